This design comes from an exercise in tuning for small area and a short achievable clock period on the open sky130 flow, not from production work.
RTL that was checked went through simulation tests only; none was proved equivalent to the original.
Order is by start time. A run may have started before the one above it ended, and the first run may already hold edits.
Not every run is shown, and edits may drop behaviour that the tests do not exercise.
Only the layout flow was run in runs 4 to 7; the RTL was not checked for function there.

===== design/flow/config.mk =====
export PLATFORM = sky130hd
export DESIGN_NAME = ml_accelerator
export DESIGN_NICKNAME = ml_accelerator
export VERILOG_FILES = /design/flow/design.v
export SDC_FILE = /design/flow/constraint.sdc
export NUM_CORES = 4
export LEC_CHECK = 0
export CAP_MARGIN = 20
export CORE_MARGIN = 2
export CORE_UTILIZATION = 40
export PLACE_DENSITY = 0.6
export SLEW_MARGIN = 20

===== design/flow/constraint.sdc =====
create_clock -name core_clock -period 17.0 [get_ports {clk}]
set_input_delay 3.4000 -clock core_clock [delete_from_list [all_inputs] [get_ports {clk}]]
set_output_delay 3.4000 -clock core_clock [all_outputs]
set_load 0.01 [all_outputs]

===== design/flow/design.v =====
`timescale 1ns/10ps
module accumulator
    #(
        parameter WIDTH = 16     
    )
    (
        input signed    [WIDTH-1:0]  operand_a,
        input signed    [WIDTH-1:0]  operand_b,
        output signed   [WIDTH-1:0]  result
    );
    assign result = operand_a + operand_b;
endmodule
`timescale 1ns/10ps
module multiplier
    #(
        parameter WIDTH = 16     
    )
    (
        input signed    [WIDTH-1:0]   operand_a, 
        input signed    [WIDTH-1:0]   operand_b,
        output signed   [WIDTH-1:0]  result
    );
    assign result = operand_a * operand_b;
endmodule
`timescale 1ns/10ps
module fifo
    #(
        parameter ADDR_WIDTH  = 3,               
        parameter DATA_WIDTH  = 16,              
        parameter DEPTH       = 2**ADDR_WIDTH    
    )
    (
        input                           clk,
        input                           rstb,
        input                           load_enable, 
        input  signed [DATA_WIDTH-1:0]  value_in,    
        input         [ADDR_WIDTH-1:0]  reg_select,  
        output signed [DATA_WIDTH-1:0]  value_out    
    );
    reg [DATA_WIDTH-1:0] memory [0:DEPTH-1];
    integer i;
    assign value_out = memory[reg_select];
    always @(posedge clk or negedge rstb) begin
        if (!rstb) begin
            for (i = 0; i < DEPTH; i = i + 1) begin
                memory[i] <= 'b0;
            end
        end else begin
            if (load_enable) begin
                for (i = DEPTH-1; i > 0; i = i - 1) begin
                    memory[i] <= memory[i-1];
                end
                memory[0] <= value_in;
            end
        end
    end
endmodule
`timescale 1ns/10ps
module pe
    #(
        parameter BITWIDTH      = 16,
        parameter RF_ADDR_WIDTH = 3,
        parameter RF_DATA_DEPTH = 2**RF_ADDR_WIDTH,
        parameter   LOAD    = 0,
                    MAC     = 1,
                    ACC     = 2,
                    NEXT_ROW= 3
    )
    (
        input   clk,             
        input   rstb,            
        input   ifmap_enable,    
        input   filter_enable,   
        output reg ready,           
        input   signed [BITWIDTH-1:0] ifmap,
        input   signed [BITWIDTH-1:0] filter,
        input   signed [BITWIDTH-1:0] input_psum,
        output  signed [BITWIDTH-1:0] output_psum
    );
    wire signed [BITWIDTH-1:0]          ifmap_from_fifo;
    wire signed [BITWIDTH-1:0]          filter_from_fifo;
    wire signed [BITWIDTH-1:0]          psum_from_fifo;
    reg                                 psum_enable;
    wire signed [BITWIDTH-1:0]          adder_input1;
    wire signed [BITWIDTH-1:0]          adder_input2;
    wire signed [BITWIDTH-1:0]          multiplier_output;
    wire signed [BITWIDTH-1:0]          acc_output;
    reg         [RF_ADDR_WIDTH-1:0]     ifmap_select;
    reg         [RF_ADDR_WIDTH-1:0]     filter_select;
    reg         [RF_ADDR_WIDTH-1:0]     psum_select;
    reg                                 acc_input_psum;
    reg                                 acc_reset;
    reg         [RF_ADDR_WIDTH-1:0]     filter_size;
    reg         [RF_ADDR_WIDTH-1:0]     final_psum_select;
    reg         [RF_ADDR_WIDTH-1:0]     count;
    reg         [2:0]                   pe_state;
    multiplier
        #(
            .WIDTH(BITWIDTH)
        )
        mac_multiplier(
            .operand_a  (filter_from_fifo),
            .operand_b  (ifmap_from_fifo),
            .result     (multiplier_output)
        );     
    accumulator 
        #(
            .WIDTH(BITWIDTH)
        )
        mac_accumulator(
            .operand_a  (adder_input1),
            .operand_b  (adder_input2),
            .result     (acc_output)
        );
    fifo
        #(
            .ADDR_WIDTH (RF_ADDR_WIDTH),
            .DATA_WIDTH (BITWIDTH),
            .DEPTH      (RF_DATA_DEPTH)
        )
        ifmap_fifo
        (
            .clk        (clk),
            .rstb       (rstb),
            .load_enable(ifmap_enable),
            .value_in   (ifmap),
            .reg_select (ifmap_select),
            .value_out  (ifmap_from_fifo)
        );
    fifo
        #(
            .ADDR_WIDTH (RF_ADDR_WIDTH),
            .DATA_WIDTH (BITWIDTH),
            .DEPTH      (RF_DATA_DEPTH)
        )
        filter_fifo
        (
            .clk        (clk),
            .rstb       (rstb),
            .load_enable(filter_enable),
            .value_in   (filter),
            .reg_select (filter_select),
            .value_out  (filter_from_fifo)
        );
        fifo
        #(
            .ADDR_WIDTH (RF_ADDR_WIDTH),
            .DATA_WIDTH (BITWIDTH),
            .DEPTH      (RF_DATA_DEPTH)
        )
        psum_fifo
        (
            .clk        (clk),
            .rstb       (rstb),
            .load_enable(psum_enable),
            .value_in   (acc_output),   
            .reg_select (psum_select),
            .value_out  (psum_from_fifo)
        );
    assign adder_input1 = (acc_input_psum) ? input_psum : multiplier_output; 
    assign adder_input2 = (acc_reset) ? 'sd0 : psum_from_fifo;
    assign output_psum = acc_output;
    always @(posedge clk or negedge rstb) begin
        if (!rstb) begin
            ifmap_select        <= 'b0;
            filter_select       <= 'b0;
            psum_select         <= 'b0;
            psum_enable         <= 'b0;
            acc_input_psum      <= 'b0;
            acc_reset           <= 'b1;
            ready               <= 'b0;
            filter_size         <= 'd3;  
            count               <= 'b0;
            pe_state            <= LOAD;
        end else begin
            case (pe_state)
                LOAD: begin
                    if (count < filter_size) begin
                        count <= (ifmap_enable) ? count + 'b1 : count;
                        acc_input_psum  <= 'b0;
                        acc_reset       <= 'b1;
                        filter_select   <= 'b0;
                        ifmap_select    <= 'b0;
                        psum_select     <= 'b0;
                        psum_enable     <= 'b1;
                        ready           <= 'b1;
                        pe_state        <= LOAD;
                    end else begin
                        count           <= 'b0;      
                        pe_state        <= MAC;      
                    end
                end
                MAC: begin
                    if (count < filter_size) begin
                        count           <= count + 'b1;
                        acc_input_psum  <= 'b0;
                        acc_reset       <= 'b0;
                        filter_select   <= filter_select + 'b1;
                        ifmap_select    <= ifmap_select + 'b1;
                        psum_select     <= 'b0;
                        psum_enable     <= 'b1;
                        ready           <= 'b0;
                        pe_state        <= MAC;
                    end else begin
                        acc_input_psum  <= 'b1;
                        count           <= 'b0;      
                        pe_state        <= ACC;      
                    end
                end
                ACC: begin
                    if (count < filter_size) begin
                        count           <= count + 'b1;
                        acc_input_psum  <= 'b1;
                        acc_reset       <= 'b0;
                        filter_select   <= 'b0;
                        ifmap_select    <= 'b0;
                        psum_select     <= count + 'b1;
                        psum_enable     <= 'b1;
                        ready           <= 'b0;
                        pe_state        <= ACC;
                    end else begin
                        acc_input_psum  <= 'b0;
                        acc_reset       <= 'b1;
                        psum_select     <= 'b0;
                        pe_state        <= NEXT_ROW;
                    end
                end
                NEXT_ROW: begin
                    if (count < filter_size) begin
                        count <= (filter_enable) ? count + 'b1 : count;
                        acc_input_psum  <= 'b0;
                        acc_reset       <= 'b0;
                        filter_select   <= 'b0;
                        ifmap_select    <= 'b0;
                        psum_select     <= 'b0;
                        psum_enable     <= 'b1;
                        ready           <= 'b1;
                        pe_state        <= NEXT_ROW;
                    end else begin
                        acc_input_psum  <= 'b0;
                        acc_reset       <= 'b1;
                        count           <= 'b1;      
                        pe_state        <= MAC;
                    end
                end
                default: begin
                end
            endcase
        end
    end
endmodule
`timescale 1ns/10ps
module multicast_controller
#(
    parameter ADDRESS_WIDTH = 4,
    parameter BITWIDTH      = 16
)
(
    input                           clk,
    input                           rstb,
    input                           program_en,             
    input       [ADDRESS_WIDTH-1:0] scan_tag_in,
    output reg  [ADDRESS_WIDTH-1:0] scan_tag_out,
    input                           controller_enable,   
    output wire                     controller_ready,    
    input       [ADDRESS_WIDTH-1:0] tag,                 
    input       [BITWIDTH-1:0]      input_value,
    output wire                     target_enable,       
    input                           target_ready,        
    output wire [BITWIDTH-1:0]      output_value         
);
    reg [ADDRESS_WIDTH-1:0] tag_id_reg;
    assign target_enable = controller_enable & target_ready & (tag_id_reg == tag);
    assign output_value = (target_enable) ? input_value : 'b0;
    assign controller_ready = target_ready;
    always @(posedge clk or negedge rstb) begin
        if (!rstb) begin
            tag_id_reg      <= 'd0;
            scan_tag_out    <= 'd0;
        end else begin
            if (program_en) begin
                tag_id_reg      <= scan_tag_in;
                scan_tag_out    <= tag_id_reg;
            end
        end
    end
endmodule
`timescale 1ns/10ps
module gin_bus
    #(
        parameter BITWIDTH          = 16,
        parameter TAG_LENGTH        = 4,
        parameter NUM_CONTROLLERS   = 4
    )
    (
        input                           clk,
        input                           rstb,
        input                           program_en,
        input  [TAG_LENGTH-1:0]         scan_tag_in,
        output [TAG_LENGTH-1:0]         scan_tag_next_bus,
        input                           bus_enable,
        output                          bus_ready,
        input  [TAG_LENGTH-1:0]         tag,
        input  [BITWIDTH-1:0]           data_source,
        input  [NUM_CONTROLLERS-1:0]    target_ready,    
        output [NUM_CONTROLLERS-1:0]    target_enable,   
        output [(BITWIDTH*NUM_CONTROLLERS)-1:0] output_value
    );
        wire   [TAG_LENGTH-1:0]         scan_tag_out    [0:NUM_CONTROLLERS];
        wire   [BITWIDTH-1:0]           mc_output       [0:NUM_CONTROLLERS-1];
        wire   [BITWIDTH-1:0]           input_value;
        wire   [NUM_CONTROLLERS-1:0]    controller_ready;
        assign scan_tag_out[0]   = scan_tag_in;
        assign scan_tag_next_bus = scan_tag_out[NUM_CONTROLLERS];
        assign bus_ready = &controller_ready;
        generate
            genvar i;
            for (i = 0; i < NUM_CONTROLLERS; i = i+1) begin : mc_vector
                assign output_value[BITWIDTH*(i+1)-1:(BITWIDTH*i)] = mc_output[i];
                multicast_controller
                #(
                    .ADDRESS_WIDTH  (TAG_LENGTH),
                    .BITWIDTH       (BITWIDTH)
                )
                mc (
                    .clk                (clk),
                    .rstb               (rstb),
                    .program_en            (program_en),
                    .scan_tag_in        (scan_tag_out[i]),
                    .scan_tag_out       (scan_tag_out[i+1]),
                    .controller_enable  (bus_enable),
                    .controller_ready   (controller_ready[i]),
                    .tag                (tag),
                    .input_value        (data_source),
                    .target_enable      (target_enable[i]),
                    .target_ready       (target_ready[i]),
                    .output_value       (mc_output[i])
                );
            end
        endgenerate
endmodule
`timescale 1ns/10ps
module gin
#(
    parameter BITWIDTH          = 16,
    parameter TAG_LENGTH        = 4,
    parameter NUM_CONTROLLERS   = 4,
    parameter Y_BUS_SIZE      = NUM_CONTROLLERS,
    parameter X_BUS_SIZE      = NUM_CONTROLLERS,
    parameter Y_PACKET_LENGTH   = 2*TAG_LENGTH + BITWIDTH,
    parameter X_PACKET_LENGTH   = TAG_LENGTH + BITWIDTH
)
(
    input                           clk,
    input                           rstb,
    input                           program_en,
    input  [TAG_LENGTH-1:0]         scan_tag_in,
    output [TAG_LENGTH-1:0]         scan_tag_out,
    input                           gin_enable,
    output                          gin_ready,
    input  [Y_PACKET_LENGTH-1:0]    data_packet,  
    output [X_BUS_SIZE*Y_BUS_SIZE-1:0] pe_enable,
    input  [X_BUS_SIZE*Y_BUS_SIZE-1:0] pe_ready,
    output [(BITWIDTH*X_BUS_SIZE*Y_BUS_SIZE)-1:0] pe_value
);
    wire [TAG_LENGTH-1:0]                   row_id;
    wire [X_PACKET_LENGTH-1:0]              y_value_to_pass;
    wire [(X_PACKET_LENGTH*Y_BUS_SIZE)-1:0] y_bus_output;
    wire [TAG_LENGTH-1:0]               col_id          [0:Y_BUS_SIZE-1];
    wire [X_PACKET_LENGTH-1:0]          x_data_packet   [0:Y_BUS_SIZE-1];
    wire [(BITWIDTH*X_BUS_SIZE)-1:0]    x_bus_output    [0:Y_BUS_SIZE-1];
    wire [BITWIDTH-1:0]                 x_value_to_pass [0:Y_BUS_SIZE-1];
    wire [Y_BUS_SIZE-1:0]               x_bus_enable;
    wire [Y_BUS_SIZE-1:0]               x_bus_ready; 
    wire [X_BUS_SIZE-1:0]               x_bus_pe_enable [0:Y_BUS_SIZE-1];
    wire [X_BUS_SIZE-1:0]               x_bus_pe_ready  [0:Y_BUS_SIZE-1];
    wire [TAG_LENGTH-1:0]               bus_scan_tag_out[0:Y_BUS_SIZE];
    assign scan_tag_out = bus_scan_tag_out[Y_BUS_SIZE];
    assign row_id = data_packet[Y_PACKET_LENGTH-1:X_PACKET_LENGTH];
    assign y_value_to_pass = data_packet[X_PACKET_LENGTH-1:0];
    assign gin_ready = &x_bus_ready;
    gin_bus
    #(
        .BITWIDTH       (X_PACKET_LENGTH),
        .TAG_LENGTH     (TAG_LENGTH),
        .NUM_CONTROLLERS(Y_BUS_SIZE)
    )
    y_bus
    (
        .clk                (clk),
        .rstb               (rstb),
        .program_en            (program_en),
        .scan_tag_in        (scan_tag_in),
        .scan_tag_next_bus  (bus_scan_tag_out[0]), 
        .bus_enable         (gin_enable),
        .bus_ready          (),
        .tag                (row_id),
        .data_source        (y_value_to_pass),
        .target_enable      (x_bus_enable),
        .target_ready       (x_bus_ready),
        .output_value       (y_bus_output)
    );
    generate
        genvar i;
        for (i = 0; i < Y_BUS_SIZE; i = i+1) begin: x_bus_vector
            assign x_data_packet[i]
                = y_bus_output[X_PACKET_LENGTH*(i+1)-1:(X_PACKET_LENGTH*i)];
            assign col_id[i] = x_data_packet[i][X_PACKET_LENGTH-1:BITWIDTH];
            assign x_value_to_pass[i] = x_data_packet[i][BITWIDTH-1:0];
            assign pe_enable[i*X_BUS_SIZE +: X_BUS_SIZE] = x_bus_pe_enable[i];
            assign pe_value[i*X_BUS_SIZE*BITWIDTH +: X_BUS_SIZE*BITWIDTH] = x_bus_output[i];
            assign x_bus_pe_ready[i] = pe_ready[i*X_BUS_SIZE +: X_BUS_SIZE];
            gin_bus
            #(
                .BITWIDTH       (BITWIDTH),
                .TAG_LENGTH     (TAG_LENGTH),
                .NUM_CONTROLLERS(X_BUS_SIZE)
            )
            x_bus
            (
                .clk                (clk),
                .rstb               (rstb),
                .program_en            (program_en),
                .scan_tag_in        (bus_scan_tag_out[i]),
                .scan_tag_next_bus  (bus_scan_tag_out[i+1]),
                .bus_enable         (x_bus_enable[i]),
                .bus_ready          (x_bus_ready[i]),
                .tag                (col_id[i]),
                .data_source        (x_value_to_pass[i]),
                .target_enable      (x_bus_pe_enable[i]),
                .target_ready       (x_bus_pe_ready[i]),
                .output_value       (x_bus_output[i])
            );
        end
    endgenerate
endmodule
`timescale 1ns/10ps
module ml_accelerator
    #(
        parameter BITWIDTH              = 16,
        parameter PE_Y_SIZE             = 3,
        parameter PE_X_SIZE             = 3,
        parameter TAG_LENGTH            = 4,
        parameter PACKET_LENGTH         = 2*TAG_LENGTH+BITWIDTH,
        parameter NUM_PE                = PE_Y_SIZE*PE_X_SIZE
    )
    (
        input   clk,
        input   rstb,
        input  [PACKET_LENGTH-1:0]          data_packet_ifmap,
        input  [PACKET_LENGTH-1:0]          data_packet_filter,
        output [BITWIDTH*PE_X_SIZE-1:0]     ofmap,
        input  [TAG_LENGTH-1:0]             scan_chain_input_ifmap,
        input  [TAG_LENGTH-1:0]             scan_chain_input_filter,
        output                              ready,
        input                               program_en,
        input                               gin_enable_filter,
        input                               gin_enable_ifmap,
        input                               pe_reset
    );
    genvar i;
    genvar j;
    wire [TAG_LENGTH-1:0]       scan_chain_output_ifmap;
    wire                        gin_ready_ifmap;
    wire [NUM_PE-1:0]           pe_enable_ifmap;
    wire [NUM_PE-1:0]           pe_ready_ifmap;
    wire [BITWIDTH*NUM_PE-1:0]  pe_value_ifmap;
    wire [TAG_LENGTH-1:0]       scan_chain_output_filter;
    wire                        gin_ready_filter;
    wire [NUM_PE-1:0]           pe_enable_filter;
    wire [NUM_PE-1:0]           pe_ready_filter;
    wire [BITWIDTH*NUM_PE-1:0]  pe_value_filter;
    wire [NUM_PE-1:0]           pe_enable;
    wire [NUM_PE-1:0]           pe_ready;
    wire [BITWIDTH*NUM_PE-1:0]  pe_psum;
    wire [BITWIDTH*(NUM_PE+PE_X_SIZE)-1:0] pe_bottom_psum;    
    wire                        pe_reset_signal;
    assign ready = gin_ready_filter & gin_ready_ifmap;
    assign pe_reset_signal = rstb & pe_reset;  
    gin
    #(
        .BITWIDTH           (BITWIDTH),
        .TAG_LENGTH         (TAG_LENGTH),
        .Y_BUS_SIZE         (PE_Y_SIZE),
        .X_BUS_SIZE         (PE_X_SIZE)
    )
    gin_ifmap
    (
        .clk                (clk),
        .rstb               (rstb),
        .program_en            (program_en),
        .scan_tag_in        (scan_chain_input_ifmap),
        .scan_tag_out       (scan_chain_output_ifmap),
        .gin_enable         (gin_enable_ifmap),
        .gin_ready          (gin_ready_ifmap),
        .data_packet        (data_packet_ifmap),
        .pe_enable          (pe_enable_ifmap),
        .pe_ready           (pe_ready),
        .pe_value           (pe_value_ifmap)
    );
    gin
    #(
        .BITWIDTH           (BITWIDTH),
        .TAG_LENGTH         (TAG_LENGTH),
        .Y_BUS_SIZE         (PE_Y_SIZE),
        .X_BUS_SIZE         (PE_X_SIZE)
    )
    gin_filter
    (
        .clk                (clk),
        .rstb               (rstb),
        .program_en            (program_en),
        .scan_tag_in        (scan_chain_input_filter),
        .scan_tag_out       (scan_chain_output_filter),
        .gin_enable         (gin_enable_filter),
        .gin_ready          (gin_ready_filter),
        .data_packet        (data_packet_filter),
        .pe_enable          (pe_enable_filter),
        .pe_ready           (pe_ready),
        .pe_value           (pe_value_filter)
    );
    generate
        for (i = 0; i < PE_Y_SIZE; i = i + 1) begin : pe_row
            for (j = 0; j < PE_X_SIZE; j = j + 1) begin : pe_col
                pe
                #(
                    .BITWIDTH       (BITWIDTH)
                )
                pe_unit
                (
                    .clk            (clk),
                    .rstb           (pe_reset_signal),
                    .ifmap_enable   (pe_enable_ifmap[i*PE_X_SIZE+j]),
                    .filter_enable  (pe_enable_filter[i*PE_X_SIZE+j]),
                    .ifmap          (pe_value_ifmap[(i*PE_X_SIZE + j)*BITWIDTH +: BITWIDTH]),
                    .filter         (pe_value_filter[(i*PE_X_SIZE + j)*BITWIDTH +: BITWIDTH]),
                    .input_psum     (pe_bottom_psum[((i+1)*PE_X_SIZE + j)*BITWIDTH +: BITWIDTH]),
                    .ready          (pe_ready[i*PE_X_SIZE+j]),
                    .output_psum    (pe_bottom_psum[(i*PE_X_SIZE + j)*BITWIDTH +: BITWIDTH])
                );
            end
        end
    endgenerate
    assign pe_bottom_psum[BITWIDTH*(NUM_PE+PE_X_SIZE)-1 : BITWIDTH*NUM_PE] = 'b0;
    generate
        for (i = 0; i < PE_X_SIZE; i = i + 1) begin
            assign ofmap[i*BITWIDTH +: BITWIDTH] = pe_bottom_psum[i*BITWIDTH +: BITWIDTH];
        end
    endgenerate
endmodule

===== design/flow/run.sh =====
#!/bin/bash
# synth_recipe.tcl (not shown) runs the flow's synth.tcl, then flattens the netlist and writes it again
# the make line also repeats each setting of config.mk as NAME=value (left out here)
make -C /OpenROAD-flow-scripts/flow DESIGN_CONFIG=/design/flow/config.mk WORK_HOME=/design/flow/orfs CLKGATE_MAP_FILE= SYNTH_SCRIPT=/design/flow/synth_recipe.tcl finish

==> reports/metrics.cfg, run 1 <==
[setup_path]
critPathMaxStageDelay_ns=0.67
crit_path_max_fanout=26
r2r_start=pe_row[2].pe_col[2].pe_unit.ifmap_select[0]
rrSetupSlack_ns=5.69
slowest_stage=clkdlybuf4s50_1
worstPathArrival_ns=12.67
cp_data_required_time_ns=13.60
critPathLaunchType=flip-flop
critPathCaptureType=output pin
crit_type=reg -> out
worst-r2r-cell-count=43

[clock_tree]
postCtsSetupBuffers=0
cts-resized-gates=0
ctsRootBufferMaster=clkbuf_16
postCtsHoldBufs=0
cts.sinks=3802
cts_tree=yes
cts_htree_levels=5
clkLatencyLatePin_ns=1.02
cts_max_path_buffers=4
cts_made_buffers=418
clkSlewWorstSetupHoldPaths_ns=0.06

[global_route]
first_global_vias=139000
grt_max_degree=178
grt-ovfl-total=0
grt_pass1_wl_um=833000
antenna_found_initial=46
grtUsageTotal_pct=19.6

[timing]
max_freq_mhz=62.2
min_period_over_period_pct=94.5
setup-violations-final=0
fin_crit_ns=16.07
hold_viol_final=0
slew_violations=0
finalSetupTns_ns=0
finalWorstSetupSlack_ns=0.927
slew_headroom_pct=21.7
rsz0062_at_grt=no
fin_skew_ns=0.0617
tightest_slew_ns=1.16

[floorplan]
core_area_um2=527000
die_y_um=731
initial_core_util_pct=40.1
die_width_um=731
rows=267
die-area_um2=534000
io_pins=111

[hold_path]
hp-class=reg -> reg
holdPathStages=2
hp-start=pe_row[0].pe_col[2].pe_unit.psum_select[1]
holdPathEnd=pe_row[0].pe_col[2].pe_unit.psum_select[1]

[job]
maxCapViolations=0

[routing]
drc_errors=0
postRouteAntennaNets=0
wl_per_cell_um=21.0
first_pass_iters=9
drt_iter0_markers=10900
wl_um=528000
routed_via_density=5.45
vias=137000

[synthesis]
synth_edf_count=0
yosysTopAreaCell=dfrtp_1
synthTopCellsByArea=dfrtp_1 (45%), mux2_2 (20%), fa_1 (6.8%), ha_1 (5.0%), inv_1 (2.4%)
synthMostInstantiatedCell=dfrtp_1
yosys_warnings=8
syn_area_um2=211000
syn_inst=17900
synth_common_cells=dfrtp_1 (3,793), mux2_2 (3,771), inv_1 (1,358)
synth_top_cell_area_share_pct=44.9
ys_ff_latch=3802
ys.flop_type=dfrtp_1
synthArstFlopShare_pct=100
avgSynthCellArea_um2=11.8
ys_types=84
synth_fp_nets=19500
ys_seq_area_share_pct=45.0

[outcome]
status=finished clean

[cells_and_area]
reg_top3=pe_row.pe_col.pe_unit.filter_fifo.memory: 1152 flops, pe_row.pe_col.pe_unit.ifmap_fifo.memory: 1152 flops, pe_row.pe_col.pe_unit.psum_fifo.memory: 1152 flops
syn_to_final_growth_pct=10.8
nets=19400
drive_above_1_share_pct=28.1

[placed_design]
port_buffers=110
dpl_worst_slack_ns=1.87
gp_congestion=0.866
place_hpwl_um=354000

[logic make-up after synthesis]
kind of cell               synth area share, %
AOI/OAI and AO/OA                         8.05
muxes                                     22.1
buffers and inverters                     4.41
xor gates and xnor gates                  2.44
DFF                                       45.0
and+or+nand+nor                           6.11
adders and majority gates                 11.9
[worst max-delay path by stage]
stage | start | to | cells past startpoint | slack (ns)
2_1_floorplan | rstb | asynchronous set/reset pin | 1 | -21.36
3_3_place_gp | pe_row[2].pe_col[0].pe_unit.filter_select[2] | ofmap[15] | 48 | 2.00
3_5_place_dp | pe_row[2].pe_col[0].pe_unit.filter_select[2] | ofmap[15] | 49 | 1.87
4_1_cts | pe_row[2].pe_col[0].pe_unit.filter_select[2] | ofmap[15] | 49 | 0.73
5_1_grt | pe_row[2].pe_col[0].pe_unit.filter_select[2] | ofmap[15] | 48 | 0.19
6_report | pe_row[2].pe_col[0].pe_unit.filter_select[2] | ofmap[15] | 49 | 0.93
[placed cells by master (no fill, tap or decap), drive strengths merged, types with 59 or more instances in the layout]
| cell | count |
|---|---|
| clkinv | 86 |
| or2 | 74 |
| dfrtp | 3793 |
| o22ai | 83 |
| xor2 | 151 |
| mux2 | 3772 |
| clkdlybuf4s50 | 75 |
| o21ai | 502 |
| nor2 | 1265 |
| diode | 59 |
| nand2 | 890 |
| ha | 853 |
| a22o | 90 |
| xnor2 | 391 |
| a21oi | 566 |
| mux2i | 225 |
| inv | 1377 |
| nor2b | 118 |
| a222oi | 262 |
| a22oi | 102 |
| a221oi | 236 |
| a211oi | 103 |
| nand4 | 71 |
| fa | 720 |
| nand2b | 115 |
| clkbuf | 617 |
| o21bai | 70 |
| nand3 | 88 |
| a21o | 63 |
| nor3 | 202 |
| mux4 | 90 |
| buf | 402 |
[per-stage QoR]
step / hold WS (ns) / util [%] / std cells / instance area (um^2)
after floorplan: 0.449 / - / 17900 / 211000
after global placement: 0.468 / 41.7 / 24300 / 220000
after detailed placement: 0.472 / 41.7 / 24300 / 220000
after CTS: 0.479 / 44.4 / 25000 / 234000
after global routing: 0.499 / 44.4 / 25100 / 234000
final: 0.479 / 44.4 / 25100 / 234000
[metal layers]
metal	part of all wire, %	up-vias	GRT usage [%]	wire length [um]
met5	0.028	-	0	150
met4	2.7	22	4.94	14300
met3	5.8	740	2.86	30800
met2	45	3092	31.0	240000
met1	46	70500	28.3	243000
li1	-	62400	-	-
[critical path: cells and delay by family, from the launching register on]
family / cells / cell delay [ns]
XOR/XNOR: 4 / 1.22
adder cells (fa/ha/maj): 11 / 3.81
AO/OA/AOI/OAI: 13 / 2.26
flip-flops: 1 / 0.64
AND/OR/NAND/NOR: 10 / 1.99
buffers and inverters: 11 / 1.74
[cell type report]
type                       instances  area [um^2]
fill                           48500       293000
antenna                           59          148
timing repair buffer             478         3960
sequential                      3802        95200
inverter                        1370         5140
clock buffer                     616        12200
multi-input combinational      11600       107000
tap                             6994         8750
clock inverter                   138         1830
Power of run 1 is not shown: the default activity estimate is doubtful for this run.
==> run 2, diff against run 1 <==
==> design/flow/design.v (replaced) <==
`timescale 1ns/10ps
module gin_tags
    (
        input             clk,
        input             rstb,
        input             program_en,
        input      [3:0]  scan_in,
        output     [47:0] tags     
    );
    reg [3:0] chain [0:22];
    integer k;
    always @(posedge clk or negedge rstb) begin
        if (!rstb) begin
            for (k = 0; k < 23; k = k + 1) chain[k] <= 4'd0;
        end else if (program_en) begin
            chain[0] <= scan_in;
            for (k = 1; k < 23; k = k + 1) chain[k] <= chain[k-1];
        end
    end
    genvar g;
    generate
        for (g = 0; g < 12; g = g + 1) begin : t
            assign tags[4*g +: 4] = chain[2*g];
        end
    endgenerate
endmodule
module pe_unit
    (
        input             clk,
        input             rstb,
        input             ifmap_enable,
        input             filter_enable,
        input      [15:0] ifmap,
        input      [15:0] filter,
        input      [15:0] input_psum,
        output reg        ready,
        output     [15:0] output_psum
    );
    reg [15:0] fm [0:3];
    reg [15:0] im [0:3];
    reg [15:0] acc;
    reg        ld;       
    reg [3:0]  st;       
    integer k;
    always @(posedge clk or negedge rstb) begin
        if (!rstb) begin
            for (k = 0; k < 4; k = k + 1) begin
                fm[k] <= 16'd0;
                im[k] <= 16'd0;
            end
        end else begin
            if (filter_enable) begin
                fm[0] <= filter;
                for (k = 1; k < 4; k = k + 1) fm[k] <= fm[k-1];
            end
            if (ifmap_enable) begin
                im[0] <= ifmap;
                for (k = 1; k < 4; k = k + 1) im[k] <= im[k-1];
            end
        end
    end
    wire is_acc = !ld && st[3:2] == 2'b01;
    always @(posedge clk or negedge rstb) begin
        if (!rstb) begin
            ld    <= 1'b1;
            st    <= 4'd0;
            ready <= 1'b0;
        end else begin
            ready <= ld;
            if (ld) begin
                if (st == 4'd3) begin
                    ld <= 1'b0;
                    st <= 4'd0;
                end else if (ifmap_enable) begin
                    st <= st + 4'd1;
                end
            end else begin
                st <= (st == 4'd11) ? 4'd4 : st + 4'd1;
            end
        end
    end
    reg [1:0] sel;
    reg       add_acc;
    always @(*) begin
        sel     = 2'd0;
        add_acc = 1'b0;
        if (!ld) begin
            case (st)
                4'd1:  begin sel = 2'd1; add_acc = 1'b1; end
                4'd2:  begin sel = 2'd2; add_acc = 1'b1; end
                4'd3:  begin sel = 2'd3; add_acc = 1'b1; end
                4'd4, 4'd5, 4'd6, 4'd7: add_acc = 1'b1;
                4'd10: begin sel = 2'd1; add_acc = 1'b1; end
                4'd11: begin sel = 2'd2; add_acc = 1'b1; end
                default: ;
            endcase
        end
    end
    wire [15:0] prod = fm[sel] * im[sel];
    wire [15:0] a    = is_acc ? input_psum : prod;
    wire [15:0] b    = add_acc ? acc : 16'd0;
    assign output_psum = a + b;
    always @(posedge clk) begin
        if (!is_acc) acc <= output_psum;
    end
endmodule
module ml_accelerator
    #(
        parameter BITWIDTH              = 16,
        parameter PE_Y_SIZE             = 3,
        parameter PE_X_SIZE             = 3,
        parameter TAG_LENGTH            = 4,
        parameter PACKET_LENGTH         = 2*TAG_LENGTH+BITWIDTH,
        parameter NUM_PE                = PE_Y_SIZE*PE_X_SIZE
    )
    (
        input   clk,
        input   rstb,
        input  [PACKET_LENGTH-1:0]          data_packet_ifmap,
        input  [PACKET_LENGTH-1:0]          data_packet_filter,
        output [BITWIDTH*PE_X_SIZE-1:0]     ofmap,
        input  [TAG_LENGTH-1:0]             scan_chain_input_ifmap,
        input  [TAG_LENGTH-1:0]             scan_chain_input_filter,
        output                              ready,
        input                               program_en,
        input                               gin_enable_filter,
        input                               gin_enable_ifmap,
        input                               pe_reset
    );
    wire pe_rstb = rstb & pe_reset;
    wire [47:0] tags_i, tags_f;
    gin_tags gt_i (.clk(clk), .rstb(rstb), .program_en(program_en),
                   .scan_in(scan_chain_input_ifmap), .tags(tags_i));
    gin_tags gt_f (.clk(clk), .rstb(rstb), .program_en(program_en),
                   .scan_in(scan_chain_input_filter), .tags(tags_f));
    wire [8:0]  pe_ready;
    wire [15:0] psum [0:11];
    assign psum[9]  = 16'd0;
    assign psum[10] = 16'd0;
    assign psum[11] = 16'd0;
    wire [3:0] rt_i = data_packet_ifmap[23:20],  ct_i = data_packet_ifmap[19:16];
    wire [3:0] rt_f = data_packet_filter[23:20], ct_f = data_packet_filter[19:16];
    genvar i, j;
    generate
        for (i = 0; i < 3; i = i + 1) begin : row
            wire row_ready = &pe_ready[3*i +: 3];
            wire row_i = gin_enable_ifmap  & row_ready & (tags_i[4*i +: 4] == rt_i);
            wire row_f = gin_enable_filter & row_ready & (tags_f[4*i +: 4] == rt_f);
            for (j = 0; j < 3; j = j + 1) begin : col
                wire en_i = row_i & (tags_i[4*(3+3*i+j) +: 4] == ct_i);
                wire en_f = row_f & (tags_f[4*(3+3*i+j) +: 4] == ct_f);
                pe_unit u (
                    .clk          (clk),
                    .rstb         (pe_rstb),
                    .ifmap_enable (en_i),
                    .filter_enable(en_f),
                    .ifmap        (data_packet_ifmap[15:0]),
                    .filter       (data_packet_filter[15:0]),
                    .input_psum   (psum[3*(i+1)+j]),
                    .ready        (pe_ready[3*i+j]),
                    .output_psum  (psum[3*i+j])
                );
            end
        end
    endgenerate
    assign ready = &pe_ready;
    assign ofmap = {psum[2], psum[1], psum[0]};
endmodule
==> run 2 against run 1 <==
Against the previous run: non-clock buffer count shrank 174; clock skew grew 0.0086 ns; die area shrank 48%; synthesized cell count shrank 42%; clock-buffer cell count shrank 374; synthesized area shrank 48%; critical path type unchanged; cell area shrank 48%; via count shrank 45%; worst setup slack gained 0.42 ns.
==> reports/metrics.cfg, run 2 <==
[clock_tree]
postCtsSetupBuffers=0  ; unchanged
postCtsHoldBufs=0  ; unchanged
cts.sinks=1534  ; was 3,802
cts_tree=yes  ; unchanged
cts-resized-gates=0  ; unchanged
cts_max_path_buffers=3  ; was 4
cts_made_buffers=171  ; was 418
ctsRootBufferMaster=clkbuf_16  ; unchanged
cts_htree_levels=4  ; was 5
clkSlewWorstSetupHoldPaths_ns=0.06  ; about the same
clkLatencyLatePin_ns=0.87  ; was 1.02 ns

[synthesis]
ys_ff_latch=1534  ; was 3,802
synthTopCellsByArea=dfrtp_1 (31%), mux2_2 (15%), fa_1 (13%), ha_1 (7.0%), inv_1 (4.5%)  ; was dfrtp_1 (45%), mux2_2 (20%), fa_1 (6.8%), ha_1 (5.0%), inv_1 (2.4%)
ys_types=85  ; was 84
synthMostInstantiatedCell=mux2_2  ; was dfrtp_1
syn_area_um2=110000  ; was 211,000 um^2
synth_common_cells=mux2_2 (1,441), dfrtp_1 (1,381), inv_1 (1,324)  ; was dfrtp_1 (3,793), mux2_2 (3,771), inv_1 (1,358)
synth_top_cell_area_share_pct=31.5  ; was 44.9%
synthArstFlopShare_pct=90.6  ; was 100%
ys.flop_type=dfrtp_1  ; unchanged
yosysTopAreaCell=dfrtp_1  ; unchanged
syn_inst=10400  ; was 17,900
synth_edf_count=144  ; was 0
synth_fp_nets=11800  ; was 19,500
ys_seq_area_share_pct=35.6  ; was 45.0%
yosys_warnings=6  ; was 8
avgSynthCellArea_um2=10.5  ; was 11.8 um^2

[timing]
setup-violations-final=0  ; unchanged
finalSetupTns_ns=0  ; unchanged
tightest_slew_ns=1.18  ; was 1.16 ns
slew_headroom_pct=19.1  ; was 21.7%
min_period_over_period_pct=92.1  ; was 94.5%
slew_violations=0  ; unchanged
max_freq_mhz=63.9  ; was 62.2 MHz
fin_skew_ns=0.0703  ; was 0.0617 ns
rsz0062_at_grt=no  ; unchanged
hold_viol_final=0  ; unchanged
fin_crit_ns=15.65  ; was 16.07 ns

[floorplan]
die-area_um2=279000  ; was 534,000 um^2
rows=192  ; was 267
die_width_um=528  ; was 731 um
initial_core_util_pct=40.2  ; was 40.1%
core_area_um2=273000  ; was 527,000 um^2
die_y_um=528  ; was 731 um
io_pins=111  ; unchanged

[setup_path]
crit_type=reg -> out  ; unchanged
critical_path.most_common_cell=ha_1
crit_path_max_fanout=34  ; was 26
critPathCaptureType=output pin  ; unchanged
critPathMaxStageDelay_ns=0.94  ; was 0.67 ns
slowest_stage=dfstp_2  ; was clkdlybuf4s50_1
worstPathArrival_ns=12.25  ; was 12.67 ns
critPathLaunchType=flip-flop  ; unchanged
cp_data_required_time_ns=13.60  ; about the same

[global_route]
first_global_vias=78800  ; was 139,000
grt-ovfl-total=0  ; unchanged
grtUsageTotal_pct=20.6  ; was 19.6%
antenna_found_initial=30  ; was 46
grt_pass1_wl_um=453000  ; was 833,000 um
grt_max_degree=174  ; was 178

[routing]
vias=74600  ; was 137,000
postRouteAntennaNets=0  ; unchanged
drc_errors=0  ; unchanged
wl_um=285000  ; was 528,000 um
routed_via_density=5.25  ; was 5.45
drt_iter0_markers=4882  ; was 10,900
wl_per_cell_um=20.0  ; was 21.0 um
first_pass_iters=7  ; was 9

[cells_and_area]
reg_top3=row.col.u.fm: 576 flops, row.col.u.im: 576 flops, row.col.u.acc: 144 flops  ; was pe_row.pe_col.pe_unit.filter_fifo.memory: 1152 flops, pe_row.pe_col.pe_unit.ifmap_fifo.memory: 1152 flops, pe_row.pe_col.pe_unit.psum_fifo.memory: 1152 flops
nets=11900  ; was 19,400
layout_common_cells=mux2_2 (1,441), dfrtp_1 (1,381), inv_1 (1,324), nand2_1 (857), nor2_1 (760)  ; was dfrtp_1 (3,774), mux2_2 (3,771), inv_1 (1,358), nor2_1 (1,264), nand2_1 (887)
drive_above_1_share_pct=20.9  ; was 28.1%
final_common_cell=mux2_2  ; was dfrtp_1
syn_to_final_growth_pct=10.7  ; was 10.8%

[placed_design]
place_hpwl_um=201000  ; was 354,000 um
gp_congestion=0.882  ; was 0.866
port_buffers=110  ; unchanged

[hold_path]
hp-class=reg -> reg  ; unchanged

[outcome]
status=finished clean  ; unchanged

[job]
maxCapViolations=0  ; unchanged

-- run 2: cell count changes in the layout (fill, tap and decap cells not counted), sizes merged, moves of 144 or more --
cell	change
or2	+151
clkbuf	-374
dfrtp	-2412
edfxtp	+144
a222oi	-262
buf	-207
a221oi	-226
mux2	-2331
nor2	-480
a21oi	-258
nor3	-148
o21ai	-269
ha	-241
-- run 2: worst max-delay path, delay by kind of cell (launching register included) --
kind                       cells  cell delay (ns)
AOI/OAI and AO/OA             15             3.82
xor gates and xnor gates       4             0.80
adders and majority gates     10             3.76
buffers and inverters          7             1.20
DFF                            1             0.94
and+or+nand+nor                7             0.89
-- run 2: final cells by class --
type	count	area, um^2
multi-input cells	7149	64300
diodes	13	32.5
inverters	1326	4980
clock buffers	242	4960
clock inverters	73	945
fillers	25500	152000
well taps	3589	4490
repair buffers	304	2640
flip-flops and latches	1534	39100
-- run 2: through the flow --
stage          cell area [um^2]  cells  worst slack (ns)  hold slack [ns]  util, %
2_1_floorplan            110000  10400              2.02            0.388        -
3_3_place_gp             115000  13900              2.38            0.481     42.2
3_5_place_dp             115000  13900              2.38            0.486     42.2
4_1_cts                  121000  14200              1.38            0.476     44.4
5_1_grt                  121000  14200             0.482            0.511     44.4
6_report                 121000  14200              1.35            0.491     44.4
-- run 2: worst paths after layout --
check	startpoint	to	slack, ns	cells after the start
worst max-delay path	row[2].col[1].u.ld	ofmap[31]	1.35	43
worst min-delay path	row[1].col[0].u.fm[1][5]	row[1].col[0].u.fm[2][5]	0.49	1
worst max register to register	row[2].col[1].u.ld	row[0].col[1].u.acc[15]	5.95	42
worst min register to register	row[1].col[0].u.fm[1][5]	row[1].col[0].u.fm[2][5]	0.49	1
max in group asynchronous	rstb	row[0].col[2].u.fm[1][8]	10.49	5
min in group asynchronous	rstb	gt_i.chain[0][1]	2.55	1
-- run 2: layer usage --
metal  GRT usage, %  vias up  share of wire (%)
li1               -    34400                  -
met1           27.1    38100                 44
met2           34.8     1700                 48
met3           2.98      435                4.9
met4           6.44       10                3.1
met5              0        -              0.024
-- run 2: logic make-up after synthesis --
kind of cell,after synthesis,synth area share (%)
adder cells (fa/ha/maj),1341,20.3
buffers and inverters,1738,6.03
AO/OA/AOI/OAI,1028,5.93
flip-flops,1534,35.6
XOR/XNOR,551,4.60
multiplexers,1659,16.8
AND/OR/NAND/NOR,2570,10.8
Power of run 2 is not shown: the default activity estimate is doubtful for this run.
==> run 3, diff against run 2 <==
==> design/flow/design.v (replaced) <==
`timescale 1ns/10ps
module gin_tags
    (
        input             clk,
        input             rstb,
        input             program_en,
        input      [3:0]  scan_in,
        output     [47:0] tags     
    );
    reg [3:0] chain [0:22];
    integer k;
    always @(posedge clk or negedge rstb) begin
        if (!rstb) begin
            for (k = 0; k < 23; k = k + 1) chain[k] <= 4'd0;
        end else if (program_en) begin
            chain[0] <= scan_in;
            for (k = 1; k < 23; k = k + 1) chain[k] <= chain[k-1];
        end
    end
    genvar g;
    generate
        for (g = 0; g < 12; g = g + 1) begin : t
            assign tags[4*g +: 4] = chain[2*g];
        end
    endgenerate
endmodule
module pe_unit
    #(
        parameter TOP = 0    
    )
    (
        input             clk,
        input             rstb,
        input             ifmap_enable,    
        input             filter_enable,   
        input             ifmap_op,        
        input             filter_op,       
        input      [15:0] ifmap,
        input      [15:0] filter,
        output reg        ready,
        output reg        in_acc,    
        output            in_acc_n,  
        output reg [15:0] cs_s,      
        output reg [15:0] cs_c,
        output     [15:0] acc_next,  
        input             up_acc_n,  
        input      [15:0] up_acc     
    );
    reg [15:0] fm [0:3];
    reg [15:0] im [0:3];
    reg [3:0]  fv, iv;
    reg [15:0] acc;
    reg        ld;       
    reg [3:0]  st;       
    integer k;
    always @(posedge clk) begin
        if (filter_enable) begin
            fm[0] <= filter;
            for (k = 1; k < 4; k = k + 1) fm[k] <= fm[k-1];
        end
        if (ifmap_enable) begin
            im[0] <= ifmap;
            for (k = 1; k < 4; k = k + 1) im[k] <= im[k-1];
        end
    end
    always @(posedge clk or negedge rstb) begin
        if (!rstb) begin
            fv <= 4'd0;
            iv <= 4'd0;
        end else begin
            if (filter_enable) fv <= {fv[2:0], 1'b1};
            if (ifmap_enable)  iv <= {iv[2:0], 1'b1};
        end
    end
    wire [15:0] f0 = fm[0] & {16{fv[0]}};
    wire [15:0] i0 = im[0] & {16{iv[0]}};
    wire [3:0] st_n = ld ? ((st == 4'd3) ? 4'd0 : (ifmap_enable ? st + 4'd1 : st))
                         : ((st == 4'd11) ? 4'd4 : st + 4'd1);
    wire       ld_n = ld & (st != 4'd3);
    assign in_acc_n = !ld && (st == 4'd3 || st == 4'd4 || st == 4'd5 ||
                              st == 4'd6 || st == 4'd11);
    always @(posedge clk or negedge rstb) begin
        if (!rstb) begin
            ld     <= 1'b1;
            st     <= 4'd0;
            ready  <= 1'b0;
            in_acc <= 1'b0;
        end else begin
            ready  <= ld;
            ld     <= ld_n;
            st     <= st_n;
            in_acc <= in_acc_n;
        end
    end
    reg [1:0] nsel;     
    reg       nzero;    
    reg       nadd;     
    always @(*) begin
        nsel  = 2'd0;
        nzero = 1'b0;
        nadd  = 1'b0;
        if (!ld) begin
            case (st)
                4'd0:  begin nsel = 2'd1; nadd = 1'b1; end
                4'd1:  begin nsel = 2'd2; nadd = 1'b1; end
                4'd2:  begin nsel = 2'd3; nadd = 1'b1; end
                4'd3, 4'd4, 4'd5, 4'd6, 4'd11: begin nzero = 1'b1; nadd = 1'b1; end
                4'd9:  begin nsel = 2'd1; nadd = 1'b1; end
                4'd10: begin nsel = 2'd2; nadd = 1'b1; end
                default: ;
            endcase
        end
    end
    wire        gfv = !nzero & fv[nsel];
    wire        giv = !nzero & iv[nsel];
    wire [15:0] gf = fm[nsel] & {16{gfv}};
    wire [15:0] gi = im[nsel] & {16{giv}};
    wire [15:0] opf = filter_op ? (ld ? filter : f0) : gf;
    wire [7:0] xo, xt, xn, go, gt, gn;
    booth_enc ex (.b(ld ? ifmap : i0), .d_one(xo), .d_two(xt), .d_neg(xn));
    booth_enc eg (.b(gi), .d_one(go), .d_two(gt), .d_neg(gn));
    wire [7:0] d_one = ifmap_op ? xo : go;
    wire [7:0] d_two = ifmap_op ? xt : gt;
    wire [7:0] d_neg = ifmap_op ? xn : gn;
    wire [15:0] v = cs_s + cs_c;
    wire [15:0] acc_n = in_acc ? acc : v;
    always @(posedge clk) acc <= acc_n;
    assign acc_next = acc_n;
    wire [15:0] ns, nc;
    generate
        if (TOP) begin : t
            mul_cs_z2 m (.a(opf), .d_one(d_one), .d_two(d_two), .d_neg(d_neg),
                         .z(nadd ? acc_n : 16'd0),
                         .z2(up_acc & {16{nzero & up_acc_n}}), .s(ns), .c(nc));
        end else begin : t
            mul_cs m (.a(opf), .d_one(d_one), .d_two(d_two), .d_neg(d_neg),
                      .z(nadd ? acc_n : 16'd0), .s(ns), .c(nc));
        end
    endgenerate
    always @(posedge clk or negedge rstb) begin
        if (!rstb) begin
            cs_s <= 16'd0;
            cs_c <= 16'd0;
        end else begin
            cs_s <= ns;
            cs_c <= nc;
        end
    end
endmodule
module tag_en
    (
        input       gin_enable,
        input       row_ready,
        input [3:0] row_tag,
        input [3:0] col_tag,
        input [3:0] y_tag,
        input [3:0] x_tag,
        output      en
    );
    assign en = gin_enable & row_ready & (row_tag == y_tag) & (col_tag == x_tag);
endmodule
module ml_accelerator
    #(
        parameter BITWIDTH              = 16,
        parameter PE_Y_SIZE             = 3,
        parameter PE_X_SIZE             = 3,
        parameter TAG_LENGTH            = 4,
        parameter PACKET_LENGTH         = 2*TAG_LENGTH+BITWIDTH,
        parameter NUM_PE                = PE_Y_SIZE*PE_X_SIZE
    )
    (
        input   clk,
        input   rstb,
        input  [PACKET_LENGTH-1:0]          data_packet_ifmap,
        input  [PACKET_LENGTH-1:0]          data_packet_filter,
        output [BITWIDTH*PE_X_SIZE-1:0]     ofmap,
        input  [TAG_LENGTH-1:0]             scan_chain_input_ifmap,
        input  [TAG_LENGTH-1:0]             scan_chain_input_filter,
        output                              ready,
        input                               program_en,
        input                               gin_enable_filter,
        input                               gin_enable_ifmap,
        input                               pe_reset
    );
    wire pe_rstb = rstb & pe_reset;
    wire [47:0] tags_i, tags_f;
    gin_tags gt_i (.clk(clk), .rstb(rstb), .program_en(program_en),
                   .scan_in(scan_chain_input_ifmap), .tags(tags_i));
    gin_tags gt_f (.clk(clk), .rstb(rstb), .program_en(program_en),
                   .scan_in(scan_chain_input_filter), .tags(tags_f));
    wire [8:0]  pe_ready;
    wire [8:0]  pe_acc;
    wire [8:0]  pe_acc_n;
    wire [15:0] pe_s [0:8];
    wire [15:0] pe_c [0:8];
    wire [15:0] pe_an [0:8];
    wire [3:0] rt_i = data_packet_ifmap[23:20],  ct_i = data_packet_ifmap[19:16];
    wire [3:0] rt_f = data_packet_filter[23:20], ct_f = data_packet_filter[19:16];
    genvar i, j;
    generate
        for (i = 0; i < 3; i = i + 1) begin : row
            wire row_ready = &pe_ready[3*i +: 3];
            for (j = 0; j < 3; j = j + 1) begin : col
                wire en_i, en_f, op_i, op_f;
                tag_en tei (.gin_enable(gin_enable_ifmap), .row_ready(row_ready),
                            .row_tag(rt_i), .col_tag(ct_i), .y_tag(tags_i[4*i +: 4]),
                            .x_tag(tags_i[4*(3+3*i+j) +: 4]), .en(en_i));
                tag_en toi (.gin_enable(gin_enable_ifmap), .row_ready(row_ready),
                            .row_tag(rt_i), .col_tag(ct_i), .y_tag(tags_i[4*i +: 4]),
                            .x_tag(tags_i[4*(3+3*i+j) +: 4]), .en(op_i));
                tag_en tef (.gin_enable(gin_enable_filter), .row_ready(row_ready),
                            .row_tag(rt_f), .col_tag(ct_f), .y_tag(tags_f[4*i +: 4]),
                            .x_tag(tags_f[4*(3+3*i+j) +: 4]), .en(en_f));
                tag_en tof (.gin_enable(gin_enable_filter), .row_ready(row_ready),
                            .row_tag(rt_f), .col_tag(ct_f), .y_tag(tags_f[4*i +: 4]),
                            .x_tag(tags_f[4*(3+3*i+j) +: 4]), .en(op_f));
                pe_unit #(.TOP(i == 0)) u (
                    .clk          (clk),
                    .rstb         (pe_rstb),
                    .ifmap_enable (en_i),
                    .filter_enable(en_f),
                    .ifmap_op     (op_i),
                    .filter_op    (op_f),
                    .ifmap        (data_packet_ifmap[15:0]),
                    .filter       (data_packet_filter[15:0]),
                    .ready        (pe_ready[3*i+j]),
                    .in_acc       (pe_acc[3*i+j]),
                    .in_acc_n     (pe_acc_n[3*i+j]),
                    .cs_s         (pe_s[3*i+j]),
                    .cs_c         (pe_c[3*i+j]),
                    .acc_next     (pe_an[3*i+j]),
                    .up_acc_n     (i == 0 ? pe_acc_n[3+j] : 1'b0),
                    .up_acc       (i == 0 ? pe_an[3+j] : 16'd0)
                );
            end
        end
        for (j = 0; j < 3; j = j + 1) begin : outcol
            reg sm, sb;
            always @(posedge clk or negedge pe_rstb) begin
                if (!pe_rstb) begin
                    sm <= 1'b0;
                    sb <= 1'b0;
                end else begin
                    sm <= pe_acc_n[j] & !pe_acc_n[3+j];
                    sb <= pe_acc_n[j] & pe_acc_n[3+j];
                end
            end
            sum4 s4 (
                .r0(pe_s[j]), .r1(pe_c[j]),
                .r2((pe_s[3+j] & {16{sm}}) | (pe_s[6+j] & {16{sb}})),
                .r3((pe_c[3+j] & {16{sm}}) | (pe_c[6+j] & {16{sb}})),
                .y(ofmap[16*j +: 16])
            );
        end
    endgenerate
    assign ready = &pe_ready;
endmodule
module xor3 (input a, input b, input c, output y);
    assign y = a ^ b ^ c;
endmodule
module xor2 (input a, input b, output y);
    assign y = a ^ b;
endmodule
module booth_enc
    (
        input  [15:0] b,
        output [7:0]  d_one,
        output [7:0]  d_two,
        output [7:0]  d_neg
    );
    assign d_one[0] = b[0] ^ 1'b0;
    assign d_two[0] = (b[1] & ~b[0] & ~1'b0) | (~b[1] & b[0] & 1'b0);
    assign d_neg[0] = b[1];
    assign d_one[1] = b[2] ^ b[1];
    assign d_two[1] = (b[3] & ~b[2] & ~b[1]) | (~b[3] & b[2] & b[1]);
    assign d_neg[1] = b[3];
    assign d_one[2] = b[4] ^ b[3];
    assign d_two[2] = (b[5] & ~b[4] & ~b[3]) | (~b[5] & b[4] & b[3]);
    assign d_neg[2] = b[5];
    assign d_one[3] = b[6] ^ b[5];
    assign d_two[3] = (b[7] & ~b[6] & ~b[5]) | (~b[7] & b[6] & b[5]);
    assign d_neg[3] = b[7];
    assign d_one[4] = b[8] ^ b[7];
    assign d_two[4] = (b[9] & ~b[8] & ~b[7]) | (~b[9] & b[8] & b[7]);
    assign d_neg[4] = b[9];
    assign d_one[5] = b[10] ^ b[9];
    assign d_two[5] = (b[11] & ~b[10] & ~b[9]) | (~b[11] & b[10] & b[9]);
    assign d_neg[5] = b[11];
    assign d_one[6] = b[12] ^ b[11];
    assign d_two[6] = (b[13] & ~b[12] & ~b[11]) | (~b[13] & b[12] & b[11]);
    assign d_neg[6] = b[13];
    assign d_one[7] = b[14] ^ b[13];
    assign d_two[7] = (b[15] & ~b[14] & ~b[13]) | (~b[15] & b[14] & b[13]);
    assign d_neg[7] = b[15];
endmodule
module mul_cs
    (
        input  [15:0] a,
        input  [7:0]  d_one,
        input  [7:0]  d_two,
        input  [7:0]  d_neg,
        input  [15:0] z,
        output [15:0] s,
        output [15:0] c
    );
    wire one0 = d_one[0];
    wire two0 = d_two[0];
    wire neg0 = d_neg[0];
    wire pp0_0 = ((one0 & a[0]) | (two0 & 1'b0)) ^ neg0;
    wire pp0_1 = ((one0 & a[1]) | (two0 & a[0])) ^ neg0;
    wire pp0_2 = ((one0 & a[2]) | (two0 & a[1])) ^ neg0;
    wire pp0_3 = ((one0 & a[3]) | (two0 & a[2])) ^ neg0;
    wire pp0_4 = ((one0 & a[4]) | (two0 & a[3])) ^ neg0;
    wire pp0_5 = ((one0 & a[5]) | (two0 & a[4])) ^ neg0;
    wire pp0_6 = ((one0 & a[6]) | (two0 & a[5])) ^ neg0;
    wire pp0_7 = ((one0 & a[7]) | (two0 & a[6])) ^ neg0;
    wire pp0_8 = ((one0 & a[8]) | (two0 & a[7])) ^ neg0;
    wire pp0_9 = ((one0 & a[9]) | (two0 & a[8])) ^ neg0;
    wire pp0_10 = ((one0 & a[10]) | (two0 & a[9])) ^ neg0;
    wire pp0_11 = ((one0 & a[11]) | (two0 & a[10])) ^ neg0;
    wire pp0_12 = ((one0 & a[12]) | (two0 & a[11])) ^ neg0;
    wire pp0_13 = ((one0 & a[13]) | (two0 & a[12])) ^ neg0;
    wire pp0_14 = ((one0 & a[14]) | (two0 & a[13])) ^ neg0;
    wire pp0_15 = ((one0 & a[15]) | (two0 & a[14])) ^ neg0;
    wire one1 = d_one[1];
    wire two1 = d_two[1];
    wire neg1 = d_neg[1];
    wire pp1_0 = ((one1 & a[0]) | (two1 & 1'b0)) ^ neg1;
    wire pp1_1 = ((one1 & a[1]) | (two1 & a[0])) ^ neg1;
    wire pp1_2 = ((one1 & a[2]) | (two1 & a[1])) ^ neg1;
    wire pp1_3 = ((one1 & a[3]) | (two1 & a[2])) ^ neg1;
    wire pp1_4 = ((one1 & a[4]) | (two1 & a[3])) ^ neg1;
    wire pp1_5 = ((one1 & a[5]) | (two1 & a[4])) ^ neg1;
    wire pp1_6 = ((one1 & a[6]) | (two1 & a[5])) ^ neg1;
    wire pp1_7 = ((one1 & a[7]) | (two1 & a[6])) ^ neg1;
    wire pp1_8 = ((one1 & a[8]) | (two1 & a[7])) ^ neg1;
    wire pp1_9 = ((one1 & a[9]) | (two1 & a[8])) ^ neg1;
    wire pp1_10 = ((one1 & a[10]) | (two1 & a[9])) ^ neg1;
    wire pp1_11 = ((one1 & a[11]) | (two1 & a[10])) ^ neg1;
    wire pp1_12 = ((one1 & a[12]) | (two1 & a[11])) ^ neg1;
    wire pp1_13 = ((one1 & a[13]) | (two1 & a[12])) ^ neg1;
    wire one2 = d_one[2];
    wire two2 = d_two[2];
    wire neg2 = d_neg[2];
    wire pp2_0 = ((one2 & a[0]) | (two2 & 1'b0)) ^ neg2;
    wire pp2_1 = ((one2 & a[1]) | (two2 & a[0])) ^ neg2;
    wire pp2_2 = ((one2 & a[2]) | (two2 & a[1])) ^ neg2;
    wire pp2_3 = ((one2 & a[3]) | (two2 & a[2])) ^ neg2;
    wire pp2_4 = ((one2 & a[4]) | (two2 & a[3])) ^ neg2;
    wire pp2_5 = ((one2 & a[5]) | (two2 & a[4])) ^ neg2;
    wire pp2_6 = ((one2 & a[6]) | (two2 & a[5])) ^ neg2;
    wire pp2_7 = ((one2 & a[7]) | (two2 & a[6])) ^ neg2;
    wire pp2_8 = ((one2 & a[8]) | (two2 & a[7])) ^ neg2;
    wire pp2_9 = ((one2 & a[9]) | (two2 & a[8])) ^ neg2;
    wire pp2_10 = ((one2 & a[10]) | (two2 & a[9])) ^ neg2;
    wire pp2_11 = ((one2 & a[11]) | (two2 & a[10])) ^ neg2;
    wire one3 = d_one[3];
    wire two3 = d_two[3];
    wire neg3 = d_neg[3];
    wire pp3_0 = ((one3 & a[0]) | (two3 & 1'b0)) ^ neg3;
    wire pp3_1 = ((one3 & a[1]) | (two3 & a[0])) ^ neg3;
    wire pp3_2 = ((one3 & a[2]) | (two3 & a[1])) ^ neg3;
    wire pp3_3 = ((one3 & a[3]) | (two3 & a[2])) ^ neg3;
    wire pp3_4 = ((one3 & a[4]) | (two3 & a[3])) ^ neg3;
    wire pp3_5 = ((one3 & a[5]) | (two3 & a[4])) ^ neg3;
    wire pp3_6 = ((one3 & a[6]) | (two3 & a[5])) ^ neg3;
    wire pp3_7 = ((one3 & a[7]) | (two3 & a[6])) ^ neg3;
    wire pp3_8 = ((one3 & a[8]) | (two3 & a[7])) ^ neg3;
    wire pp3_9 = ((one3 & a[9]) | (two3 & a[8])) ^ neg3;
    wire one4 = d_one[4];
    wire two4 = d_two[4];
    wire neg4 = d_neg[4];
    wire pp4_0 = ((one4 & a[0]) | (two4 & 1'b0)) ^ neg4;
    wire pp4_1 = ((one4 & a[1]) | (two4 & a[0])) ^ neg4;
    wire pp4_2 = ((one4 & a[2]) | (two4 & a[1])) ^ neg4;
    wire pp4_3 = ((one4 & a[3]) | (two4 & a[2])) ^ neg4;
    wire pp4_4 = ((one4 & a[4]) | (two4 & a[3])) ^ neg4;
    wire pp4_5 = ((one4 & a[5]) | (two4 & a[4])) ^ neg4;
    wire pp4_6 = ((one4 & a[6]) | (two4 & a[5])) ^ neg4;
    wire pp4_7 = ((one4 & a[7]) | (two4 & a[6])) ^ neg4;
    wire one5 = d_one[5];
    wire two5 = d_two[5];
    wire neg5 = d_neg[5];
    wire pp5_0 = ((one5 & a[0]) | (two5 & 1'b0)) ^ neg5;
    wire pp5_1 = ((one5 & a[1]) | (two5 & a[0])) ^ neg5;
    wire pp5_2 = ((one5 & a[2]) | (two5 & a[1])) ^ neg5;
    wire pp5_3 = ((one5 & a[3]) | (two5 & a[2])) ^ neg5;
    wire pp5_4 = ((one5 & a[4]) | (two5 & a[3])) ^ neg5;
    wire pp5_5 = ((one5 & a[5]) | (two5 & a[4])) ^ neg5;
    wire one6 = d_one[6];
    wire two6 = d_two[6];
    wire neg6 = d_neg[6];
    wire pp6_0 = ((one6 & a[0]) | (two6 & 1'b0)) ^ neg6;
    wire pp6_1 = ((one6 & a[1]) | (two6 & a[0])) ^ neg6;
    wire pp6_2 = ((one6 & a[2]) | (two6 & a[1])) ^ neg6;
    wire pp6_3 = ((one6 & a[3]) | (two6 & a[2])) ^ neg6;
    wire one7 = d_one[7];
    wire two7 = d_two[7];
    wire neg7 = d_neg[7];
    wire x7_0 = one7 & a[0];
    wire x7_1 = (one7 & a[1]) | (two7 & a[0]);
    wire pp7_0 = x7_0;
    wire pp7_1 = x7_1 ^ (neg7 & x7_0);
    wire t_1 = pp0_8 ^ pp1_6;
    wire t_2 = pp0_8 & pp1_6;
    wire t_3 = pp0_9 ^ pp1_7;
    wire t_4 = pp0_9 & pp1_7;
    wire t_5 = pp0_10 ^ pp1_8 ^ pp2_6;
    wire t_6 = (pp0_10 & pp1_8) | (pp0_10 & pp2_6) | (pp1_8 & pp2_6);
    wire t_7 = pp3_4 ^ pp4_2;
    wire t_8 = pp3_4 & pp4_2;
    wire t_9 = pp0_11 ^ pp1_9 ^ pp2_7;
    wire t_10 = (pp0_11 & pp1_9) | (pp0_11 & pp2_7) | (pp1_9 & pp2_7);
    wire t_11 = pp3_5 ^ pp4_3;
    wire t_12 = pp3_5 & pp4_3;
    wire t_13 = pp0_12 ^ pp1_10 ^ pp2_8;
    wire t_14 = (pp0_12 & pp1_10) | (pp0_12 & pp2_8) | (pp1_10 & pp2_8);
    wire t_15 = pp3_6 ^ pp4_4 ^ pp5_2;
    wire t_16 = (pp3_6 & pp4_4) | (pp3_6 & pp5_2) | (pp4_4 & pp5_2);
    wire t_17 = pp6_0 ^ neg6;
    wire t_18 = pp6_0 & neg6;
    wire t_19 = pp0_13 ^ pp1_11 ^ pp2_9;
    wire t_20 = (pp0_13 & pp1_11) | (pp0_13 & pp2_9) | (pp1_11 & pp2_9);
    wire t_21 = pp3_7 ^ pp4_5 ^ pp5_3;
    wire t_22 = (pp3_7 & pp4_5) | (pp3_7 & pp5_3) | (pp4_5 & pp5_3);
    wire t_23 = pp6_1 ^ z[13];
    wire t_24 = pp6_1 & z[13];
    wire t_25 = pp0_14 ^ pp1_12 ^ pp2_10;
    wire t_26 = (pp0_14 & pp1_12) | (pp0_14 & pp2_10) | (pp1_12 & pp2_10);
    wire t_27 = pp3_8 ^ pp4_6 ^ pp5_4;
    wire t_28 = (pp3_8 & pp4_6) | (pp3_8 & pp5_4) | (pp4_6 & pp5_4);
    wire t_29 = pp6_2 ^ pp7_0 ^ z[14];
    wire t_30 = (pp6_2 & pp7_0) | (pp6_2 & z[14]) | (pp7_0 & z[14]);
    wire t_31;
    xor3 t_31_x (.a(pp0_15), .b(pp1_13), .c(pp2_11), .y(t_31));
    wire t_33;
    xor3 t_33_x (.a(pp3_9), .b(pp4_7), .c(pp5_5), .y(t_33));
    wire t_35;
    xor3 t_35_x (.a(pp6_3), .b(pp7_1), .c(z[15]), .y(t_35));
    wire t_37 = pp0_4 ^ pp1_2;
    wire t_38 = pp0_4 & pp1_2;
    wire t_39 = pp0_5 ^ pp1_3;
    wire t_40 = pp0_5 & pp1_3;
    wire t_41 = pp0_6 ^ pp1_4 ^ pp2_2;
    wire t_42 = (pp0_6 & pp1_4) | (pp0_6 & pp2_2) | (pp1_4 & pp2_2);
    wire t_43 = pp3_0 ^ neg3;
    wire t_44 = pp3_0 & neg3;
    wire t_45 = pp0_7 ^ pp1_5 ^ pp2_3;
    wire t_46 = (pp0_7 & pp1_5) | (pp0_7 & pp2_3) | (pp1_5 & pp2_3);
    wire t_47 = pp3_1 ^ z[7];
    wire t_48 = pp3_1 & z[7];
    wire t_49 = pp2_4 ^ pp3_2 ^ pp4_0;
    wire t_50 = (pp2_4 & pp3_2) | (pp2_4 & pp4_0) | (pp3_2 & pp4_0);
    wire t_51 = neg4 ^ z[8] ^ t_1;
    wire t_52 = (neg4 & z[8]) | (neg4 & t_1) | (z[8] & t_1);
    wire t_53 = pp2_5 ^ pp3_3 ^ pp4_1;
    wire t_54 = (pp2_5 & pp3_3) | (pp2_5 & pp4_1) | (pp3_3 & pp4_1);
    wire t_55 = z[9] ^ t_2 ^ t_3;
    wire t_56 = (z[9] & t_2) | (z[9] & t_3) | (t_2 & t_3);
    wire t_57 = pp5_0 ^ neg5 ^ z[10];
    wire t_58 = (pp5_0 & neg5) | (pp5_0 & z[10]) | (neg5 & z[10]);
    wire t_59 = t_4 ^ t_5 ^ t_7;
    wire t_60 = (t_4 & t_5) | (t_4 & t_7) | (t_5 & t_7);
    wire t_61 = pp5_1 ^ z[11] ^ t_6;
    wire t_62 = (pp5_1 & z[11]) | (pp5_1 & t_6) | (z[11] & t_6);
    wire t_63 = t_8 ^ t_9 ^ t_11;
    wire t_64 = (t_8 & t_9) | (t_8 & t_11) | (t_9 & t_11);
    wire t_65 = z[12] ^ t_10 ^ t_12;
    wire t_66 = (z[12] & t_10) | (z[12] & t_12) | (t_10 & t_12);
    wire t_67 = t_13 ^ t_15 ^ t_17;
    wire t_68 = (t_13 & t_15) | (t_13 & t_17) | (t_15 & t_17);
    wire t_69 = t_14 ^ t_16 ^ t_18;
    wire t_70 = (t_14 & t_16) | (t_14 & t_18) | (t_16 & t_18);
    wire t_71 = t_19 ^ t_21 ^ t_23;
    wire t_72 = (t_19 & t_21) | (t_19 & t_23) | (t_21 & t_23);
    wire t_73 = t_20 ^ t_22 ^ t_24;
    wire t_74 = (t_20 & t_22) | (t_20 & t_24) | (t_22 & t_24);
    wire t_75 = t_25 ^ t_27 ^ t_29;
    wire t_76 = (t_25 & t_27) | (t_25 & t_29) | (t_27 & t_29);
    wire t_77;
    xor3 t_77_x (.a(t_26), .b(t_28), .c(t_30), .y(t_77));
    wire t_79;
    xor3 t_79_x (.a(t_31), .b(t_33), .c(t_35), .y(t_79));
    wire t_81 = pp0_2 ^ pp1_0;
    wire t_82 = pp0_2 & pp1_0;
    wire t_83 = pp0_3 ^ pp1_1;
    wire t_84 = pp0_3 & pp1_1;
    wire t_85 = pp2_0 ^ neg2 ^ z[4];
    wire t_86 = (pp2_0 & neg2) | (pp2_0 & z[4]) | (neg2 & z[4]);
    wire t_87 = pp2_1 ^ z[5] ^ t_38;
    wire t_88 = (pp2_1 & z[5]) | (pp2_1 & t_38) | (z[5] & t_38);
    wire t_89 = z[6] ^ t_40 ^ t_41;
    wire t_90 = (z[6] & t_40) | (z[6] & t_41) | (t_40 & t_41);
    wire t_91 = t_42 ^ t_44 ^ t_45;
    wire t_92 = (t_42 & t_44) | (t_42 & t_45) | (t_44 & t_45);
    wire t_93 = t_46 ^ t_48 ^ t_49;
    wire t_94 = (t_46 & t_48) | (t_46 & t_49) | (t_48 & t_49);
    wire t_95 = t_50 ^ t_52 ^ t_53;
    wire t_96 = (t_50 & t_52) | (t_50 & t_53) | (t_52 & t_53);
    wire t_97 = t_54 ^ t_56 ^ t_57;
    wire t_98 = (t_54 & t_56) | (t_54 & t_57) | (t_56 & t_57);
    wire t_99 = t_58 ^ t_60 ^ t_61;
    wire t_100 = (t_58 & t_60) | (t_58 & t_61) | (t_60 & t_61);
    wire t_101 = t_62 ^ t_64 ^ t_65;
    wire t_102 = (t_62 & t_64) | (t_62 & t_65) | (t_64 & t_65);
    wire t_103 = t_66 ^ t_68 ^ t_69;
    wire t_104 = (t_66 & t_68) | (t_66 & t_69) | (t_68 & t_69);
    wire t_105 = t_70 ^ t_72 ^ t_73;
    wire t_106 = (t_70 & t_72) | (t_70 & t_73) | (t_72 & t_73);
    wire t_107;
    xor3 t_107_x (.a(t_74), .b(t_76), .c(t_77), .y(t_107));
    wire t_109 = pp0_0 ^ neg0;
    wire t_110 = pp0_0 & neg0;
    wire t_111 = pp0_1 ^ z[1];
    wire t_112 = pp0_1 & z[1];
    wire t_113 = neg1 ^ z[2] ^ t_81;
    wire t_114 = (neg1 & z[2]) | (neg1 & t_81) | (z[2] & t_81);
    wire t_115 = z[3] ^ t_82 ^ t_83;
    wire t_116 = (z[3] & t_82) | (z[3] & t_83) | (t_82 & t_83);
    wire t_117 = t_37 ^ t_84 ^ t_85;
    wire t_118 = (t_37 & t_84) | (t_37 & t_85) | (t_84 & t_85);
    wire t_119 = t_39 ^ t_86 ^ t_87;
    wire t_120 = (t_39 & t_86) | (t_39 & t_87) | (t_86 & t_87);
    wire t_121 = t_43 ^ t_88 ^ t_89;
    wire t_122 = (t_43 & t_88) | (t_43 & t_89) | (t_88 & t_89);
    wire t_123 = t_47 ^ t_90 ^ t_91;
    wire t_124 = (t_47 & t_90) | (t_47 & t_91) | (t_90 & t_91);
    wire t_125 = t_51 ^ t_92 ^ t_93;
    wire t_126 = (t_51 & t_92) | (t_51 & t_93) | (t_92 & t_93);
    wire t_127 = t_55 ^ t_94 ^ t_95;
    wire t_128 = (t_55 & t_94) | (t_55 & t_95) | (t_94 & t_95);
    wire t_129 = t_59 ^ t_96 ^ t_97;
    wire t_130 = (t_59 & t_96) | (t_59 & t_97) | (t_96 & t_97);
    wire t_131 = t_63 ^ t_98 ^ t_99;
    wire t_132 = (t_63 & t_98) | (t_63 & t_99) | (t_98 & t_99);
    wire t_133 = t_67 ^ t_100 ^ t_101;
    wire t_134 = (t_67 & t_100) | (t_67 & t_101) | (t_100 & t_101);
    wire t_135 = t_71 ^ t_102 ^ t_103;
    wire t_136 = (t_71 & t_102) | (t_71 & t_103) | (t_102 & t_103);
    wire t_137 = t_75 ^ t_104 ^ t_105;
    wire t_138 = (t_75 & t_104) | (t_75 & t_105) | (t_104 & t_105);
    wire t_139;
    xor3 t_139_x (.a(t_79), .b(t_106), .c(t_107), .y(t_139));
    assign s = {t_138, t_136, t_134, t_132, t_130, t_128, t_126, t_124, t_122, t_120, t_118, t_116, t_114, t_112, t_110, z[0]};
    assign c = {t_139, t_137, t_135, t_133, t_131, t_129, t_127, t_125, t_123, t_121, t_119, t_117, t_115, t_113, t_111, t_109};
endmodule
module mul_cs_z2
    (
        input  [15:0] a,
        input  [15:0] z2,     
        input  [7:0]  d_one,
        input  [7:0]  d_two,
        input  [7:0]  d_neg,
        input  [15:0] z,
        output [15:0] s,
        output [15:0] c
    );
    wire one0 = d_one[0];
    wire two0 = d_two[0];
    wire neg0 = d_neg[0];
    wire pp0_0 = (((one0 & a[0]) | (two0 & 1'b0)) ^ neg0) | z2[0];
    wire pp0_1 = (((one0 & a[1]) | (two0 & a[0])) ^ neg0) | z2[1];
    wire pp0_2 = (((one0 & a[2]) | (two0 & a[1])) ^ neg0) | z2[2];
    wire pp0_3 = (((one0 & a[3]) | (two0 & a[2])) ^ neg0) | z2[3];
    wire pp0_4 = (((one0 & a[4]) | (two0 & a[3])) ^ neg0) | z2[4];
    wire pp0_5 = (((one0 & a[5]) | (two0 & a[4])) ^ neg0) | z2[5];
    wire pp0_6 = (((one0 & a[6]) | (two0 & a[5])) ^ neg0) | z2[6];
    wire pp0_7 = (((one0 & a[7]) | (two0 & a[6])) ^ neg0) | z2[7];
    wire pp0_8 = (((one0 & a[8]) | (two0 & a[7])) ^ neg0) | z2[8];
    wire pp0_9 = (((one0 & a[9]) | (two0 & a[8])) ^ neg0) | z2[9];
    wire pp0_10 = (((one0 & a[10]) | (two0 & a[9])) ^ neg0) | z2[10];
    wire pp0_11 = (((one0 & a[11]) | (two0 & a[10])) ^ neg0) | z2[11];
    wire pp0_12 = (((one0 & a[12]) | (two0 & a[11])) ^ neg0) | z2[12];
    wire pp0_13 = (((one0 & a[13]) | (two0 & a[12])) ^ neg0) | z2[13];
    wire pp0_14 = (((one0 & a[14]) | (two0 & a[13])) ^ neg0) | z2[14];
    wire pp0_15 = (((one0 & a[15]) | (two0 & a[14])) ^ neg0) | z2[15];
    wire one1 = d_one[1];
    wire two1 = d_two[1];
    wire neg1 = d_neg[1];
    wire pp1_0 = ((one1 & a[0]) | (two1 & 1'b0)) ^ neg1;
    wire pp1_1 = ((one1 & a[1]) | (two1 & a[0])) ^ neg1;
    wire pp1_2 = ((one1 & a[2]) | (two1 & a[1])) ^ neg1;
    wire pp1_3 = ((one1 & a[3]) | (two1 & a[2])) ^ neg1;
    wire pp1_4 = ((one1 & a[4]) | (two1 & a[3])) ^ neg1;
    wire pp1_5 = ((one1 & a[5]) | (two1 & a[4])) ^ neg1;
    wire pp1_6 = ((one1 & a[6]) | (two1 & a[5])) ^ neg1;
    wire pp1_7 = ((one1 & a[7]) | (two1 & a[6])) ^ neg1;
    wire pp1_8 = ((one1 & a[8]) | (two1 & a[7])) ^ neg1;
    wire pp1_9 = ((one1 & a[9]) | (two1 & a[8])) ^ neg1;
    wire pp1_10 = ((one1 & a[10]) | (two1 & a[9])) ^ neg1;
    wire pp1_11 = ((one1 & a[11]) | (two1 & a[10])) ^ neg1;
    wire pp1_12 = ((one1 & a[12]) | (two1 & a[11])) ^ neg1;
    wire pp1_13 = ((one1 & a[13]) | (two1 & a[12])) ^ neg1;
    wire one2 = d_one[2];
    wire two2 = d_two[2];
    wire neg2 = d_neg[2];
    wire pp2_0 = ((one2 & a[0]) | (two2 & 1'b0)) ^ neg2;
    wire pp2_1 = ((one2 & a[1]) | (two2 & a[0])) ^ neg2;
    wire pp2_2 = ((one2 & a[2]) | (two2 & a[1])) ^ neg2;
    wire pp2_3 = ((one2 & a[3]) | (two2 & a[2])) ^ neg2;
    wire pp2_4 = ((one2 & a[4]) | (two2 & a[3])) ^ neg2;
    wire pp2_5 = ((one2 & a[5]) | (two2 & a[4])) ^ neg2;
    wire pp2_6 = ((one2 & a[6]) | (two2 & a[5])) ^ neg2;
    wire pp2_7 = ((one2 & a[7]) | (two2 & a[6])) ^ neg2;
    wire pp2_8 = ((one2 & a[8]) | (two2 & a[7])) ^ neg2;
    wire pp2_9 = ((one2 & a[9]) | (two2 & a[8])) ^ neg2;
    wire pp2_10 = ((one2 & a[10]) | (two2 & a[9])) ^ neg2;
    wire pp2_11 = ((one2 & a[11]) | (two2 & a[10])) ^ neg2;
    wire one3 = d_one[3];
    wire two3 = d_two[3];
    wire neg3 = d_neg[3];
    wire pp3_0 = ((one3 & a[0]) | (two3 & 1'b0)) ^ neg3;
    wire pp3_1 = ((one3 & a[1]) | (two3 & a[0])) ^ neg3;
    wire pp3_2 = ((one3 & a[2]) | (two3 & a[1])) ^ neg3;
    wire pp3_3 = ((one3 & a[3]) | (two3 & a[2])) ^ neg3;
    wire pp3_4 = ((one3 & a[4]) | (two3 & a[3])) ^ neg3;
    wire pp3_5 = ((one3 & a[5]) | (two3 & a[4])) ^ neg3;
    wire pp3_6 = ((one3 & a[6]) | (two3 & a[5])) ^ neg3;
    wire pp3_7 = ((one3 & a[7]) | (two3 & a[6])) ^ neg3;
    wire pp3_8 = ((one3 & a[8]) | (two3 & a[7])) ^ neg3;
    wire pp3_9 = ((one3 & a[9]) | (two3 & a[8])) ^ neg3;
    wire one4 = d_one[4];
    wire two4 = d_two[4];
    wire neg4 = d_neg[4];
    wire pp4_0 = ((one4 & a[0]) | (two4 & 1'b0)) ^ neg4;
    wire pp4_1 = ((one4 & a[1]) | (two4 & a[0])) ^ neg4;
    wire pp4_2 = ((one4 & a[2]) | (two4 & a[1])) ^ neg4;
    wire pp4_3 = ((one4 & a[3]) | (two4 & a[2])) ^ neg4;
    wire pp4_4 = ((one4 & a[4]) | (two4 & a[3])) ^ neg4;
    wire pp4_5 = ((one4 & a[5]) | (two4 & a[4])) ^ neg4;
    wire pp4_6 = ((one4 & a[6]) | (two4 & a[5])) ^ neg4;
    wire pp4_7 = ((one4 & a[7]) | (two4 & a[6])) ^ neg4;
    wire one5 = d_one[5];
    wire two5 = d_two[5];
    wire neg5 = d_neg[5];
    wire pp5_0 = ((one5 & a[0]) | (two5 & 1'b0)) ^ neg5;
    wire pp5_1 = ((one5 & a[1]) | (two5 & a[0])) ^ neg5;
    wire pp5_2 = ((one5 & a[2]) | (two5 & a[1])) ^ neg5;
    wire pp5_3 = ((one5 & a[3]) | (two5 & a[2])) ^ neg5;
    wire pp5_4 = ((one5 & a[4]) | (two5 & a[3])) ^ neg5;
    wire pp5_5 = ((one5 & a[5]) | (two5 & a[4])) ^ neg5;
    wire one6 = d_one[6];
    wire two6 = d_two[6];
    wire neg6 = d_neg[6];
    wire pp6_0 = ((one6 & a[0]) | (two6 & 1'b0)) ^ neg6;
    wire pp6_1 = ((one6 & a[1]) | (two6 & a[0])) ^ neg6;
    wire pp6_2 = ((one6 & a[2]) | (two6 & a[1])) ^ neg6;
    wire pp6_3 = ((one6 & a[3]) | (two6 & a[2])) ^ neg6;
    wire one7 = d_one[7];
    wire two7 = d_two[7];
    wire neg7 = d_neg[7];
    wire x7_0 = one7 & a[0];
    wire x7_1 = (one7 & a[1]) | (two7 & a[0]);
    wire pp7_0 = x7_0;
    wire pp7_1 = x7_1 ^ (neg7 & x7_0);
    wire t_1 = pp0_8 ^ pp1_6;
    wire t_2 = pp0_8 & pp1_6;
    wire t_3 = pp0_9 ^ pp1_7;
    wire t_4 = pp0_9 & pp1_7;
    wire t_5 = pp0_10 ^ pp1_8 ^ pp2_6;
    wire t_6 = (pp0_10 & pp1_8) | (pp0_10 & pp2_6) | (pp1_8 & pp2_6);
    wire t_7 = pp3_4 ^ pp4_2;
    wire t_8 = pp3_4 & pp4_2;
    wire t_9 = pp0_11 ^ pp1_9 ^ pp2_7;
    wire t_10 = (pp0_11 & pp1_9) | (pp0_11 & pp2_7) | (pp1_9 & pp2_7);
    wire t_11 = pp3_5 ^ pp4_3;
    wire t_12 = pp3_5 & pp4_3;
    wire t_13 = pp0_12 ^ pp1_10 ^ pp2_8;
    wire t_14 = (pp0_12 & pp1_10) | (pp0_12 & pp2_8) | (pp1_10 & pp2_8);
    wire t_15 = pp3_6 ^ pp4_4 ^ pp5_2;
    wire t_16 = (pp3_6 & pp4_4) | (pp3_6 & pp5_2) | (pp4_4 & pp5_2);
    wire t_17 = pp6_0 ^ neg6;
    wire t_18 = pp6_0 & neg6;
    wire t_19 = pp0_13 ^ pp1_11 ^ pp2_9;
    wire t_20 = (pp0_13 & pp1_11) | (pp0_13 & pp2_9) | (pp1_11 & pp2_9);
    wire t_21 = pp3_7 ^ pp4_5 ^ pp5_3;
    wire t_22 = (pp3_7 & pp4_5) | (pp3_7 & pp5_3) | (pp4_5 & pp5_3);
    wire t_23 = pp6_1 ^ z[13];
    wire t_24 = pp6_1 & z[13];
    wire t_25 = pp0_14 ^ pp1_12 ^ pp2_10;
    wire t_26 = (pp0_14 & pp1_12) | (pp0_14 & pp2_10) | (pp1_12 & pp2_10);
    wire t_27 = pp3_8 ^ pp4_6 ^ pp5_4;
    wire t_28 = (pp3_8 & pp4_6) | (pp3_8 & pp5_4) | (pp4_6 & pp5_4);
    wire t_29 = pp6_2 ^ pp7_0 ^ z[14];
    wire t_30 = (pp6_2 & pp7_0) | (pp6_2 & z[14]) | (pp7_0 & z[14]);
    wire t_31;
    xor3 t_31_x (.a(pp0_15), .b(pp1_13), .c(pp2_11), .y(t_31));
    wire t_33;
    xor3 t_33_x (.a(pp3_9), .b(pp4_7), .c(pp5_5), .y(t_33));
    wire t_35;
    xor3 t_35_x (.a(pp6_3), .b(pp7_1), .c(z[15]), .y(t_35));
    wire t_37 = pp0_4 ^ pp1_2;
    wire t_38 = pp0_4 & pp1_2;
    wire t_39 = pp0_5 ^ pp1_3;
    wire t_40 = pp0_5 & pp1_3;
    wire t_41 = pp0_6 ^ pp1_4 ^ pp2_2;
    wire t_42 = (pp0_6 & pp1_4) | (pp0_6 & pp2_2) | (pp1_4 & pp2_2);
    wire t_43 = pp3_0 ^ neg3;
    wire t_44 = pp3_0 & neg3;
    wire t_45 = pp0_7 ^ pp1_5 ^ pp2_3;
    wire t_46 = (pp0_7 & pp1_5) | (pp0_7 & pp2_3) | (pp1_5 & pp2_3);
    wire t_47 = pp3_1 ^ z[7];
    wire t_48 = pp3_1 & z[7];
    wire t_49 = pp2_4 ^ pp3_2 ^ pp4_0;
    wire t_50 = (pp2_4 & pp3_2) | (pp2_4 & pp4_0) | (pp3_2 & pp4_0);
    wire t_51 = neg4 ^ z[8] ^ t_1;
    wire t_52 = (neg4 & z[8]) | (neg4 & t_1) | (z[8] & t_1);
    wire t_53 = pp2_5 ^ pp3_3 ^ pp4_1;
    wire t_54 = (pp2_5 & pp3_3) | (pp2_5 & pp4_1) | (pp3_3 & pp4_1);
    wire t_55 = z[9] ^ t_2 ^ t_3;
    wire t_56 = (z[9] & t_2) | (z[9] & t_3) | (t_2 & t_3);
    wire t_57 = pp5_0 ^ neg5 ^ z[10];
    wire t_58 = (pp5_0 & neg5) | (pp5_0 & z[10]) | (neg5 & z[10]);
    wire t_59 = t_4 ^ t_5 ^ t_7;
    wire t_60 = (t_4 & t_5) | (t_4 & t_7) | (t_5 & t_7);
    wire t_61 = pp5_1 ^ z[11] ^ t_6;
    wire t_62 = (pp5_1 & z[11]) | (pp5_1 & t_6) | (z[11] & t_6);
    wire t_63 = t_8 ^ t_9 ^ t_11;
    wire t_64 = (t_8 & t_9) | (t_8 & t_11) | (t_9 & t_11);
    wire t_65 = z[12] ^ t_10 ^ t_12;
    wire t_66 = (z[12] & t_10) | (z[12] & t_12) | (t_10 & t_12);
    wire t_67 = t_13 ^ t_15 ^ t_17;
    wire t_68 = (t_13 & t_15) | (t_13 & t_17) | (t_15 & t_17);
    wire t_69 = t_14 ^ t_16 ^ t_18;
    wire t_70 = (t_14 & t_16) | (t_14 & t_18) | (t_16 & t_18);
    wire t_71 = t_19 ^ t_21 ^ t_23;
    wire t_72 = (t_19 & t_21) | (t_19 & t_23) | (t_21 & t_23);
    wire t_73 = t_20 ^ t_22 ^ t_24;
    wire t_74 = (t_20 & t_22) | (t_20 & t_24) | (t_22 & t_24);
    wire t_75 = t_25 ^ t_27 ^ t_29;
    wire t_76 = (t_25 & t_27) | (t_25 & t_29) | (t_27 & t_29);
    wire t_77;
    xor3 t_77_x (.a(t_26), .b(t_28), .c(t_30), .y(t_77));
    wire t_79;
    xor3 t_79_x (.a(t_31), .b(t_33), .c(t_35), .y(t_79));
    wire t_81 = pp0_2 ^ pp1_0;
    wire t_82 = pp0_2 & pp1_0;
    wire t_83 = pp0_3 ^ pp1_1;
    wire t_84 = pp0_3 & pp1_1;
    wire t_85 = pp2_0 ^ neg2 ^ z[4];
    wire t_86 = (pp2_0 & neg2) | (pp2_0 & z[4]) | (neg2 & z[4]);
    wire t_87 = pp2_1 ^ z[5] ^ t_38;
    wire t_88 = (pp2_1 & z[5]) | (pp2_1 & t_38) | (z[5] & t_38);
    wire t_89 = z[6] ^ t_40 ^ t_41;
    wire t_90 = (z[6] & t_40) | (z[6] & t_41) | (t_40 & t_41);
    wire t_91 = t_42 ^ t_44 ^ t_45;
    wire t_92 = (t_42 & t_44) | (t_42 & t_45) | (t_44 & t_45);
    wire t_93 = t_46 ^ t_48 ^ t_49;
    wire t_94 = (t_46 & t_48) | (t_46 & t_49) | (t_48 & t_49);
    wire t_95 = t_50 ^ t_52 ^ t_53;
    wire t_96 = (t_50 & t_52) | (t_50 & t_53) | (t_52 & t_53);
    wire t_97 = t_54 ^ t_56 ^ t_57;
    wire t_98 = (t_54 & t_56) | (t_54 & t_57) | (t_56 & t_57);
    wire t_99 = t_58 ^ t_60 ^ t_61;
    wire t_100 = (t_58 & t_60) | (t_58 & t_61) | (t_60 & t_61);
    wire t_101 = t_62 ^ t_64 ^ t_65;
    wire t_102 = (t_62 & t_64) | (t_62 & t_65) | (t_64 & t_65);
    wire t_103 = t_66 ^ t_68 ^ t_69;
    wire t_104 = (t_66 & t_68) | (t_66 & t_69) | (t_68 & t_69);
    wire t_105 = t_70 ^ t_72 ^ t_73;
    wire t_106 = (t_70 & t_72) | (t_70 & t_73) | (t_72 & t_73);
    wire t_107;
    xor3 t_107_x (.a(t_74), .b(t_76), .c(t_77), .y(t_107));
    wire t_109 = pp0_0 ^ neg0;
    wire t_110 = pp0_0 & neg0;
    wire t_111 = pp0_1 ^ z[1];
    wire t_112 = pp0_1 & z[1];
    wire t_113 = neg1 ^ z[2] ^ t_81;
    wire t_114 = (neg1 & z[2]) | (neg1 & t_81) | (z[2] & t_81);
    wire t_115 = z[3] ^ t_82 ^ t_83;
    wire t_116 = (z[3] & t_82) | (z[3] & t_83) | (t_82 & t_83);
    wire t_117 = t_37 ^ t_84 ^ t_85;
    wire t_118 = (t_37 & t_84) | (t_37 & t_85) | (t_84 & t_85);
    wire t_119 = t_39 ^ t_86 ^ t_87;
    wire t_120 = (t_39 & t_86) | (t_39 & t_87) | (t_86 & t_87);
    wire t_121 = t_43 ^ t_88 ^ t_89;
    wire t_122 = (t_43 & t_88) | (t_43 & t_89) | (t_88 & t_89);
    wire t_123 = t_47 ^ t_90 ^ t_91;
    wire t_124 = (t_47 & t_90) | (t_47 & t_91) | (t_90 & t_91);
    wire t_125 = t_51 ^ t_92 ^ t_93;
    wire t_126 = (t_51 & t_92) | (t_51 & t_93) | (t_92 & t_93);
    wire t_127 = t_55 ^ t_94 ^ t_95;
    wire t_128 = (t_55 & t_94) | (t_55 & t_95) | (t_94 & t_95);
    wire t_129 = t_59 ^ t_96 ^ t_97;
    wire t_130 = (t_59 & t_96) | (t_59 & t_97) | (t_96 & t_97);
    wire t_131 = t_63 ^ t_98 ^ t_99;
    wire t_132 = (t_63 & t_98) | (t_63 & t_99) | (t_98 & t_99);
    wire t_133 = t_67 ^ t_100 ^ t_101;
    wire t_134 = (t_67 & t_100) | (t_67 & t_101) | (t_100 & t_101);
    wire t_135 = t_71 ^ t_102 ^ t_103;
    wire t_136 = (t_71 & t_102) | (t_71 & t_103) | (t_102 & t_103);
    wire t_137 = t_75 ^ t_104 ^ t_105;
    wire t_138 = (t_75 & t_104) | (t_75 & t_105) | (t_104 & t_105);
    wire t_139;
    xor3 t_139_x (.a(t_79), .b(t_106), .c(t_107), .y(t_139));
    assign s = {t_138, t_136, t_134, t_132, t_130, t_128, t_126, t_124, t_122, t_120, t_118, t_116, t_114, t_112, t_110, z[0]};
    assign c = {t_139, t_137, t_135, t_133, t_131, t_129, t_127, t_125, t_123, t_121, t_119, t_117, t_115, t_113, t_111, t_109};
endmodule
module sum4
    (
        input  [15:0] r0, r1, r2, r3,
        output [15:0] y
    );
    wire u_1 = r0[0] ^ r1[0];
    wire u_2 = r0[0] & r1[0];
    wire u_3 = r0[1] ^ r1[1] ^ r2[1];
    wire u_4 = (r0[1] & r1[1]) | (r0[1] & r2[1]) | (r1[1] & r2[1]);
    wire u_5 = r0[2] ^ r1[2] ^ r2[2];
    wire u_6 = (r0[2] & r1[2]) | (r0[2] & r2[2]) | (r1[2] & r2[2]);
    wire u_7 = r0[3] ^ r1[3] ^ r2[3];
    wire u_8 = (r0[3] & r1[3]) | (r0[3] & r2[3]) | (r1[3] & r2[3]);
    wire u_9 = r0[4] ^ r1[4] ^ r2[4];
    wire u_10 = (r0[4] & r1[4]) | (r0[4] & r2[4]) | (r1[4] & r2[4]);
    wire u_11 = r0[5] ^ r1[5] ^ r2[5];
    wire u_12 = (r0[5] & r1[5]) | (r0[5] & r2[5]) | (r1[5] & r2[5]);
    wire u_13 = r0[6] ^ r1[6] ^ r2[6];
    wire u_14 = (r0[6] & r1[6]) | (r0[6] & r2[6]) | (r1[6] & r2[6]);
    wire u_15 = r0[7] ^ r1[7] ^ r2[7];
    wire u_16 = (r0[7] & r1[7]) | (r0[7] & r2[7]) | (r1[7] & r2[7]);
    wire u_17 = r0[8] ^ r1[8] ^ r2[8];
    wire u_18 = (r0[8] & r1[8]) | (r0[8] & r2[8]) | (r1[8] & r2[8]);
    wire u_19 = r0[9] ^ r1[9] ^ r2[9];
    wire u_20 = (r0[9] & r1[9]) | (r0[9] & r2[9]) | (r1[9] & r2[9]);
    wire u_21 = r0[10] ^ r1[10] ^ r2[10];
    wire u_22 = (r0[10] & r1[10]) | (r0[10] & r2[10]) | (r1[10] & r2[10]);
    wire u_23 = r0[11] ^ r1[11] ^ r2[11];
    wire u_24 = (r0[11] & r1[11]) | (r0[11] & r2[11]) | (r1[11] & r2[11]);
    wire u_25 = r0[12] ^ r1[12] ^ r2[12];
    wire u_26 = (r0[12] & r1[12]) | (r0[12] & r2[12]) | (r1[12] & r2[12]);
    wire u_27 = r0[13] ^ r1[13] ^ r2[13];
    wire u_28 = (r0[13] & r1[13]) | (r0[13] & r2[13]) | (r1[13] & r2[13]);
    wire u_29 = r0[14] ^ r1[14] ^ r2[14];
    wire u_30 = (r0[14] & r1[14]) | (r0[14] & r2[14]) | (r1[14] & r2[14]);
    wire u_31;
    xor3 u_31_x (.a(r0[15]), .b(r1[15]), .c(r2[15]), .y(u_31));
    wire u_33 = r2[0] ^ r3[0];
    wire u_34 = r2[0] & r3[0];
    wire u_35 = r3[1] ^ u_2 ^ u_3;
    wire u_36 = (r3[1] & u_2) | (r3[1] & u_3) | (u_2 & u_3);
    wire u_37 = r3[2] ^ u_4 ^ u_5;
    wire u_38 = (r3[2] & u_4) | (r3[2] & u_5) | (u_4 & u_5);
    wire u_39 = r3[3] ^ u_6 ^ u_7;
    wire u_40 = (r3[3] & u_6) | (r3[3] & u_7) | (u_6 & u_7);
    wire u_41 = r3[4] ^ u_8 ^ u_9;
    wire u_42 = (r3[4] & u_8) | (r3[4] & u_9) | (u_8 & u_9);
    wire u_43 = r3[5] ^ u_10 ^ u_11;
    wire u_44 = (r3[5] & u_10) | (r3[5] & u_11) | (u_10 & u_11);
    wire u_45 = r3[6] ^ u_12 ^ u_13;
    wire u_46 = (r3[6] & u_12) | (r3[6] & u_13) | (u_12 & u_13);
    wire u_47 = r3[7] ^ u_14 ^ u_15;
    wire u_48 = (r3[7] & u_14) | (r3[7] & u_15) | (u_14 & u_15);
    wire u_49 = r3[8] ^ u_16 ^ u_17;
    wire u_50 = (r3[8] & u_16) | (r3[8] & u_17) | (u_16 & u_17);
    wire u_51 = r3[9] ^ u_18 ^ u_19;
    wire u_52 = (r3[9] & u_18) | (r3[9] & u_19) | (u_18 & u_19);
    wire u_53 = r3[10] ^ u_20 ^ u_21;
    wire u_54 = (r3[10] & u_20) | (r3[10] & u_21) | (u_20 & u_21);
    wire u_55 = r3[11] ^ u_22 ^ u_23;
    wire u_56 = (r3[11] & u_22) | (r3[11] & u_23) | (u_22 & u_23);
    wire u_57 = r3[12] ^ u_24 ^ u_25;
    wire u_58 = (r3[12] & u_24) | (r3[12] & u_25) | (u_24 & u_25);
    wire u_59 = r3[13] ^ u_26 ^ u_27;
    wire u_60 = (r3[13] & u_26) | (r3[13] & u_27) | (u_26 & u_27);
    wire u_61 = r3[14] ^ u_28 ^ u_29;
    wire u_62 = (r3[14] & u_28) | (r3[14] & u_29) | (u_28 & u_29);
    wire u_63;
    xor3 u_63_x (.a(r3[15]), .b(u_30), .c(u_31), .y(u_63));
    wire [15:0] p = {u_62, u_60, u_58, u_56, u_54, u_52, u_50, u_48, u_46, u_44, u_42, u_40, u_38, u_36, u_34, u_1};
    wire [15:0] q = {u_63, u_61, u_59, u_57, u_55, u_53, u_51, u_49, u_47, u_45, u_43, u_41, u_39, u_37, u_35, u_33};
    assign y = p + q;
endmodule
--- a/design/flow/config.mk
+++ b/design/flow/config.mk
@@ -8,5 +8,7 @@
 export CAP_MARGIN = 20
 export CORE_MARGIN = 2
-export CORE_UTILIZATION = 40
-export PLACE_DENSITY = 0.6
-export SLEW_MARGIN = 20
+export CORE_UTILIZATION = 55
+export PLACE_DENSITY = 0.7
+export SLEW_MARGIN = 40
+export SYNTH_HIERARCHICAL = 1
+export SYNTH_MINIMUM_KEEP_SIZE = 0
==> run 3 against run 2 <==
Against the previous run: critical path depth is 31 lower; via count is 19% higher; non-clock buffer count is 13 higher; synthesized cell count rose by 11%.
==> reports/metrics.cfg, run 3 <==
[outcome]
status=finished clean  ; unchanged

[floorplan]
io_pins=111  ; unchanged
die_y_um=487  ; was 528 um
initial_core_util_pct=55.2  ; was 40.2%
rows=177  ; was 192
die-area_um2=237000  ; was 279,000 um^2
die_width_um=487  ; was 528 um
core_area_um2=232000  ; was 273,000 um^2

[timing]
rsz0062_at_grt=no  ; unchanged
tightest_slew_ns=0.901  ; was 1.18 ns
fin_skew_ns=0.0569  ; was 0.0703 ns
fin_crit_ns=9.32  ; was 15.65 ns
finalSetupTns_ns=0  ; unchanged
setup-violations-final=0  ; unchanged
min_period_over_period_pct=54.8  ; was 92.1%
slew_headroom_pct=39.5  ; was 19.1%
hold_viol_final=0  ; unchanged
slew_violations=0  ; unchanged
max_freq_mhz=107  ; was 63.9 MHz

[cells_and_area]
final_util_pct=58.1  ; was 44.4%
layout_common_cells=edfxtp_1 (1,152), nand2_1 (947), xnor2_1 (837), inv_1 (831), dfrtp_1 (595)  ; was mux2_2 (1,441), dfrtp_1 (1,381), inv_1 (1,324), nand2_1 (857), nor2_1 (760)
drive_above_1_share_pct=13.8  ; was 20.9%
syn_to_final_growth_pct=5.34  ; was 10.7%
final_common_cell=edfxtp_1  ; was mux2_2
reg_top3=row.col.u.fm: 576 flops, row.col.u.im: 576 flops  ; was row.col.u.fm: 576 flops, row.col.u.im: 576 flops, row.col.u.acc: 144 flops
nets=11800  ; was 11,900

[setup_path]
crit_type=reg -> out  ; unchanged
cp_data_required_time_ns=13.60  ; about the same
critPathLaunchType=flip-flop  ; unchanged
worstPathArrival_ns=5.92  ; was 12.25 ns
critPathCaptureType=output pin  ; unchanged
crit_path_max_fanout=32  ; was 34
rrSetupSlack_ns=10.53  ; was 5.95 ns

[synthesis]
yosys_warnings=15  ; was 6
avgSynthCellArea_um2=11.1  ; was 10.5 um^2
synth_fp_nets=12400  ; was 11,800
syn_area_um2=128000  ; was 110,000 um^2
syn_inst=11500  ; was 10,400

[placed_design]
gp_congestion=0.953  ; was 0.882
port_buffers=110  ; unchanged
place_hpwl_um=238000  ; was 201,000 um

[clock_tree]
cts_max_path_buffers=3  ; unchanged
clkLatencyLatePin_ns=0.88  ; was 0.87 ns
postCtsSetupBuffers=0  ; unchanged
ctsRootBufferMaster=clkbuf_16  ; unchanged
clkSlewWorstSetupHoldPaths_ns=0.07  ; was 0.06 ns
cts_htree_levels=4  ; unchanged
cts_made_buffers=205  ; was 171
postCtsHoldBufs=0  ; unchanged
cts_tree=yes  ; unchanged
cts-resized-gates=0  ; unchanged
cts.sinks=1909  ; was 1,534

[global_route]
grt-ovfl-total=0  ; unchanged
grt_pass1_wl_um=535000  ; was 453,000 um
first_global_vias=87500  ; was 78,800
antenna_found_initial=25  ; was 30
grtUsageTotal_pct=29.2  ; was 20.6%
grt_max_degree=82  ; was 174

[routing]
wl_per_cell_um=24.8  ; was 20.0 um
first_pass_iters=7  ; unchanged
routed_via_density=6.26  ; was 5.25
vias=88600  ; was 74,600
postRouteAntennaNets=0  ; unchanged
drt_iter0_markers=9945  ; was 4,882
wl_um=351000  ; was 285,000 um
drc_errors=0  ; unchanged

[job]
maxCapViolations=0  ; unchanged

[hold_path]
hp-class=reg -> reg  ; unchanged

## run 3: path summary, 6_finish.rpt
path,cells after the start,startpoint,to
min in group asynchronous,1,rstb,gt_f.chain[13][3]
worst max-delay path,12,outcol[1].sm,ofmap[31]
max in group asynchronous,5,rstb,row[0].col[0].u.st[1]
worst min register to register,0,row[1].col[1].u.im[1][0],row[1].col[1].u.im[2][0]
worst max register to register,19,row[0].col[1].u.st[0],row[0].col[1].u.cs_c[14]
worst min-delay path,0,row[1].col[1].u.im[1][0],row[1].col[1].u.im[2][0]
## run 3: metal layers
layer  vias up  wire (um)  track usage (%)
met2      3854     158000             44.8
met5         -        239                0
met4         6      15600             11.9
met1     44700     148000             40.6
li1      39400          -                -
met3       664      29400             5.80
## run 3: cell type report
| type | instances | area (um^2) |
|---|---|---|
| clock buffers | 262 | 5660 |
| well taps | 3043 | 3810 |
| flip-flops and latches | 1909 | 52800 |
| inverters | 834 | 3130 |
| repair buffers | 317 | 2570 |
| diodes | 7 | 17.5 |
| clock inverters | 130 | 1470 |
| multi-input cells | 7653 | 65500 |
| fillers | 18900 | 97100 |
## run 3: critical path, stage by stage, from the launching register on
cell and delay [ns]:
dfrtp_2 0.74, a22o_1 0.24, inv_1 0.11, fa_1 0.49, fa_1 0.52, inv_1 0.07, ha_1 0.31, a211oi_1 0.54
o211ai_1 0.28, a221oi_1 0.70, xnor2_1 0.20, buf_4 0.22, clkdlybuf4s50_1 0.61
## run 3: through the flow
step / hold slack [ns] / setup WS (ns) / instances / cell area [um^2]
3_3_place_gp: 0.424 / 7.50 / 13800 / 128000
4_1_cts: 0.402 / 7.54 / 14100 / 135000
6_report: 0.399 / 7.68 / 14200 / 135000
5_1_grt: 0.418 / 7.35 / 14100 / 135000
2_1_floorplan: 0.388 / 6.34 / 11500 / 128000
3_5_place_dp: 0.431 / 8.20 / 13800 / 128000
Power of run 3 is not shown: the default activity estimate is doubtful for this run.
==> run 4, diff against run 3 <==
--- a/design/flow/design.v
+++ b/design/flow/design.v
@@ -148,4 +148,13 @@
     end
 endmodule
+module pe_en
+    (
+        input       row_hit,
+        input [3:0] col_tag,
+        input [3:0] x_tag,
+        output      en
+    );
+    assign en = row_hit & (col_tag == x_tag);
+endmodule
 module tag_en
     (
@@ -201,15 +210,15 @@
         for (i = 0; i < 3; i = i + 1) begin : row
             wire row_ready = &pe_ready[3*i +: 3];
+            wire hit_i = gin_enable_ifmap  & row_ready & (tags_i[4*i +: 4] == rt_i);
+            wire hit_f = gin_enable_filter & row_ready & (tags_f[4*i +: 4] == rt_f);
             for (j = 0; j < 3; j = j + 1) begin : col
                 wire en_i, en_f, op_i, op_f;
-                tag_en tei (.gin_enable(gin_enable_ifmap), .row_ready(row_ready),
-                            .row_tag(rt_i), .col_tag(ct_i), .y_tag(tags_i[4*i +: 4]),
-                            .x_tag(tags_i[4*(3+3*i+j) +: 4]), .en(en_i));
+                pe_en tei (.row_hit(hit_i), .col_tag(ct_i),
+                           .x_tag(tags_i[4*(3+3*i+j) +: 4]), .en(en_i));
                 tag_en toi (.gin_enable(gin_enable_ifmap), .row_ready(row_ready),
                             .row_tag(rt_i), .col_tag(ct_i), .y_tag(tags_i[4*i +: 4]),
                             .x_tag(tags_i[4*(3+3*i+j) +: 4]), .en(op_i));
-                tag_en tef (.gin_enable(gin_enable_filter), .row_ready(row_ready),
-                            .row_tag(rt_f), .col_tag(ct_f), .y_tag(tags_f[4*i +: 4]),
-                            .x_tag(tags_f[4*(3+3*i+j) +: 4]), .en(en_f));
+                pe_en tef (.row_hit(hit_f), .col_tag(ct_f),
+                           .x_tag(tags_f[4*(3+3*i+j) +: 4]), .en(en_f));
                 tag_en tof (.gin_enable(gin_enable_filter), .row_ready(row_ready),
                             .row_tag(rt_f), .col_tag(ct_f), .y_tag(tags_f[4*i +: 4]),
--- a/design/flow/config.mk
+++ b/design/flow/config.mk
@@ -6,9 +6,9 @@
 export NUM_CORES = 4
 export LEC_CHECK = 0
-export CAP_MARGIN = 20
+export CAP_MARGIN = 50
 export CORE_MARGIN = 2
 export CORE_UTILIZATION = 55
 export PLACE_DENSITY = 0.7
-export SLEW_MARGIN = 40
+export SLEW_MARGIN = 80
 export SYNTH_HIERARCHICAL = 1
 export SYNTH_MINIMUM_KEEP_SIZE = 0
==> run 4 against run 3 <==
Against the previous run: maximum frequency is 4.0% higher; critical endpoint is now ofmap[41]; critical path type unchanged; worst hold slack gained 0.025 ns; synthesized cell count about the same; non-clock buffer count up 361; highest routed layer is now met4; core utilization up 5.1 points.
==> reports/metrics.cfg, run 4 <==
[timing]
min_period_over_period_pct=52.7  ; was 54.8%
fin_skew_ns=0.0545  ; was 0.0569 ns
hold_viol_final=0  ; unchanged
slew_violations=0  ; unchanged
rsz0062_at_grt=no  ; unchanged
finalWorstSetupSlack_ns=8.03  ; was 7.68 ns
setup-violations-final=0  ; unchanged
slew_headroom_pct=77.9  ; was 39.5%
max_freq_mhz=112  ; was 107 MHz
tightest_slew_ns=0.331  ; was 0.901 ns
fin_crit_ns=8.97  ; was 9.32 ns
finalSetupTns_ns=0  ; unchanged

[cells_and_area]
nets=12200  ; was 11,800
reg_top3=row.col.u.fm: 576 flops, row.col.u.im: 576 flops  ; unchanged
drive_above_1_share_pct=21.2  ; was 13.8%
fin_cells=14500  ; was 14,200
final_common_cell=edfxtp_1  ; unchanged
layout_common_cells=edfxtp_1 (1,152), nand2_1 (937), inv_1 (875), xnor2_1 (657), dfrtp_1 (547)  ; was edfxtp_1 (1,152), nand2_1 (947), xnor2_1 (837), inv_1 (831), dfrtp_1 (595)
syn_to_final_growth_pct=14.2  ; was 5.34%
fill_cells=17300  ; was 18,900

[synthesis]
avgSynthCellArea_um2=11.1  ; about the same
syn_inst=11500  ; about the same
yosys_warnings=15  ; unchanged
synth_fp_nets=12400  ; about the same
syn_area_um2=128000  ; about the same

[routing]
drt_iter0_markers=9526  ; was 9,945
wl_per_cell_um=24.7  ; was 24.8 um
wl_um=358000  ; was 351,000 um
first_pass_iters=6  ; was 7
vias=90700  ; was 88,600
postRouteAntennaNets=0  ; unchanged
routed_via_density=6.26  ; about the same
drc_errors=0  ; unchanged

[global_route]
antenna_found_initial=12  ; was 25
first_global_vias=90700  ; was 87,500
grt_pass1_wl_um=549000  ; was 535,000 um
grtUsageTotal_pct=29.7  ; was 29.2%
grt_max_degree=49  ; was 82
grt-ovfl-total=0  ; unchanged

[floorplan]
io_pins=111  ; unchanged
die_y_um=486  ; was 487 um
core_area_um2=231000  ; was 232,000 um^2
die-area_um2=236000  ; was 237,000 um^2
rows=176  ; was 177
initial_core_util_pct=55.4  ; was 55.2%
die_width_um=486  ; was 487 um

[placed_design]
place_hpwl_um=261000  ; was 238,000 um
port_buffers=110  ; unchanged
dpl_worst_slack_ns=8.33  ; was 8.20 ns
dp_cells=14000  ; was 13,800
gp_congestion=0.926  ; was 0.953

[setup_path]
cp_top_family=buffers and inverters  ; was compound AO/OA/AOI/OAI gates
slowest_stage=clkdlybuf4s50_1  ; was dfrtp_2
worst-path-buf-inv=6  ; was 4
worstPathArrival_ns=5.57  ; was 5.92 ns
critPathCaptureType=output pin  ; unchanged
crit_chain=buf_6 > a22o_1 > inv_1 > fa_1 > fa_1 > inv_1 > ha_2 > nor2_1 > a2111oi_4 > clkdlybuf4s50_1 > clkdlybuf4s50_1 > o311ai_2 > clkdlybuf4s50_1  ; was a22o_1 > inv_1 > fa_1 > fa_1 > inv_1 > ha_1 > a211oi_1 > o211ai_1 > a221oi_1 > xnor2_1 > buf_4 > clkdlybuf4s50_1
crit_type=reg -> out  ; unchanged
cp_data_required_time_ns=13.60  ; about the same
crit_path_max_fanout=22  ; was 32
critical_path.most_common_cell=clkdlybuf4s50_1
critPathLaunchType=flip-flop  ; unchanged
critPathMaxStageDelay_ns=0.56  ; was 0.74 ns

[clock_tree]
ctsRootBufferMaster=clkbuf_16  ; unchanged
postCtsSetupBuffers=0  ; unchanged
cts.sinks=1909  ; unchanged
clkSlewWorstSetupHoldPaths_ns=0.06  ; was 0.07 ns
cts_max_path_buffers=3  ; unchanged
cts-resized-gates=0  ; unchanged
cts_htree_levels=4  ; unchanged
postCtsHoldBufs=0  ; unchanged
cts_tree=yes  ; unchanged
cts_made_buffers=208  ; was 205
clkLatencyLatePin_ns=0.88  ; about the same

[hold_path]
hp-class=reg -> reg  ; unchanged

[job]
maxCapViolations=0  ; unchanged

[outcome]
status=finished clean  ; unchanged

## run 4: worst paths after layout
path / start / endpoint / slack, ns / depth (start not counted)
min in group asynchronous: rstb / gt_f.chain[4][3] / 2.41 / 1
max in group asynchronous: pe_reset / row[2].col[1].u.ld / 12.39 / 9
worst max-delay path: outcol[2].sm / ofmap[41] / 8.03 / 13
worst min register to register: row[1].col[2].u.im[2][12] / row[1].col[2].u.im[3][12] / 0.42 / 0
worst min-delay path: row[1].col[2].u.im[2][12] / row[1].col[2].u.im[3][12] / 0.42 / 0
worst max register to register: row[0].col[0].u.st[0] / row[0].col[0].u.cs_c[14] / 10.81 / 24
## run 4: stage by stage
step / hold slack (ns) / util [%] / cell area [um^2]
after floorplan: 0.388 / - / 128000
after global placement: 0.424 / 55.2 / 127000
after detailed placement: 0.429 / 59.4 / 137000
after CTS: 0.436 / 62.5 / 144000
after global routing: 0.433 / 63.3 / 146000
final: 0.424 / 63.3 / 146000
## run 4: layout make-up
cell class                      instances  area (um^2)  share of cell area [%]
Clock inverter                        121         1540                    1.05
Tap cell                             3026         3790                    2.60
Sequential cell                      1909        53000                    36.3
Clock buffer                          274         5740                    3.94
Multi-Input combinational cell       7583        69700                    47.8
Timing Repair Buffer                  678         8750                    6.00
Inverter                              897         3400                    2.33
Antenna cell                            3         7.51                 0.00515
## run 4: per-layer routing
metal,wire (um),vias to the layer above,global-route usage [%]
met1,151000,45800,42.1
li1,-,40200,-
met2,162000,4040,45.9
met4,16200,0,12.2
met5,0,-,0
met3,28300,721,4.64
Power of run 4 is not shown: the default activity estimate is doubtful for this run.
==> run 5, diff against run 4 <==
--- a/design/flow/design.v
+++ b/design/flow/design.v
@@ -44,4 +44,6 @@
         output reg [15:0] cs_c,
         output     [15:0] acc_next,  
+        output     [15:0] cs_s_next,  
+        output     [15:0] cs_c_next,
         input             up_acc_n,  
         input      [15:0] up_acc     
@@ -127,4 +129,6 @@
     always @(posedge clk) acc <= acc_n;
     assign acc_next = acc_n;
+    assign cs_s_next = ns;
+    assign cs_c_next = nc;
     wire [15:0] ns, nc;
     generate
@@ -204,4 +208,6 @@
     wire [15:0] pe_c [0:8];
     wire [15:0] pe_an [0:8];
+    wire [15:0] pe_sn [0:8];
+    wire [15:0] pe_cn [0:8];
     wire [3:0] rt_i = data_packet_ifmap[23:20],  ct_i = data_packet_ifmap[19:16];
     wire [3:0] rt_f = data_packet_filter[23:20], ct_f = data_packet_filter[19:16];
@@ -239,4 +245,6 @@
                     .cs_c         (pe_c[3*i+j]),
                     .acc_next     (pe_an[3*i+j]),
+                    .cs_s_next    (pe_sn[3*i+j]),
+                    .cs_c_next    (pe_cn[3*i+j]),
                     .up_acc_n     (i == 0 ? pe_acc_n[3+j] : 1'b0),
                     .up_acc       (i == 0 ? pe_an[3+j] : 16'd0)
@@ -245,20 +253,18 @@
         end
         for (j = 0; j < 3; j = j + 1) begin : outcol
-            reg sm, sb;
+            wire sm = pe_acc_n[j] & !pe_acc_n[3+j];
+            wire sb = pe_acc_n[j] & pe_acc_n[3+j];
+            reg [15:0] xs, xc;
             always @(posedge clk or negedge pe_rstb) begin
                 if (!pe_rstb) begin
-                    sm <= 1'b0;
-                    sb <= 1'b0;
+                    xs <= 16'd0;
+                    xc <= 16'd0;
                 end else begin
-                    sm <= pe_acc_n[j] & !pe_acc_n[3+j];
-                    sb <= pe_acc_n[j] & pe_acc_n[3+j];
+                    xs <= (pe_sn[3+j] & {16{sm}}) | (pe_sn[6+j] & {16{sb}});
+                    xc <= (pe_cn[3+j] & {16{sm}}) | (pe_cn[6+j] & {16{sb}});
                 end
             end
-            sum4 s4 (
-                .r0(pe_s[j]), .r1(pe_c[j]),
-                .r2((pe_s[3+j] & {16{sm}}) | (pe_s[6+j] & {16{sb}})),
-                .r3((pe_c[3+j] & {16{sm}}) | (pe_c[6+j] & {16{sb}})),
-                .y(ofmap[16*j +: 16])
-            );
+            sum4 s4 (.r0(pe_s[j]), .r1(pe_c[j]), .r2(xs), .r3(xc),
+                     .y(ofmap[16*j +: 16]));
         end
     endgenerate
--- a/design/flow/config.mk
+++ b/design/flow/config.mk
@@ -8,6 +8,6 @@
 export CAP_MARGIN = 50
 export CORE_MARGIN = 2
-export CORE_UTILIZATION = 55
-export PLACE_DENSITY = 0.7
+export CORE_UTILIZATION = 70
+export PLACE_DENSITY = 0.8
 export SLEW_MARGIN = 80
 export SYNTH_HIERARCHICAL = 1
==> run 5 against run 4 <==
Against the previous run: sequential share of layout area grew 0.95 points; synthesized cell count rose by 1.6%; wire length grew 5.5%; first-iteration DRC count is 28% higher; non-clock buffer count is 8 lower; cell count down 2.5%; clock skew fell by 0.0073 ns; via count is 4.9% higher; sequential cell count rose by 90; maximum frequency rose by 4.8%; core utilization increased by 17 points; synthesized area grew 2.4%; critical path type is now in -> reg.
==> reports/metrics.cfg, run 5 <==
[outcome]
status=finished clean  ; unchanged

[floorplan]
die-area_um2=190000  ; was 236,000 um^2
die_width_um=436  ; was 486 um
io_pins=111  ; unchanged
core_area_um2=186000  ; was 231,000 um^2
die_y_um=436  ; was 486 um
initial_core_util_pct=70.5  ; was 55.4%
rows=158  ; was 176

[synthesis]
syn_inst=11700  ; was 11,500
syn_area_um2=131000  ; was 128,000 um^2
synth_fp_nets=12600  ; was 12,400
avgSynthCellArea_um2=11.2  ; was 11.1 um^2
yosys_warnings=15  ; unchanged

[routing]
drc_errors=0  ; unchanged
vias=95100  ; was 90,700
routed_via_density=6.73  ; was 6.26
wl_um=378000  ; was 358,000 um
drt_iter0_markers=12200  ; was 9,526
first_pass_iters=7  ; was 6
wl_per_cell_um=26.7  ; was 24.7 um
postRouteAntennaNets=0  ; unchanged

[clock_tree]
ctsRootBufferMaster=clkbuf_16  ; unchanged
cts_max_path_buffers=3  ; unchanged
postCtsSetupBuffers=0  ; unchanged
cts_htree_levels=4  ; unchanged
cts.sinks=1999  ; was 1,909
clkSlewWorstSetupHoldPaths_ns=0.06  ; about the same
cts_made_buffers=204  ; was 208
postCtsHoldBufs=0  ; unchanged
clkLatencyLatePin_ns=0.88  ; about the same
cts_tree=yes  ; unchanged
cts-resized-gates=0  ; unchanged

[hold_path]
holdPathEnd=row[0].col[1].u.im[3][7]  ; was row[1].col[2].u.im[3][12]
hp-start=row[0].col[1].u.im[2][7]  ; was row[1].col[2].u.im[2][12]
hp-class=reg -> reg  ; unchanged
holdPathStages=0  ; unchanged

[setup_path]
r2r_start=row[2].col[1].u.st[0]  ; was row[0].col[0].u.st[0]
worstPathArrival_ns=9.35  ; was 5.57 ns
rrSetupSlack_ns=10.38  ; was 10.81 ns
crit_type=in -> reg  ; was reg -> out
worst-r2r-cell-count=25  ; was 24
critPathLaunchType=input pin  ; was flip-flop
critPathCaptureType=flip-flop  ; was output pin
cp_data_required_time_ns=17.79  ; was 13.60 ns
r2r_end=outcol[1].xc[14]  ; was row[0].col[0].u.cs_c[14]
crit_path_max_fanout=27  ; was 22

[placed_design]
dpl_worst_slack_ns=7.66  ; was 8.33 ns
port_buffers=110  ; unchanged
place_hpwl_um=269000  ; was 261,000 um
gp_congestion=0.953  ; was 0.926

[timing]
fin_crit_ns=8.56  ; was 8.97 ns
hold_viol_final=0  ; unchanged
fin_skew_ns=0.0472  ; was 0.0545 ns
slew_violations=0  ; unchanged
rsz0062_at_grt=no  ; unchanged
finalWorstSetupSlack_ns=8.44  ; was 8.03 ns
min_period_over_period_pct=50.3  ; was 52.7%
max_freq_mhz=117  ; was 112 MHz
setup-violations-final=0  ; unchanged
tightest_slew_ns=0.370  ; was 0.331 ns
finalSetupTns_ns=0  ; unchanged
slew_headroom_pct=75.3  ; was 77.9%

[global_route]
grt_pass1_wl_um=571000  ; was 549,000 um
first_global_vias=94100  ; was 90,700
antenna_found_initial=17  ; was 12
grt_max_degree=44  ; was 49
grt-ovfl-total=0  ; unchanged
grtUsageTotal_pct=38.8  ; was 29.7%

[cells_and_area]
reg_top3=row.col.u.fm: 576 flops, row.col.u.im: 576 flops  ; unchanged
layout_common_cells=edfxtp_1 (1,152), nand2_1 (938), inv_1 (876), xnor2_1 (646), dfrtp_1 (638)  ; was edfxtp_1 (1,152), nand2_1 (937), inv_1 (875), xnor2_1 (657), dfrtp_1 (547)
final_common_cell=edfxtp_1  ; unchanged
nets=12400  ; was 12,200
syn_to_final_growth_pct=13.3  ; was 14.2%
drive_above_1_share_pct=21.1  ; was 21.2%

[job]
maxCapViolations=0  ; unchanged

-- run 5: through the flow --
stage / instances / cell area, um^2 / util (%) / hold WS [ns]
after floorplan: 11700 / 131000 / - / 0.388
after global placement: 13400 / 130000 / 69.8 / 0.422
after detailed placement: 13700 / 139000 / 74.9 / 0.431
after CTS: 14100 / 146000 / 78.7 / 0.430
after global routing: 14100 / 148000 / 79.8 / 0.440
final: 14100 / 148000 / 79.8 / 0.439
-- run 5: metal layers --
metal | vias to the layer above | share of wire (%) | track usage (%)
li1 | 40600 | - | -
met1 | 47800 | 39 | 53.6
met2 | 5734 | 45 | 59.2
met3 | 932 | 11 | 8.55
met4 | 4 | 5.2 | 17.7
met5 | - | 0.0064 | 0
-- run 5: critical path, cell delays in order --
cell and delay, ns:
clkdlybuf4s50_1 0.49, buf_6 0.26, xnor2_1 0.16, nand3_1 0.14, nor3_4 0.20, buf_2 0.25, buf_2 0.22, clkdlybuf4s15_2 0.28
clkdlybuf4s15_2 0.28, buf_2 0.18, buf_1 0.22, mux2_2 0.46, a22oi_1 0.25, xnor2_1 0.12, fa_1 0.43, fa_1 0.51
inv_1 0.05, fa_1 0.57, inv_1 0.07, fa_1 0.58, mux2i_1 0.08, nor2b_1 0.11
-- run 5: cell type report --
class | count | area, um^2
multi-input cells | 7673 | 70500
flip-flops and latches | 1999 | 55200
fillers | 10700 | 37500
repair buffers | 670 | 8710
clock buffers | 277 | 5800
inverters | 896 | 3390
well taps | 2480 | 3100
clock inverters | 111 | 1370
diodes | 20 | 50.0
-- run 5: worst max-delay path by stage --
stage	startpoint	end	cells after the start
floorplan	rstb	outcol[0].xc[0]	1
global placement	data_packet_filter[16]	outcol[1].xc[13]	18
detailed placement	data_packet_ifmap[18]	outcol[2].xc[13]	22
CTS	data_packet_ifmap[16]	outcol[2].xc[13]	22
global route	data_packet_ifmap[17]	outcol[2].xc[14]	22
finish	data_packet_ifmap[16]	outcol[2].xc[14]	22
Power of run 5 is not shown: the default activity estimate is doubtful for this run.
==> run 6, diff against run 5 <==
--- a/design/flow/design.v
+++ b/design/flow/design.v
@@ -39,13 +39,24 @@
         input      [15:0] filter,
         output reg        ready,
-        output reg        in_acc,    
-        output            in_acc_n,  
-        output reg [15:0] cs_s,      
-        output reg [15:0] cs_c,
-        output     [15:0] acc_next,  
-        output     [15:0] cs_s_next,  
-        output     [15:0] cs_c_next,
-        input             up_acc_n,  
-        input      [15:0] up_acc     
+        output            in_acc_n,    
+        output     [15:0] v,           
+        output     [15:0] o_a,
+        output     [7:0]  o_one,
+        output     [7:0]  o_two,
+        output     [7:0]  o_neg,
+        output     [15:0] o_z,
+        output     [15:0] o_acc,
+        input             m_in_acc_n,
+        input      [15:0] m_a,
+        input      [7:0]  m_one,
+        input      [7:0]  m_two,
+        input      [7:0]  m_neg,
+        input      [15:0] m_z,
+        input      [15:0] m_acc,
+        input      [15:0] b_a,
+        input      [7:0]  b_one,
+        input      [7:0]  b_two,
+        input      [7:0]  b_neg,
+        input      [15:0] b_z
     );
     reg [15:0] fm [0:3];
@@ -55,4 +66,6 @@
     reg        ld;       
     reg [3:0]  st;       
+    reg        in_acc;   
+    reg [15:0] cs_s, cs_c;
     integer k;
     always @(posedge clk) begin
@@ -125,19 +138,31 @@
     wire [7:0] d_two = ifmap_op ? xt : gt;
     wire [7:0] d_neg = ifmap_op ? xn : gn;
-    wire [15:0] v = cs_s + cs_c;
+    assign v = cs_s + cs_c;
     wire [15:0] acc_n = in_acc ? acc : v;
     always @(posedge clk) acc <= acc_n;
-    assign acc_next = acc_n;
-    assign cs_s_next = ns;
-    assign cs_c_next = nc;
+    wire [15:0] z = nadd ? acc_n : 16'd0;
+    assign o_a   = opf;
+    assign o_one = d_one;
+    assign o_two = d_two;
+    assign o_neg = d_neg;
+    assign o_z   = z;
+    assign o_acc = acc_n;
     wire [15:0] ns, nc;
     generate
         if (TOP) begin : t
-            mul_cs_z2 m (.a(opf), .d_one(d_one), .d_two(d_two), .d_neg(d_neg),
-                         .z(nadd ? acc_n : 16'd0),
-                         .z2(up_acc & {16{nzero & up_acc_n}}), .s(ns), .c(nc));
+            wire        sm = nzero & !m_in_acc_n;
+            wire        sb = nzero & m_in_acc_n;
+            wire [15:0] zm = m_z + acc_n;
+            wire [15:0] zb = b_z + acc_n + m_acc;
+            wire [15:0] a   = opf   | (m_a   & {16{sm}}) | (b_a   & {16{sb}});
+            wire [7:0]  one = d_one | (m_one & {8{sm}})  | (b_one & {8{sb}});
+            wire [7:0]  two = d_two | (m_two & {8{sm}})  | (b_two & {8{sb}});
+            wire [7:0]  neg = d_neg | (m_neg & {8{sm}})  | (b_neg & {8{sb}});
+            wire [15:0] zz  = sm ? zm : sb ? zb : z;
+            mul_cs m (.a(a), .d_one(one), .d_two(two), .d_neg(neg),
+                      .z(zz), .s(ns), .c(nc));
         end else begin : t
             mul_cs m (.a(opf), .d_one(d_one), .d_two(d_two), .d_neg(d_neg),
-                      .z(nadd ? acc_n : 16'd0), .s(ns), .c(nc));
+                      .z(z), .s(ns), .c(nc));
         end
     endgenerate
@@ -203,11 +228,12 @@
                    .scan_in(scan_chain_input_filter), .tags(tags_f));
     wire [8:0]  pe_ready;
-    wire [8:0]  pe_acc;
     wire [8:0]  pe_acc_n;
-    wire [15:0] pe_s [0:8];
-    wire [15:0] pe_c [0:8];
-    wire [15:0] pe_an [0:8];
-    wire [15:0] pe_sn [0:8];
-    wire [15:0] pe_cn [0:8];
+    wire [15:0] pe_v   [0:8];
+    wire [15:0] pe_a   [0:8];
+    wire [7:0]  pe_one [0:8];
+    wire [7:0]  pe_two [0:8];
+    wire [7:0]  pe_neg [0:8];
+    wire [15:0] pe_z   [0:8];
+    wire [15:0] pe_acc [0:8];
     wire [3:0] rt_i = data_packet_ifmap[23:20],  ct_i = data_packet_ifmap[19:16];
     wire [3:0] rt_f = data_packet_filter[23:20], ct_f = data_packet_filter[19:16];
@@ -240,34 +266,30 @@
                     .filter       (data_packet_filter[15:0]),
                     .ready        (pe_ready[3*i+j]),
-                    .in_acc       (pe_acc[3*i+j]),
                     .in_acc_n     (pe_acc_n[3*i+j]),
-                    .cs_s         (pe_s[3*i+j]),
-                    .cs_c         (pe_c[3*i+j]),
-                    .acc_next     (pe_an[3*i+j]),
-                    .cs_s_next    (pe_sn[3*i+j]),
-                    .cs_c_next    (pe_cn[3*i+j]),
-                    .up_acc_n     (i == 0 ? pe_acc_n[3+j] : 1'b0),
-                    .up_acc       (i == 0 ? pe_an[3+j] : 16'd0)
+                    .v            (pe_v[3*i+j]),
+                    .o_a          (pe_a[3*i+j]),
+                    .o_one        (pe_one[3*i+j]),
+                    .o_two        (pe_two[3*i+j]),
+                    .o_neg        (pe_neg[3*i+j]),
+                    .o_z          (pe_z[3*i+j]),
+                    .o_acc        (pe_acc[3*i+j]),
+                    .m_in_acc_n   (i == 0 ? pe_acc_n[3+j] : 1'b0),
+                    .m_a          (i == 0 ? pe_a[3+j]     : 16'd0),
+                    .m_one        (i == 0 ? pe_one[3+j]   : 8'd0),
+                    .m_two        (i == 0 ? pe_two[3+j]   : 8'd0),
+                    .m_neg        (i == 0 ? pe_neg[3+j]   : 8'd0),
+                    .m_z          (i == 0 ? pe_z[3+j]     : 16'd0),
+                    .m_acc        (i == 0 ? pe_acc[3+j]   : 16'd0),
+                    .b_a          (i == 0 ? pe_a[6+j]     : 16'd0),
+                    .b_one        (i == 0 ? pe_one[6+j]   : 8'd0),
+                    .b_two        (i == 0 ? pe_two[6+j]   : 8'd0),
+                    .b_neg        (i == 0 ? pe_neg[6+j]   : 8'd0),
+                    .b_z          (i == 0 ? pe_z[6+j]     : 16'd0)
                 );
             end
         end
-        for (j = 0; j < 3; j = j + 1) begin : outcol
-            wire sm = pe_acc_n[j] & !pe_acc_n[3+j];
-            wire sb = pe_acc_n[j] & pe_acc_n[3+j];
-            reg [15:0] xs, xc;
-            always @(posedge clk or negedge pe_rstb) begin
-                if (!pe_rstb) begin
-                    xs <= 16'd0;
-                    xc <= 16'd0;
-                end else begin
-                    xs <= (pe_sn[3+j] & {16{sm}}) | (pe_sn[6+j] & {16{sb}});
-                    xc <= (pe_cn[3+j] & {16{sm}}) | (pe_cn[6+j] & {16{sb}});
-                end
-            end
-            sum4 s4 (.r0(pe_s[j]), .r1(pe_c[j]), .r2(xs), .r3(xc),
-                     .y(ofmap[16*j +: 16]));
-        end
     endgenerate
     assign ready = &pe_ready;
+    assign ofmap = {pe_v[2], pe_v[1], pe_v[0]};
 endmodule
 module xor3 (input a, input b, input c, output y);
@@ -560,327 +582,2 @@
     assign c = {t_139, t_137, t_135, t_133, t_131, t_129, t_127, t_125, t_123, t_121, t_119, t_117, t_115, t_113, t_111, t_109};
 endmodule
-module mul_cs_z2
-    (
-        input  [15:0] a,
-        input  [15:0] z2,     
-        input  [7:0]  d_one,
-        input  [7:0]  d_two,
-        input  [7:0]  d_neg,
-        input  [15:0] z,
-        output [15:0] s,
-        output [15:0] c
-    );
-    wire one0 = d_one[0];
-    wire two0 = d_two[0];
-    wire neg0 = d_neg[0];
-    wire pp0_0 = (((one0 & a[0]) | (two0 & 1'b0)) ^ neg0) | z2[0];
-    wire pp0_1 = (((one0 & a[1]) | (two0 & a[0])) ^ neg0) | z2[1];
-    wire pp0_2 = (((one0 & a[2]) | (two0 & a[1])) ^ neg0) | z2[2];
-    wire pp0_3 = (((one0 & a[3]) | (two0 & a[2])) ^ neg0) | z2[3];
-    wire pp0_4 = (((one0 & a[4]) | (two0 & a[3])) ^ neg0) | z2[4];
-    wire pp0_5 = (((one0 & a[5]) | (two0 & a[4])) ^ neg0) | z2[5];
-    wire pp0_6 = (((one0 & a[6]) | (two0 & a[5])) ^ neg0) | z2[6];
-    wire pp0_7 = (((one0 & a[7]) | (two0 & a[6])) ^ neg0) | z2[7];
-    wire pp0_8 = (((one0 & a[8]) | (two0 & a[7])) ^ neg0) | z2[8];
-    wire pp0_9 = (((one0 & a[9]) | (two0 & a[8])) ^ neg0) | z2[9];
-    wire pp0_10 = (((one0 & a[10]) | (two0 & a[9])) ^ neg0) | z2[10];
-    wire pp0_11 = (((one0 & a[11]) | (two0 & a[10])) ^ neg0) | z2[11];
-    wire pp0_12 = (((one0 & a[12]) | (two0 & a[11])) ^ neg0) | z2[12];
-    wire pp0_13 = (((one0 & a[13]) | (two0 & a[12])) ^ neg0) | z2[13];
-    wire pp0_14 = (((one0 & a[14]) | (two0 & a[13])) ^ neg0) | z2[14];
-    wire pp0_15 = (((one0 & a[15]) | (two0 & a[14])) ^ neg0) | z2[15];
-    wire one1 = d_one[1];
-    wire two1 = d_two[1];
-    wire neg1 = d_neg[1];
-    wire pp1_0 = ((one1 & a[0]) | (two1 & 1'b0)) ^ neg1;
-    wire pp1_1 = ((one1 & a[1]) | (two1 & a[0])) ^ neg1;
-    wire pp1_2 = ((one1 & a[2]) | (two1 & a[1])) ^ neg1;
-    wire pp1_3 = ((one1 & a[3]) | (two1 & a[2])) ^ neg1;
-    wire pp1_4 = ((one1 & a[4]) | (two1 & a[3])) ^ neg1;
-    wire pp1_5 = ((one1 & a[5]) | (two1 & a[4])) ^ neg1;
-    wire pp1_6 = ((one1 & a[6]) | (two1 & a[5])) ^ neg1;
-    wire pp1_7 = ((one1 & a[7]) | (two1 & a[6])) ^ neg1;
-    wire pp1_8 = ((one1 & a[8]) | (two1 & a[7])) ^ neg1;
-    wire pp1_9 = ((one1 & a[9]) | (two1 & a[8])) ^ neg1;
-    wire pp1_10 = ((one1 & a[10]) | (two1 & a[9])) ^ neg1;
-    wire pp1_11 = ((one1 & a[11]) | (two1 & a[10])) ^ neg1;
-    wire pp1_12 = ((one1 & a[12]) | (two1 & a[11])) ^ neg1;
-    wire pp1_13 = ((one1 & a[13]) | (two1 & a[12])) ^ neg1;
-    wire one2 = d_one[2];
-    wire two2 = d_two[2];
-    wire neg2 = d_neg[2];
-    wire pp2_0 = ((one2 & a[0]) | (two2 & 1'b0)) ^ neg2;
-    wire pp2_1 = ((one2 & a[1]) | (two2 & a[0])) ^ neg2;
-    wire pp2_2 = ((one2 & a[2]) | (two2 & a[1])) ^ neg2;
-    wire pp2_3 = ((one2 & a[3]) | (two2 & a[2])) ^ neg2;
-    wire pp2_4 = ((one2 & a[4]) | (two2 & a[3])) ^ neg2;
-    wire pp2_5 = ((one2 & a[5]) | (two2 & a[4])) ^ neg2;
-    wire pp2_6 = ((one2 & a[6]) | (two2 & a[5])) ^ neg2;
-    wire pp2_7 = ((one2 & a[7]) | (two2 & a[6])) ^ neg2;
-    wire pp2_8 = ((one2 & a[8]) | (two2 & a[7])) ^ neg2;
-    wire pp2_9 = ((one2 & a[9]) | (two2 & a[8])) ^ neg2;
-    wire pp2_10 = ((one2 & a[10]) | (two2 & a[9])) ^ neg2;
-    wire pp2_11 = ((one2 & a[11]) | (two2 & a[10])) ^ neg2;
-    wire one3 = d_one[3];
-    wire two3 = d_two[3];
-    wire neg3 = d_neg[3];
-    wire pp3_0 = ((one3 & a[0]) | (two3 & 1'b0)) ^ neg3;
-    wire pp3_1 = ((one3 & a[1]) | (two3 & a[0])) ^ neg3;
-    wire pp3_2 = ((one3 & a[2]) | (two3 & a[1])) ^ neg3;
-    wire pp3_3 = ((one3 & a[3]) | (two3 & a[2])) ^ neg3;
-    wire pp3_4 = ((one3 & a[4]) | (two3 & a[3])) ^ neg3;
-    wire pp3_5 = ((one3 & a[5]) | (two3 & a[4])) ^ neg3;
-    wire pp3_6 = ((one3 & a[6]) | (two3 & a[5])) ^ neg3;
-    wire pp3_7 = ((one3 & a[7]) | (two3 & a[6])) ^ neg3;
-    wire pp3_8 = ((one3 & a[8]) | (two3 & a[7])) ^ neg3;
-    wire pp3_9 = ((one3 & a[9]) | (two3 & a[8])) ^ neg3;
-    wire one4 = d_one[4];
-    wire two4 = d_two[4];
-    wire neg4 = d_neg[4];
-    wire pp4_0 = ((one4 & a[0]) | (two4 & 1'b0)) ^ neg4;
-    wire pp4_1 = ((one4 & a[1]) | (two4 & a[0])) ^ neg4;
-    wire pp4_2 = ((one4 & a[2]) | (two4 & a[1])) ^ neg4;
-    wire pp4_3 = ((one4 & a[3]) | (two4 & a[2])) ^ neg4;
-    wire pp4_4 = ((one4 & a[4]) | (two4 & a[3])) ^ neg4;
-    wire pp4_5 = ((one4 & a[5]) | (two4 & a[4])) ^ neg4;
-    wire pp4_6 = ((one4 & a[6]) | (two4 & a[5])) ^ neg4;
-    wire pp4_7 = ((one4 & a[7]) | (two4 & a[6])) ^ neg4;
-    wire one5 = d_one[5];
-    wire two5 = d_two[5];
-    wire neg5 = d_neg[5];
-    wire pp5_0 = ((one5 & a[0]) | (two5 & 1'b0)) ^ neg5;
-    wire pp5_1 = ((one5 & a[1]) | (two5 & a[0])) ^ neg5;
-    wire pp5_2 = ((one5 & a[2]) | (two5 & a[1])) ^ neg5;
-    wire pp5_3 = ((one5 & a[3]) | (two5 & a[2])) ^ neg5;
-    wire pp5_4 = ((one5 & a[4]) | (two5 & a[3])) ^ neg5;
-    wire pp5_5 = ((one5 & a[5]) | (two5 & a[4])) ^ neg5;
-    wire one6 = d_one[6];
-    wire two6 = d_two[6];
-    wire neg6 = d_neg[6];
-    wire pp6_0 = ((one6 & a[0]) | (two6 & 1'b0)) ^ neg6;
-    wire pp6_1 = ((one6 & a[1]) | (two6 & a[0])) ^ neg6;
-    wire pp6_2 = ((one6 & a[2]) | (two6 & a[1])) ^ neg6;
-    wire pp6_3 = ((one6 & a[3]) | (two6 & a[2])) ^ neg6;
-    wire one7 = d_one[7];
-    wire two7 = d_two[7];
-    wire neg7 = d_neg[7];
-    wire x7_0 = one7 & a[0];
-    wire x7_1 = (one7 & a[1]) | (two7 & a[0]);
-    wire pp7_0 = x7_0;
-    wire pp7_1 = x7_1 ^ (neg7 & x7_0);
-    wire t_1 = pp0_8 ^ pp1_6;
-    wire t_2 = pp0_8 & pp1_6;
-    wire t_3 = pp0_9 ^ pp1_7;
-    wire t_4 = pp0_9 & pp1_7;
-    wire t_5 = pp0_10 ^ pp1_8 ^ pp2_6;
-    wire t_6 = (pp0_10 & pp1_8) | (pp0_10 & pp2_6) | (pp1_8 & pp2_6);
-    wire t_7 = pp3_4 ^ pp4_2;
-    wire t_8 = pp3_4 & pp4_2;
-    wire t_9 = pp0_11 ^ pp1_9 ^ pp2_7;
-    wire t_10 = (pp0_11 & pp1_9) | (pp0_11 & pp2_7) | (pp1_9 & pp2_7);
-    wire t_11 = pp3_5 ^ pp4_3;
-    wire t_12 = pp3_5 & pp4_3;
-    wire t_13 = pp0_12 ^ pp1_10 ^ pp2_8;
-    wire t_14 = (pp0_12 & pp1_10) | (pp0_12 & pp2_8) | (pp1_10 & pp2_8);
-    wire t_15 = pp3_6 ^ pp4_4 ^ pp5_2;
-    wire t_16 = (pp3_6 & pp4_4) | (pp3_6 & pp5_2) | (pp4_4 & pp5_2);
-    wire t_17 = pp6_0 ^ neg6;
-    wire t_18 = pp6_0 & neg6;
-    wire t_19 = pp0_13 ^ pp1_11 ^ pp2_9;
-    wire t_20 = (pp0_13 & pp1_11) | (pp0_13 & pp2_9) | (pp1_11 & pp2_9);
-    wire t_21 = pp3_7 ^ pp4_5 ^ pp5_3;
-    wire t_22 = (pp3_7 & pp4_5) | (pp3_7 & pp5_3) | (pp4_5 & pp5_3);
-    wire t_23 = pp6_1 ^ z[13];
-    wire t_24 = pp6_1 & z[13];
-    wire t_25 = pp0_14 ^ pp1_12 ^ pp2_10;
-    wire t_26 = (pp0_14 & pp1_12) | (pp0_14 & pp2_10) | (pp1_12 & pp2_10);
-    wire t_27 = pp3_8 ^ pp4_6 ^ pp5_4;
-    wire t_28 = (pp3_8 & pp4_6) | (pp3_8 & pp5_4) | (pp4_6 & pp5_4);
-    wire t_29 = pp6_2 ^ pp7_0 ^ z[14];
-    wire t_30 = (pp6_2 & pp7_0) | (pp6_2 & z[14]) | (pp7_0 & z[14]);
-    wire t_31;
-    xor3 t_31_x (.a(pp0_15), .b(pp1_13), .c(pp2_11), .y(t_31));
-    wire t_33;
-    xor3 t_33_x (.a(pp3_9), .b(pp4_7), .c(pp5_5), .y(t_33));
-    wire t_35;
-    xor3 t_35_x (.a(pp6_3), .b(pp7_1), .c(z[15]), .y(t_35));
-    wire t_37 = pp0_4 ^ pp1_2;
-    wire t_38 = pp0_4 & pp1_2;
-    wire t_39 = pp0_5 ^ pp1_3;
-    wire t_40 = pp0_5 & pp1_3;
-    wire t_41 = pp0_6 ^ pp1_4 ^ pp2_2;
-    wire t_42 = (pp0_6 & pp1_4) | (pp0_6 & pp2_2) | (pp1_4 & pp2_2);
-    wire t_43 = pp3_0 ^ neg3;
-    wire t_44 = pp3_0 & neg3;
-    wire t_45 = pp0_7 ^ pp1_5 ^ pp2_3;
-    wire t_46 = (pp0_7 & pp1_5) | (pp0_7 & pp2_3) | (pp1_5 & pp2_3);
-    wire t_47 = pp3_1 ^ z[7];
-    wire t_48 = pp3_1 & z[7];
-    wire t_49 = pp2_4 ^ pp3_2 ^ pp4_0;
-    wire t_50 = (pp2_4 & pp3_2) | (pp2_4 & pp4_0) | (pp3_2 & pp4_0);
-    wire t_51 = neg4 ^ z[8] ^ t_1;
-    wire t_52 = (neg4 & z[8]) | (neg4 & t_1) | (z[8] & t_1);
-    wire t_53 = pp2_5 ^ pp3_3 ^ pp4_1;
-    wire t_54 = (pp2_5 & pp3_3) | (pp2_5 & pp4_1) | (pp3_3 & pp4_1);
-    wire t_55 = z[9] ^ t_2 ^ t_3;
-    wire t_56 = (z[9] & t_2) | (z[9] & t_3) | (t_2 & t_3);
-    wire t_57 = pp5_0 ^ neg5 ^ z[10];
-    wire t_58 = (pp5_0 & neg5) | (pp5_0 & z[10]) | (neg5 & z[10]);
-    wire t_59 = t_4 ^ t_5 ^ t_7;
-    wire t_60 = (t_4 & t_5) | (t_4 & t_7) | (t_5 & t_7);
-    wire t_61 = pp5_1 ^ z[11] ^ t_6;
-    wire t_62 = (pp5_1 & z[11]) | (pp5_1 & t_6) | (z[11] & t_6);
-    wire t_63 = t_8 ^ t_9 ^ t_11;
-    wire t_64 = (t_8 & t_9) | (t_8 & t_11) | (t_9 & t_11);
-    wire t_65 = z[12] ^ t_10 ^ t_12;
-    wire t_66 = (z[12] & t_10) | (z[12] & t_12) | (t_10 & t_12);
-    wire t_67 = t_13 ^ t_15 ^ t_17;
-    wire t_68 = (t_13 & t_15) | (t_13 & t_17) | (t_15 & t_17);
-    wire t_69 = t_14 ^ t_16 ^ t_18;
-    wire t_70 = (t_14 & t_16) | (t_14 & t_18) | (t_16 & t_18);
-    wire t_71 = t_19 ^ t_21 ^ t_23;
-    wire t_72 = (t_19 & t_21) | (t_19 & t_23) | (t_21 & t_23);
-    wire t_73 = t_20 ^ t_22 ^ t_24;
-    wire t_74 = (t_20 & t_22) | (t_20 & t_24) | (t_22 & t_24);
-    wire t_75 = t_25 ^ t_27 ^ t_29;
-    wire t_76 = (t_25 & t_27) | (t_25 & t_29) | (t_27 & t_29);
-    wire t_77;
-    xor3 t_77_x (.a(t_26), .b(t_28), .c(t_30), .y(t_77));
-    wire t_79;
-    xor3 t_79_x (.a(t_31), .b(t_33), .c(t_35), .y(t_79));
-    wire t_81 = pp0_2 ^ pp1_0;
-    wire t_82 = pp0_2 & pp1_0;
-    wire t_83 = pp0_3 ^ pp1_1;
-    wire t_84 = pp0_3 & pp1_1;
-    wire t_85 = pp2_0 ^ neg2 ^ z[4];
-    wire t_86 = (pp2_0 & neg2) | (pp2_0 & z[4]) | (neg2 & z[4]);
-    wire t_87 = pp2_1 ^ z[5] ^ t_38;
-    wire t_88 = (pp2_1 & z[5]) | (pp2_1 & t_38) | (z[5] & t_38);
-    wire t_89 = z[6] ^ t_40 ^ t_41;
-    wire t_90 = (z[6] & t_40) | (z[6] & t_41) | (t_40 & t_41);
-    wire t_91 = t_42 ^ t_44 ^ t_45;
-    wire t_92 = (t_42 & t_44) | (t_42 & t_45) | (t_44 & t_45);
-    wire t_93 = t_46 ^ t_48 ^ t_49;
-    wire t_94 = (t_46 & t_48) | (t_46 & t_49) | (t_48 & t_49);
-    wire t_95 = t_50 ^ t_52 ^ t_53;
-    wire t_96 = (t_50 & t_52) | (t_50 & t_53) | (t_52 & t_53);
-    wire t_97 = t_54 ^ t_56 ^ t_57;
-    wire t_98 = (t_54 & t_56) | (t_54 & t_57) | (t_56 & t_57);
-    wire t_99 = t_58 ^ t_60 ^ t_61;
-    wire t_100 = (t_58 & t_60) | (t_58 & t_61) | (t_60 & t_61);
-    wire t_101 = t_62 ^ t_64 ^ t_65;
-    wire t_102 = (t_62 & t_64) | (t_62 & t_65) | (t_64 & t_65);
-    wire t_103 = t_66 ^ t_68 ^ t_69;
-    wire t_104 = (t_66 & t_68) | (t_66 & t_69) | (t_68 & t_69);
-    wire t_105 = t_70 ^ t_72 ^ t_73;
-    wire t_106 = (t_70 & t_72) | (t_70 & t_73) | (t_72 & t_73);
-    wire t_107;
-    xor3 t_107_x (.a(t_74), .b(t_76), .c(t_77), .y(t_107));
-    wire t_109 = pp0_0 ^ neg0;
-    wire t_110 = pp0_0 & neg0;
-    wire t_111 = pp0_1 ^ z[1];
-    wire t_112 = pp0_1 & z[1];
-    wire t_113 = neg1 ^ z[2] ^ t_81;
-    wire t_114 = (neg1 & z[2]) | (neg1 & t_81) | (z[2] & t_81);
-    wire t_115 = z[3] ^ t_82 ^ t_83;
-    wire t_116 = (z[3] & t_82) | (z[3] & t_83) | (t_82 & t_83);
-    wire t_117 = t_37 ^ t_84 ^ t_85;
-    wire t_118 = (t_37 & t_84) | (t_37 & t_85) | (t_84 & t_85);
-    wire t_119 = t_39 ^ t_86 ^ t_87;
-    wire t_120 = (t_39 & t_86) | (t_39 & t_87) | (t_86 & t_87);
-    wire t_121 = t_43 ^ t_88 ^ t_89;
-    wire t_122 = (t_43 & t_88) | (t_43 & t_89) | (t_88 & t_89);
-    wire t_123 = t_47 ^ t_90 ^ t_91;
-    wire t_124 = (t_47 & t_90) | (t_47 & t_91) | (t_90 & t_91);
-    wire t_125 = t_51 ^ t_92 ^ t_93;
-    wire t_126 = (t_51 & t_92) | (t_51 & t_93) | (t_92 & t_93);
-    wire t_127 = t_55 ^ t_94 ^ t_95;
-    wire t_128 = (t_55 & t_94) | (t_55 & t_95) | (t_94 & t_95);
-    wire t_129 = t_59 ^ t_96 ^ t_97;
-    wire t_130 = (t_59 & t_96) | (t_59 & t_97) | (t_96 & t_97);
-    wire t_131 = t_63 ^ t_98 ^ t_99;
-    wire t_132 = (t_63 & t_98) | (t_63 & t_99) | (t_98 & t_99);
-    wire t_133 = t_67 ^ t_100 ^ t_101;
-    wire t_134 = (t_67 & t_100) | (t_67 & t_101) | (t_100 & t_101);
-    wire t_135 = t_71 ^ t_102 ^ t_103;
-    wire t_136 = (t_71 & t_102) | (t_71 & t_103) | (t_102 & t_103);
-    wire t_137 = t_75 ^ t_104 ^ t_105;
-    wire t_138 = (t_75 & t_104) | (t_75 & t_105) | (t_104 & t_105);
-    wire t_139;
-    xor3 t_139_x (.a(t_79), .b(t_106), .c(t_107), .y(t_139));
-    assign s = {t_138, t_136, t_134, t_132, t_130, t_128, t_126, t_124, t_122, t_120, t_118, t_116, t_114, t_112, t_110, z[0]};
-    assign c = {t_139, t_137, t_135, t_133, t_131, t_129, t_127, t_125, t_123, t_121, t_119, t_117, t_115, t_113, t_111, t_109};
-endmodule
-module sum4
-    (
-        input  [15:0] r0, r1, r2, r3,
-        output [15:0] y
-    );
-    wire u_1 = r0[0] ^ r1[0];
-    wire u_2 = r0[0] & r1[0];
-    wire u_3 = r0[1] ^ r1[1] ^ r2[1];
-    wire u_4 = (r0[1] & r1[1]) | (r0[1] & r2[1]) | (r1[1] & r2[1]);
-    wire u_5 = r0[2] ^ r1[2] ^ r2[2];
-    wire u_6 = (r0[2] & r1[2]) | (r0[2] & r2[2]) | (r1[2] & r2[2]);
-    wire u_7 = r0[3] ^ r1[3] ^ r2[3];
-    wire u_8 = (r0[3] & r1[3]) | (r0[3] & r2[3]) | (r1[3] & r2[3]);
-    wire u_9 = r0[4] ^ r1[4] ^ r2[4];
-    wire u_10 = (r0[4] & r1[4]) | (r0[4] & r2[4]) | (r1[4] & r2[4]);
-    wire u_11 = r0[5] ^ r1[5] ^ r2[5];
-    wire u_12 = (r0[5] & r1[5]) | (r0[5] & r2[5]) | (r1[5] & r2[5]);
-    wire u_13 = r0[6] ^ r1[6] ^ r2[6];
-    wire u_14 = (r0[6] & r1[6]) | (r0[6] & r2[6]) | (r1[6] & r2[6]);
-    wire u_15 = r0[7] ^ r1[7] ^ r2[7];
-    wire u_16 = (r0[7] & r1[7]) | (r0[7] & r2[7]) | (r1[7] & r2[7]);
-    wire u_17 = r0[8] ^ r1[8] ^ r2[8];
-    wire u_18 = (r0[8] & r1[8]) | (r0[8] & r2[8]) | (r1[8] & r2[8]);
-    wire u_19 = r0[9] ^ r1[9] ^ r2[9];
-    wire u_20 = (r0[9] & r1[9]) | (r0[9] & r2[9]) | (r1[9] & r2[9]);
-    wire u_21 = r0[10] ^ r1[10] ^ r2[10];
-    wire u_22 = (r0[10] & r1[10]) | (r0[10] & r2[10]) | (r1[10] & r2[10]);
-    wire u_23 = r0[11] ^ r1[11] ^ r2[11];
-    wire u_24 = (r0[11] & r1[11]) | (r0[11] & r2[11]) | (r1[11] & r2[11]);
-    wire u_25 = r0[12] ^ r1[12] ^ r2[12];
-    wire u_26 = (r0[12] & r1[12]) | (r0[12] & r2[12]) | (r1[12] & r2[12]);
-    wire u_27 = r0[13] ^ r1[13] ^ r2[13];
-    wire u_28 = (r0[13] & r1[13]) | (r0[13] & r2[13]) | (r1[13] & r2[13]);
-    wire u_29 = r0[14] ^ r1[14] ^ r2[14];
-    wire u_30 = (r0[14] & r1[14]) | (r0[14] & r2[14]) | (r1[14] & r2[14]);
-    wire u_31;
-    xor3 u_31_x (.a(r0[15]), .b(r1[15]), .c(r2[15]), .y(u_31));
-    wire u_33 = r2[0] ^ r3[0];
-    wire u_34 = r2[0] & r3[0];
-    wire u_35 = r3[1] ^ u_2 ^ u_3;
-    wire u_36 = (r3[1] & u_2) | (r3[1] & u_3) | (u_2 & u_3);
-    wire u_37 = r3[2] ^ u_4 ^ u_5;
-    wire u_38 = (r3[2] & u_4) | (r3[2] & u_5) | (u_4 & u_5);
-    wire u_39 = r3[3] ^ u_6 ^ u_7;
-    wire u_40 = (r3[3] & u_6) | (r3[3] & u_7) | (u_6 & u_7);
-    wire u_41 = r3[4] ^ u_8 ^ u_9;
-    wire u_42 = (r3[4] & u_8) | (r3[4] & u_9) | (u_8 & u_9);
-    wire u_43 = r3[5] ^ u_10 ^ u_11;
-    wire u_44 = (r3[5] & u_10) | (r3[5] & u_11) | (u_10 & u_11);
-    wire u_45 = r3[6] ^ u_12 ^ u_13;
-    wire u_46 = (r3[6] & u_12) | (r3[6] & u_13) | (u_12 & u_13);
-    wire u_47 = r3[7] ^ u_14 ^ u_15;
-    wire u_48 = (r3[7] & u_14) | (r3[7] & u_15) | (u_14 & u_15);
-    wire u_49 = r3[8] ^ u_16 ^ u_17;
-    wire u_50 = (r3[8] & u_16) | (r3[8] & u_17) | (u_16 & u_17);
-    wire u_51 = r3[9] ^ u_18 ^ u_19;
-    wire u_52 = (r3[9] & u_18) | (r3[9] & u_19) | (u_18 & u_19);
-    wire u_53 = r3[10] ^ u_20 ^ u_21;
-    wire u_54 = (r3[10] & u_20) | (r3[10] & u_21) | (u_20 & u_21);
-    wire u_55 = r3[11] ^ u_22 ^ u_23;
-    wire u_56 = (r3[11] & u_22) | (r3[11] & u_23) | (u_22 & u_23);
-    wire u_57 = r3[12] ^ u_24 ^ u_25;
-    wire u_58 = (r3[12] & u_24) | (r3[12] & u_25) | (u_24 & u_25);
-    wire u_59 = r3[13] ^ u_26 ^ u_27;
-    wire u_60 = (r3[13] & u_26) | (r3[13] & u_27) | (u_26 & u_27);
-    wire u_61 = r3[14] ^ u_28 ^ u_29;
-    wire u_62 = (r3[14] & u_28) | (r3[14] & u_29) | (u_28 & u_29);
-    wire u_63;
-    xor3 u_63_x (.a(r3[15]), .b(u_30), .c(u_31), .y(u_63));
-    wire [15:0] p = {u_62, u_60, u_58, u_56, u_54, u_52, u_50, u_48, u_46, u_44, u_42, u_40, u_38, u_36, u_34, u_1};
-    wire [15:0] q = {u_63, u_61, u_59, u_57, u_55, u_53, u_51, u_49, u_47, u_45, u_43, u_41, u_39, u_37, u_35, u_33};
-    assign y = p + q;
-endmodule
--- a/design/flow/config.mk
+++ b/design/flow/config.mk
@@ -6,9 +6,9 @@
 export NUM_CORES = 4
 export LEC_CHECK = 0
-export CAP_MARGIN = 50
+export CAP_MARGIN = 20
 export CORE_MARGIN = 2
-export CORE_UTILIZATION = 70
-export PLACE_DENSITY = 0.8
-export SLEW_MARGIN = 80
+export CORE_UTILIZATION = 55
+export PLACE_DENSITY = 0.7
+export SLEW_MARGIN = 40
 export SYNTH_HIERARCHICAL = 1
 export SYNTH_MINIMUM_KEEP_SIZE = 0
==> run 6 against run 5 <==
Against the previous run: non-clock buffer count fell by 282; critical path depth shrank 5; synthesized area fell by 1.6%; core utilization fell by 21 points.
==> reports/metrics.cfg, run 6 <==
[setup_path]
endpoint=row[0].col[1].u.cs_c[13]  ; was outcol[2].xc[14]
rrSetupSlack_ns=9.68  ; was 10.38 ns
crit_chain=clkdlybuf4s50_1 > xnor2_1 > nand3_1 > nor3_4 > buf_4 > or3_1 > o21ai_1 > mux2i_1 > o21bai_1 > a22oi_1 > xnor2_1 > fa_1 > fa_1 > inv_1 > fa_1 > inv_1 > fa_1  ; was clkdlybuf4s50_1 > buf_6 > xnor2_1 > nand3_1 > nor3_4 > buf_2 > buf_2 > clkdlybuf4s15_2 > clkdlybuf4s15_2 > buf_2 > buf_1 > mux2_2 > a22oi_1 > xnor2_1 > fa_1 > fa_1 > inv_1 > fa_1 > inv_1 > fa_1 > mux2i_1 > nor2b_1
critPathCaptureType=flip-flop  ; unchanged
crit_path_max_fanout=17  ; was 27
r2r_end=row[0].col[2].u.cs_c[13]  ; was outcol[1].xc[14]
worstPathArrival_ns=9.97  ; was 9.35 ns
slowest_stage=clkdlybuf4s50_1  ; was fa_1
crit_start=data_packet_filter[23]  ; was data_packet_ifmap[16]
critPathLaunchType=input pin  ; unchanged
crit_type=in -> reg  ; unchanged
cp_data_required_time_ns=17.76  ; was 17.79 ns
r2r_start=row[2].col[2].u.st[0]  ; was row[2].col[1].u.st[0]
critical_path.most_common_cell=fa_1  ; unchanged
critPathMaxStageDelay_ns=0.80  ; was 0.58 ns
worst-r2r-cell-count=21  ; was 25

[floorplan]
initial_core_util_pct=55.3  ; was 70.5%
rows=177  ; was 158
core_area_um2=233000  ; was 186,000 um^2
die_y_um=488  ; was 436 um
io_pins=111  ; unchanged
die-area_um2=238000  ; was 190,000 um^2
die_width_um=488  ; was 436 um

[cells_and_area]
layout_common_cells=edfxtp_1 (1,152), nand2_1 (1,141), xnor2_1 (771), inv_1 (714), dfrtp_1 (592)  ; was edfxtp_1 (1,152), nand2_1 (938), inv_1 (876), xnor2_1 (646), dfrtp_1 (638)
syn_to_final_growth_pct=5.93  ; was 13.3%
drive_above_1_share_pct=13.7  ; was 21.1%
fill_cells=19100  ; was 10,700
final_util_pct=58.6  ; was 79.8%
final_common_cell=edfxtp_1  ; unchanged
nets=12200  ; was 12,400
reg_top3=row.col.u.fm: 576 flops, row.col.u.im: 576 flops  ; unchanged

[clock_tree]
postCtsHoldBufs=0  ; unchanged
cts_max_path_buffers=3  ; unchanged
cts-resized-gates=0  ; unchanged
cts_made_buffers=206  ; was 204
postCtsSetupBuffers=0  ; unchanged
clkSlewWorstSetupHoldPaths_ns=0.07  ; was 0.06 ns
cts_tree=yes  ; unchanged
cts_htree_levels=4  ; unchanged
ctsRootBufferMaster=clkbuf_16  ; unchanged
clkLatencyLatePin_ns=0.89  ; was 0.88 ns
cts.sinks=1903  ; was 1,999

[routing]
vias=91800  ; was 95,100
wl_per_cell_um=25.7  ; was 26.7 um
routed_via_density=6.33  ; was 6.73
postRouteAntennaNets=0  ; unchanged
drc_errors=0  ; unchanged
drt_iter0_markers=10800  ; was 12,200
first_pass_iters=7  ; unchanged
wl_um=373000  ; was 378,000 um

[outcome]
status=finished clean  ; unchanged

[global_route]
grt-ovfl-total=0  ; unchanged
grtUsageTotal_pct=31.0  ; was 38.8%
antenna_found_initial=16  ; was 17
grt_max_degree=84  ; was 44
grt_pass1_wl_um=566000  ; was 571,000 um
first_global_vias=90600  ; was 94,100

[timing]
fin_skew_ns=0.0798  ; was 0.0472 ns
hold_viol_final=0  ; unchanged
rsz0062_at_grt=no  ; unchanged
max_freq_mhz=109  ; was 117 MHz
finalSetupTns_ns=0  ; unchanged
min_period_over_period_pct=54.2  ; was 50.3%
tightest_slew_ns=0.952  ; was 0.370 ns
fin_crit_ns=9.21  ; was 8.56 ns
slew_headroom_pct=35.9  ; was 75.3%
slew_violations=0  ; unchanged
setup-violations-final=0  ; unchanged

[job]
maxCapViolations=0  ; unchanged

[placed_design]
gp_congestion=0.963  ; was 0.953
port_buffers=110  ; unchanged
place_hpwl_um=261000  ; was 269,000 um

[hold_path]
hp-class=reg -> reg  ; unchanged
hp-start=row[1].col[0].u.im[2][10]  ; was row[0].col[1].u.im[2][7]

[synthesis]
avgSynthCellArea_um2=10.9  ; was 11.2 um^2
syn_area_um2=129000  ; was 131,000 um^2
yosys_warnings=15  ; unchanged
synth_fp_nets=12800  ; was 12,600
syn_inst=11800  ; was 11,700

## run 6: worst min path at each step
stage          cells past startpoint                        end  slack [ns]
2_1_floorplan                      0      row[0].col[0].u.ready        0.39
3_3_place_gp                       0   row[2].col[1].u.im[2][8]        0.43
3_5_place_dp                       0   row[2].col[2].u.fm[2][8]        0.43
4_1_cts                            0   row[0].col[1].u.fm[2][5]        0.42
5_1_grt                            0  row[1].col[0].u.im[3][10]        0.44
6_report                           0  row[1].col[0].u.im[3][10]        0.43
## run 6: final cells by class
type                       count  area, um^2  share of cell area [%]
multi-input combinational   8062       66800                    49.0
tap                         3043        3810                    2.79
timing repair buffer         388        3170                    2.32
inverter                     714        2680                    1.97
clock inverter               106        1340                   0.984
clock buffer                 288        5780                    4.24
sequential                  1903       52700                    38.7
antenna                        6        15.0                  0.0110
## run 6: critical path: cells and delay by family
family	cells	cell delay [ns]
adder cells (fa/ha/maj)	4	1.98
AO/OA/AOI/OAI	3	1.63
AND/OR/NAND/NOR	3	0.91
XOR/XNOR	2	0.47
buffers and inverters	4	1.13
multiplexers	1	0.38
## run 6: per-stage QoR
step / setup slack, ns / cell area, um^2 / hold slack (ns) / std cells
floorplan: 6.45 / 129000 / 0.388 / 11800
global placement: 6.47 / 129000 / 0.428 / 14100
detailed placement: 6.94 / 129000 / 0.431 / 14100
CTS: 7.84 / 136000 / 0.420 / 14500
global route: 7.56 / 136000 / 0.440 / 14500
finish: 7.79 / 136000 / 0.426 / 14500
## run 6: layer usage
| metal | track usage (%) | part of all wire [%] | routed length [um] |
|---|---|---|---|
| met1 | 43.7 | 42 | 157000 |
| met4 | 11.8 | 4.1 | 15300 |
| met3 | 5.59 | 8.9 | 33300 |
| met5 | 0.694 | 0.057 | 214 |
| met2 | 47.6 | 45 | 168000 |
Power of run 6 is not shown: the default activity estimate is doubtful for this run.
==> run 7, diff against run 6 <==
==> design/flow/design.v (replaced) <==
`timescale 1ns/10ps
module gin_tags
    (
        input             clk,
        input             rstb,
        input             program_en,
        input      [3:0]  scan_in,
        output     [47:0] tags     
    );
    reg [3:0] chain [0:22];
    integer k;
    always @(posedge clk or negedge rstb) begin
        if (!rstb) begin
            for (k = 0; k < 23; k = k + 1) chain[k] <= 4'd0;
        end else if (program_en) begin
            chain[0] <= scan_in;
            for (k = 1; k < 23; k = k + 1) chain[k] <= chain[k-1];
        end
    end
    genvar g;
    generate
        for (g = 0; g < 12; g = g + 1) begin : t
            assign tags[4*g +: 4] = chain[2*g];
        end
    endgenerate
endmodule
module pe_unit
    #(
        parameter TOP = 0    
    )
    (
        input             clk,
        input             rstb,
        input             ifmap_enable,    
        input             filter_enable,   
        input             gin_enable_ifmap,
        input             gin_enable_filter,
        input             row_ready,
        input      [7:0]  tag_i,           
        input      [7:0]  tag_f,
        input      [7:0]  own_i,           
        input      [7:0]  own_f,
        input      [15:0] ifmap,
        input      [15:0] filter,
        output reg        ready,
        output            in_acc_n,    
        output     [15:0] v,           
        output     [15:0] o_a,
        output     [7:0]  o_one,
        output     [7:0]  o_two,
        output     [7:0]  o_neg,
        output     [15:0] o_z,
        output     [15:0] o_acc,
        input             m_in_acc_n,
        input      [15:0] m_a,
        input      [7:0]  m_one,
        input      [7:0]  m_two,
        input      [7:0]  m_neg,
        input      [15:0] m_z,
        input      [15:0] m_acc,
        input      [15:0] b_a,
        input      [7:0]  b_one,
        input      [7:0]  b_two,
        input      [7:0]  b_neg,
        input      [15:0] b_z
    );
    reg [15:0] fm [0:3];
    reg [15:0] im [0:3];
    reg [3:0]  fv, iv;
    reg [15:0] acc;
    reg        ld;       
    reg [3:0]  st;       
    reg        in_acc;   
    reg [15:0] cs_s, cs_c;
    integer k;
    always @(posedge clk) begin
        if (filter_enable) begin
            fm[0] <= filter;
            for (k = 1; k < 4; k = k + 1) fm[k] <= fm[k-1];
        end
        if (ifmap_enable) begin
            im[0] <= ifmap;
            for (k = 1; k < 4; k = k + 1) im[k] <= im[k-1];
        end
    end
    always @(posedge clk or negedge rstb) begin
        if (!rstb) begin
            fv <= 4'd0;
            iv <= 4'd0;
        end else begin
            if (filter_enable) fv <= {fv[2:0], 1'b1};
            if (ifmap_enable)  iv <= {iv[2:0], 1'b1};
        end
    end
    wire ifmap_op  = gin_enable_ifmap  & row_ready & (tag_i == own_i);
    wire filter_op = gin_enable_filter & row_ready & (tag_f == own_f);
    wire [15:0] f0 = fm[0] & {16{fv[0]}};
    wire [15:0] i0 = im[0] & {16{iv[0]}};
    wire [3:0] st_n = ld ? ((st == 4'd3) ? 4'd0 : (ifmap_enable ? st + 4'd1 : st))
                         : ((st == 4'd11) ? 4'd4 : st + 4'd1);
    wire       ld_n = ld & (st != 4'd3);
    assign in_acc_n = !ld && (st == 4'd3 || st == 4'd4 || st == 4'd5 ||
                              st == 4'd6 || st == 4'd11);
    always @(posedge clk or negedge rstb) begin
        if (!rstb) begin
            ld     <= 1'b1;
            st     <= 4'd0;
            ready  <= 1'b0;
            in_acc <= 1'b0;
        end else begin
            ready  <= ld;
            ld     <= ld_n;
            st     <= st_n;
            in_acc <= in_acc_n;
        end
    end
    reg [1:0] nsel;     
    reg       nzero;    
    reg       nadd;     
    always @(*) begin
        nsel  = 2'd0;
        nzero = 1'b0;
        nadd  = 1'b0;
        if (!ld) begin
            case (st)
                4'd0:  begin nsel = 2'd1; nadd = 1'b1; end
                4'd1:  begin nsel = 2'd2; nadd = 1'b1; end
                4'd2:  begin nsel = 2'd3; nadd = 1'b1; end
                4'd3, 4'd4, 4'd5, 4'd6, 4'd11: begin nzero = 1'b1; nadd = 1'b1; end
                4'd9:  begin nsel = 2'd1; nadd = 1'b1; end
                4'd10: begin nsel = 2'd2; nadd = 1'b1; end
                default: ;
            endcase
        end
    end
    wire        gfv = !nzero & fv[nsel];
    wire        giv = !nzero & iv[nsel];
    wire [15:0] gf = fm[nsel] & {16{gfv}};
    wire [15:0] gi = im[nsel] & {16{giv}};
    wire [15:0] opf = filter_op ? (ld ? filter : f0) : gf;
    wire [7:0] xo, xt, xn, go, gt, gn;
    booth_enc ex (.b(ld ? ifmap : i0), .d_one(xo), .d_two(xt), .d_neg(xn));
    booth_enc eg (.b(gi), .d_one(go), .d_two(gt), .d_neg(gn));
    wire [7:0] d_one = ifmap_op ? xo : go;
    wire [7:0] d_two = ifmap_op ? xt : gt;
    wire [7:0] d_neg = ifmap_op ? xn : gn;
    add16 vadd (.a(cs_s), .b(cs_c), .y(v));
    wire [15:0] acc_n = in_acc ? acc : v;
    always @(posedge clk) acc <= acc_n;
    wire [15:0] z = nadd ? acc_n : 16'd0;
    assign o_a   = opf;
    assign o_one = d_one;
    assign o_two = d_two;
    assign o_neg = d_neg;
    assign o_z   = z;
    assign o_acc = acc_n;
    wire [15:0] ns, nc;
    generate
        if (TOP) begin : t
            wire        sm = nzero & !m_in_acc_n;
            wire        sb = nzero & m_in_acc_n;
            wire [15:0] zm = m_z + acc_n;
            wire [15:0] zb = b_z + acc_n + m_acc;
            wire [15:0] a   = opf   | (m_a   & {16{sm}}) | (b_a   & {16{sb}});
            wire [7:0]  one = d_one | (m_one & {8{sm}})  | (b_one & {8{sb}});
            wire [7:0]  two = d_two | (m_two & {8{sm}})  | (b_two & {8{sb}});
            wire [7:0]  neg = d_neg | (m_neg & {8{sm}})  | (b_neg & {8{sb}});
            wire [15:0] zz  = sm ? zm : sb ? zb : z;
            assign ma = a;
            assign m_o = one;
            assign m_t = two;
            assign m_n = neg;
            assign mz = zz;
        end else begin : t
            assign ma = opf;
            assign m_o = d_one;
            assign m_t = d_two;
            assign m_n = d_neg;
            assign mz = z;
        end
    endgenerate
    wire [15:0] ma, mz;
    wire [7:0]  m_o, m_t, m_n;
    wire pp0_0 = ((m_o[0] & ma[0]) | (m_t[0] & 1'b0)) ^ m_n[0];
    wire pp0_1 = ((m_o[0] & ma[1]) | (m_t[0] & ma[0])) ^ m_n[0];
    wire pp0_2 = ((m_o[0] & ma[2]) | (m_t[0] & ma[1])) ^ m_n[0];
    wire pp0_3 = ((m_o[0] & ma[3]) | (m_t[0] & ma[2])) ^ m_n[0];
    wire pp0_4 = ((m_o[0] & ma[4]) | (m_t[0] & ma[3])) ^ m_n[0];
    wire pp0_5 = ((m_o[0] & ma[5]) | (m_t[0] & ma[4])) ^ m_n[0];
    wire pp0_6 = ((m_o[0] & ma[6]) | (m_t[0] & ma[5])) ^ m_n[0];
    wire pp0_7 = ((m_o[0] & ma[7]) | (m_t[0] & ma[6])) ^ m_n[0];
    wire pp0_8 = ((m_o[0] & ma[8]) | (m_t[0] & ma[7])) ^ m_n[0];
    wire pp0_9 = ((m_o[0] & ma[9]) | (m_t[0] & ma[8])) ^ m_n[0];
    wire pp0_10 = ((m_o[0] & ma[10]) | (m_t[0] & ma[9])) ^ m_n[0];
    wire pp0_11 = ((m_o[0] & ma[11]) | (m_t[0] & ma[10])) ^ m_n[0];
    wire pp0_12 = ((m_o[0] & ma[12]) | (m_t[0] & ma[11])) ^ m_n[0];
    wire pp0_13 = ((m_o[0] & ma[13]) | (m_t[0] & ma[12])) ^ m_n[0];
    wire pp0_14 = ((m_o[0] & ma[14]) | (m_t[0] & ma[13])) ^ m_n[0];
    wire pp0_15 = ((m_o[0] & ma[15]) | (m_t[0] & ma[14])) ^ m_n[0];
    wire pp1_0 = ((m_o[1] & ma[0]) | (m_t[1] & 1'b0)) ^ m_n[1];
    wire pp1_1 = ((m_o[1] & ma[1]) | (m_t[1] & ma[0])) ^ m_n[1];
    wire pp1_2 = ((m_o[1] & ma[2]) | (m_t[1] & ma[1])) ^ m_n[1];
    wire pp1_3 = ((m_o[1] & ma[3]) | (m_t[1] & ma[2])) ^ m_n[1];
    wire pp1_4 = ((m_o[1] & ma[4]) | (m_t[1] & ma[3])) ^ m_n[1];
    wire pp1_5 = ((m_o[1] & ma[5]) | (m_t[1] & ma[4])) ^ m_n[1];
    wire pp1_6 = ((m_o[1] & ma[6]) | (m_t[1] & ma[5])) ^ m_n[1];
    wire pp1_7 = ((m_o[1] & ma[7]) | (m_t[1] & ma[6])) ^ m_n[1];
    wire pp1_8 = ((m_o[1] & ma[8]) | (m_t[1] & ma[7])) ^ m_n[1];
    wire pp1_9 = ((m_o[1] & ma[9]) | (m_t[1] & ma[8])) ^ m_n[1];
    wire pp1_10 = ((m_o[1] & ma[10]) | (m_t[1] & ma[9])) ^ m_n[1];
    wire pp1_11 = ((m_o[1] & ma[11]) | (m_t[1] & ma[10])) ^ m_n[1];
    wire pp1_12 = ((m_o[1] & ma[12]) | (m_t[1] & ma[11])) ^ m_n[1];
    wire pp1_13 = ((m_o[1] & ma[13]) | (m_t[1] & ma[12])) ^ m_n[1];
    wire pp2_0 = ((m_o[2] & ma[0]) | (m_t[2] & 1'b0)) ^ m_n[2];
    wire pp2_1 = ((m_o[2] & ma[1]) | (m_t[2] & ma[0])) ^ m_n[2];
    wire pp2_2 = ((m_o[2] & ma[2]) | (m_t[2] & ma[1])) ^ m_n[2];
    wire pp2_3 = ((m_o[2] & ma[3]) | (m_t[2] & ma[2])) ^ m_n[2];
    wire pp2_4 = ((m_o[2] & ma[4]) | (m_t[2] & ma[3])) ^ m_n[2];
    wire pp2_5 = ((m_o[2] & ma[5]) | (m_t[2] & ma[4])) ^ m_n[2];
    wire pp2_6 = ((m_o[2] & ma[6]) | (m_t[2] & ma[5])) ^ m_n[2];
    wire pp2_7 = ((m_o[2] & ma[7]) | (m_t[2] & ma[6])) ^ m_n[2];
    wire pp2_8 = ((m_o[2] & ma[8]) | (m_t[2] & ma[7])) ^ m_n[2];
    wire pp2_9 = ((m_o[2] & ma[9]) | (m_t[2] & ma[8])) ^ m_n[2];
    wire pp2_10 = ((m_o[2] & ma[10]) | (m_t[2] & ma[9])) ^ m_n[2];
    wire pp2_11 = ((m_o[2] & ma[11]) | (m_t[2] & ma[10])) ^ m_n[2];
    wire pp3_0 = ((m_o[3] & ma[0]) | (m_t[3] & 1'b0)) ^ m_n[3];
    wire pp3_1 = ((m_o[3] & ma[1]) | (m_t[3] & ma[0])) ^ m_n[3];
    wire pp3_2 = ((m_o[3] & ma[2]) | (m_t[3] & ma[1])) ^ m_n[3];
    wire pp3_3 = ((m_o[3] & ma[3]) | (m_t[3] & ma[2])) ^ m_n[3];
    wire pp3_4 = ((m_o[3] & ma[4]) | (m_t[3] & ma[3])) ^ m_n[3];
    wire pp3_5 = ((m_o[3] & ma[5]) | (m_t[3] & ma[4])) ^ m_n[3];
    wire pp3_6 = ((m_o[3] & ma[6]) | (m_t[3] & ma[5])) ^ m_n[3];
    wire pp3_7 = ((m_o[3] & ma[7]) | (m_t[3] & ma[6])) ^ m_n[3];
    wire pp3_8 = ((m_o[3] & ma[8]) | (m_t[3] & ma[7])) ^ m_n[3];
    wire pp3_9 = ((m_o[3] & ma[9]) | (m_t[3] & ma[8])) ^ m_n[3];
    wire pp4_0 = ((m_o[4] & ma[0]) | (m_t[4] & 1'b0)) ^ m_n[4];
    wire pp4_1 = ((m_o[4] & ma[1]) | (m_t[4] & ma[0])) ^ m_n[4];
    wire pp4_2 = ((m_o[4] & ma[2]) | (m_t[4] & ma[1])) ^ m_n[4];
    wire pp4_3 = ((m_o[4] & ma[3]) | (m_t[4] & ma[2])) ^ m_n[4];
    wire pp4_4 = ((m_o[4] & ma[4]) | (m_t[4] & ma[3])) ^ m_n[4];
    wire pp4_5 = ((m_o[4] & ma[5]) | (m_t[4] & ma[4])) ^ m_n[4];
    wire pp4_6 = ((m_o[4] & ma[6]) | (m_t[4] & ma[5])) ^ m_n[4];
    wire pp4_7 = ((m_o[4] & ma[7]) | (m_t[4] & ma[6])) ^ m_n[4];
    wire pp5_0 = ((m_o[5] & ma[0]) | (m_t[5] & 1'b0)) ^ m_n[5];
    wire pp5_1 = ((m_o[5] & ma[1]) | (m_t[5] & ma[0])) ^ m_n[5];
    wire pp5_2 = ((m_o[5] & ma[2]) | (m_t[5] & ma[1])) ^ m_n[5];
    wire pp5_3 = ((m_o[5] & ma[3]) | (m_t[5] & ma[2])) ^ m_n[5];
    wire pp5_4 = ((m_o[5] & ma[4]) | (m_t[5] & ma[3])) ^ m_n[5];
    wire pp5_5 = ((m_o[5] & ma[5]) | (m_t[5] & ma[4])) ^ m_n[5];
    wire pp6_0 = ((m_o[6] & ma[0]) | (m_t[6] & 1'b0)) ^ m_n[6];
    wire pp6_1 = ((m_o[6] & ma[1]) | (m_t[6] & ma[0])) ^ m_n[6];
    wire pp6_2 = ((m_o[6] & ma[2]) | (m_t[6] & ma[1])) ^ m_n[6];
    wire pp6_3 = ((m_o[6] & ma[3]) | (m_t[6] & ma[2])) ^ m_n[6];
    wire x7_0 = m_o[7] & ma[0];
    wire x7_1 = (m_o[7] & ma[1]) | (m_t[7] & ma[0]);
    wire pp7_0 = x7_0;
    wire pp7_1 = x7_1 ^ (m_n[7] & x7_0);
    wire mt_1 = pp0_8 ^ pp1_6;
    wire mt_2 = pp0_8 & pp1_6;
    wire mt_3 = pp0_9 ^ pp1_7;
    wire mt_4 = pp0_9 & pp1_7;
    wire mt_5 = pp0_10 ^ pp1_8 ^ pp2_6;
    wire mt_6 = (pp0_10 & pp1_8) | (pp0_10 & pp2_6) | (pp1_8 & pp2_6);
    wire mt_7 = pp3_4 ^ pp4_2;
    wire mt_8 = pp3_4 & pp4_2;
    wire mt_9 = pp0_11 ^ pp1_9 ^ pp2_7;
    wire mt_10 = (pp0_11 & pp1_9) | (pp0_11 & pp2_7) | (pp1_9 & pp2_7);
    wire mt_11 = pp3_5 ^ pp4_3;
    wire mt_12 = pp3_5 & pp4_3;
    wire mt_13 = pp0_12 ^ pp1_10 ^ pp2_8;
    wire mt_14 = (pp0_12 & pp1_10) | (pp0_12 & pp2_8) | (pp1_10 & pp2_8);
    wire mt_15 = pp3_6 ^ pp4_4 ^ pp5_2;
    wire mt_16 = (pp3_6 & pp4_4) | (pp3_6 & pp5_2) | (pp4_4 & pp5_2);
    wire mt_17 = pp6_0 ^ m_n[6];
    wire mt_18 = pp6_0 & m_n[6];
    wire mt_19 = pp0_13 ^ pp1_11 ^ pp2_9;
    wire mt_20 = (pp0_13 & pp1_11) | (pp0_13 & pp2_9) | (pp1_11 & pp2_9);
    wire mt_21 = pp3_7 ^ pp4_5 ^ pp5_3;
    wire mt_22 = (pp3_7 & pp4_5) | (pp3_7 & pp5_3) | (pp4_5 & pp5_3);
    wire mt_23 = pp6_1 ^ mz[13];
    wire mt_24 = pp6_1 & mz[13];
    wire mt_25 = pp0_14 ^ pp1_12 ^ pp2_10;
    wire mt_26 = (pp0_14 & pp1_12) | (pp0_14 & pp2_10) | (pp1_12 & pp2_10);
    wire mt_27 = pp3_8 ^ pp4_6 ^ pp5_4;
    wire mt_28 = (pp3_8 & pp4_6) | (pp3_8 & pp5_4) | (pp4_6 & pp5_4);
    wire mt_29 = pp6_2 ^ pp7_0 ^ mz[14];
    wire mt_30 = (pp6_2 & pp7_0) | (pp6_2 & mz[14]) | (pp7_0 & mz[14]);
    wire mt_31;
    xor3 mt_31_x (.a(pp0_15), .b(pp1_13), .c(pp2_11), .y(mt_31));
    wire mt_33;
    xor3 mt_33_x (.a(pp3_9), .b(pp4_7), .c(pp5_5), .y(mt_33));
    wire mt_35;
    xor3 mt_35_x (.a(pp6_3), .b(pp7_1), .c(mz[15]), .y(mt_35));
    wire mt_37 = pp0_4 ^ pp1_2;
    wire mt_38 = pp0_4 & pp1_2;
    wire mt_39 = pp0_5 ^ pp1_3;
    wire mt_40 = pp0_5 & pp1_3;
    wire mt_41 = pp0_6 ^ pp1_4 ^ pp2_2;
    wire mt_42 = (pp0_6 & pp1_4) | (pp0_6 & pp2_2) | (pp1_4 & pp2_2);
    wire mt_43 = pp3_0 ^ m_n[3];
    wire mt_44 = pp3_0 & m_n[3];
    wire mt_45 = pp0_7 ^ pp1_5 ^ pp2_3;
    wire mt_46 = (pp0_7 & pp1_5) | (pp0_7 & pp2_3) | (pp1_5 & pp2_3);
    wire mt_47 = pp3_1 ^ mz[7];
    wire mt_48 = pp3_1 & mz[7];
    wire mt_49 = pp2_4 ^ pp3_2 ^ pp4_0;
    wire mt_50 = (pp2_4 & pp3_2) | (pp2_4 & pp4_0) | (pp3_2 & pp4_0);
    wire mt_51 = m_n[4] ^ mz[8] ^ mt_1;
    wire mt_52 = (m_n[4] & mz[8]) | (m_n[4] & mt_1) | (mz[8] & mt_1);
    wire mt_53 = pp2_5 ^ pp3_3 ^ pp4_1;
    wire mt_54 = (pp2_5 & pp3_3) | (pp2_5 & pp4_1) | (pp3_3 & pp4_1);
    wire mt_55 = mz[9] ^ mt_2 ^ mt_3;
    wire mt_56 = (mz[9] & mt_2) | (mz[9] & mt_3) | (mt_2 & mt_3);
    wire mt_57 = pp5_0 ^ m_n[5] ^ mz[10];
    wire mt_58 = (pp5_0 & m_n[5]) | (pp5_0 & mz[10]) | (m_n[5] & mz[10]);
    wire mt_59 = mt_4 ^ mt_5 ^ mt_7;
    wire mt_60 = (mt_4 & mt_5) | (mt_4 & mt_7) | (mt_5 & mt_7);
    wire mt_61 = pp5_1 ^ mz[11] ^ mt_6;
    wire mt_62 = (pp5_1 & mz[11]) | (pp5_1 & mt_6) | (mz[11] & mt_6);
    wire mt_63 = mt_8 ^ mt_9 ^ mt_11;
    wire mt_64 = (mt_8 & mt_9) | (mt_8 & mt_11) | (mt_9 & mt_11);
    wire mt_65 = mz[12] ^ mt_10 ^ mt_12;
    wire mt_66 = (mz[12] & mt_10) | (mz[12] & mt_12) | (mt_10 & mt_12);
    wire mt_67 = mt_13 ^ mt_15 ^ mt_17;
    wire mt_68 = (mt_13 & mt_15) | (mt_13 & mt_17) | (mt_15 & mt_17);
    wire mt_69 = mt_14 ^ mt_16 ^ mt_18;
    wire mt_70 = (mt_14 & mt_16) | (mt_14 & mt_18) | (mt_16 & mt_18);
    wire mt_71 = mt_19 ^ mt_21 ^ mt_23;
    wire mt_72 = (mt_19 & mt_21) | (mt_19 & mt_23) | (mt_21 & mt_23);
    wire mt_73 = mt_20 ^ mt_22 ^ mt_24;
    wire mt_74 = (mt_20 & mt_22) | (mt_20 & mt_24) | (mt_22 & mt_24);
    wire mt_75 = mt_25 ^ mt_27 ^ mt_29;
    wire mt_76 = (mt_25 & mt_27) | (mt_25 & mt_29) | (mt_27 & mt_29);
    wire mt_77;
    xor3 mt_77_x (.a(mt_26), .b(mt_28), .c(mt_30), .y(mt_77));
    wire mt_79;
    xor3 mt_79_x (.a(mt_31), .b(mt_33), .c(mt_35), .y(mt_79));
    wire mt_81 = pp0_2 ^ pp1_0;
    wire mt_82 = pp0_2 & pp1_0;
    wire mt_83 = pp0_3 ^ pp1_1;
    wire mt_84 = pp0_3 & pp1_1;
    wire mt_85 = pp2_0 ^ m_n[2] ^ mz[4];
    wire mt_86 = (pp2_0 & m_n[2]) | (pp2_0 & mz[4]) | (m_n[2] & mz[4]);
    wire mt_87 = pp2_1 ^ mz[5] ^ mt_38;
    wire mt_88 = (pp2_1 & mz[5]) | (pp2_1 & mt_38) | (mz[5] & mt_38);
    wire mt_89 = mz[6] ^ mt_40 ^ mt_41;
    wire mt_90 = (mz[6] & mt_40) | (mz[6] & mt_41) | (mt_40 & mt_41);
    wire mt_91 = mt_42 ^ mt_44 ^ mt_45;
    wire mt_92 = (mt_42 & mt_44) | (mt_42 & mt_45) | (mt_44 & mt_45);
    wire mt_93 = mt_46 ^ mt_48 ^ mt_49;
    wire mt_94 = (mt_46 & mt_48) | (mt_46 & mt_49) | (mt_48 & mt_49);
    wire mt_95 = mt_50 ^ mt_52 ^ mt_53;
    wire mt_96 = (mt_50 & mt_52) | (mt_50 & mt_53) | (mt_52 & mt_53);
    wire mt_97 = mt_54 ^ mt_56 ^ mt_57;
    wire mt_98 = (mt_54 & mt_56) | (mt_54 & mt_57) | (mt_56 & mt_57);
    wire mt_99 = mt_58 ^ mt_60 ^ mt_61;
    wire mt_100 = (mt_58 & mt_60) | (mt_58 & mt_61) | (mt_60 & mt_61);
    wire mt_101 = mt_62 ^ mt_64 ^ mt_65;
    wire mt_102 = (mt_62 & mt_64) | (mt_62 & mt_65) | (mt_64 & mt_65);
    wire mt_103 = mt_66 ^ mt_68 ^ mt_69;
    wire mt_104 = (mt_66 & mt_68) | (mt_66 & mt_69) | (mt_68 & mt_69);
    wire mt_105 = mt_70 ^ mt_72 ^ mt_73;
    wire mt_106 = (mt_70 & mt_72) | (mt_70 & mt_73) | (mt_72 & mt_73);
    wire mt_107;
    xor3 mt_107_x (.a(mt_74), .b(mt_76), .c(mt_77), .y(mt_107));
    wire mt_109 = pp0_0 ^ m_n[0];
    wire mt_110 = pp0_0 & m_n[0];
    wire mt_111 = pp0_1 ^ mz[1];
    wire mt_112 = pp0_1 & mz[1];
    wire mt_113 = m_n[1] ^ mz[2] ^ mt_81;
    wire mt_114 = (m_n[1] & mz[2]) | (m_n[1] & mt_81) | (mz[2] & mt_81);
    wire mt_115 = mz[3] ^ mt_82 ^ mt_83;
    wire mt_116 = (mz[3] & mt_82) | (mz[3] & mt_83) | (mt_82 & mt_83);
    wire mt_117 = mt_37 ^ mt_84 ^ mt_85;
    wire mt_118 = (mt_37 & mt_84) | (mt_37 & mt_85) | (mt_84 & mt_85);
    wire mt_119 = mt_39 ^ mt_86 ^ mt_87;
    wire mt_120 = (mt_39 & mt_86) | (mt_39 & mt_87) | (mt_86 & mt_87);
    wire mt_121 = mt_43 ^ mt_88 ^ mt_89;
    wire mt_122 = (mt_43 & mt_88) | (mt_43 & mt_89) | (mt_88 & mt_89);
    wire mt_123 = mt_47 ^ mt_90 ^ mt_91;
    wire mt_124 = (mt_47 & mt_90) | (mt_47 & mt_91) | (mt_90 & mt_91);
    wire mt_125 = mt_51 ^ mt_92 ^ mt_93;
    wire mt_126 = (mt_51 & mt_92) | (mt_51 & mt_93) | (mt_92 & mt_93);
    wire mt_127 = mt_55 ^ mt_94 ^ mt_95;
    wire mt_128 = (mt_55 & mt_94) | (mt_55 & mt_95) | (mt_94 & mt_95);
    wire mt_129 = mt_59 ^ mt_96 ^ mt_97;
    wire mt_130 = (mt_59 & mt_96) | (mt_59 & mt_97) | (mt_96 & mt_97);
    wire mt_131 = mt_63 ^ mt_98 ^ mt_99;
    wire mt_132 = (mt_63 & mt_98) | (mt_63 & mt_99) | (mt_98 & mt_99);
    wire mt_133 = mt_67 ^ mt_100 ^ mt_101;
    wire mt_134 = (mt_67 & mt_100) | (mt_67 & mt_101) | (mt_100 & mt_101);
    wire mt_135 = mt_71 ^ mt_102 ^ mt_103;
    wire mt_136 = (mt_71 & mt_102) | (mt_71 & mt_103) | (mt_102 & mt_103);
    wire mt_137 = mt_75 ^ mt_104 ^ mt_105;
    wire mt_138 = (mt_75 & mt_104) | (mt_75 & mt_105) | (mt_104 & mt_105);
    wire mt_139;
    xor3 mt_139_x (.a(mt_79), .b(mt_106), .c(mt_107), .y(mt_139));
    assign ns = {mt_138, mt_136, mt_134, mt_132, mt_130, mt_128, mt_126, mt_124, mt_122, mt_120, mt_118, mt_116, mt_114, mt_112, mt_110, mz[0]};
    assign nc = {mt_139, mt_137, mt_135, mt_133, mt_131, mt_129, mt_127, mt_125, mt_123, mt_121, mt_119, mt_117, mt_115, mt_113, mt_111, mt_109};
    always @(posedge clk or negedge rstb) begin
        if (!rstb) begin
            cs_s <= 16'd0;
            cs_c <= 16'd0;
        end else begin
            cs_s <= ns;
            cs_c <= nc;
        end
    end
endmodule
module pe_en
    (
        input       row_hit,
        input [3:0] col_tag,
        input [3:0] x_tag,
        output      en
    );
    assign en = row_hit & (col_tag == x_tag);
endmodule
module ml_accelerator
    #(
        parameter BITWIDTH              = 16,
        parameter PE_Y_SIZE             = 3,
        parameter PE_X_SIZE             = 3,
        parameter TAG_LENGTH            = 4,
        parameter PACKET_LENGTH         = 2*TAG_LENGTH+BITWIDTH,
        parameter NUM_PE                = PE_Y_SIZE*PE_X_SIZE
    )
    (
        input   clk,
        input   rstb,
        input  [PACKET_LENGTH-1:0]          data_packet_ifmap,
        input  [PACKET_LENGTH-1:0]          data_packet_filter,
        output [BITWIDTH*PE_X_SIZE-1:0]     ofmap,
        input  [TAG_LENGTH-1:0]             scan_chain_input_ifmap,
        input  [TAG_LENGTH-1:0]             scan_chain_input_filter,
        output                              ready,
        input                               program_en,
        input                               gin_enable_filter,
        input                               gin_enable_ifmap,
        input                               pe_reset
    );
    wire pe_rstb = rstb & pe_reset;
    wire [47:0] tags_i, tags_f;
    gin_tags gt_i (.clk(clk), .rstb(rstb), .program_en(program_en),
                   .scan_in(scan_chain_input_ifmap), .tags(tags_i));
    gin_tags gt_f (.clk(clk), .rstb(rstb), .program_en(program_en),
                   .scan_in(scan_chain_input_filter), .tags(tags_f));
    wire [8:0]  pe_ready;
    wire [8:0]  pe_acc_n;
    wire [15:0] pe_v   [0:8];
    wire [15:0] pe_a   [0:8];
    wire [7:0]  pe_one [0:8];
    wire [7:0]  pe_two [0:8];
    wire [7:0]  pe_neg [0:8];
    wire [15:0] pe_z   [0:8];
    wire [15:0] pe_acc [0:8];
    wire [3:0] rt_i = data_packet_ifmap[23:20],  ct_i = data_packet_ifmap[19:16];
    wire [3:0] rt_f = data_packet_filter[23:20], ct_f = data_packet_filter[19:16];
    genvar i, j;
    generate
        for (i = 0; i < 3; i = i + 1) begin : row
            wire row_ready = &pe_ready[3*i +: 3];
            wire hit_i = gin_enable_ifmap  & row_ready & (tags_i[4*i +: 4] == rt_i);
            wire hit_f = gin_enable_filter & row_ready & (tags_f[4*i +: 4] == rt_f);
            for (j = 0; j < 3; j = j + 1) begin : col
                wire en_i, en_f;
                pe_en tei (.row_hit(hit_i), .col_tag(ct_i),
                           .x_tag(tags_i[4*(3+3*i+j) +: 4]), .en(en_i));
                pe_en tef (.row_hit(hit_f), .col_tag(ct_f),
                           .x_tag(tags_f[4*(3+3*i+j) +: 4]), .en(en_f));
                pe_unit #(.TOP(i == 0)) u (
                    .clk          (clk),
                    .rstb         (pe_rstb),
                    .ifmap_enable (en_i),
                    .filter_enable(en_f),
                    .gin_enable_ifmap (gin_enable_ifmap),
                    .gin_enable_filter(gin_enable_filter),
                    .row_ready    (row_ready),
                    .tag_i        (data_packet_ifmap[23:16]),
                    .tag_f        (data_packet_filter[23:16]),
                    .own_i        ({tags_i[4*i +: 4], tags_i[4*(3+3*i+j) +: 4]}),
                    .own_f        ({tags_f[4*i +: 4], tags_f[4*(3+3*i+j) +: 4]}),
                    .ifmap        (data_packet_ifmap[15:0]),
                    .filter       (data_packet_filter[15:0]),
                    .ready        (pe_ready[3*i+j]),
                    .in_acc_n     (pe_acc_n[3*i+j]),
                    .v            (pe_v[3*i+j]),
                    .o_a          (pe_a[3*i+j]),
                    .o_one        (pe_one[3*i+j]),
                    .o_two        (pe_two[3*i+j]),
                    .o_neg        (pe_neg[3*i+j]),
                    .o_z          (pe_z[3*i+j]),
                    .o_acc        (pe_acc[3*i+j]),
                    .m_in_acc_n   (i == 0 ? pe_acc_n[3+j] : 1'b0),
                    .m_a          (i == 0 ? pe_a[3+j]     : 16'd0),
                    .m_one        (i == 0 ? pe_one[3+j]   : 8'd0),
                    .m_two        (i == 0 ? pe_two[3+j]   : 8'd0),
                    .m_neg        (i == 0 ? pe_neg[3+j]   : 8'd0),
                    .m_z          (i == 0 ? pe_z[3+j]     : 16'd0),
                    .m_acc        (i == 0 ? pe_acc[3+j]   : 16'd0),
                    .b_a          (i == 0 ? pe_a[6+j]     : 16'd0),
                    .b_one        (i == 0 ? pe_one[6+j]   : 8'd0),
                    .b_two        (i == 0 ? pe_two[6+j]   : 8'd0),
                    .b_neg        (i == 0 ? pe_neg[6+j]   : 8'd0),
                    .b_z          (i == 0 ? pe_z[6+j]     : 16'd0)
                );
            end
        end
    endgenerate
    assign ready = &pe_ready;
    assign ofmap = {pe_v[2], pe_v[1], pe_v[0]};
endmodule
module xor3 (input a, input b, input c, output y);
    assign y = a ^ b ^ c;
endmodule
module xor2 (input a, input b, output y);
    assign y = a ^ b;
endmodule
module booth_enc
    (
        input  [15:0] b,
        output [7:0]  d_one,
        output [7:0]  d_two,
        output [7:0]  d_neg
    );
    assign d_one[0] = b[0] ^ 1'b0;
    assign d_two[0] = (b[1] & ~b[0] & ~1'b0) | (~b[1] & b[0] & 1'b0);
    assign d_neg[0] = b[1];
    assign d_one[1] = b[2] ^ b[1];
    assign d_two[1] = (b[3] & ~b[2] & ~b[1]) | (~b[3] & b[2] & b[1]);
    assign d_neg[1] = b[3];
    assign d_one[2] = b[4] ^ b[3];
    assign d_two[2] = (b[5] & ~b[4] & ~b[3]) | (~b[5] & b[4] & b[3]);
    assign d_neg[2] = b[5];
    assign d_one[3] = b[6] ^ b[5];
    assign d_two[3] = (b[7] & ~b[6] & ~b[5]) | (~b[7] & b[6] & b[5]);
    assign d_neg[3] = b[7];
    assign d_one[4] = b[8] ^ b[7];
    assign d_two[4] = (b[9] & ~b[8] & ~b[7]) | (~b[9] & b[8] & b[7]);
    assign d_neg[4] = b[9];
    assign d_one[5] = b[10] ^ b[9];
    assign d_two[5] = (b[11] & ~b[10] & ~b[9]) | (~b[11] & b[10] & b[9]);
    assign d_neg[5] = b[11];
    assign d_one[6] = b[12] ^ b[11];
    assign d_two[6] = (b[13] & ~b[12] & ~b[11]) | (~b[13] & b[12] & b[11]);
    assign d_neg[6] = b[13];
    assign d_one[7] = b[14] ^ b[13];
    assign d_two[7] = (b[15] & ~b[14] & ~b[13]) | (~b[15] & b[14] & b[13]);
    assign d_neg[7] = b[15];
endmodule
module add16 (input [15:0] a, input [15:0] b, output [15:0] y);
    assign y = a + b;
endmodule
==> run 7 against run 6 <==
Against the previous run: wire length up 6.0%; synthesized area is 2.7% lower; non-clock buffer count is 31 higher; clock-buffer cell count shrank 15; critical path type unchanged.
==> reports/metrics.cfg, run 7 <==
[outcome]
status=finished clean  ; unchanged

[synthesis]
syn_inst=11200  ; was 11,800
avgSynthCellArea_um2=11.2  ; was 10.9 um^2
synth_fp_nets=12200  ; was 12,800
yosys_warnings=15  ; unchanged
syn_area_um2=125000  ; was 129,000 um^2

[clock_tree]
cts_tree=yes  ; unchanged
postCtsSetupBuffers=0  ; unchanged
cts_max_path_buffers=3  ; unchanged
postCtsHoldBufs=0  ; unchanged
cts.sinks=1903  ; unchanged
clkLatencyLatePin_ns=0.90  ; was 0.89 ns
cts_htree_levels=4  ; unchanged
ctsRootBufferMaster=clkbuf_16  ; unchanged
clkSlewWorstSetupHoldPaths_ns=0.06  ; was 0.07 ns
cts-resized-gates=0  ; unchanged
cts_made_buffers=207  ; was 206

[setup_path]
r2r_end=row[0].col[2].u.cs_c[12]  ; was row[0].col[2].u.cs_c[13]
critical_path.most_common_cell=fa_1  ; unchanged
critPathCaptureType=flip-flop  ; unchanged
worst-path-buf-inv=6  ; was 4
cp_num_cells=20  ; was 17
worstPathArrival_ns=10.28  ; was 9.97 ns
crit_start=data_packet_filter[23]  ; unchanged
slowest_stage=clkdlybuf4s50_1  ; unchanged
critPathLaunchType=input pin  ; unchanged
critPathMaxStageDelay_ns=0.79  ; was 0.80 ns
crit_chain=clkdlybuf4s50_1 > xor2_1 > nor4_1 > nand3_1 > buf_4 > o311ai_4 > buf_4 > o32a_1 > inv_1 > mux2i_1 > o22ai_1 > a21oi_2 > o22ai_1 > xor2_1 > fa_1 > fa_1 > inv_1 > fa_1 > inv_1 > fa_1  ; was clkdlybuf4s50_1 > xnor2_1 > nand3_1 > nor3_4 > buf_4 > or3_1 > o21ai_1 > mux2i_1 > o21bai_1 > a22oi_1 > xnor2_1 > fa_1 > fa_1 > inv_1 > fa_1 > inv_1 > fa_1
cp_top_family=adder cells  ; unchanged
rrSetupSlack_ns=9.36  ; was 9.68 ns
worst-r2r-cell-count=21  ; unchanged
r2r_start=row[2].col[2].u.st[0]  ; unchanged
cp_data_required_time_ns=17.81  ; was 17.76 ns
endpoint=row[0].col[2].u.cs_c[14]  ; was row[0].col[1].u.cs_c[13]
crit_type=in -> reg  ; unchanged
crit_path_max_fanout=17  ; unchanged

[placed_design]
place_hpwl_um=283000  ; was 261,000 um
gp_congestion=1.01  ; was 0.963
port_buffers=110  ; unchanged
placed_area_um2=129000  ; about the same

[cells_and_area]
syn_to_final_growth_pct=9.12  ; was 5.93%
reg_top3=row.col.u.fm: 576 flops, row.col.u.im: 576 flops  ; unchanged
layout_common_cells=edfxtp_1 (1,152), inv_1 (807), nand2_1 (775), o22ai_1 (738), xnor2_1 (651)  ; was edfxtp_1 (1,152), nand2_1 (1,141), xnor2_1 (771), inv_1 (714), dfrtp_1 (592)
final_common_cell=edfxtp_1  ; unchanged
drive_above_1_share_pct=13.9  ; was 13.7%
nets=12100  ; was 12,200
stdcell_area_um2=137000  ; was 136,000 um^2

[global_route]
grt_max_degree=131  ; was 84
grtUsageTotal_pct=33.7  ; was 31.0%
grt_pass1_wl_um=588000  ; was 566,000 um
grt-ovfl-total=0  ; unchanged
first_global_vias=90400  ; was 90,600
antenna_found_initial=26  ; was 16

[routing]
postRouteAntennaNets=0  ; unchanged
wl_um=395000  ; was 373,000 um
wl_per_cell_um=27.5  ; was 25.7 um
drt_iter0_markers=11100  ; was 10,800
first_pass_iters=8  ; was 7
routed_via_density=6.41  ; was 6.33
drc_errors=0  ; unchanged
vias=92100  ; was 91,800

[floorplan]
die_width_um=481  ; was 488 um
core_area_um2=227000  ; was 233,000 um^2
die_y_um=481  ; was 488 um
rows=175  ; was 177
io_pins=111  ; unchanged
die-area_um2=231000  ; was 238,000 um^2
initial_core_util_pct=55.2  ; was 55.3%

[timing]
fin_skew_ns=0.0684  ; was 0.0798 ns
min_period_over_period_pct=55.7  ; was 54.2%
slew_headroom_pct=38.9  ; was 35.9%
max_freq_mhz=106  ; was 109 MHz
tightest_slew_ns=0.905  ; was 0.952 ns
fin_crit_ns=9.47  ; was 9.21 ns
hold_viol_final=0  ; unchanged
setup-violations-final=0  ; unchanged
slew_violations=0  ; unchanged
finalSetupTns_ns=0  ; unchanged
rsz0062_at_grt=no  ; unchanged

[hold_path]
hp-class=reg -> reg  ; unchanged

[job]
maxCapViolations=0  ; unchanged

run 7: final cells by class:
type	count	area (um^2)
Inverter	849	3190
Antenna cell	10	25.0
Clock buffer	273	5830
Sequential cell	1903	52700
Fill cell	18400	90200
Tap cell	3009	3760
Multi-Input combinational cell	7774	66100
Clock inverter	121	1550
Timing Repair Buffer	419	3500
run 7: metal layers:
layer / GRT usage [%] / vias to the layer above / part of all wire (%)
li1: - / 40400 / -
met1: 47.0 / 46300 / 41
met2: 51.7 / 4596 / 45
met3: 6.58 / 728 / 9.2
met4: 13.6 / 2 / 4.6
met5: 0 / - / 0.0051
run 7: how the worst min path moves through the flow:
stage / start / to / slack (ns) / depth (start not counted)
after floorplan: row[0].col[0].u.ld / row[0].col[0].u.ready / 0.39 / 0
after global placement: row[1].col[0].u.fm[1][1] / row[1].col[0].u.fm[2][1] / 0.43 / 0
after detailed placement: row[0].col[1].u.im[2][3] / row[0].col[1].u.im[3][3] / 0.43 / 0
after CTS: row[0].col[0].u.im[2][8] / row[0].col[0].u.im[3][8] / 0.41 / 0
after global routing: row[0].col[0].u.im[1][5] / row[0].col[0].u.im[2][5] / 0.43 / 0
final: row[0].col[0].u.im[2][8] / row[0].col[0].u.im[3][8] / 0.41 / 0
run 7: through the flow:
stage               utilization [%]  instances  worst slack (ns)  hold WS, ns
floorplan                         -      11200              6.45        0.388
CTS                            60.1      14300              7.72        0.411
global route                   60.2      14300              7.34        0.428
finish                         60.2      14400              7.53        0.413
global placement               56.7      13900              6.53        0.426
detailed placement             56.8      13900              6.82        0.431
run 7: worst register-to-register path, stage by stage (launching register included):
cell and delay [ns]:
dfrtp_1 0.42, inv_1 0.11, ha_1 0.26, nor3_2 0.42, or3_1 0.67, nand2_1 0.12
a21oi_1 0.16, o21ai_1 0.07, buf_4 0.23, nor2_1 0.49, o22ai_1 0.21, mux2i_2 0.56
inv_1 0.34, mux2_2 0.36, a21oi_2 0.59, o22ai_1 0.18, xnor2_1 0.26, fa_1 0.46
fa_1 0.51, fa_1 0.55, inv_1 0.05, fa_1 0.47
Power of run 7 is not shown: the default activity estimate is doubtful for this run.

## separate check: timing with driven ports
How much do the figures lean on ideal ports? The routed layouts below were timed once more, with nothing changed but the port constraints. Step 1 (the two cells are an assumption about what drives the block):
set clk [get_ports {clk}]
set_driving_cell -lib_cell sky130_fd_sc_hd__clkbuf_16 $clk
set_driving_cell -lib_cell sky130_fd_sc_hd__buf_2 [delete_from_list [all_inputs] $clk]
Step 2, shift: input delay + t, output delay - t, t = (earliest + latest rising clock arrival at the registers) / 2. This alone moves slack from input paths to output paths. Three values: ideal ports, drivers, drivers and shift; two values: the first two.
run | shift t [ns] | setup WS [ns] | worst setup path after step 2 | slew at the worst register clock pin (ns) | worst data-port slew with drivers (ns)
run 1 | 1.119 | 0.927 / 0.797 / 1.916 | register to output | 0.07 / 0.07 | 0.63
run 2 | 0.913 | 1.349 / 1.255 / 2.168 | register to output | 0.07 / 0.07 | 0.16
run 3 | 0.943 | 7.678 / 7.584 / 8.193 | input to register | 0.07 / 0.07 | 0.07
run 4 | 0.947 | 8.033 / 7.943 / 8.203 | input to register | 0.07 / 0.07 | 0.05
run 5 | 0.954 | 8.443 / 8.517 / 7.563 | input to register | 0.07 / 0.07 | 0.19
run 6 | 0.948 | 7.795 / 7.865 / 6.917 | input to register | 0.07 / 0.07 | 0.05
run 7 | 0.970 | 7.530 / 7.601 / 6.631 | input to register | 0.07 / 0.07 | 0.06
After both steps every run listed still meets setup and hold. For run 7, which loses most, drivers alone change the setup slack by +0.071 ns; drivers and shift together by -0.899 ns.
